This design comes from an exercise in tuning for small area on the open sky130 flow, not from production work.
Where RTL was checked, it was by simulation tests only, not by an equivalence proof against the original.
Order is by start time. A run may have started before the one above it ended, and the first run may already hold edits.
The series may have gaps, and a smaller design here may also do less where the tests do not look.
The RTL of runs 3 to 6 was laid out without a check of its function.
The clock cells of runs 8 to 13 and 15 come from the design's own scripts or RTL, not from TritonCTS.
No driver is modelled on the clock port, so clock power and skew are understated where the tree is cut down; a real chip needs a root buffer or a tree.
Power is estimated from default activity; no workload was simulated.

==> flow/design.v <==
`timescale 1ns / 1ps
module MESI_FSM #( 
    parameter Cache_Block_Size = 8,  
    parameter host_pid = 2'b00 )(  
    input logic clk,  
    input logic resetn,  
    input logic Core_Op,  
    output logic PrHlt,  
    input logic [3:0] pr_addr,  
    output logic [Cache_Block_Size-1:0] Cache_output,  
    input logic [Cache_Block_Size-1:0] Cache_input,  
    input logic [(2+3+2+2+Cache_Block_Size)-1:0] bus_in,  
    output logic [(2+3+2+2+Cache_Block_Size)-1:0] bus_out,  
    input logic flag_in,  
    output logic flag_out  
    );
    typedef enum logic {PrRd = 1'b0,  
                        PrWr = 1'b1  
                        } Pr_Op;  
    typedef enum bit[1:0] {Modified = 2'b11,  
                           Exclusive = 2'b10,
                           Shared = 2'b01,
                           Invalid = 2'b00} MESI;  
    typedef enum logic[2:0]{BusRd = 3'b000,  
                           BusRdX = 3'b001,  
                           BusUpgr = 3'b010,  
                           FlushOpt = 3'b011,  
                           Fill = 3'b100,  
                           NotValid = 3'b111
                           } bus_transaction_id;  
    logic [Cache_Block_Size-1:0] L1_Cache [0:3];  
    logic [1:0] tag_directory [0:3];  
    MESI Cache_Status [0:3];  
    logic [1:0] index;
    logic [1:0] tag;
    assign tag = pr_addr[3:2];
    assign index = pr_addr[1:0];
    logic [1:0] guest_pid;  
    bus_transaction_id trans_id;  
    logic [1:0] bus_tag;  
    logic [1:0] bus_index;  
    logic [Cache_Block_Size-1:0] bus_data;  
    assign guest_pid = bus_in[(2+3+2+2+Cache_Block_Size)-1:(2+3+2+2+Cache_Block_Size)-2];  
    assign bus_tag = bus_in[(2+3+2+2+Cache_Block_Size)-6:(2+3+2+2+Cache_Block_Size)-7];  
    assign bus_index = bus_in[(2+3+2+2+Cache_Block_Size)-8:(2+3+2+2+Cache_Block_Size)-9];  
    assign bus_data = bus_in[Cache_Block_Size-1:0];  
    always_comb begin
        case (bus_in[(2+3+2+2+Cache_Block_Size)-3:(2+3+2+2+Cache_Block_Size)-5])
            3'b000: trans_id = BusRd;
            3'b001: trans_id = BusRdX;
            3'b010: trans_id = BusUpgr;
            3'b011: trans_id = FlushOpt;
            3'b100: trans_id = Fill;
            default: trans_id = NotValid;  
        endcase
    end
    bit [1:0] bus_access_counter;
    bit [3:0] invalid_state_counter;
    function logic is_hit(input logic [1:0] _tag_, input logic [1:0] _index_);
        is_hit = ((Cache_Status[_index_] != Invalid) && (tag_directory[index] == _tag_));
    endfunction
    always_ff@(posedge clk)
        begin 
            if(!resetn) begin  
                Cache_Status[0] = Invalid; Cache_Status[1] = Invalid; Cache_Status[2] = Invalid; Cache_Status[3] = Invalid;  
                L1_Cache[0] = '0; L1_Cache[1] = '0; L1_Cache[2] = '0; L1_Cache[3] = '0;  
                tag_directory[0] = 2'b00; tag_directory[1] = 2'b00; tag_directory[2] = 2'b00; tag_directory[3] = 2'b00;  
                Cache_output = '0;
                bus_out = '0;
                bus_access_counter = 2'b00;  
                invalid_state_counter = 3'b00;  
                flag_out = 1'b0; 
                PrHlt = 1'b0;
            end
            else begin
                flag_out = 1'b0;  
                bus_access_counter = bus_access_counter + 1;  
                if((guest_pid != host_pid) && is_hit(bus_tag, bus_index) && (flag_in)) begin  
                    case(Cache_Status[bus_index])
                        Modified: begin 
                            case(trans_id)
                                BusRd: begin 
                                    Cache_Status[bus_index] = Shared;
                                    bus_out = {host_pid, FlushOpt, bus_tag, bus_index, L1_Cache[bus_index]};
                                    flag_out = 1'b1; 
                                end
                                BusRdX: begin 
                                    Cache_Status[bus_index] = Invalid;
                                    bus_out = {host_pid, FlushOpt, bus_tag, bus_index, L1_Cache[bus_index]};
                                    flag_out = 1'b1;
                                end 
                            endcase
                        end
                        Exclusive: begin 
                            case(trans_id)
                                BusRd: begin 
                                    Cache_Status[bus_index] = Shared;
                                end
                                BusRdX: begin 
                                    Cache_Status[bus_index] = Invalid;
                                end 
                            endcase
                        end
                        Shared: begin 
                            case(trans_id)
                                BusRd: begin end  
                                BusRdX: begin 
                                    Cache_Status[bus_index] = Invalid;
                                end
                                BusUpgr: begin 
                                    Cache_Status[bus_index] = Invalid;
                                end  
                            endcase    
                        end
                        Invalid: begin
                            if(PrHlt == 1'b1) begin  
                                case(trans_id) 
                                    FlushOpt: begin  
                                        PrHlt = 1'b0;  
                                        case(Core_Op)
                                            PrRd: begin 
                                                L1_Cache[bus_index] = bus_data;  
                                                Cache_output = L1_Cache[bus_index];
                                                Cache_Status[index] = Shared;  
                                            end
                                            PrWr: begin 
                                                L1_Cache[bus_index] = Cache_input; 
                                                tag_directory[index] = bus_tag;
                                                Cache_Status[index] = Modified;  
                                            end
                                        endcase
                                    end
                                endcase
                            end     
                        end
                    endcase
                end
                else if((guest_pid != host_pid) && (!is_hit(bus_tag, bus_index)) && (flag_in)) begin 
                    if(PrHlt == 1'b1) begin  
                                case(trans_id) 
                                    FlushOpt: begin  
                                        PrHlt = 1'b0;  
                                        case(Core_Op)
                                            PrRd: begin 
                                                L1_Cache[bus_index] = bus_data;  
                                                tag_directory[index] = bus_tag;
                                                Cache_output = L1_Cache[bus_index];
                                                Cache_Status[index] = Shared;  
                                            end
                                            PrWr: begin 
                                                L1_Cache[bus_index] = Cache_input; 
                                                tag_directory[index] = bus_tag;
                                                Cache_Status[index] = Modified;  
                                            end
                                        endcase
                                    end
                                endcase
                            end     
                end
                if(is_hit(tag, index)) begin  
                    case(Cache_Status[index])
                        Modified: begin
                                case(Core_Op)
                                PrRd: begin
                                        Cache_output = L1_Cache[index];   
                                    end   
                                PrWr: begin 
                                    L1_Cache[index] = Cache_input;  
                                    tag_directory[index] = tag;
                                end   
                                endcase
                        end
                        Exclusive: begin
                                case(Core_Op)
                                PrRd: begin
                                        Cache_output = L1_Cache[index];   
                                    end   
                                PrWr: begin 
                                    L1_Cache[index] = Cache_input;  
                                    tag_directory[index] = tag;
                                    Cache_Status[index] = Modified;  
                                end   
                                endcase
                        end
                        Shared: begin
                                case(Core_Op)
                                PrRd: begin
                                        Cache_output = L1_Cache[index];   
                                    end   
                                PrWr: begin 
                                    bus_out = {host_pid, BusUpgr, tag, index, 8'h00};  
                                    flag_out = 1'b1;
                                    L1_Cache[index] = Cache_input;  
                                    tag_directory[index] = tag;
                                    Cache_Status[index] = Modified;  
                                end   
                                endcase
                        end
                        Invalid: begin
                                case(Core_Op)
                                PrRd: begin
                                        bus_out = {host_pid, BusRd, tag, index, 8'h00};  
                                        flag_out = 1'b1;
                                        PrHlt = 1'b1;  
                                        if(invalid_state_counter == 3'b010) begin  
                                            bus_out = {host_pid, Fill, tag, index, 8'b11111111};  
                                            flag_out = 1'b1;
                                            L1_Cache[index] = 8'b11111111;
                                            tag_directory[index] = tag;
                                            Cache_output = L1_Cache[index];   
                                            Cache_Status[index] = Exclusive;  
                                            PrHlt = 1'b0;  
                                            invalid_state_counter = 0;         
                                        end
                                        else
                                            invalid_state_counter = invalid_state_counter + 1;
                                    end   
                                    PrWr: begin 
                                        bus_out = {host_pid, BusRdX, tag, index, 8'h00};  
                                        flag_out = 1'b1;
                                        PrHlt = 1'b1;  
                                        if(invalid_state_counter == 3'b010) begin  
                                            bus_out = {host_pid, Fill, tag, index, 8'b11111111};  
                                            flag_out = 1'b1;
                                            L1_Cache[index] = 8'b11111111;  
                                            tag_directory[index] = tag;
                                            L1_Cache[index] = Cache_input;   
                                            tag_directory[index] = tag;  
                                            Cache_Status[index] = Modified;  
                                            PrHlt = 1'b0;  
                                            invalid_state_counter = 0;         
                                        end
                                        else
                                            invalid_state_counter = invalid_state_counter + 1;
                                    end   
                                endcase
                        end
                        default: begin 
                                 end      
                    endcase
                end
                else begin 
                    case(Core_Op)
                        PrRd: begin
                                bus_out = {host_pid, BusRd, tag, index, 8'h00};  
                                flag_out = 1'b1;
                                PrHlt = 1'b1;  
                                if(invalid_state_counter == 3'b010) begin  
                                    bus_out = {host_pid, Fill, tag, index, 8'b11111111};  
                                    flag_out = 1'b1;
                                    L1_Cache[index] = 8'b11111111;
                                    tag_directory[index] = tag;
                                    Cache_output = L1_Cache[index];   
                                    Cache_Status[index] = (tag == bus_tag && index == bus_index)? Shared : Exclusive;  
                                    PrHlt = 1'b0;  
                                    invalid_state_counter = 0;         
                                end
                                else
                                    invalid_state_counter = invalid_state_counter + 1;
                            end   
                            PrWr: begin 
                                bus_out = {host_pid, BusRdX, tag, index, 8'h00};  
                                flag_out = 1'b1;
                                PrHlt = 1'b1;  
                                if(invalid_state_counter == 3'b010) begin  
                                    bus_out = {host_pid, Fill, tag, index, 8'b11111111};  
                                    flag_out = 1'b1;
                                    L1_Cache[index] = 8'b11111111;  
                                    tag_directory[index] = tag;
                                    L1_Cache[index] = Cache_input;   
                                    tag_directory[index] = tag;  
                                    Cache_Status[index] = Modified;  
                                    PrHlt = 1'b0;  
                                    invalid_state_counter = 0;         
                                end
                                else
                                    invalid_state_counter = invalid_state_counter + 1;
                            end   
                    endcase
                end 
            end
        end
endmodule
==> flow/run.sh <==
#!/bin/bash
# synth_recipe.tcl (not shown) runs the flow's synth.tcl, then flattens the netlist and writes it again
# the make line also repeats each setting of config.mk as NAME=value (left out here)
make -C /OpenROAD-flow-scripts/flow DESIGN_CONFIG=/design/flow/config.mk WORK_HOME=/design/flow/orfs CLKGATE_MAP_FILE= SYNTH_SCRIPT=/design/flow/synth_recipe.tcl finish
==> flow/config.mk <==
export PLATFORM = sky130hd
export DESIGN_NAME = MESI_FSM
export DESIGN_NICKNAME = MESI_FSM
export VERILOG_FILES = /design/flow/design.v
export SDC_FILE = /design/flow/constraint.sdc
export NUM_CORES = 4
export LEC_CHECK = 0
export CAP_MARGIN = 20
export CORE_MARGIN = 2
export CORE_UTILIZATION = 40
export SLEW_MARGIN = 20
==> flow/constraint.sdc <==
create_clock -name core_clock -period 8.0 [get_ports {clk}]
set_input_delay 1.6000 -clock core_clock [delete_from_list [all_inputs] [get_ports {clk}]]
set_output_delay 1.6000 -clock core_clock [all_outputs]
set_load 0.01 [all_outputs]
==> results of run 1 <==
==> per-stage QoR <==
stage | cells | power (mW) | hold slack, ns
after CTS | 848 | 1.405 | 0.4897
after global placement | 832 | 0.9678 | 0.4767
after floorplan | 642 | 0.8210 | 0.4674
final | 848 | 1.407 | 0.4854
after detailed placement | 832 | 0.9679 | 0.4801
after global routing | 848 | 1.471 | 0.5147
==> cell usage in the layout, fill, tap and decap left out, types with 3 or more instances in the layout <==
cell,count
o221a_2,6
inv_1,11
buf_4,15
clkdlybuf4s50_1,59
mux2_2,6
or3_1,3
o21ai_0,53
o211ai_1,4
and2_1,3
a21oi_1,52
clkbuf_16,9
a31oi_1,7
and3_1,4
a221oi_1,4
nor2b_1,3
dfxtp_1,79
xor2_1,4
ha_1,3
o31ai_1,18
nand2b_1,6
xnor2_1,9
o221a_1,3
o21a_1,7
nor4_1,3
nor3_1,36
o211a_1,17
a311oi_1,12
nand3_1,10
a211oi_1,11
mux2i_1,26
nor2_1,50
mux4_2,21
nand2_1,61
==> routing by layer <==
layer | share of wire | track usage
met4 | 0.035 | 0.1083
met2 | 0.45 | 0.4153
met3 | 0.084 | 0.04670
met1 | 0.43 | 0.3658
met5 | 0 | 0
==> power by group through the flow <==
stage	sequential [mW]	clock [mW]	combinational (mW)
after global routing	0.490	0.457	0.524
final	0.484	0.436	0.487
after detailed placement	0.492	0	0.476
after floorplan	0.489	0	0.332
after CTS	0.484	0.442	0.478
after global placement	0.492	0	0.476
==> state kept, by name (all words and copies together) (netlist names) <==
register               flops
Cache_Status               8
Cache_output               8
L1_Cache                  32
PrHlt                      1
bus_out                   17
flag_out                   1
invalid_state_counter      4
tag_directory              8
==> area by class of cell <==
| cell class | instances | area, um^2 | area share |
|---|---|---|---|
| clock buffers | 10 | 239.0 | 0.03741 |
| clock inverters | 6 | 68.82 | 0.01077 |
| inverters | 12 | 45.04 | 0.007052 |
| multi-input cells | 491 | 3530 | 0.5526 |
| flip-flops and latches | 79 | 1582 | 0.2476 |
| well taps | 176 | 220.2 | 0.03448 |
| repair buffers | 74 | 703.2 | 0.1101 |
==> worst max-delay path by stage <==
| stage | from | endpoint | slack (ns) |
|---|---|---|---|
| 2_1_floorplan | pr_addr[0] | Cache_output[1] | 2.45 |
| 3_3_place_gp | pr_addr[1] | tag_directory[3][0] | 1.05 |
| 3_5_place_dp | pr_addr[1] | tag_directory[0][0] | 0.89 |
| 4_1_cts | pr_addr[1] | tag_directory[0][0] | 1.23 |
| 5_1_grt | pr_addr[1] | tag_directory[0][0] | 0.76 |
| 6_report | pr_addr[1] | tag_directory[0][0] | 1.09 |
==> kinds of logic (layout without fill, tap and decap cells) <==
kind of cell,after synthesis,in the layout,share of synthesized area
AND/OR/NAND/NOR,191,191,0.1628
flip-flops,79,79,0.2906
multiplexers,54,54,0.1513
AO/OA/AOI/OAI,229,229,0.3003
adder cells (fa/ha/maj),3,3,0.006899
buffers and inverters,72,102,0.06208
XOR/XNOR,14,14,0.02598
==> critical path: cells and delay by family <==
kind | cells | cell delay (ns)
muxes | 2 | 0.69
and+or+nand+nor | 4 | 1.31
adders and majority gates | 1 | 0.30
AOI/OAI and AO/OA | 7 | 1.96
xor gates and xnor gates | 1 | 0.38
buffers and inverters | 2 | 0.84
==> metrics.md, run 1 <==
| Metric | Value |
|---|---|
| Worst setup margin | 1.090 ns |
| First-pass GRT wire length | 29710 um |
| Main flop type after synthesis | dfxtp_1 |
| Final setup fails | 0 |
| IO Pins | 60 |
| Ant. Diodes | 0 |
| P_sw | around 0.51 mW |
| Min Clock Period, post-route | 6.910 ns |
| Max-cap violations | 0 |
| CTS max path bufs | 2 |
| Hold Path Origin | bus_out[11] |
| Sequential power share | 0.344 |
| R2R Path Start | tag_directory[0][0] |
| Layout cells sized above 1 | 0.1205 |
| Via/cell ratio | between 6 and 7 |
| CTS tree | yes |
| Slowest stage delay, CP | between 0.6 and 0.7 ns |
| Slowest CP cell | a21oi_2 |
| Max_slew headroom | 0.3516 |
| RSZ-0062 raised after global routing | no |
| Initial antenna violation count | 0 |
| Postcts setup bufs | 0 |
| Wirelength, routed | around 19000 um |
| EDFF count, synth | 0 |
| Largest net degree at the start of global routing | 47 |
| Clk pwr share | 0.310 |
| Root Buffer | clkbuf_16 |
| Tcrit/Tclk final | 0.8637 |
| Setup_tns | 0 ns |
| Worst Tran Pin Value | between 0.9 and 1 ns |
| DR vias | ~5.5k |
| Vias in the first global route | about 5.3k |
| Final hold violation count | 0 |
| CTS H-Tree Depth | 3 |
| Area grow syn2layout | 17.38% |
| Final Cell Area | 6387 um^2 |
| Switching share of total power | 0.3633 |
| NumNets Final | 703 |
| DRT antenna net count | 0 |
| Ranking of synthesized cells by area | dfxtp_1 29%, mux4_2 8.7%, o21ai_0 4.9%, a21oi_1 4.8%, mux2i_1 4.8% |
| Clk latency of the worst-skew pair | approximately 0.35 ns |
| Combinational cell fraction of total power | 0.346 |
| Die Footprint | 14550 um^2 |
| Synth unique cells | 72 |
| # port buffers | 59 |
| Slew Viols, Final | 0 |
| Setup Crit Path Kind | in -> reg |
| CTS clock-pin slew for the worst setup and hold paths | 0.07 ns |
| Placed Area | 6080 um^2 |
| 1st-pass router iterations | 6 |
| Synth cell count leaders | 79 x dfxtp_1, 61 x nand2_1, 53 x o21ai_0 |
| Final Wtd Congestion | ~0.96 |
| Hpwl dp | 12950 um |
| Asr flop ratio synth | 0 |
| R2R depth | 15 |
| Max Fclk | around 0.14 GHz |
| Worst r2r dst | tag_directory[0][0] |
| Leakage power | 2.252 nW |
| Hold Path Depth | 2 |
| Hold path endpoint | bus_out[11] |
| Initial Utilization | 0.4109 |
| DRC Markers | 0 |
| Routed WL per cell | 22.58 um |
| Arrival @ worst endpoint | around 7.1 ns |
| Yosys top cell area share | 0.2906 |
| Post-Syn Area per Cell | around 8.5 um^2 |
| DRT iter0 DRCs | 758 |
| Sequential area share after synthesis | 0.2906 |
| Startpoint class of the critical path | input port |
| CP Max Fanout | 20 |
| Internal Dissipation | 0.8960 mW |
| Final Util | 0.4823 |
| Remaining global-route overflow | 0 |
| Clk sinks | 79 |
| CTS hold repair buffers | 0 |
| Most common cell in the synthesized netlist | dfxtp_1 |
| Fillers | 1272 |
| # rows | 42 |
| Mapped Cells | 642 |
| Clock skew | 0.009491 ns |
| Post_cts resized | 0 |
| Critical path capture point type | register |
| PwrDens | 220.3 nW/um^2 |
| Synth warn | 4 |
| Die width | 120.6 um |
| Crit path cell chain | clkdlybuf4s50_1 > buf_4 > mux4_2 > xnor2_1 > nand3_1 > nor4_1 > o21ai_0 > a32oi_1 > mux2i_1 > nand2_1 > o21ai_0 > ha_1 > a221oi_2 > o31a_2 > nand2_1 > a21oi_2 > o311ai_0 |
| Post-synth top area cell | dfxtp_1 |
| Worst Hold Class | reg -> reg |
| Worst vdd ir | 134.6 uV |
| Core area | between 10000 and 15000 um^2 |
| Post-Syn Area | 5441 um^2 |
| GR Util All Layers | 0.2669 |
| DP Worst Slack | 0.8855 ns |
| Seq cells post-synth | 79 |
| CTS buffer count | 9 |
| Status | complete, no violations |
| Critical Path RT | 8.18 ns |
| Die Y | 120.6 um |
| R2R Setup Slk | 2.87 ns |
==> run 2, diff against run 1 <==
==> flow/design.v (replaced) <==
module MESI_FSM #(
    parameter Cache_Block_Size = 8,
    parameter host_pid = 2'b00 )(
    input logic clk,
    input logic resetn,
    input logic Core_Op,                     
    output logic PrHlt,
    input logic [3:0] pr_addr,               
    output logic [Cache_Block_Size-1:0] Cache_output,
    input logic [Cache_Block_Size-1:0] Cache_input,
    input logic [(2+3+2+2+Cache_Block_Size)-1:0] bus_in,
    output logic [(2+3+2+2+Cache_Block_Size)-1:0] bus_out,
    input logic flag_in,
    output logic flag_out
    );
    logic [7:0] data [0:3];
    logic [1:0] tagd [0:3];
    logic [1:0] st   [0:3];
    logic [1:0] cnt;           
    logic [2:0] bo_tid;
    logic [3:0] bo_addr;
    logic [7:0] bo_data;
    wire       op    = Core_Op;
    wire [1:0] ptag  = pr_addr[3:2];
    wire [1:0] pidx  = pr_addr[1:0];
    wire [2:0] tid   = bus_in[14:12];
    wire [1:0] btag  = bus_in[11:10];
    wire [1:0] bidx  = bus_in[9:8];
    wire [7:0] bdata = bus_in[7:0];
    wire       snoop = flag_in & (bus_in[16] | bus_in[15]);
    wire [1:0] sb    = st[bidx];
    wire [1:0] tp    = tagd[pidx];
    wire [1:0] sp    = st[pidx];
    wire       hitA  = (sb != 2'b00) & (tp == btag);
    wire       A     = snoop & hitA;
    wire       B     = snoop & ~hitA & PrHlt & (tid == 3'd3);
    wire       t0    = (tid == 3'd0);
    wire       t1    = (tid == 3'd1);
    wire       t2    = (tid == 3'd2);
    wire       flush = A & (sb == 2'b11) & (t0 | t1);
    wire [1:0] sb_a  = t0 ? 2'b01 : (t1 | (t2 & (sb == 2'b01))) ? 2'b00 : sb;
    wire       same  = (pidx == bidx);
    wire [1:0] t1p   = B ? btag : tp;
    wire [1:0] s1p   = B ? {op, 1'b1} : (A & same) ? sb_a : sp;
    wire       hitP  = (s1p != 2'b00) & (t1p == ptag);
    wire       miss  = ~hitP;
    wire       fill  = miss & (cnt == 2'd2);
    wire       upgr  = hitP & op & (s1p == 2'b01);
    wire       preq  = miss | upgr;
    wire       pwr   = (hitP & op) | fill;           
    wire [7:0] pval  = op ? Cache_input : 8'hFF;
    wire [7:0] bval  = op ? Cache_input : bdata;
    wire [1:0] sfill = op ? 2'b11 : ((ptag == btag) & same) ? 2'b01 : 2'b10;
    wire [7:0] dp    = data[pidx];
    wire [7:0] db    = data[bidx];
    always_ff @(posedge clk) begin
        if (!resetn) begin
            for (int i = 0; i < 4; i++) begin
                data[i] <= '0;
                tagd[i] <= '0;
                st[i]   <= '0;
            end
            cnt          <= '0;
            PrHlt        <= 1'b0;
            flag_out     <= 1'b0;
            Cache_output <= '0;
            bo_tid       <= '0;
            bo_addr      <= '0;
            bo_data      <= '0;
        end else begin
            for (int i = 0; i < 4; i++) begin
                if (pwr && pidx == i)
                    data[i] <= pval;
                else if (B && bidx == i)
                    data[i] <= bval;
                if (fill && pidx == i)
                    tagd[i] <= ptag;
                else if (B && pidx == i)
                    tagd[i] <= btag;
                if (hitP && op && pidx == i)
                    st[i] <= 2'b11;
                else if (fill && pidx == i)
                    st[i] <= sfill;
                else if (B && pidx == i)
                    st[i] <= {op, 1'b1};
                else if (A && bidx == i)
                    st[i] <= sb_a;
            end
            if (miss)
                cnt <= fill ? 2'd0 : cnt + 2'd1;
            if (miss)
                PrHlt <= ~fill;
            else if (B)
                PrHlt <= 1'b0;
            flag_out <= preq | flush;
            if (!op) begin
                if (hitP)
                    Cache_output <= (B & same) ? bdata : dp;
                else if (fill)
                    Cache_output <= 8'hFF;
                else if (B)
                    Cache_output <= bdata;
            end
            if (preq) begin
                bo_tid  <= fill ? 3'd4 : upgr ? 3'd2 : {2'b00, op};
                bo_addr <= pr_addr;
                bo_data <= fill ? 8'hFF : 8'h00;
            end else if (flush) begin
                bo_tid  <= 3'd3;
                bo_addr <= bus_in[11:8];
                bo_data <= db;
            end
        end
    end
    assign bus_out = {host_pid, bo_tid, bo_addr, bo_data};
endmodule
==> run 2 against run 1 <==
Maximum frequency rose by 31%. Register-to-register slack improved by 1.8 ns. Combinational power fell by 66%. Clock-buffer cell count fell by 1. Global-route usage fell by 2.9 points.
==> metrics.md, run 2 <==
| Metric | Value |
|---|---|
| Status | complete, no violations |
| R2R depth | 9 |
| Die Footprint | around 12000 um^2 |
| Largest net degree at the start of global routing | 29 |
| NumNets Final | 544 |
| Max_slew headroom | 0.3470 |
| Asr flop ratio synth | 0 |
| R2R Setup Slk | 4.62 ns |
| Most common cell in the synthesized netlist | dfxtp_1 |
| Slowest CP cell | clkdlybuf4s50_1 |
| IO Pins | 60 |
| Critical Path RT | 8.24 ns |
| Post_cts resized | 0 |
| Most frequent cells in the layout | 75 x dfxtp_1, 57 x clkdlybuf4s50_1, 52 x a21oi_1 |
| Routed WL per cell | 20.51 um |
| Setup Crit Path Kind | in -> reg |
| CTS clock-pin slew for the worst setup and hold paths | roughly 0.080 ns |
| # port buffers | 57 |
| Slew Viols, Final | 0 |
| Arrival @ worst endpoint | 5.52 ns |
| Fin Hold WS | 0.4566 ns |
| Postcts setup bufs | 0 |
| R2R Path Start | tagd[3][0] |
| Die Y | 107.4 um |
| Max reg flops | 32 |
| DRC Markers | 0 |
| Crit path buf inv count | 2 |
| Max Fclk | 0.1892 GHz |
| CP Max Fanout | 17 |
| Post-Syn Area per Cell | about 9.2 um^2 |
| Synth cell count leaders | 75 x dfxtp_1, 52 x a21oi_1, 52 x nor2_1 |
| Synth unique cells | 59 |
| Area grow syn2layout | 19.42% |
| GR Util All Layers | 0.2381 |
| DR vias | 3967 |
| Ant. Diodes | 0 |
| Tcrit/Tclk final | 0.6608 |
| Sequential area share after synthesis | 0.3509 |
| Hold Path Depth | 2 |
| PwrDens | 166.8 nW/um^2 |
| CTS buffer count | 9 |
| Main flop type after synthesis | dfxtp_1 |
| Remaining global-route overflow | 0 |
| Via/cell ratio | 6.084 |
| Mapped Cells | about 470 |
| Hold path endpoint | bo_tid[2] |
| Wirelength, routed | 13370 um |
| Initial antenna violation count | 0 |
| Worst r2r dst | data[2][5] |
| EDFF count, synth | 0 |
| CTS H-Tree Depth | 3 |
| Ranking of synthesized cells by area | dfxtp_1 35%, mux4_2 12%, o2bb2ai_1 6.5%, a21oi_1 6.1%, nor2_1 4.6% |
| Clk latency of the worst-skew pair | approximately 0.37 ns |
| Fillers | 1006 |
| Core area | between 10000 and 15000 um^2 |
| Clock skew | around 0.014 ns |
| First-pass GRT wire length | 20740 um |
| Startpoint class of the critical path | input port |
| Layout cells sized above 1 | 0.1395 |
| Final hold violation count | 0 |
| Vias in the first global route | 3747 |
| Clk sinks | 75 |
| Seq cells post-synth | 75 |
| Die width | ~110 um |
| Synth warn | 4 |
| Initial Utilization | 0.4126 |
| DRT iter0 DRCs | 336 |
| Commonest non-fill, non-tap cell in the layout | dfxtp_1 |
| Leakage power | 1.763 nW |
| Final Wtd Congestion | a little under 0.9 |
| Worst vdd ir | 63.18 uV |
| RSZ-0062 raised after global routing | no |
| Root Buffer | clkbuf_8 |
| Post-synth top area cell | dfxtp_1 |
| Final setup fails | 0 |
| Setup_tns | 0 ns |
| Worst Hold Class | reg -> reg |
| Hpwl dp | 9528 um |
| DRT antenna net count | 0 |
| CTS max path bufs | 2 |
| Slowest stage delay, CP | around 1.1 ns |
| CTS tree | yes |
| Worst Tran Pin Value | around 0.98 ns |
| # rows | 37 |
| Post-Syn Area | 4279 um^2 |
| Critical path capture point type | register |
| Crit path cell chain | clkdlybuf4s50_1 > mux4_2 > o311a_1 > o21a_1 > o311ai_2 > buf_4 > mux2i_1 > and2_1 > nor3_4 > o2bb2ai_1 |
| Yosys top cell area share | 0.3509 |
| CTS hold repair buffers | 0 |
| Crit path max-delay family | buffers and inverters |
| Max-cap violations | 0 |
| Min Clock Period, post-route | 5.286 ns |
| 1st-pass router iterations | 8 |
| Hold Path Origin | bo_tid[2] |
run 2: cell types whose count changed in the layout (fill, tap and decap cells not counted), sizes merged, moves of 13 or more:
cell / change
a311oi: -13
mux2i: -15
nand2: -36
nor3: -25
o211a: -17
o21ai: -34
o22ai: +13
o2bb2ai: +32
o31ai: -17
run 2: how the worst max path moves through the flow:
stage	cells after the start	to	start	slack [ns]
floorplan	9	st[3][0]	pr_addr[1]	3.90
global placement	10	Cache_output[2]	bus_in[9]	2.48
detailed placement	10	data[2][3]	bus_in[9]	2.41
CTS	10	data[2][5]	bus_in[9]	2.79
global route	10	data[2][6]	bus_in[9]	2.59
finish	10	data[2][5]	bus_in[9]	2.71
run 2: per-stage QoR:
stage	std cells	util	power, mW	instance area (um^2)	worst slack [ns]
final	652	0.4928	0.8522	5110	2.714
after global routing	652	0.4928	0.8914	5110	2.587
after CTS	652	0.4925	0.8564	5107	2.793
after detailed placement	636	0.4747	0.5757	4922	2.405
after global placement	636	0.4742	0.5752	4917	2.480
after floorplan	468	-	0.5114	4283	3.896
run 2: power by group:
part	internal (mW)	switching (mW)	total (mW)
registers	0.391	0.0117	0.402
clock network	0.118	0.164	0.282
logic	0.0734	0.0941	0.167
total	0.583	0.270	0.852
run 2: layout make-up:
type                            count  area (um^2)  area share
Multi-Input combinational cell    356         2608      0.5103
Sequential cell                    75         1501      0.2938
Timing Repair Buffer               65        630.6      0.1234
Tap cell                          136        170.2     0.03330
Clock buffer                        9        123.9     0.02424
Clock inverter                      7        61.31     0.01200
Inverter                            4        15.01    0.002938
run 2: per-layer routing:
metal	wire length [um]	GRT usage
met3	1251	0.05932
met4	261	0.07326
met5	0	0
met1	6090	0.3445
met2	5768	0.3490
run 2: worst reg2reg max path: stages (launching register included):
cell and delay [ns]:
dfxtp_1 0.33, mux4_2 0.54, xnor2_1 0.27, nand3_1 0.28, o311ai_2 0.36, buf_4 0.26
mux2i_1 0.39, and2_1 0.47, nor3_4 0.17, o2bb2ai_1 0.18
run 2: logic make-up (layout without fill, tap and decap cells):
group / Yosys count / count (layout) / synth area share
mux: 35 / 35 / 0.1465
xor+xnor: 10 / 10 / 0.02047
simple gates: 143 / 143 / 0.1784
buf+inv: 37 / 85 / 0.04356
flops: 75 / 75 / 0.3509
other cells: 1 / 2 / 0.0008764
compound gates: 166 / 166 / 0.2594
==> run 3, diff against run 2 <==
==> flow/design.v (replaced) <==
module MESI_FSM #(
    parameter Cache_Block_Size = 8,
    parameter host_pid = 2'b00 )(
    input logic clk,
    input logic resetn,
    input logic Core_Op,                     
    output logic PrHlt,
    input logic [3:0] pr_addr,               
    output logic [Cache_Block_Size-1:0] Cache_output,
    input logic [Cache_Block_Size-1:0] Cache_input,
    input logic [(2+3+2+2+Cache_Block_Size)-1:0] bus_in,
    output logic [(2+3+2+2+Cache_Block_Size)-1:0] bus_out,
    input logic flag_in,
    output logic flag_out
    );
    logic [7:0] data [0:3];
    logic [1:0] tagd [0:3];
    logic [1:0] st   [0:3];
    logic [1:0] cnt;           
    logic [2:0] bo_tid;
    logic [3:0] bo_addr;
    logic [7:0] bo_data;
    wire       op    = Core_Op;
    wire [1:0] ptag  = pr_addr[3:2];
    wire [1:0] pidx  = pr_addr[1:0];
    wire [2:0] tid   = bus_in[14:12];
    wire [1:0] btag  = bus_in[11:10];
    wire [1:0] bidx  = bus_in[9:8];
    wire [7:0] bdata = bus_in[7:0];
    wire       rst   = ~resetn;
    wire [3:0] ps, bs;
    assign ps[0] = ~pidx[1] & ~pidx[0];
    assign ps[1] = ~pidx[1] &  pidx[0];
    assign ps[2] =  pidx[1] & ~pidx[0];
    assign ps[3] =  pidx[1] &  pidx[0];
    assign bs[0] = ~bidx[1] & ~bidx[0];
    assign bs[1] = ~bidx[1] &  bidx[0];
    assign bs[2] =  bidx[1] & ~bidx[0];
    assign bs[3] =  bidx[1] &  bidx[0];
    wire       snoop = flag_in & (bus_in[16] | bus_in[15]);
    wire [1:0] sb    = (st[0] & {2{bs[0]}}) | (st[1] & {2{bs[1]}}) |
                       (st[2] & {2{bs[2]}}) | (st[3] & {2{bs[3]}});
    wire [1:0] tp    = (tagd[0] & {2{ps[0]}}) | (tagd[1] & {2{ps[1]}}) |
                       (tagd[2] & {2{ps[2]}}) | (tagd[3] & {2{ps[3]}});
    wire [1:0] sp    = (st[0] & {2{ps[0]}}) | (st[1] & {2{ps[1]}}) |
                       (st[2] & {2{ps[2]}}) | (st[3] & {2{ps[3]}});
    wire       hitA  = (sb != 2'b00) & (tp == btag);
    wire       A     = snoop & hitA;
    wire       B     = snoop & ~hitA & PrHlt & (tid == 3'd3);
    wire       t0    = (tid == 3'd0);
    wire       t1    = (tid == 3'd1);
    wire       t2    = (tid == 3'd2);
    wire       flush = A & sb[1] & sb[0] & (t0 | t1);
    wire       same  = (pidx == bidx);
    function automatic logic [1:0] snoop_next(input logic [1:0] s);
        snoop_next[1] = ~(t0 | t1) & s[1];
        snoop_next[0] = t0 | (~t1 & ~(t2 & ~s[1]) & s[0]);
    endfunction
    wire [1:0] sb_a  = snoop_next(sb);
    wire [1:0] s1p   = B ? {op, 1'b1} : (A & same) ? sb_a : sp;
    wire       hitP  = B ? (btag == ptag) : ((s1p != 2'b00) & (tp == ptag));
    wire       miss  = ~hitP;
    wire       fill  = miss & cnt[1];
    wire       upgr  = hitP & op & ~s1p[1];
    wire       preq  = miss | upgr;
    wire       pwr   = (hitP & op) | fill;           
    wire       shr   = (ptag == btag) & same;
    wire [7:0] xval  = (op ? Cache_input : bdata) & {8{resetn}};
    wire       ones  = ~op & fill & resetn;          
    wire [3:0] dwe;
    genvar gi;
    generate for (gi = 0; gi < 4; gi++) begin : g_we
        assign dwe[gi] = rst | (pwr & ps[gi]) | (B & bs[gi]);
    end endgenerate
    wire       co_dp  = ~op & hitP & ~(B & same);
    wire       co_bd  = ~op & B & (hitP ? same : ~fill);
    wire       co_ff  = ~op & fill;
    wire       co_ld  = rst | co_dp | co_bd | co_ff;
    wire [7:0] dp     = (data[0] & {8{ps[0]}}) | (data[1] & {8{ps[1]}}) |
                        (data[2] & {8{ps[2]}}) | (data[3] & {8{ps[3]}});
    wire [7:0] db     = (data[0] & {8{bs[0]}}) | (data[1] & {8{bs[1]}}) |
                        (data[2] & {8{bs[2]}}) | (data[3] & {8{bs[3]}});
    always_ff @(posedge clk) begin
        for (int i = 0; i < 4; i++) begin
            data[i] <= (data[i] & {8{~dwe[i]}}) | (xval & {8{dwe[i]}}) | {8{ones & ps[i]}};
            if (rst)
                tagd[i] <= '0;
            else if (fill && ps[i])
                tagd[i] <= ptag;
            else if (B && ps[i])
                tagd[i] <= btag;
            if (rst)
                st[i] <= '0;
            else if (pwr && ps[i])
                st[i] <= {op | ~shr, op | shr};
            else if (B && ps[i])
                st[i] <= {op, 1'b1};
            else if (A && bs[i])
                st[i] <= snoop_next(st[i]);
        end
        if (rst)
            cnt <= '0;
        else if (miss)
            cnt <= {~cnt[1] & cnt[0], ~cnt[1] & ~cnt[0]};
        if (rst)
            PrHlt <= 1'b0;
        else if (miss)
            PrHlt <= ~cnt[1];
        else if (B)
            PrHlt <= 1'b0;
        flag_out <= resetn & (preq | flush);
        Cache_output <= (Cache_output & {8{~co_ld}}) |
                        (dp & {8{co_dp & resetn}}) |
                        (bdata & {8{co_bd & resetn}}) |
                        {8{co_ff & resetn}};
        if (rst) begin
            bo_tid  <= '0;
            bo_addr <= '0;
            bo_data <= '0;
        end else if (preq) begin
            bo_tid  <= fill ? 3'd4 : upgr ? 3'd2 : {2'b00, op};
            bo_addr <= pr_addr;
            bo_data <= {8{fill}};
        end else if (flush) begin
            bo_tid  <= 3'd3;
            bo_addr <= bus_in[11:8];
            bo_data <= db;
        end
    end
    assign bus_out = {host_pid, bo_tid, bo_addr, bo_data};
endmodule
==> flow/flow/run.sh (new file) <==
#!/bin/bash
# Standard ORFS flow (standard.sh, unchanged synthesis), with
# smaller port buffers and a lighter clock tree.
set -euo pipefail
cd "$(dirname "$0")/.."
bash standard.sh \
  REMOVE_ABC_BUFFERS=1 \
  BUFFER_PORTS_ARGS="-buffer_cell sky130_fd_sc_hd__buf_1" \
  CTS_ARGS="-sink_clustering_enable -repair_clock_nets -dont_use_dummy_load -buf_list sky130_fd_sc_hd__clkbuf_8 -sink_clustering_size 20" \
  finish > flow_standard.log 2>&1
==> flow/standard.sh (new file) <==
#!/bin/bash
# synth_recipe.tcl (not shown) runs the flow's synth.tcl, then flattens the netlist and writes it again
# the make line also repeats each setting of config.mk as NAME=value (left out here)
make -C /OpenROAD-flow-scripts/flow DESIGN_CONFIG=/design/flow/config.mk WORK_HOME=/design/flow/orfs CLKGATE_MAP_FILE= SYNTH_SCRIPT=/design/flow/synth_recipe.tcl "${@:-finish}"
--- a/flow/config.mk
+++ b/flow/config.mk
@@ -7,5 +7,6 @@
 export LEC_CHECK = 0
-export CAP_MARGIN = 20
+export CAP_MARGIN = 0
 export CORE_MARGIN = 2
 export CORE_UTILIZATION = 40
-export SLEW_MARGIN = 20
+export GPL_TIMING_DRIVEN = 0
+export SLEW_MARGIN = 0
removed: flow/run.sh
==> run 3 against run 2 <==
Final area is 6.1% lower. Highest routed layer unchanged. Sequential power rose by about 10%. Clock power fell by 19%. Still clean. Largest cell class unchanged.
==> metrics.md, run 3 <==
| Metric | Value |
|---|---|
| Fillers | 1094 |
| Initial antenna violation count | 0 |
| DRC Markers | 0 |
| Ranking of synthesized cells by area | dfxtp_1 34%, mux4_2 11%, o211ai_1 5.4%, nand4_1 4.6%, mux2_2 3.3% |
| Max_slew headroom | 0.08049 |
| Top cell by count, worst path | o22ai_1 |
| Final Util | 0.4405 |
| Status | complete, no violations |
| CTS tree | yes |
| Setup_tns | 0 ns |
| Commonest non-fill, non-tap cell in the layout | dfxtp_1 |
| Min Clock Period, post-route | 5.542 ns |
| Clk latency of the worst-skew pair | 0.36 ns |
| Routed WL per cell | 21.07 um |
| Synth warn | 4 |
| Final hold violation count | 0 |
| Worst vdd ir | around 79 uV |
| CTS buffer count | 9 |
| # rows | 38 |
| Crit path cell chain | buf_1 > mux4_2 > xor2_1 > or3_1 > o21a_1 > o22ai_1 > nand2b_1 > o22ai_1 |
| Vias in the first global route | 3951 |
| Cell count after placement | 634 |
| Postcts setup bufs | 0 |
| Core area | 10890 um^2 |
| DRT iter0 DRCs | about 350 |
| Final Wtd Congestion | 0.9083 |
| CTS max path bufs | 2 |
| Asr flop ratio synth | 0 |
| 1st-pass router iterations | 5 |
| NumNets Final | 538 |
| Post_cts resized | 0 |
| Critical Path RT | roughly 8.2 ns |
| Root Buffer | clkbuf_8 |
| DRT antenna net count | 0 |
| Final setup fails | 0 |
| Clk sinks | 75 |
| Critical path capture point type | register |
| Area grow syn2layout | 7.277% |
| Synth cell count leaders | 75 x dfxtp_1, 33 x nand4_1, 32 x o211ai_1 |
| Most frequent cells in the layout | 75 x dfxtp_1, 54 x buf_1, 33 x nand4_1 |
| Crit path max-delay family | compound AO/OA/AOI/OAI gates |
| Die width | 109.7 um |
| Slew Viols, Final | 0 |
| Mapped Cells | 474 |
| CTS hold repair buffers | 0 |
| First-pass GRT wire length | 21070 um |
| IO Pins | 60 |
| DP Worst Slack | a little under 2 ns |
| Synth unique cells | 60 |
| Post-synth top area cell | dfxtp_1 |
| EDFF count, synth | 0 |
| Final Cell Area | approximately 4800 um^2 |
| Slowest stage delay, CP | 1.03 ns |
| CTS clock-pin slew for the worst setup and hold paths | 0.08 ns |
| Max reg flops | 32 |
| PwrDens | around 180 nW/um^2 |
| Worst setup margin | 2.458 ns |
| Clock skew | 0.02023 ns |
| Slowest CP cell | o22ai_1 |
| DR vias | 4166 |
| Hpwl dp | between 9000 and 10000 um |
| Fin cells | 643 |
| Remaining global-route overflow | 0 |
| Die Y | approximately 110 um |
| Max-cap violations | 0 |
| Die Footprint | approximately 12000 um^2 |
| Total power draw | 0.8871 mW |
| Placed Area | 4671 um^2 |
| Yosys top cell area share | 0.3359 |
| Initial Utilization | 0.4106 |
| Layout cells sized above 1 | 0.1372 |
| Crit path buf inv count | 1 |
| Max Fclk | 0.1805 GHz |
| Sequential area share after synthesis | 0.3359 |
| Startpoint class of the critical path | input port |
| Leakage power | 1.701 nW |
| Seq cells post-synth | 75 |
| # port buffers | 57 |
| RSZ-0062 raised after global routing | no |
| Via/cell ratio | 6.479 |
| Tcrit/Tclk final | 0.6927 |
| Worst Tran Pin Value | 1.379 ns |
| CP Max Fanout | 23 |
| Post-Syn Area per Cell | 9.432 um^2 |
| Setup Crit Path Kind | in -> reg |
| Largest net degree at the start of global routing | 35 |
| Arrival @ worst endpoint | 5.77 ns |
| Ant. Diodes | 0 |
| Post-Syn Area | 4471 um^2 |
| Main flop type after synthesis | dfxtp_1 |
| Worst Hold Class | reg -> reg |
| Fin Hold WS | around 0.47 ns |
| CTS H-Tree Depth | 3 |
| Most common cell in the synthesized netlist | dfxtp_1 |
| Wirelength, routed | 13550 um |
| GR Util All Layers | 0.2333 |
-- run 3: cells by family after synthesis --
group                  share of synthesized area
buffers and inverters                    0.05290
other                                  0.0008388
XOR/XNOR                                 0.01959
flip-flops                                0.3359
AND/OR/NAND/NOR                           0.1819
multiplexers                              0.1637
AO/OA/AOI/OAI                             0.2452
-- run 3: worst paths after layout --
kind / from / to / slack (ns) / cells past startpoint
worst max-delay path: pr_addr[1] / bo_tid[2] / 2.46 / 8
worst min-delay path: bo_tid[2] / bo_tid[2] / 0.47 / 2
worst max register to register: tagd[3][0] / bo_tid[2] / 4.35 / 7
worst min register to register: bo_tid[2] / bo_tid[2] / 0.47 / 2
-- run 3: worst reg2reg max path, stage by stage (launching register included) --
cell and delay (ns):
dfxtp_1 0.31, mux4_2 0.51, xor2_1 0.21, or3_1 0.54
o21a_1 0.33, o22ai_1 1.03, nand2b_1 0.44, o22ai_1 0.15
-- run 3: layout make-up --
class / instances / area (um^2) / area share
clock buffer: 9 / 123.9 / 0.02583
tap: 140 / 175.2 / 0.03652
inverter: 11 / 41.29 / 0.008609
sequential: 75 / 1501 / 0.3131
multi-input combinational: 351 / 2736 / 0.5706
timing repair buffer: 57 / 217.7 / 0.04540
-- run 3: power breakdown --
part | leakage (nW) | internal [mW] | total (mW) | switching (mW)
combinational | 1.02 | 0.0891 | 0.216 | 0.127
clock | 0.0647 | 0.100 | 0.228 | 0.127
sequential | 0.618 | 0.413 | 0.444 | 0.0310
total | 1.70 | 0.602 | 0.887 | 0.285
-- run 3: layer usage --
metal  part of all wire  track usage
met4              0.021      0.09403
met5                  0            0
met1               0.43       0.3055
met3              0.076      0.05335
met2               0.47       0.3717
==> run 4, diff against run 3 <==
--- a/flow/design.v
+++ b/flow/design.v
@@ -29,3 +29,2 @@
     wire [7:0] bdata = bus_in[7:0];
-    wire       rst   = ~resetn;
     wire [3:0] ps, bs;
@@ -39,9 +38,10 @@
     assign bs[3] =  bidx[1] &  bidx[0];
+    wire [1:0] sb, sp, tp;
+    genvar gi, gj;
+    generate for (gj = 0; gj < 2; gj++) begin : g_rd
+        mesi_sel4 u_sb (.d0(st[0][gj]),   .d1(st[1][gj]),   .d2(st[2][gj]),   .d3(st[3][gj]),   .s(bs), .y(sb[gj]));
+        mesi_sel4 u_sp (.d0(st[0][gj]),   .d1(st[1][gj]),   .d2(st[2][gj]),   .d3(st[3][gj]),   .s(ps), .y(sp[gj]));
+        mesi_sel4 u_tp (.d0(tagd[0][gj]), .d1(tagd[1][gj]), .d2(tagd[2][gj]), .d3(tagd[3][gj]), .s(ps), .y(tp[gj]));
+    end endgenerate
     wire       snoop = flag_in & (bus_in[16] | bus_in[15]);
-    wire [1:0] sb    = (st[0] & {2{bs[0]}}) | (st[1] & {2{bs[1]}}) |
-                       (st[2] & {2{bs[2]}}) | (st[3] & {2{bs[3]}});
-    wire [1:0] tp    = (tagd[0] & {2{ps[0]}}) | (tagd[1] & {2{ps[1]}}) |
-                       (tagd[2] & {2{ps[2]}}) | (tagd[3] & {2{ps[3]}});
-    wire [1:0] sp    = (st[0] & {2{ps[0]}}) | (st[1] & {2{ps[1]}}) |
-                       (st[2] & {2{ps[2]}}) | (st[3] & {2{ps[3]}});
     wire       hitA  = (sb != 2'b00) & (tp == btag);
@@ -67,8 +67,23 @@
     wire       shr   = (ptag == btag) & same;
-    wire [7:0] xval  = (op ? Cache_input : bdata) & {8{resetn}};
-    wire       ones  = ~op & fill & resetn;          
-    wire [3:0] dwe;
-    genvar gi;
-    generate for (gi = 0; gi < 4; gi++) begin : g_we
-        assign dwe[gi] = rst | (pwr & ps[gi]) | (B & bs[gi]);
+    wire [7:0] xval  = op ? Cache_input : bdata;
+    wire       ones  = resetn & ~op & fill;          
+    logic [7:0] dnext [0:3];
+    generate for (gi = 0; gi < 4; gi++) begin : g_blk
+        wire wr   = (pwr & ps[gi]) | (B & bs[gi]);
+        wire load = resetn & wr;
+        wire keep = resetn & ~wr;
+        wire one  = ones & ps[gi];
+        for (gj = 0; gj < 8; gj++) begin : g_bit
+            mesi_a221o u_d (.a1(data[gi][gj]), .a2(keep), .b1(xval[gj]), .b2(load), .c1(one), .x(dnext[gi][gj]));
+        end
+    end endgenerate
+    wire [1:0] tv    = fill ? ptag : btag;
+    logic [1:0] tnext [0:3];
+    generate for (gi = 0; gi < 4; gi++) begin : g_tag
+        wire wr   = ps[gi] & (fill | B);
+        wire load = resetn & wr;
+        wire keep = resetn & ~wr;
+        for (gj = 0; gj < 2; gj++) begin : g_bit
+            mesi_a22o u_t (.a1(tagd[gi][gj]), .a2(keep), .b1(tv[gj]), .b2(load), .x(tnext[gi][gj]));
+        end
     end endgenerate
@@ -77,17 +92,28 @@
     wire       co_ff  = ~op & fill;
-    wire       co_ld  = rst | co_dp | co_bd | co_ff;
-    wire [7:0] dp     = (data[0] & {8{ps[0]}}) | (data[1] & {8{ps[1]}}) |
-                        (data[2] & {8{ps[2]}}) | (data[3] & {8{ps[3]}});
-    wire [7:0] db     = (data[0] & {8{bs[0]}}) | (data[1] & {8{bs[1]}}) |
-                        (data[2] & {8{bs[2]}}) | (data[3] & {8{bs[3]}});
+    wire [3:0] co_s   = ps & {4{resetn & co_dp}};
+    wire       co_sbd = resetn & co_bd;
+    wire       co_k   = resetn & ~(co_dp | co_bd | co_ff);
+    wire       co_nff = ~(resetn & co_ff);
+    wire [7:0] co_next;
+    generate for (gj = 0; gj < 8; gj++) begin : g_co
+        wire u, v;
+        mesi_a222oi u_u (.a1(data[0][gj]), .a2(co_s[0]), .b1(data[1][gj]), .b2(co_s[1]), .c1(data[2][gj]), .c2(co_s[2]), .y(u));
+        mesi_a222oi u_v (.a1(data[3][gj]), .a2(co_s[3]), .b1(bdata[gj]), .b2(co_sbd), .c1(Cache_output[gj]), .c2(co_k), .y(v));
+        mesi_nand3 u_o (.a(u), .b(v), .c(co_nff), .y(co_next[gj]));
+    end endgenerate
+    wire [3:0] bo_s   = bs & {4{resetn & flush & ~preq}};
+    wire       bo_k   = resetn & ~(preq | flush);
+    wire       bo_nff = ~(resetn & fill);
+    wire [7:0] bo_next;
+    generate for (gj = 0; gj < 8; gj++) begin : g_bo
+        wire u, v;
+        mesi_a222oi u_u (.a1(data[0][gj]), .a2(bo_s[0]), .b1(data[1][gj]), .b2(bo_s[1]), .c1(data[2][gj]), .c2(bo_s[2]), .y(u));
+        mesi_a22oi  u_v (.a1(data[3][gj]), .a2(bo_s[3]), .b1(bo_data[gj]), .b2(bo_k), .y(v));
+        mesi_nand3 u_o (.a(u), .b(v), .c(bo_nff), .y(bo_next[gj]));
+    end endgenerate
     always_ff @(posedge clk) begin
         for (int i = 0; i < 4; i++) begin
-            data[i] <= (data[i] & {8{~dwe[i]}}) | (xval & {8{dwe[i]}}) | {8{ones & ps[i]}};
-            if (rst)
-                tagd[i] <= '0;
-            else if (fill && ps[i])
-                tagd[i] <= ptag;
-            else if (B && ps[i])
-                tagd[i] <= btag;
-            if (rst)
+            data[i] <= dnext[i];
+            tagd[i] <= tnext[i];
+            if (!resetn)
                 st[i] <= '0;
@@ -100,3 +126,3 @@
         end
-        if (rst)
+        if (!resetn)
             cnt <= '0;
@@ -104,3 +130,3 @@
             cnt <= {~cnt[1] & cnt[0], ~cnt[1] & ~cnt[0]};
-        if (rst)
+        if (!resetn)
             PrHlt <= 1'b0;
@@ -110,11 +136,8 @@
             PrHlt <= 1'b0;
-        flag_out <= resetn & (preq | flush);
-        Cache_output <= (Cache_output & {8{~co_ld}}) |
-                        (dp & {8{co_dp & resetn}}) |
-                        (bdata & {8{co_bd & resetn}}) |
-                        {8{co_ff & resetn}};
-        if (rst) begin
+        flag_out     <= resetn & (preq | flush);
+        Cache_output <= co_next;
+        bo_data      <= bo_next;
+        if (!resetn) begin
             bo_tid  <= '0;
             bo_addr <= '0;
-            bo_data <= '0;
         end else if (preq) begin
@@ -122,3 +145,2 @@
             bo_addr <= pr_addr;
-            bo_data <= {8{fill}};
         end else if (flush) begin
@@ -126,3 +148,2 @@
             bo_addr <= bus_in[11:8];
-            bo_data <= db;
         end
@@ -131 +152,22 @@
 endmodule
+module mesi_a221o (input logic a1, a2, b1, b2, c1, output logic x);
+    assign x = (a1 & a2) | (b1 & b2) | c1;
+endmodule
+module mesi_a22o (input logic a1, a2, b1, b2, output logic x);
+    assign x = (a1 & a2) | (b1 & b2);
+endmodule
+module mesi_a222oi (input logic a1, a2, b1, b2, c1, c2, output logic y);
+    assign y = ~((a1 & a2) | (b1 & b2) | (c1 & c2));
+endmodule
+module mesi_a22oi (input logic a1, a2, b1, b2, output logic y);
+    assign y = ~((a1 & a2) | (b1 & b2));
+endmodule
+module mesi_nand3 (input logic a, b, c, output logic y);
+    assign y = ~(a & b & c);
+endmodule
+module mesi_sel4 (input logic d0, d1, d2, d3, input logic [3:0] s, output logic y);
+    wire u, v;
+    mesi_a22oi u_u (.a1(d0), .a2(s[0]), .b1(d1), .b2(s[1]), .y(u));
+    mesi_a22oi u_v (.a1(d2), .a2(s[2]), .b1(d3), .b2(s[3]), .y(v));
+    assign y = ~(u & v);
+endmodule
==> flow/flow/run.sh (replaced) <==
#!/bin/bash
# The standard ORFS flow (standard.sh, unchanged synthesis) with:
# ABC's buffers removed and every combinational cell downsized after
# floorplan, buf_1 port buffers, and a clock tree of clkbuf_8 without
# dummy loads.
set -euo pipefail
cd "$(dirname "$0")/.."
W=$(pwd)
bash standard.sh \
  REMOVE_ABC_BUFFERS=1 \
  POST_FLOORPLAN_TCL=$W/flow/downsize.tcl \
  BUFFER_PORTS_ARGS="-buffer_cell sky130_fd_sc_hd__buf_1" \
  CTS_ARGS="-sink_clustering_enable -repair_clock_nets -dont_use_dummy_load -buf_list sky130_fd_sc_hd__clkbuf_8 -sink_clustering_size 20" \
  finish > flow_standard.log 2>&1
==> flow/flow/downsize.tcl (new file) <==
# Swap every combinational cell for the smallest cell of the same function
# (same name up to the drive-strength suffix). Later repair steps fix any
# slew, capacitance or timing this breaks.
set db [ord::get_db]
set block [[$db getChip] getBlock]
set dont_use [split $::env(DONT_USE_CELLS)]
set n 0
foreach inst [$block getInsts] {
  set m [$inst getMaster]
  set name [$m getName]
  if { ![regexp {^(sky130_fd_sc_hd__[a-z0-9]+)_([0-9]+)$} $name -> base sz] } { continue }
  if { [regexp {df|dl|tap|fill|decap|conb|clk|probe|lpflow|diode} $base] } { continue }
  set best $m
  foreach s {0 1 2 4 6 8 12 16} {
    set c [$db findMaster ${base}_$s]
    if { $c eq "NULL" || $c eq "" } { continue }
    if { [lsearch -exact $dont_use ${base}_$s] >= 0 } { continue }
    if { [$c getWidth] < [$best getWidth] } { set best $c }
  }
  if { $best ne $m } {
    replace_cell [$inst getName] [$best getName]
    incr n
  }
}
puts "downsize: replaced $n cells"
--- a/flow/config.mk
+++ b/flow/config.mk
@@ -12 +12,3 @@
 export SLEW_MARGIN = 0
+export SYNTH_HIERARCHICAL = 1
+export SYNTH_MINIMUM_KEEP_SIZE = 0
==> run 4 against run 3 <==
Die area down 5.9%. Clock power about the same. Synthesized cell count down 9.3%. Clock skew up 0.0028 ns. Largest cell class unchanged. Combinational power down 31%. Non-clock buffer count up 3. Synthesized area down 6.2%. Register-to-register slack worse by 1.1 ns. Utilization down 0.91 points. Critical path depth up 5. Setup slack worse by 1.0 ns. Wire length down 4.3%.
==> metrics.md, run 4 <==
| Metric | Value |
|---|---|
| Post-synth top area cell | dfxtp_1 |
| Max-cap violations | 0 |
| Min Clock Period, post-route | about 6.6 ns |
| CTS hold repair buffers | 0 |
| CTS clock-pin slew for the worst setup and hold paths | 0.08 ns |
| Root Buffer | clkbuf_8 |
| Leakage power | approximately 1.6 nW |
| PwrDens | 180.7 nW/um^2 |
| Met2 WL | 5944 um |
| 1st-pass router iterations | 6 |
| Critical path capture point type | register |
| # rows | 37 |
| Initial antenna violation count | 0 |
| Largest net degree at the start of global routing | 31 |
| DRC Markers | 0 |
| Most frequent cells in the layout | 75 x dfxtp_1, 57 x buf_1, 41 x nor2_1 |
| Asr flop ratio synth | 0 |
| Layout cells sized above 1 | 0.08125 |
| Wire length on met3 | 1022 um |
| DR vias | 4049 |
| Die Y | approximately 110 um |
| Mapped Cells | 430 |
| NumNets Final | 515 |
| Clock skew | 0.02308 ns |
| Worst vdd ir | 76.98 uV |
| Worst Hold Class | reg -> reg |
| Post-Syn Area | 4195 um^2 |
| Ranking of synthesized cells by area | dfxtp_1 36%, a221o_1 7.6%, a22oi_2 6.0%, a222oi_1 5.7%, mux2_2 3.8% |
| DR top layer | met4 |
| Startpoint class of the critical path | input port |
| DRT iter0 DRCs | 470 |
| IO Pins | 60 |
| EDFF count, synth | 0 |
| Critical Path RT | 8.28 ns |
| Wire length on met1 | 5632 um |
| Core area | 10230 um^2 |
| CTS buffer count | 9 |
| Wirelength, routed | between 10000 and 15000 um |
| Remaining global-route overflow | 0 |
| Max Fclk | 0.1521 GHz |
| Synth cell count leaders | 75 x dfxtp_1, 41 x nor2_1, 36 x nand2_1 |
| Post-Syn Area per Cell | 9.756 um^2 |
| GR Util All Layers | 0.2331 |
| Post_cts resized | 0 |
| Setup Crit Path Kind | in -> reg |
| Worst Tran Pin Value | 1.393 ns |
| Max reg flops | 32 |
| Ant. Diodes | 0 |
| Final Wtd Congestion | 0.9258 |
| Setup_tns | 0 ns |
| Hpwl dp | 8965 um |
| Worst setup margin | 1.424 ns |
| Synth unique cells | 64 |
| Die width | around 110 um |
| Arrival @ worst endpoint | 6.85 ns |
| Clk sinks | 75 |
| CTS max path bufs | 2 |
| Yosys top cell area share | 0.3579 |
| Main flop type after synthesis | dfxtp_1 |
| Routed WL per cell | about 21 um |
| Commonest non-fill, non-tap cell in the layout | dfxtp_1 |
| CTS H-Tree Depth | 3 |
| Most common cell in the synthesized netlist | dfxtp_1 |
| Via/cell ratio | about 6.6 |
| Synth warn | 15 |
| Sequential area share after synthesis | 0.3579 |
| Area grow syn2layout | 5.189% |
| Slew Viols, Final | 0 |
| Status | complete, no violations |
| First-pass GRT wire length | just over 20000 um |
| CTS tree | yes |
| Seq cells post-synth | 75 |
| Die Footprint | 11320 um^2 |
| Initial Utilization | 0.4101 |
| Tcrit/Tclk final | 0.8220 |
| Postcts setup bufs | 0 |
| Vias in the first global route | approximately 3.8k |
| Final hold violation count | 0 |
| DP Worst Slack | 1.310 ns |
| Max_slew headroom | 0.07115 |
| # port buffers | 57 |
| Final setup fails | 0 |
| RSZ-0062 raised after global routing | no |
| CP Max Fanout | 11 |
| DRT antenna net count | 0 |
| Clk latency of the worst-skew pair | 0.35 ns |
[run 4: cell types whose count changed in the layout (fill, tap and decap cells not counted), moves of 7 or more]
cell	previous run	this run
a222oi_1	0	24
a22oi_1	1	21
a31oi_1	9	1
a21oi_1	24	9
o21ai_0	25	12
o211ai_1	32	3
o31ai_1	1	8
nand3_1	7	24
a22o_1	0	8
nor2_1	23	41
nand2_1	29	36
nand4_1	33	4
a221o_1	8	32
mux4_2	22	0
[run 4: cell families (layout without fill, tap and decap cells)]
logic type      count (synthesis)  after routing  synth area share
compound gates                156            156            0.3570
simple gates                  136            136            0.1631
flops                          75             75            0.3579
buf+inv                        30             79           0.03937
mux                            22             22           0.06084
xor+xnor                       10             10           0.02088
other cells                     1              2         0.0008939
[run 4: stage by stage]
stage	util	instances	instance area, um^2	hold WS [ns]	total power, mW
after CTS	0.4299	615	4398	0.4756	0.7994
after floorplan	-	411	4071	0.4757	0.5310
after detailed placement	0.4178	606	4274	0.4631	0.5724
after global placement	0.4125	604	4220	0.4535	0.5669
final	0.4313	616	4413	0.4682	0.7976
after global routing	0.4313	616	4413	0.4993	0.8343
[run 4: final cells by class]
type / instances / area, um^2
Clock buffer: 9 / 123.9
Sequential cell: 75 / 1501
Tap cell: 136 / 170.2
Timing Repair Buffer: 60 / 247.7
Fill cell: 1062 / 5818
Multi-Input combinational cell: 326 / 2332
Inverter: 10 / 37.54
[run 4: per-module statistics from Yosys (local to each module, per instance)]
module | cells inside | cell area (um^2) | flip-flops and latches
MESI_FSM | 324 | 3212 | 75
mesi_a222oi | 1 | 10.01 | 0
mesi_a22o | 1 | 8.758 | 0
mesi_sel4 | 1 | 3.754 | 0
mesi_nand3 | 1 | 5.005 | 0
mesi_a221o | 1 | 10.01 | 0
mesi_a22oi | 1 | 12.51 | 0
[run 4: power breakdown]
group	switching (mW)	total (mW)	internal (mW)	leakage [nW]
clock	0.129	0.230	0.101	0.0647
sequential	0.0207	0.419	0.398	0.610
combinational	0.0946	0.149	0.0544	0.969
[run 4: final timing paths]
check | to | slack (ns) | cells past startpoint | from
max | data[3][7] | 1.42 | 13 | pr_addr[1]
min | bo_tid[2] | 0.47 | 2 | bo_tid[2]
max reg2reg | data[3][7] | 3.22 | 10 | tagd[2][0]
min reg2reg | bo_tid[2] | 0.47 | 2 | bo_tid[2]
[run 4: layer usage]
metal | vias to the layer above | GRT usage
met3 | 41 | 0.03863
met4 | 0 | 0.1002
met5 | - | 0
met1 | 1935 | 0.3103
li1 | 1849 | -
met2 | 224 | 0.3727
[run 4: critical path, stage by stage]
cell and delay, ns:
buf_1 0.22, nand2b_1 0.37, inv_1 0.29, a22oi_1 0.22, nand2_1 0.16, xor2_1 0.22
or4_1 0.70, nor4_1 0.89, o31ai_2 0.09, buf_4 0.23, mux2_1 0.39, a221oi_1 1.14
a221o_1 0.32
==> run 5, diff against run 4 <==
==> flow/design.v (replaced) <==
module MESI_FSM #(
    parameter Cache_Block_Size = 8,
    parameter host_pid = 2'b00 )(
    input logic clk,
    input logic resetn,
    input logic Core_Op,                     
    output logic PrHlt,
    input logic [3:0] pr_addr,               
    output logic [Cache_Block_Size-1:0] Cache_output,
    input logic [Cache_Block_Size-1:0] Cache_input,
    input logic [(2+3+2+2+Cache_Block_Size)-1:0] bus_in,
    output logic [(2+3+2+2+Cache_Block_Size)-1:0] bus_out,
    input logic flag_in,
    output logic flag_out
    );
    logic [7:0] data [0:3];
    logic [1:0] tagd [0:3];
    logic [1:0] st   [0:3];
    logic [1:0] cnt;           
    logic [2:0] bo_tid;
    logic [3:0] bo_addr;
    logic [7:0] bo_data;
    wire       rn    = resetn;
    wire       op    = Core_Op;
    wire [1:0] ptag  = pr_addr[3:2];
    wire [1:0] pidx  = pr_addr[1:0];
    wire [2:0] tid   = bus_in[14:12];
    wire [1:0] btag  = bus_in[11:10];
    wire [1:0] bidx  = bus_in[9:8];
    wire [7:0] bdata = bus_in[7:0];
    wire [3:0] ps, bs, nps, nbs;
    mesi_dec u_pdec (.a(pidx), .s(ps), .ns(nps));
    mesi_dec u_bdec (.a(bidx), .s(bs), .ns(nbs));
    wire [1:0] sb, sp, tp;
    genvar gi, gj;
    generate for (gj = 0; gj < 2; gj++) begin : g_rd
        mesi_sel4 u_sb (.d0(st[0][gj]),   .d1(st[1][gj]),   .d2(st[2][gj]),   .d3(st[3][gj]),   .ns(nbs), .y(sb[gj]));
        mesi_sel4 u_sp (.d0(st[0][gj]),   .d1(st[1][gj]),   .d2(st[2][gj]),   .d3(st[3][gj]),   .ns(nps), .y(sp[gj]));
        mesi_sel4 u_tp (.d0(tagd[0][gj]), .d1(tagd[1][gj]), .d2(tagd[2][gj]), .d3(tagd[3][gj]), .ns(nps), .y(tp[gj]));
    end endgenerate
    wire       snoop = flag_in & (bus_in[16] | bus_in[15]);
    wire       hitA  = (sb != 2'b00) & (tp == btag);
    wire       A     = snoop & hitA;
    wire       B     = snoop & ~hitA & PrHlt & (tid == 3'd3);
    wire       t0    = (tid == 3'd0);
    wire       t1    = (tid == 3'd1);
    wire       t2    = (tid == 3'd2);
    wire       t01   = ~tid[2] & ~tid[1];
    wire       flush = A & sb[1] & sb[0] & t01;
    wire       same  = (pidx == bidx);
    wire [1:0] sba;
    assign sba[1] = ~t01 & sb[1];
    assign sba[0] = t0 | (~t1 & ~(t2 & ~sb[1]) & sb[0]);
    wire       v1p   = (A & same) ? (sba != 2'b00) : (sp != 2'b00);
    wire       s1p1  = (A & same) ? sba[1] : sp[1];
    wire       eqpb  = (ptag == btag);
    wire       hitP  = B ? eqpb : (v1p & (tp == ptag));
    wire       miss  = ~hitP;
    wire       fill  = miss & cnt[1];
    wire       upgr  = ~B & hitP & op & ~s1p1;
    wire       preq  = miss | upgr;
    wire       pwr   = (hitP & op) | fill;           
    wire       shr   = eqpb & same;
    wire [1:0] wv    = {op | (pwr & ~shr), ~pwr | op | shr};
    wire [1:0] tv    = (B & ~fill) ? btag : ptag;
    wire       WR    = rn & (pwr | B);
    wire       AR    = rn & A;
    wire       pwrR  = rn & pwr;
    wire       BR    = rn & B;
    wire       ones  = rn & ~op & fill;              
    wire [7:0] xval  = op ? Cache_input : bdata;
    wire       co_dp  = ~op & hitP & ~(B & same);
    wire       co_bd  = ~op & B & (hitP ? same : ~fill);
    wire       co_ff  = ~op & fill;
    wire       CD     = rn & co_dp;
    wire       co_sbd = rn & co_bd;
    wire       co_k   = rn & ~(co_dp | co_bd | co_ff);
    wire       co_nff = ~(rn & co_ff);
    wire       BD     = rn & flush & ~preq;
    wire       SPR    = rn & preq;
    wire       bo_k   = rn & ~(preq | flush);
    wire       bo_nff = ~(rn & fill);
    wire [3:0] Lp, tkeep, Ab, Kp, load, keep, one, co_s, bo_s;
    generate for (gi = 0; gi < 4; gi++) begin : g_blk
        mesi_blk u_blk (.rn(rn), .ps(ps[gi]), .bs(bs[gi]), .nps(nps[gi]), .nbs(nbs[gi]),
                        .WR(WR), .AR(AR), .pwrR(pwrR), .BR(BR), .ones(ones), .CD(CD), .BD(BD),
                        .Lp(Lp[gi]), .tkeep(tkeep[gi]), .Ab(Ab[gi]), .Kp(Kp[gi]),
                        .load(load[gi]), .keep(keep[gi]), .one(one[gi]),
                        .co_s(co_s[gi]), .bo_s(bo_s[gi]));
    end endgenerate
    logic [7:0] dnext [0:3];
    logic [1:0] tnext [0:3];
    logic [1:0] snext [0:3];
    wire  [7:0] co_next, bod_next;
    wire  [3:0] boa_next;
    generate for (gi = 0; gi < 4; gi++) begin : g_dp
        for (gj = 0; gj < 8; gj++) begin : g_d
            mesi_a221o u_d (.a1(data[gi][gj]), .a2(keep[gi]), .b1(xval[gj]), .b2(load[gi]), .c1(one[gi]), .x(dnext[gi][gj]));
        end
        for (gj = 0; gj < 2; gj++) begin : g_ts
            mesi_a22o  u_t (.a1(tagd[gi][gj]), .a2(tkeep[gi]), .b1(tv[gj]), .b2(Lp[gi]), .x(tnext[gi][gj]));
            mesi_a222o u_s (.a1(st[gi][gj]), .a2(Kp[gi]), .b1(sba[gj]), .b2(Ab[gi]), .c1(wv[gj]), .c2(Lp[gi]), .x(snext[gi][gj]));
        end
    end endgenerate
    generate for (gj = 0; gj < 8; gj++) begin : g_out
        wire u, v, w, z;
        mesi_a222oi u_cu (.a1(data[0][gj]), .a2(co_s[0]), .b1(data[1][gj]), .b2(co_s[1]), .c1(data[2][gj]), .c2(co_s[2]), .y(u));
        mesi_a222oi u_cv (.a1(data[3][gj]), .a2(co_s[3]), .b1(bdata[gj]), .b2(co_sbd), .c1(Cache_output[gj]), .c2(co_k), .y(v));
        mesi_nand3  u_co (.a(u), .b(v), .c(co_nff), .y(co_next[gj]));
        mesi_a222oi u_bu (.a1(data[0][gj]), .a2(bo_s[0]), .b1(data[1][gj]), .b2(bo_s[1]), .c1(data[2][gj]), .c2(bo_s[2]), .y(w));
        mesi_a22oi  u_bv (.a1(data[3][gj]), .a2(bo_s[3]), .b1(bo_data[gj]), .b2(bo_k), .y(z));
        mesi_nand3  u_bo (.a(w), .b(z), .c(bo_nff), .y(bod_next[gj]));
    end endgenerate
    generate for (gj = 0; gj < 4; gj++) begin : g_boa
        mesi_a222o u_a (.a1(pr_addr[gj]), .a2(SPR), .b1(bus_in[8+gj]), .b2(BD), .c1(bo_addr[gj]), .c2(bo_k), .x(boa_next[gj]));
    end endgenerate
    always_ff @(posedge clk) begin
        for (int i = 0; i < 4; i++) begin
            data[i] <= dnext[i];
            tagd[i] <= tnext[i];
            st[i]   <= snext[i];
        end
        bo_data      <= bod_next;
        bo_addr      <= boa_next;
        Cache_output <= co_next;
        bo_tid[2] <= (rn & fill) | (bo_tid[2] & bo_k);
        bo_tid[1] <= (rn & upgr) | BD | (bo_tid[1] & bo_k);
        bo_tid[0] <= (rn & miss & ~cnt[1] & op) | BD | (bo_tid[0] & bo_k);
        flag_out <= rn & (preq | flush);
        if (!rn)
            cnt <= '0;
        else if (miss)
            cnt <= {~cnt[1] & cnt[0], ~cnt[1] & ~cnt[0]};
        if (!rn)
            PrHlt <= 1'b0;
        else if (miss)
            PrHlt <= ~cnt[1];
        else if (B)
            PrHlt <= 1'b0;
    end
    assign bus_out = {host_pid, bo_tid, bo_addr, bo_data};
endmodule
module mesi_blk (
    input  logic rn, ps, bs, nps, nbs,
    input  logic WR, AR, pwrR, BR, ones, CD, BD,
    output logic Lp, tkeep, Ab, Kp, load, keep, one, co_s, bo_s);
    assign Lp    = ps & WR;                  
    assign tkeep = rn & ~Lp;
    assign Ab    = bs & AR & ~Lp;            
    assign Kp    = rn & ~Lp & ~(bs & AR);
    assign load  = (pwrR & ps) | (BR & bs);  
    assign keep  = rn & ~load;
    assign one   = ones & ps;
    assign co_s  = ps & CD;
    assign bo_s  = bs & BD;
endmodule
module mesi_dec (input logic [1:0] a, output logic [3:0] s, output logic [3:0] ns);
    assign s[0]  = ~a[1] & ~a[0];
    assign s[1]  = ~a[1] &  a[0];
    assign s[2]  =  a[1] & ~a[0];
    assign s[3]  =  a[1] &  a[0];
    assign ns[0] =  a[1] |  a[0];
    assign ns[1] =  a[1] | ~a[0];
    assign ns[2] = ~a[1] |  a[0];
    assign ns[3] = ~a[1] | ~a[0];
endmodule
module mesi_sel4 (input logic d0, d1, d2, d3, input logic [3:0] ns, output logic y);
    wire u, v;
    mesi_o22ai u_u (.a1(d0), .a2(ns[0]), .b1(d1), .b2(ns[1]), .y(u));
    mesi_o22ai u_v (.a1(d2), .a2(ns[2]), .b1(d3), .b2(ns[3]), .y(v));
    mesi_nor2  u_y (.a(u), .b(v), .y(y));
endmodule
module mesi_a221o (input logic a1, a2, b1, b2, c1, output logic x);
    assign x = (a1 & a2) | (b1 & b2) | c1;
endmodule
module mesi_a22o (input logic a1, a2, b1, b2, output logic x);
    assign x = (a1 & a2) | (b1 & b2);
endmodule
module mesi_a222o (input logic a1, a2, b1, b2, c1, c2, output logic x);
    wire y;
    mesi_a222oi u_y (.a1(a1), .a2(a2), .b1(b1), .b2(b2), .c1(c1), .c2(c2), .y(y));
    assign x = ~y;
endmodule
module mesi_a222oi (input logic a1, a2, b1, b2, c1, c2, output logic y);
    assign y = ~((a1 & a2) | (b1 & b2) | (c1 & c2));
endmodule
module mesi_a22oi (input logic a1, a2, b1, b2, output logic y);
    assign y = ~((a1 & a2) | (b1 & b2));
endmodule
module mesi_o22ai (input logic a1, a2, b1, b2, output logic y);
    assign y = ~((a1 | a2) & (b1 | b2));
endmodule
module mesi_nor2 (input logic a, b, output logic y);
    assign y = ~(a | b);
endmodule
module mesi_nand3 (input logic a, b, c, output logic y);
    assign y = ~(a & b & c);
endmodule
==> run 5 against run 4 <==
First-iteration DRC count is 39% lower. Clock power is 4% lower. Utilization is 0.95 points higher. Clock skew is 0.0044 ns higher. Worst hold slack better by 0.0056 ns. Final area is 9.0% lower. Final cell count is 12% lower. Synthesized area is 12% lower. Largest cell class unchanged. Largest power group unchanged. Maximum frequency is 6.3% higher. Die area is 11% lower. Setup slack better by 0.39 ns. Critical path depth stayed put.
==> metrics.md, run 5 <==
| Metric | Value |
|---|---|
| Max_slew headroom | 0.2019 |
| CP Depth | 13 |
| Compound-gate portion of the synthesized area | 0.3169 |
| Clk sinks | 75 |
| Arrival @ worst endpoint | 6.47 ns |
| Die Y | 100.1 um |
| Clk pwr share | 0.285 |
| Simple-gate share of the synthesized area | 0.1828 |
| CTS tree | yes |
| Internal Dissipation | 0.5506 mW |
| Clk latency of the worst-skew pair | 0.35 ns |
| P_sw | 0.2219 mW |
| RSZ-0062 raised after global routing | no |
| R2R Path Start | tagd[0][0] |
| Post-Syn Area | 3696 um^2 |
| Worst r2r dst | data[3][1] |
| Origin of the worst setup path | pr_addr[1] |
| Asr flop ratio synth | 0 |
| Post-synthesis mux area share | 0.04130 |
| Leakage power | 1.568 nW |
| Synth cell count leaders | 75 x dfxtp_1, 36 x a222oi_1, 32 x a221o_1 |
| Min Clock Period, post-route | around 6.2 ns |
| Final setup fails | 0 |
| # rows | 35 |
| Layout cells sized above 1 | 0.04630 |
| Final Wtd Congestion | 0.8408 |
| Worst Hold Class | reg -> reg |
| Post-synthesis xor/xnor area fraction | 0.01896 |
| Setup Crit Path Kind | in -> reg |
| Most frequent cells in the layout | 75 x dfxtp_1, 57 x buf_1, 36 x a222oi_1 |
| Initial antenna violation count | 0 |
| Yosys top cell area share | 0.4062 |
| GR Util All Layers | 0.2301 |
| IO Pins | 60 |
| # port buffers | 57 |
| Crit path cell chain | buf_1 > or2_1 > o22ai_1 > nor2_1 > xor2_1 > o311ai_0 > nor2_1 > nor3_1 > mux2i_1 > nor2_1 > a22o_1 > nor2_1 > a221o_1 |
| Worst vdd ir | between 80 and 90 uV |
| Commonest non-fill, non-tap cell in the layout | dfxtp_1 |
| Post-Syn Area per Cell | 9.936 um^2 |
| CTS hold repair buffers | 0 |
| Slowest CP cell | nor3_1 |
| CTS H-Tree Depth | 3 |
| Crit path buf inv count | 1 |
| CTS clock-pin slew for the worst setup and hold paths | 0.06 ns |
| Core area | 9109 um^2 |
| Synth unique cells | 49 |
| Final Cell Area | between 4000 and 5000 um^2 |
| DRT antenna net count | 0 |
| R2R depth | 11 |
| Largest family of logic cells by synthesized area | compound AO/OA/AOI/OAI gates |
| Worst Tran Pin Value | roughly 1.2 ns |
| Sequential area share after synthesis | 0.4062 |
| Setup_tns | 0 ns |
| Fin Hold WS | approximately 0.47 ns |
| Slew Viols, Final | 0 |
| CTS buffer count | 9 |
| Top cell by count, worst path | nor2_1 |
| Post-synth top area cell | dfxtp_1 |
| Most common cell in the synthesized netlist | dfxtp_1 |
| Setup crit end | data[3][1] |
| Sequential power share | 0.544 |
| Combinational cell fraction of total power | 0.172 |
| Startpoint class of the critical path | input port |
| Hpwl dp | approximately 8000 um |
| Largest net degree at the start of global routing | 18 |
| Final hold violation count | 0 |
| EDFF count, synth | 0 |
| 1st-pass router iterations | 8 |
| PwrDens | 192.4 nW/um^2 |
| Initial Utilization | 0.4058 |
| DRC Markers | 0 |
| Via/cell ratio | roughly 6.4 |
| Synth warn | 16 |
| Crit path max-delay family | simple AND/OR/NAND/NOR gates |
| Tcrit/Tclk final | 0.7735 |
| Max reg flops | 32 |
| Postcts setup bufs | 0 |
| Critical Path RT | 8.28 ns |
| Max-cap violations | 0 |
| Post_cts resized | 0 |
| Post-synthesis adder-cell area fraction | 0 |
| Max Fclk | 0.1616 GHz |
| Die Footprint | 10030 um^2 |
| NumNets Final | 467 |
| Clock skew | between 0.02 and 0.03 ns |
| DRT iter0 DRCs | 287 |
| First-pass GRT wire length | roughly 18000 um |
| Slowest stage delay, CP | 0.96 ns |
| Seq cells post-synth | 75 |
| Area grow syn2layout | 8.632% |
| Die width | 100.1 um |
| Ranking of synthesized cells by area | dfxtp_1 41%, a222oi_1 9.7%, a221o_1 8.7%, mux2_2 3.0%, and2_2 2.8% |
| Vias in the first global route | approximately 3.5k |
| Wirelength, routed | about 11000 um |
| CTS max path bufs | 2 |
| Placed Area | 3891 um^2 |
| CP Max Fanout | 10 |
| Switching share of total power | 0.2873 |
| Main flop type after synthesis | dfxtp_1 |
| Critical path capture point type | register |
| Mapped Cells | 372 |
| DR vias | about 3.5k |
| Routed WL per cell | 20.61 um |
| Root Buffer | clkbuf_8 |
| Status | complete, no violations |
| Remaining global-route overflow | 0 |
| Ant. Diodes | 0 |
| R2R Setup Slk | 3.33 ns |
run 5: layout make-up:
cell class	count	area [um^2]
multi-input cells	270	1958
flip-flops and latches	75	1501
well taps	111	138.9
repair buffers	57	214.0
inverters	21	78.83
clock buffers	9	123.9
fillers	926	5094
run 5: metal layers:
metal	track usage	wire length, um	part of all wire	vias up
met5	0	0	0	-
met4	0.09589	272	0.024	0
met3	0.05710	886	0.079	25
met2	0.3753	5329	0.48	193
met1	0.2907	4702	0.42	1634
li1	-	-	-	1628
run 5: logic make-up after synthesis:
| kind of cell | after synthesis |
|---|---|
| compound gates | 127 |
| xor+xnor | 8 |
| buf+inv | 28 |
| flops | 75 |
| mux | 14 |
| other cells | 1 |
| simple gates | 119 |
run 5: Yosys stat by module, one instance, submodules excluded, a selection:
module       cells inside  flops+latches  copies in the design  area (um^2)
MESI_FSM              182             75                     1         2235
mesi_a221o              1              0                    32        10.01
mesi_a222o              1              0                    12        3.754
mesi_a222oi             1              0                    36        10.01
mesi_a22o               1              0                     8        8.758
mesi_a22oi              1              0                     8        12.51
mesi_dec                8              0                     2        46.29
mesi_nand3              1              0                    16        5.005
mesi_nor2               1              0                     6        3.754
mesi_o22ai              1              0                    12        6.256
run 5: how the worst min path moves through the flow:
stage                     startpoint    endpoint  slack, ns  cells past startpoint
after floorplan           tagd[1][0]  tagd[1][0]       0.46                      1
after CTS                  bo_tid[2]   bo_tid[2]       0.49                      2
after global placement     bo_tid[2]   bo_tid[2]       0.46                      2
final                      bo_tid[2]   bo_tid[2]       0.47                      2
after global routing       bo_tid[2]   bo_tid[2]       0.50                      2
after detailed placement  bo_addr[3]  bo_addr[3]       0.47                      2
run 5: power groups by stage:
stage / Combinational, mW / Sequential [mW] / Clock, mW
6_report: 0.133 / 0.420 / 0.220
5_1_grt: 0.146 / 0.423 / 0.243
4_1_cts: 0.132 / 0.419 / 0.230
3_5_place_dp: 0.131 / 0.428 / 0
3_3_place_gp: 0.129 / 0.427 / 0
2_1_floorplan: 0.0869 / 0.429 / 0
run 5: worst register-to-register path, delay by kind of cell (launching register included):
| family | cells | cell delay (ns) |
|---|---|---|
| compound gates | 4 | 1.68 |
| flops | 1 | 0.32 |
| xor+xnor | 1 | 0.21 |
| simple gates | 5 | 2.13 |
| mux | 1 | 0.28 |
run 5: metrics by stage:
step           total power, mW    util  instances  setup WS (ns)
2_1_floorplan           0.5154       -        366          3.030
3_3_place_gp            0.5560  0.4272        534          1.596
3_5_place_dp            0.5589  0.4272        534          1.535
4_1_cts                 0.7806  0.4408        543          1.921
5_1_grt                 0.8116  0.4408        543          1.487
6_report                0.7726  0.4408        543          1.812
==> run 6, diff against run 5 <==
--- a/flow/flow/run.sh
+++ b/flow/flow/run.sh
@@ -12,3 +12,3 @@
   BUFFER_PORTS_ARGS="-buffer_cell sky130_fd_sc_hd__buf_1" \
-  CTS_ARGS="-sink_clustering_enable -repair_clock_nets -dont_use_dummy_load -buf_list sky130_fd_sc_hd__clkbuf_8 -sink_clustering_size 20" \
+  CTS_ARGS="-sink_clustering_enable -repair_clock_nets -dont_use_dummy_load -buf_list sky130_fd_sc_hd__clkbuf_16 -sink_clustering_size 40 -sink_clustering_max_diameter 200" \
   finish > flow_standard.log 2>&1
==> run 6 against run 5 <==
Still clean on timing, DRC and antenna. Worst hold slack worse by 0.0018 ns. Synthesized area unchanged. Clock skew decreased by 0.010 ns. Final area up 2.5%. Global-route usage increased by 0.24 points. Sequential power about the same. Utilization is 1.1 points higher. Final cell count unchanged. Register-to-register slack lost 0.02 ns. Non-clock buffer count unchanged. Largest cell class unchanged. Largest power group unchanged.
==> metrics.md, run 6 <==
| Metric | Value |
|---|---|
| Status | complete, no violations |
| Fillers | 906 |
| Hpwl dp | 8005 um |
| Final Util | 0.4519 |
| Synth cell count leaders | 75 x dfxtp_1, 36 x a222oi_1, 32 x a221o_1 |
| CP Max Fanout | 10 |
| # rows | 35 |
| Sequential area share after synthesis | 0.4062 |
| Mapped Cells | 372 |
| Post_cts resized | 0 |
| Die width | 100.1 um |
| Slew Viols, Final | 0 |
| Wire length on met3 | 922 um |
| DRT iter0 DRCs | 296 |
| CTS max path bufs | 2 |
| Clock skew | ~0.017 ns |
| Layout cells sized above 1 | 0.04630 |
| Slowest stage delay, CP | 0.98 ns |
| Commonest non-fill, non-tap cell in the layout | dfxtp_1 |
| Switching share of total power | 0.2694 |
| Asr flop ratio synth | 0 |
| Slowest CP cell | nor3_1 |
| R2R Path Start | st[2][0] |
| CTS hold repair buffers | 0 |
| GR Util All Layers | 0.2326 |
| Crit path max-delay family | simple AND/OR/NAND/NOR gates |
| Die Footprint | 10030 um^2 |
| Max_slew headroom | 0.1838 |
| Critical Path RT | roughly 8.3 ns |
| Wire length on met1 | 4712 um |
| Final setup fails | 0 |
| Met2 WL | 5233 um |
| RSZ-0062 raised after global routing | no |
| Cell count after placement | approximately 530 |
| Most common cell in the synthesized netlist | dfxtp_1 |
| Leakage power | around 1.6 nW |
| DRT antenna net count | 0 |
| Setup_tns | 0 ns |
| Ant. Diodes | 0 |
| Main flop type after synthesis | dfxtp_1 |
| Worst vdd ir | 105.0 uV |
| Crit path buf inv count | 1 |
| Core area | 9109 um^2 |
| Max Fclk | ~0.16 GHz |
| Arrival @ worst endpoint | between 6 and 7 ns |
| DR top layer | met4 |
| DRC Markers | 0 |
| Worst Tran Pin Value | 1.215 ns |
| Die Y | 100.1 um |
| Postcts setup bufs | 0 |
| First-pass GRT wire length | 18040 um |
| IO Pins | 60 |
| Post-Syn Area per Cell | between 9 and 10 um^2 |
| Final Wtd Congestion | 0.8408 |
| Clk sinks | 75 |
| CTS clock-pin slew for the worst setup and hold paths | about 0.050 ns |
| Wirelength, routed | roughly 11000 um |
| Max reg flops | 32 |
| Seq cells post-synth | 75 |
| Fin cells | 543 |
| Most frequent cells in the layout | 75 x dfxtp_1, 57 x buf_1, 36 x a222oi_1 |
| Largest net degree at the start of global routing | 18 |
| CTS buffer count | 9 |
| Synth unique cells | roughly 50 |
| Combinational cell fraction of total power | 0.150 |
| Tcrit/Tclk final | 0.7748 |
| Crit path cell chain | buf_1 > or2_1 > o22ai_1 > nor2_1 > xor2_1 > o311ai_0 > nor2_1 > nor3_1 > mux2i_1 > nor2_1 > a22o_1 > nor2_1 > a221o_1 |
| Min Clock Period, post-route | about 6.2 ns |
| Internal Dissipation | 0.6479 mW |
| NumNets Final | 467 |
| P_sw | 0.2389 mW |
| Routed WL per cell | 20.56 um |
| Sequential power share | 0.474 |
| Top cell by count, worst path | nor2_1 |
| Max-cap violations | 0 |
| EDFF count, synth | 0 |
| Synth warn | 16 |
| Initial antenna violation count | 0 |
| Final hold violation count | 0 |
| Remaining global-route overflow | 0 |
| Ranking of synthesized cells by area | dfxtp_1 41%, a222oi_1 9.7%, a221o_1 8.7%, mux2_2 3.0%, and2_2 2.8% |
| Post-synth top area cell | dfxtp_1 |
| Critical path capture point type | register |
| Hold Path Origin | bo_tid[2] |
| CTS H-Tree Depth | 3 |
| Post-Syn Area | 3696 um^2 |
| Via/cell ratio | 6.401 |
| Startpoint class of the critical path | input port |
| Initial Utilization | 0.4058 |
| Clk latency of the worst-skew pair | 0.33 ns |
| # port buffers | 57 |
| Area grow syn2layout | 11.37% |
| Yosys top cell area share | 0.4062 |
| Total power draw | 0.8868 mW |
| CTS tree | yes |
| Clk pwr share | 0.376 |
| Origin of the worst setup path | pr_addr[1] |
| Vias in the first global route | 3460 |
| DR vias | between 3k and 4k |
| Worst Hold Class | reg -> reg |
| 1st-pass router iterations | 8 |
| PwrDens | 215.4 nW/um^2 |
| Setup Crit Path Kind | in -> reg |
| Root Buffer | clkbuf_16 |
run 6: layout make-up:
type | instances | area (um^2) | share of cell area
Inverter | 21 | 78.83 | 0.01915
Multi-Input combinational cell | 270 | 1958 | 0.4757
Sequential cell | 75 | 1501 | 0.3647
Clock buffer | 9 | 225.2 | 0.05471
Timing Repair Buffer | 57 | 214.0 | 0.05198
Tap cell | 111 | 138.9 | 0.03374
run 6: stage by stage:
step / hold slack, ns / worst slack (ns) / instance area (um^2)
CTS: 0.4841 / 1.863 / 4116
finish: 0.4720 / 1.802 / 4116
global placement: 0.4571 / 1.596 / 3891
detailed placement: 0.4713 / 1.535 / 3891
global route: 0.4988 / 1.358 / 4116
floorplan: 0.4565 / 3.030 / 3657
run 6: kinds of logic (layout without fill, tap and decap cells):
| kind of cell | count (synthesis) | count (layout) | share of synthesized area |
|---|---|---|---|
| AOI/OAI and AO/OA | 127 | 127 | 0.3169 |
| xor gates and xnor gates | 8 | 8 | 0.01896 |
| buffers and inverters | 28 | 87 | 0.03283 |
| DFF | 75 | 75 | 0.4062 |
| muxes | 14 | 14 | 0.04130 |
| other | 1 | 2 | 0.001015 |
| and+or+nand+nor | 119 | 119 | 0.1828 |
run 6: power by group through the flow:
| stage | sequential [mW] | clock, mW | combinational (mW) |
|---|---|---|---|
| floorplan | 0.429 | 0 | 0.0869 |
| global placement | 0.427 | 0 | 0.129 |
| detailed placement | 0.428 | 0 | 0.131 |
| CTS | 0.420 | 0.339 | 0.132 |
| global route | 0.424 | 0.352 | 0.146 |
| finish | 0.421 | 0.334 | 0.133 |
run 6: modules after synthesis (local to each module, per instance), a selection:
module	cell area [um^2]	copies in the design	flops+latches	cells
mesi_dec	46.29	2	0	8
MESI_FSM	2235	1	75	182
mesi_a222oi	10.01	36	0	1
mesi_nand3	5.005	16	0	1
mesi_a222o	3.754	12	0	1
mesi_blk	73.82	4	0	11
mesi_a221o	10.01	32	0	1
run 6: final timing paths:
kind | endpoint | slack [ns] | cells past startpoint
worst max-delay path | data[3][1] | 1.80 | 13
worst min-delay path | bo_tid[2] | 0.47 | 2
worst max register to register | data[3][1] | 3.31 | 11
worst min register to register | bo_tid[2] | 0.47 | 2
run 6: layer usage:
metal	vias to the layer above	track usage
met1	1638	0.2941
met4	0	0.1096
li1	1625	-
met3	28	0.05084
met5	-	0
met2	185	0.3779
run 6: tightest hold or removal path, stage by stage (launching register included):
cell and delay (ns):
dfxtp_1 0.30, inv_1 0.05, o31ai_1 0.07
==> run 7, diff against run 6 <==
--- a/flow/design.v
+++ b/flow/design.v
@@ -40,48 +40,98 @@
     end endgenerate
-    wire       snoop = flag_in & (bus_in[16] | bus_in[15]);
-    wire       hitA  = (sb != 2'b00) & (tp == btag);
-    wire       A     = snoop & hitA;
-    wire       B     = snoop & ~hitA & PrHlt & (tid == 3'd3);
-    wire       t0    = (tid == 3'd0);
-    wire       t1    = (tid == 3'd1);
-    wire       t2    = (tid == 3'd2);
-    wire       t01   = ~tid[2] & ~tid[1];
-    wire       flush = A & sb[1] & sb[0] & t01;
-    wire       same  = (pidx == bidx);
+    wire rst, nsnoopR, t01, x1, x0, nsbv, nhitA, A, nA, is3H, B, flush;
+    c_inv    u_rst  (.a(rn), .y(rst));
+    c_o211ai u_snp  (.a1(bus_in[16]), .a2(bus_in[15]), .b1(flag_in), .c1(rn), .y(nsnoopR));
+    c_nor2   u_t01  (.a(tid[2]), .b(tid[1]), .y(t01));
+    c_xnor2  u_x1   (.a(tp[1]), .b(btag[1]), .y(x1));
+    c_xnor2  u_x0   (.a(tp[0]), .b(btag[0]), .y(x0));
+    c_nor2   u_nsbv (.a(sb[1]), .b(sb[0]), .y(nsbv));
+    c_nand3b u_nhA  (.an(nsbv), .b(x1), .c(x0), .y(nhitA));      
+    c_nor2   u_A    (.a(nsnoopR), .b(nhitA), .y(A));               
+    c_inv    u_nA   (.a(A), .y(nA));
+    c_and4b  u_is3H (.an(tid[2]), .b(tid[1]), .c(tid[0]), .d(PrHlt), .x(is3H));
+    c_and3b  u_B    (.an(nsnoopR), .b(nhitA), .c(is3H), .x(B));    
+    c_and4   u_fl   (.a(A), .b(sb[1]), .c(sb[0]), .d(t01), .x(flush));
     wire [1:0] sba;
-    assign sba[1] = ~t01 & sb[1];
-    assign sba[0] = t0 | (~t1 & ~(t2 & ~sb[1]) & sb[0]);
-    wire       v1p   = (A & same) ? (sba != 2'b00) : (sp != 2'b00);
-    wire       s1p1  = (A & same) ? sba[1] : sp[1];
-    wire       eqpb  = (ptag == btag);
-    wire       hitP  = B ? eqpb : (v1p & (tp == ptag));
-    wire       miss  = ~hitP;
-    wire       fill  = miss & cnt[1];
-    wire       upgr  = ~B & hitP & op & ~s1p1;
-    wire       preq  = miss | upgr;
-    wire       pwr   = (hitP & op) | fill;           
-    wire       shr   = eqpb & same;
-    wire [1:0] wv    = {op | (pwr & ~shr), ~pwr | op | shr};
-    wire [1:0] tv    = (B & ~fill) ? btag : ptag;
-    wire       WR    = rn & (pwr | B);
-    wire       AR    = rn & A;
-    wire       pwrR  = rn & pwr;
-    wire       BR    = rn & B;
-    wire       ones  = rn & ~op & fill;              
-    wire [7:0] xval  = op ? Cache_input : bdata;
-    wire       co_dp  = ~op & hitP & ~(B & same);
-    wire       co_bd  = ~op & B & (hitP ? same : ~fill);
-    wire       co_ff  = ~op & fill;
-    wire       CD     = rn & co_dp;
-    wire       co_sbd = rn & co_bd;
-    wire       co_k   = rn & ~(co_dp | co_bd | co_ff);
-    wire       co_nff = ~(rn & co_ff);
-    wire       BD     = rn & flush & ~preq;
-    wire       SPR    = rn & preq;
-    wire       bo_k   = rn & ~(preq | flush);
-    wire       bo_nff = ~(rn & fill);
+    wire nk0, sbx;
+    c_nor2b  u_sba1 (.a(t01), .bn(sb[1]), .y(sba[1]));
+    c_inv    u_nk0  (.a(tid[0]), .y(nk0));
+    c_o31a   u_sbx  (.a1(tid[2]), .a2(tid[0]), .a3(sb[1]), .b1(sb[0]), .x(sbx));
+    c_mux2   u_sba0 (.a0(sbx), .a1(nk0), .s(t01), .x(sba[0]));
+    wire sm1, sm0, e1, e0, y1, y0, same, eqpb, nshr, shr;
+    c_xnor2  u_sm1  (.a(pidx[1]), .b(bidx[1]), .y(sm1));
+    c_xnor2  u_sm0  (.a(pidx[0]), .b(bidx[0]), .y(sm0));
+    c_xnor2  u_e1   (.a(ptag[1]), .b(btag[1]), .y(e1));
+    c_xnor2  u_e0   (.a(ptag[0]), .b(btag[0]), .y(e0));
+    c_xnor2  u_y1   (.a(tp[1]), .b(ptag[1]), .y(y1));
+    c_xnor2  u_y0   (.a(tp[0]), .b(ptag[0]), .y(y0));
+    c_and2   u_same (.a(sm1), .b(sm0), .x(same));
+    c_and2   u_eqpb (.a(e1), .b(e0), .x(eqpb));
+    c_nand2  u_nshr (.a(same), .b(eqpb), .y(nshr));
+    c_inv    u_shr  (.a(nshr), .y(shr));
+    wire ASm, sbav, spv, v1p, vt, nhitP, hitP, nAt, ns1p1, upgr;
+    c_and2   u_ASm  (.a(A), .b(same), .x(ASm));
+    c_or2    u_sbav (.a(sba[1]), .b(sba[0]), .x(sbav));
+    c_or2    u_spv  (.a(sp[1]), .b(sp[0]), .x(spv));
+    c_mux2   u_v1p  (.a0(spv), .a1(sbav), .s(ASm), .x(v1p));
+    c_and4   u_vt   (.a(v1p), .b(y1), .c(y0), .d(rn), .x(vt));
+    c_mux2i  u_nhP  (.a0(vt), .a1(eqpb), .s(B), .y(nhitP));
+    c_inv    u_hP   (.a(nhitP), .y(hitP));                         
+    c_nand2  u_nAt  (.a(ASm), .b(t01), .y(nAt));
+    c_nand2  u_ns1  (.a(sp[1]), .b(nAt), .y(ns1p1));                
+    c_and4b  u_upg  (.an(B), .b(vt), .c(Core_Op), .d(ns1p1), .x(upgr));
+    wire missR, fillR, nfillR, pwrR, preqR, nWR, nones;
+    c_and2   u_miss (.a(nhitP), .b(rn), .x(missR));
+    c_and2   u_fill (.a(missR), .b(cnt[1]), .x(fillR));
+    c_inv    u_nfil (.a(fillR), .y(nfillR));
+    c_a21o   u_pwr  (.a1(hitP), .a2(Core_Op), .b1(fillR), .x(pwrR));    
+    c_or2    u_preq (.a(missR), .b(upgr), .x(preqR));                    
+    c_nor2   u_nWR  (.a(pwrR), .b(B), .y(nWR));
+    c_or2b   u_none (.a(Core_Op), .bn(fillR), .x(nones));               
+    wire Bs, CD, nCD, cbx, cby, co_sbd, cbz, co_k, co_nff;
+    c_and2   u_Bs   (.a(B), .b(same), .x(Bs));
+    c_nor3   u_CD   (.a(Core_Op), .b(nhitP), .c(Bs), .y(CD));
+    c_inv    u_nCD  (.a(CD), .y(nCD));
+    c_nor2   u_cbx  (.a(eqpb), .b(cnt[1]), .y(cbx));
+    c_or2    u_cby  (.a(shr), .b(cbx), .x(cby));
+    c_and3b  u_csbd (.an(Core_Op), .b(B), .c(cby), .x(co_sbd));
+    c_nor3   u_cbz  (.a(B), .b(hitP), .c(cnt[1]), .y(cbz));
+    c_o21a   u_cok  (.a1(Core_Op), .a2(cbz), .b1(rn), .x(co_k));
+    assign co_nff = nones;
+    wire BD, nBD, SPR, bo_k, bo_nff;
+    c_nor2b  u_BD   (.a(preqR), .bn(flush), .y(BD));
+    c_inv    u_nBD  (.a(BD), .y(nBD));
+    c_nor3   u_bok  (.a(preqR), .b(flush), .c(rst), .y(bo_k));
+    assign SPR    = preqR;
+    assign bo_nff = nfillR;
+    wire [2:0] tid_next;
+    wire nc1, mw, f_next, zc, hb;
+    wire [1:0] cnt_next;
+    wire h_next;
+    c_a21o   u_tid2 (.a1(bo_tid[2]), .a2(bo_k), .b1(fillR), .x(tid_next[2]));
+    c_a211o  u_tid1 (.a1(bo_tid[1]), .a2(bo_k), .b1(upgr), .c1(BD), .x(tid_next[1]));
+    c_inv    u_nc1  (.a(cnt[1]), .y(nc1));
+    c_and3   u_mw   (.a(missR), .b(nc1), .c(Core_Op), .x(mw));
+    c_a211o  u_tid0 (.a1(bo_tid[0]), .a2(bo_k), .b1(mw), .c1(BD), .x(tid_next[0]));
+    c_or2    u_fo   (.a(preqR), .b(flush), .x(f_next));
+    c_a22o   u_c1   (.a1(missR), .a2(cnt[0]), .b1(hitP), .b2(cnt[1]), .x(cnt_next[1]));
+    c_nor2   u_zc   (.a(cnt[1]), .b(cnt[0]), .y(zc));
+    c_a22o   u_c0   (.a1(missR), .a2(zc), .b1(hitP), .b2(cnt[0]), .x(cnt_next[0]));
+    c_and3b  u_hb   (.an(B), .b(hitP), .c(PrHlt), .x(hb));
+    c_a21o   u_h    (.a1(missR), .a2(nc1), .b1(hb), .x(h_next));
+    wire [1:0] wv, tv;
+    wire Bnf;
+    wire [7:0] xval;
+    c_a21o   u_wv1  (.a1(pwrR), .a2(nshr), .b1(Core_Op), .x(wv[1]));
+    c_or3b   u_wv0  (.a(Core_Op), .b(shr), .cn(pwrR), .x(wv[0]));
+    c_nor2b  u_Bnf  (.a(fillR), .bn(B), .y(Bnf));
+    generate for (gj = 0; gj < 2; gj++) begin : g_tv
+        c_mux2 u_tv (.a0(ptag[gj]), .a1(btag[gj]), .s(Bnf), .x(tv[gj]));
+    end endgenerate
+    generate for (gj = 0; gj < 8; gj++) begin : g_xv
+        c_mux2 u_xv (.a0(bdata[gj]), .a1(Cache_input[gj]), .s(Core_Op), .x(xval[gj]));
+    end endgenerate
     wire [3:0] Lp, tkeep, Ab, Kp, load, keep, one, co_s, bo_s;
     generate for (gi = 0; gi < 4; gi++) begin : g_blk
-        mesi_blk u_blk (.rn(rn), .ps(ps[gi]), .bs(bs[gi]), .nps(nps[gi]), .nbs(nbs[gi]),
-                        .WR(WR), .AR(AR), .pwrR(pwrR), .BR(BR), .ones(ones), .CD(CD), .BD(BD),
+        mesi_blk u_blk (.rst(rst), .ps(ps[gi]), .bs(bs[gi]), .nps(nps[gi]), .nbs(nbs[gi]),
+                        .nWR(nWR), .nA(nA), .pwrR(pwrR), .B(B), .nones(nones), .nCD(nCD), .nBD(nBD),
                         .Lp(Lp[gi]), .tkeep(tkeep[gi]), .Ab(Ab[gi]), .Kp(Kp[gi]),
@@ -125,16 +175,6 @@
         Cache_output <= co_next;
-        bo_tid[2] <= (rn & fill) | (bo_tid[2] & bo_k);
-        bo_tid[1] <= (rn & upgr) | BD | (bo_tid[1] & bo_k);
-        bo_tid[0] <= (rn & miss & ~cnt[1] & op) | BD | (bo_tid[0] & bo_k);
-        flag_out <= rn & (preq | flush);
-        if (!rn)
-            cnt <= '0;
-        else if (miss)
-            cnt <= {~cnt[1] & cnt[0], ~cnt[1] & ~cnt[0]};
-        if (!rn)
-            PrHlt <= 1'b0;
-        else if (miss)
-            PrHlt <= ~cnt[1];
-        else if (B)
-            PrHlt <= 1'b0;
+        bo_tid   <= tid_next;
+        flag_out <= f_next;
+        cnt      <= cnt_next;
+        PrHlt    <= h_next;
     end
@@ -143,24 +183,29 @@
 module mesi_blk (
-    input  logic rn, ps, bs, nps, nbs,
-    input  logic WR, AR, pwrR, BR, ones, CD, BD,
+    input  logic rst, ps, bs, nps, nbs,
+    input  logic nWR, nA, pwrR, B, nones, nCD, nBD,
     output logic Lp, tkeep, Ab, Kp, load, keep, one, co_s, bo_s);
-    assign Lp    = ps & WR;                  
-    assign tkeep = rn & ~Lp;
-    assign Ab    = bs & AR & ~Lp;            
-    assign Kp    = rn & ~Lp & ~(bs & AR);
-    assign load  = (pwrR & ps) | (BR & bs);  
-    assign keep  = rn & ~load;
-    assign one   = ones & ps;
-    assign co_s  = ps & CD;
-    assign bo_s  = bs & BD;
+    wire bsA;
+    c_nor2 u_Lp (.a(nps), .b(nWR), .y(Lp));           
+    c_nor2 u_tk (.a(Lp), .b(rst), .y(tkeep));
+    c_nor2 u_bA (.a(nbs), .b(nA), .y(bsA));           
+    c_nor3 u_Ab (.a(nbs), .b(nA), .c(Lp), .y(Ab));
+    c_nor3 u_Kp (.a(rst), .b(Lp), .c(bsA), .y(Kp));
+    c_a22o u_ld (.a1(pwrR), .a2(ps), .b1(B), .b2(bs), .x(load));    
+    c_nor2 u_kp (.a(load), .b(rst), .y(keep));
+    c_nor2 u_on (.a(nones), .b(nps), .y(one));
+    c_nor2 u_cs (.a(nCD), .b(nps), .y(co_s));
+    c_nor2 u_bs (.a(nBD), .b(nbs), .y(bo_s));
 endmodule
 module mesi_dec (input logic [1:0] a, output logic [3:0] s, output logic [3:0] ns);
-    assign s[0]  = ~a[1] & ~a[0];
-    assign s[1]  = ~a[1] &  a[0];
-    assign s[2]  =  a[1] & ~a[0];
-    assign s[3]  =  a[1] &  a[0];
-    assign ns[0] =  a[1] |  a[0];
-    assign ns[1] =  a[1] | ~a[0];
-    assign ns[2] = ~a[1] |  a[0];
-    assign ns[3] = ~a[1] | ~a[0];
+    wire n1, n0;
+    c_inv   u_n1 (.a(a[1]), .y(n1));
+    c_inv   u_n0 (.a(a[0]), .y(n0));
+    c_nor2  u_s0 (.a(a[1]), .b(a[0]), .y(s[0]));
+    c_nor2  u_s1 (.a(a[1]), .b(n0),   .y(s[1]));
+    c_nor2  u_s2 (.a(n1),   .b(a[0]), .y(s[2]));
+    c_nor2  u_s3 (.a(n1),   .b(n0),   .y(s[3]));
+    c_nand2 u_n0s (.a(n1),   .b(n0),   .y(ns[0]));
+    c_nand2 u_n1s (.a(n1),   .b(a[0]), .y(ns[1]));
+    c_nand2 u_n2s (.a(a[1]), .b(n0),   .y(ns[2]));
+    c_nand2 u_n3s (.a(a[1]), .b(a[0]), .y(ns[3]));
 endmodule
@@ -198 +243,24 @@
 endmodule
+module c_inv    (input logic a, output logic y);                   assign y = ~a;                         endmodule
+module c_nand2  (input logic a, b, output logic y);                assign y = ~(a & b);                   endmodule
+module c_nor2   (input logic a, b, output logic y);                assign y = ~(a | b);                   endmodule
+module c_nor3   (input logic a, b, c, output logic y);             assign y = ~(a | b | c);               endmodule
+module c_and2   (input logic a, b, output logic x);                assign x = a & b;                      endmodule
+module c_and3   (input logic a, b, c, output logic x);             assign x = a & b & c;                  endmodule
+module c_and4   (input logic a, b, c, d, output logic x);          assign x = a & b & c & d;              endmodule
+module c_or2    (input logic a, b, output logic x);                assign x = a | b;                      endmodule
+module c_xnor2  (input logic a, b, output logic y);                assign y = ~(a ^ b);                   endmodule
+module c_nor2b  (input logic a, bn, output logic y);               assign y = ~a & bn;                    endmodule
+module c_or2b   (input logic a, bn, output logic x);               assign x = a | ~bn;                    endmodule
+module c_or3b   (input logic a, b, cn, output logic x);            assign x = a | b | ~cn;                endmodule
+module c_nand3b (input logic an, b, c, output logic y);            assign y = an | ~b | ~c;               endmodule
+module c_and3b  (input logic an, b, c, output logic x);            assign x = ~an & b & c;                endmodule
+module c_and4b  (input logic an, b, c, d, output logic x);         assign x = ~an & b & c & d;            endmodule
+module c_o211ai (input logic a1, a2, b1, c1, output logic y);      assign y = ~((a1 | a2) & b1 & c1);     endmodule
+module c_o21a   (input logic a1, a2, b1, output logic x);          assign x = (a1 | a2) & b1;             endmodule
+module c_o31a   (input logic a1, a2, a3, b1, output logic x);      assign x = (a1 | a2 | a3) & b1;        endmodule
+module c_a21o   (input logic a1, a2, b1, output logic x);          assign x = (a1 & a2) | b1;             endmodule
+module c_a211o  (input logic a1, a2, b1, c1, output logic x);      assign x = (a1 & a2) | b1 | c1;        endmodule
+module c_a22o   (input logic a1, a2, b1, b2, output logic x);      assign x = (a1 & a2) | (b1 & b2);      endmodule
+module c_mux2   (input logic a0, a1, s, output logic x);           assign x = s ? a1 : a0;                endmodule
+module c_mux2i  (input logic a0, a1, s, output logic y);           assign y = ~(s ? a1 : a0);             endmodule
--- a/flow/flow/run.sh
+++ b/flow/flow/run.sh
@@ -12,3 +12,3 @@
   BUFFER_PORTS_ARGS="-buffer_cell sky130_fd_sc_hd__buf_1" \
-  CTS_ARGS="-sink_clustering_enable -repair_clock_nets -dont_use_dummy_load -buf_list sky130_fd_sc_hd__clkbuf_16 -sink_clustering_size 40 -sink_clustering_max_diameter 200" \
+  CTS_ARGS="-sink_clustering_enable -repair_clock_nets -dont_use_dummy_load -buf_list sky130_fd_sc_hd__clkbuf_8 -sink_clustering_size 20" \
   finish > flow_standard.log 2>&1
==> run 7 against run 6 <==
Clock-buffer cell count unchanged. Clock power shrank 34%. Sequential power hardly changed. Setup slack better by 0.26 ns.
==> metrics.md, run 7 <==
| Metric | Value |
|---|---|
| Status | complete, no violations |
| Initial antenna violation count | 0 |
| Crit path buf inv count | 3 |
| Min Clock Period, post-route | 5.935 ns |
| Sequential area share after synthesis | 0.4237 |
| Mapped Cells | about 350 |
| CTS hold repair buffers | 0 |
| Most common cell in the synthesized netlist | dfxtp_1 |
| Max-cap violations | 0 |
| Startpoint class of the critical path | input port |
| Commonest non-fill, non-tap cell in the layout | dfxtp_1 |
| Die width | between 90 and 100 um |
| Worst Hold Class | reg -> reg |
| Top cell by count, worst path | nor2_1 |
| Post_cts resized | 0 |
| Arrival @ worst endpoint | 6.22 ns |
| IO Pins | 60 |
| Vias in the first global route | 2941 |
| CTS clock-pin slew for the worst setup and hold paths | about 0.070 ns |
| Slowest CP cell | nor2_1 |
| Critical Path RT | around 8.3 ns |
| DRT iter0 DRCs | ~370 |
| Postcts setup bufs | 0 |
| Initial Utilization | 0.4103 |
| Crit path cell chain | buf_1 > inv_1 > nand2_1 > o22ai_1 > nor2_1 > xnor2_1 > nand3b_1 > nor2_1 > and2_1 > mux2_1 > and4_1 > and4b_1 > or2_1 > nor2b_1 > inv_1 > nor2_1 > a222oi_1 > nand3_1 |
| Final Cell Area | 3842 um^2 |
| Worst vdd ir | 64.21 uV |
| Final setup fails | 0 |
| Max reg flops | 32 |
| Layout cells sized above 1 | 0.02433 |
| CTS tree | yes |
| Wirelength, routed | roughly 10000 um |
| Crit path max-delay family | simple AND/OR/NAND/NOR gates |
| NumNets Final | 446 |
| Setup_tns | 0 ns |
| Largest net degree at the start of global routing | 18 |
| Max_slew headroom | 0.3573 |
| Total power draw | between 0.7 and 0.8 mW |
| DRC Markers | 0 |
| First-pass GRT wire length | 16120 um |
| Asr flop ratio synth | 0 |
| Synth cell count leaders | 75 x dfxtp_1, 48 x nor2_1, 36 x a222oi_1 |
| 1st-pass router iterations | 6 |
| RSZ-0062 raised after global routing | no |
| Ranking of synthesized cells by area | dfxtp_1 42%, a222oi_1 10%, a221o_1 9.0%, mux2_4 5.1%, nor2_1 5.1% |
| Synth warn | 16 |
| Area grow syn2layout | 8.439% |
| Remaining global-route overflow | 0 |
| Routed WL per cell | ~20 um |
| # port buffers | 57 |
| GR Util All Layers | 0.2137 |
| Tcrit/Tclk final | 0.7419 |
| EDFF count, synth | 0 |
| Final hold violation count | 0 |
| Seq cells post-synth | 75 |
| Leakage power | 1.554 nW |
| Setup Crit Path Kind | in -> reg |
| Slowest stage delay, CP | between 0.5 and 0.6 ns |
| CTS max path bufs | 2 |
| Post-Syn Area per Cell | 10.24 um^2 |
| Core area | 8636 um^2 |
| Post-synth top area cell | dfxtp_1 |
| Max Fclk | 0.1685 GHz |
| Die Y | 98.12 um |
| Synth unique cells | 31 |
| Worst Tran Pin Value | 0.9588 ns |
| PwrDens | 199.1 nW/um^2 |
| Via/cell ratio | 6.378 |
| Ant. Diodes | 0 |
| Yosys top cell area share | 0.4237 |
| Die Footprint | 9628 um^2 |
| DRT antenna net count | 0 |
| CTS H-Tree Depth | 3 |
| Hpwl dp | between 7000 and 8000 um |
| CTS buffer count | 9 |
| Placed Area | 3719 um^2 |
| Clk latency of the worst-skew pair | 0.35 ns |
| Most frequent cells in the layout | 75 x dfxtp_1, 57 x buf_1, 48 x nor2_1 |
| Clk sinks | 75 |
| CP Max Fanout | 8 |
| Post-Syn Area | 3543 um^2 |
| DR vias | 3310 |
| Final Wtd Congestion | roughly 0.86 |
| Critical path capture point type | register |
| Clock skew | 0.01365 ns |
| Root Buffer | clkbuf_8 |
| Slew Viols, Final | 0 |
| # rows | 34 |
| Main flop type after synthesis | dfxtp_1 |
==> run 7: changes by cell type after synthesis, moves of 7 or more <==
cell	delta
nor2b_1	-7
mux2_2	-10
mux2_4	+12
nor2_1	+22
and2_2	-14
nor3_2	+11
==> run 7: power by group <==
| group | switching, mW | internal [mW] |
|---|---|---|
| Sequential | 0.0199 | 0.402 |
| Clock | 0.122 | 0.100 |
| Combinational | 0.0734 | 0.0477 |
==> run 7: worst reg2reg max path, cell delays in order, from the launching register on <==
cell      delay (ns)
dfxtp_1         0.33
o22ai_1         0.17
nor2_1          0.12
o31a_1          0.25
mux2_1          0.39
or2_1           0.26
mux2_1          0.30
and4_1          0.19
and4b_1         0.22
or2_1           0.34
nor2b_1         0.52
inv_1           0.18
nor2_1          0.59
a222oi_1        0.29
nand3_1         0.15
==> run 7: layer usage <==
layer	GRT usage	up-vias	routed length [um]
li1	-	1521	-
met4	0.08120	0	193
met5	0	-	0
met2	0.3198	168	4628
met3	0.04868	16	827
met1	0.3004	1605	4810
==> run 7: cell type report <==
| class | count | area [um^2] |
|---|---|---|
| tap | 108 | 135.1 |
| fill | 863 | 4793 |
| inverter | 25 | 93.84 |
| multi-input combinational | 245 | 1774 |
| clock buffer | 9 | 123.9 |
| timing repair buffer | 57 | 214.0 |
| sequential | 75 | 1501 |
==> run 7: metrics by stage <==
step / utilization / hold WS [ns] / setup WS, ns / instances
final: 0.4449 / 0.4604 / 2.065 / 519
after global routing: 0.4449 / 0.4969 / 1.770 / 519
after floorplan: - / 0.4565 / 2.937 / 345
after CTS: 0.4449 / 0.4643 / 2.194 / 519
after detailed placement: 0.4306 / 0.4507 / 1.849 / 510
after global placement: 0.4300 / 0.4469 / 1.996 / 510
==> run 7: logic make-up after synthesis <==
family,Yosys count,share of synthesized area
and+or+nand+nor,111,0.1734
xor gates and xnor gates,8,0.01977
muxes,13,0.05367
AOI/OAI and AO/OA,111,0.2977
DFF,75,0.4237
other,1,0.001058
buffers and inverters,27,0.03072
==> run 7: path summary, 6_finish.rpt <==
check        startpoint  slack [ns]         end  cells after the start
max          pr_addr[1]        2.06  bo_data[0]                     18
min           bo_tid[2]        0.46   bo_tid[2]                      1
max reg2reg    st[2][1]        3.68  bo_data[0]                     14
min reg2reg   bo_tid[2]        0.46   bo_tid[2]                      1
==> run 7: Yosys stat by module, one instance, submodules excluded, excerpt <==
module | cells | copies in the design | flops+latches | area [um^2]
mesi_a222o | 1 | 12 | 0 | 3.754
c_a21o | 1 | 4 | 0 | 7.507
c_or2b | 1 | 1 | 0 | 6.256
c_nand3b | 1 | 1 | 0 | 7.507
MESI_FSM | 78 | 1 | 75 | 1520
mesi_nor2 | 1 | 6 | 0 | 3.754
c_a211o | 1 | 2 | 0 | 8.758
c_a22o | 1 | 6 | 0 | 8.758
mesi_nand3 | 1 | 16 | 0 | 5.005
mesi_a222oi | 1 | 36 | 0 | 10.01
c_nand2 | 1 | 11 | 0 | 3.754
c_and4b | 1 | 2 | 0 | 10.01
c_xnor2 | 1 | 8 | 0 | 8.758
c_nor2 | 1 | 42 | 0 | 3.754
c_and2 | 1 | 6 | 0 | 6.256
==> run 8, diff against run 7 <==
==> flow/flow/run.sh (replaced) <==
#!/bin/bash
# The standard ORFS flow (standard.sh, unchanged synthesis) with:
# ABC's buffers removed and every combinational cell downsized after
# floorplan (flow/downsize.tcl), buf_1 port buffers, and a one-level clock
# tree of three buffers in place of clock_tree_synthesis (flow/manual_cts.tcl).
set -euo pipefail
cd "$(dirname "$0")/.."
W=$(pwd)
bash standard.sh \
  REMOVE_ABC_BUFFERS=1 \
  POST_FLOORPLAN_TCL=$W/flow/downsize.tcl \
  PRE_CTS_TCL=$W/flow/manual_cts.tcl \
  BUFFER_PORTS_ARGS="-buffer_cell sky130_fd_sc_hd__buf_1" \
  finish > flow_standard.log 2>&1
==> flow/flow/manual_cts.tcl (new file) <==
proc mcts_split { pts k } {
  if { $k <= 1 || [llength $pts] <= 1 } { return [list $pts] }
  set xs {}; set ys {}
  foreach p $pts { lappend xs [lindex $p 1]; lappend ys [lindex $p 2] }
  set xs [lsort -integer $xs]; set ys [lsort -integer $ys]
  set dx [expr {[lindex $xs end] - [lindex $xs 0]}]
  set dy [expr {[lindex $ys end] - [lindex $ys 0]}]
  set idx [expr {$dx >= $dy ? 1 : 2}]
  set s [lsort -integer -index $idx $pts]
  set k1 [expr {$k / 2}]
  set n1 [expr {int(round(double([llength $s]) * $k1 / $k))}]
  return [concat [mcts_split [lrange $s 0 [expr {$n1 - 1}]] $k1] \
                 [mcts_split [lrange $s $n1 end] [expr {$k - $k1}]]]
}

proc mcts_centre { pts } {
  set sx 0; set sy 0
  foreach p $pts { incr sx [lindex $p 1]; incr sy [lindex $p 2] }
  set n [llength $pts]
  return [list [expr {$sx / $n}] [expr {$sy / $n}]]
}

proc clock_tree_synthesis { args } {
  set k 3
  set leaf sky130_fd_sc_hd__buf_12
  set root ""
  if { [info exists ::env(MCTS_K)] } { set k $::env(MCTS_K) }
  if { [info exists ::env(MCTS_BUF)] } { set leaf $::env(MCTS_BUF) }
  if { [info exists ::env(MCTS_ROOT)] } { set root $::env(MCTS_ROOT) }
  set db [ord::get_db]
  set block [[$db getChip] getBlock]
  set clk [$block findNet clk]
  set pts {}
  foreach it [$clk getITerms] {
    if { [$it isInputSignal] } {
      set inst [$it getInst]
      set loc [$inst getLocation]
      lappend pts [list $it [lindex $loc 0] [lindex $loc 1]]
    }
  }
  puts "manual cts: [llength $pts] sinks, $k groups of $leaf, root '$root'"
  set groups [mcts_split $pts $k]
  set drv $clk
  if { $root ne "" } {
    set rnet [odb::dbNet_create $block clknet_root]
    $rnet setSigType CLOCK
    set rinst [odb::dbInst_create $block [$db findMaster $root] clkbuf_root]
    [$rinst findITerm A] connect $clk
    [$rinst findITerm X] connect $rnet
    set c [mcts_centre $pts]
    $rinst setLocation [lindex $c 0] [lindex $c 1]
    $rinst setPlacementStatus PLACED
    set drv $rnet
  }
  set g 0
  foreach grp $groups {
    set net [odb::dbNet_create $block clknet_leaf_$g]
    $net setSigType CLOCK
    set inst [odb::dbInst_create $block [$db findMaster $leaf] clkbuf_leaf_$g]
    [$inst findITerm A] connect $drv
    [$inst findITerm X] connect $net
    foreach p $grp {
      set it [lindex $p 0]
      $it disconnect
      $it connect $net
    }
    set c [mcts_centre $grp]
    $inst setLocation [lindex $c 0] [lindex $c 1]
    $inst setPlacementStatus PLACED
    puts "manual cts: group $g: [llength $grp] sinks"
    incr g
  }
  set_propagated_clock [all_clocks]
}
==> run 8 against run 7 <==
Final area decreased by 1.7%. Still clean. Critical path type unchanged. Setup slack worse by 0.21 ns. Wire length fell by 1.1%. Clock power shrank 29%.
==> metrics.md, run 8 <==
| Metric | Value |
|---|---|
| Yosys top cell area share | 0.4237 |
| Final setup fails | 0 |
| Slowest stage delay, CP | around 0.55 ns |
| CTS clock-pin slew for the worst setup and hold paths | 0.11 ns |
| Switching share of total power | 0.2710 |
| Tcrit/Tclk final | 0.7676 |
| Clock skew | 0.009012 ns |
| CP Max Fanout | 8 |
| Top cell by count, worst path | nor2_1 |
| Arrival @ worst endpoint | 6.22 ns |
| Total power draw | 0.7000 mW |
| Remaining global-route overflow | 0 |
| Cell count after placement | around 500 |
| Grt peak-use layer | met2 |
| Simple-gate share of the synthesized area | 0.1734 |
| Status | complete, no violations |
| 1st-pass router iterations | 6 |
| Worst Tran Pin Value | just under 1 ns |
| Post-Syn Area | 3543 um^2 |
| Max_slew headroom | 0.3444 |
| Clk pwr share | 0.225 |
| RSZ-0062 raised after global routing | no |
| Global-route met2 utilization | 0.3193 |
| First-pass GRT wire length | 15960 um |
| Die width | 98.12 um |
| Met1 usage | 0.3013 |
| Setup Crit Path Kind | in -> reg |
| # port buffers | 57 |
| Setup_tns | 0 ns |
| DRT antenna net count | 0 |
| Sequential area share after synthesis | 0.4237 |
| Max Fclk | around 0.16 GHz |
| Initial antenna violation count | 0 |
| Core area | 8636 um^2 |
| Post-synthesis xor/xnor area fraction | 0.01977 |
| Crit path cell chain | buf_1 > inv_1 > nand2_1 > o22ai_1 > nor2_1 > xnor2_1 > nand3b_1 > nor2_1 > and2_1 > mux2_1 > and4_1 > and4b_1 > or2_1 > nor2b_1 > inv_1 > nor2_1 > a222oi_1 > nand3_1 |
| Max-cap violations | 0 |
| Slowest CP cell | nor2_1 |
| Die Y | 98.12 um |
| Fin Hold WS | around 0.48 ns |
| Startpoint class of the critical path | input port |
| P_sw | 0.1897 mW |
| Final Wtd Congestion | 0.8560 |
| Critical path capture point type | register |
| Mapped Cells | 346 |
| Sequential power share | 0.602 |
| NumNets Final | 440 |
| Final Util | 0.4376 |
| Wirelength, routed | 10340 um |
| Routed WL per cell | 20.16 um |
| Synth cell count leaders | 75 x dfxtp_1, 48 x nor2_1, 36 x a222oi_1 |
| Post-synthesis adder-cell area fraction | 0 |
| Synth warn | 16 |
| Initial Utilization | 0.4103 |
| Vias in the first global route | 2899 |
| Worst vdd ir | 94.97 uV |
| Post_cts resized | 0 |
| Synth unique cells | 31 |
| Asr flop ratio synth | 0 |
| Slew Viols, Final | 0 |
| Ant. Diodes | 0 |
| Worst Hold Class | reg -> reg |
| Final hold violation count | 0 |
| Area grow syn2layout | 6.638% |
| Post-synth top area cell | dfxtp_1 |
| Hpwl dp | around 7600 um |
| Combinational cell fraction of total power | 0.173 |
| Largest family of logic cells by synthesized area | compound AO/OA/AOI/OAI gates |
| # rows | 34 |
| IO Pins | 60 |
| Clk latency of the worst-skew pair | 0.14 ns |
| Leakage power | 1.518 nW |
| Post-synthesis mux area share | 0.05367 |
| Postcts setup bufs | 0 |
| DR vias | 3230 |
| Via/cell ratio | approximately 6.3 |
| Max reg flops | 32 |
| Fin cells | 513 |
| Critical Path RT | 8.07 ns |
| DRC Markers | 0 |
| Die Footprint | 9628 um^2 |
| Main flop type after synthesis | dfxtp_1 |
| Internal Dissipation | 0.5102 mW |
| Seq cells post-synth | 75 |
| Largest net degree at the start of global routing | 26 |
| Commonest non-fill, non-tap cell in the layout | dfxtp_1 |
| PwrDens | 185.2 nW/um^2 |
| DRT iter0 DRCs | about 410 |
| Global routing usage on met3 | 0.02577 |
| Post-Syn Area per Cell | 10.24 um^2 |
| Most common cell in the synthesized netlist | dfxtp_1 |
| EDFF count, synth | 0 |
| CTS hold repair buffers | 0 |
| Ranking of synthesized cells by area | dfxtp_1 42%, a222oi_1 10%, a221o_1 9.0%, mux2_4 5.1%, nor2_1 5.1% |
| Compound-gate portion of the synthesized area | 0.2977 |
| Most frequent cells in the layout | 75 x dfxtp_1, 57 x buf_1, 48 x nor2_1 |
| GR Util All Layers | 0.2022 |
| Min Clock Period, post-route | 6.141 ns |
| Layout cells sized above 1 | 0.009877 |
-- run 8: cell types whose count changed in the layout (fill, tap and decap cells not counted) --
cell / before / now
clkbuf_8: 9 / 0
buf_12: 0 / 3
-- run 8: final cells by class --
class                   count  area (um^2)
well taps                 108        135.1
multi-input cells         245         1774
inverters                  25        93.84
plain buffers               3        60.06
flip-flops and latches     75         1501
fillers                   864         4857
repair buffers             57        214.0
-- run 8: metrics by stage --
stage	instance area, um^2	worst slack, ns
floorplan	3532	2.937
global placement	3714	1.996
detailed placement	3719	1.849
CTS	3779	1.983
global route	3779	1.568
finish	3779	1.859
-- run 8: layer usage --
metal	wire, um	part of all wire
met5	0	0
met1	4842	0.47
met2	4622	0.45
met3	740	0.072
met4	136	0.013
-- run 8: per-module statistics from Yosys (local to each module, per instance), excerpt --
| module | flops+latches | times used | cells |
|---|---|---|---|
| c_nand3b | 0 | 1 | 1 |
| c_mux2 | 0 | 12 | 1 |
| c_o21a | 0 | 1 | 1 |
| mesi_a22o | 0 | 8 | 1 |
| c_o31a | 0 | 1 | 1 |
| c_nor2b | 0 | 3 | 1 |
| c_mux2i | 0 | 1 | 1 |
| c_a21o | 0 | 4 | 1 |
| mesi_o22ai | 0 | 12 | 1 |
| mesi_a221o | 0 | 32 | 1 |
| c_a211o | 0 | 2 | 1 |
| c_or2 | 0 | 5 | 1 |
| c_or2b | 0 | 1 | 1 |
| c_and2 | 0 | 6 | 1 |
| c_and4 | 0 | 2 | 1 |
-- run 8: cell families after synthesis --
kind of cell / Yosys count
compound gates: 111
flops: 75
buf+inv: 27
mux: 13
xor+xnor: 8
simple gates: 111
other cells: 1
-- run 8: path summary, 6_finish.rpt --
path         startpoint          to  slack (ns)  cells after the start
max          pr_addr[1]  bo_data[1]        1.86                     18
min reg2reg   bo_tid[0]   bo_tid[0]        0.48                      1
max reg2reg    st[2][1]  bo_data[1]        3.63                     14
min           bo_tid[0]   bo_tid[0]        0.48                      1
-- run 8: critical path, delay by kind of cell --
kind                      cells  cell delay, ns
xor gates and xnor gates      1            0.17
buffers and inverters         3            0.61
and+or+nand+nor              11            3.03
muxes                         1            0.33
AOI/OAI and AO/OA             2            0.46
-- run 8: power by group through the flow --
stage | combinational [mW] | clock [mW] | sequential [mW]
after global placement | 0.117 | 0 | 0.428
after floorplan | 0.0808 | 0 | 0.431
after detailed placement | 0.119 | 0 | 0.429
final | 0.121 | 0.158 | 0.421
after CTS | 0.119 | 0.161 | 0.421
after global routing | 0.132 | 0.176 | 0.425
==> run 9, diff against run 8 <==
--- a/flow/flow/run.sh
+++ b/flow/flow/run.sh
@@ -4,3 +4,3 @@
 # floorplan (flow/downsize.tcl), buf_1 port buffers, and a one-level clock
-# tree of three buffers in place of clock_tree_synthesis (flow/manual_cts.tcl).
+# tree of a few buffers in place of clock_tree_synthesis (flow/manual_cts.tcl).
 set -euo pipefail
==> flow/flow/manual_cts.tcl (replaced) <==
proc mcts_split { pts k } {
  if { $k <= 1 || [llength $pts] <= 1 } { return [list $pts] }
  set xs {}; set ys {}
  foreach p $pts { lappend xs [lindex $p 1]; lappend ys [lindex $p 2] }
  set xs [lsort -integer $xs]; set ys [lsort -integer $ys]
  set dx [expr {[lindex $xs end] - [lindex $xs 0]}]
  set dy [expr {[lindex $ys end] - [lindex $ys 0]}]
  set idx [expr {$dx >= $dy ? 1 : 2}]
  set s [lsort -integer -index $idx $pts]
  set k1 [expr {$k / 2}]
  set n1 [expr {int(round(double([llength $s]) * $k1 / $k))}]
  return [concat [mcts_split [lrange $s 0 [expr {$n1 - 1}]] $k1] \
                 [mcts_split [lrange $s $n1 end] [expr {$k - $k1}]]]
}

proc mcts_centre { pts } {
  set sx 0; set sy 0
  foreach p $pts { incr sx [lindex $p 1]; incr sy [lindex $p 2] }
  set n [llength $pts]
  return [list [expr {$sx / $n}] [expr {$sy / $n}]]
}

# build K groups driven by cell leaf; returns the created instances and nets
proc mcts_build { block clk pts k leaf tag } {
  set db [ord::get_db]
  set made {}
  set g 0
  foreach grp [mcts_split $pts $k] {
    set net [odb::dbNet_create $block clknet_${tag}_$g]
    $net setSigType CLOCK
    set inst [odb::dbInst_create $block [$db findMaster $leaf] clkbuf_${tag}_$g]
    [$inst findITerm A] connect $clk
    [$inst findITerm X] connect $net
    foreach p $grp {
      set it [lindex $p 0]
      $it disconnect
      $it connect $net
    }
    set c [mcts_centre $grp]
    $inst setLocation [lindex $c 0] [lindex $c 1]
    $inst setPlacementStatus PLACED
    lappend made [list $inst $net $grp]
    incr g
  }
  return $made
}

proc mcts_undo { clk made } {
  foreach m $made {
    lassign $m inst net grp
    foreach p $grp {
      set it [lindex $p 0]
      $it disconnect
      $it connect $clk
    }
    odb::dbInst_destroy $inst
    odb::dbNet_destroy $net
  }
}

proc mcts_max_slew { } {
  set mx 0
  foreach p [get_pins -hierarchical */CLK] {
    foreach t {rise fall} {
      set s [get_property $p slew_max_$t]
      if { $s > $mx } { set mx $s }
    }
  }
  return $mx
}

proc clock_tree_synthesis { args } {
  set target 0.115
  if { [info exists ::env(MCTS_TARGET)] } { set target $::env(MCTS_TARGET) }
  set cands {
    {2 sky130_fd_sc_hd__buf_12}
    {3 sky130_fd_sc_hd__buf_8}
    {2 sky130_fd_sc_hd__clkbuf_16}
    {2 sky130_fd_sc_hd__buf_16}
    {4 sky130_fd_sc_hd__clkbuf_8}
    {3 sky130_fd_sc_hd__buf_12}
    {4 sky130_fd_sc_hd__buf_8}
    {3 sky130_fd_sc_hd__clkbuf_16}
    {4 sky130_fd_sc_hd__buf_12}
    {3 sky130_fd_sc_hd__buf_16}
    {4 sky130_fd_sc_hd__buf_16}
  }
  set db [ord::get_db]
  set block [[$db getChip] getBlock]
  set clk [$block findNet clk]
  set pts {}
  foreach it [$clk getITerms] {
    if { [$it isInputSignal] } {
      set loc [[$it getInst] getLocation]
      lappend pts [list $it [lindex $loc 0] [lindex $loc 1]]
    }
  }
  set_propagated_clock [all_clocks]
  set n 0
  foreach c $cands {
    lassign $c k leaf
    set made [mcts_build $block $clk $pts $k $leaf t$n]
    estimate_parasitics -placement
    set s [mcts_max_slew]
    puts "manual cts: $k x $leaf: estimated max clock-pin slew [format %.1f [expr {$s * 1000}]] ps"
    if { $s <= $target || $n == [llength $cands] - 1 } {
      puts "manual cts: kept $k x $leaf for [llength $pts] flip-flops"
      return
    }
    mcts_undo $clk $made
    incr n
  }
}
--- a/flow/config.mk
+++ b/flow/config.mk
@@ -9,3 +9,3 @@
 export CORE_MARGIN = 2
-export CORE_UTILIZATION = 40
+export CORE_UTILIZATION = 60
 export GPL_TIMING_DRIVEN = 0
==> run 9 against run 8 <==
Register-to-register slack better by 0.18 ns. Clock skew decreased by 0.0024 ns. Flip-flop and latch count unchanged. Worst hold slack better by 0.0031 ns. Final cell count fell by 7.0%.
==> metrics.md, run 9 <==
| Metric | Value |
|---|---|
| Hpwl dp | 6825 um |
| Tcrit/Tclk final | 0.7417 |
| Slowest stage delay, CP | 0.40 ns |
| Yosys top cell area share | 0.4237 |
| Slowest CP cell | nor2_1 |
| Sequential area share after synthesis | 0.4237 |
| Most common cell in the synthesized netlist | dfxtp_1 |
| Max-cap violations | 0 |
| Fin Hold WS | 0.4784 ns |
| Max_slew headroom | 0.4060 |
| Critical Path RT | 8.03 ns |
| Seq cells post-synth | 75 |
| GR Util All Layers | 0.2740 |
| DRT iter0 DRCs | approximately 410 |
| DP Worst Slack | 1.996 ns |
| Critical path capture point type | register |
| Worst Hold Class | reg -> reg |
| DRC Markers | 0 |
| 1st-pass router iterations | 8 |
| NumNets Final | 440 |
| Worst vdd ir | 225.5 uV |
| Setup Crit Path Kind | in -> reg |
| Worst Tran Pin Value | 0.8862 ns |
| DRT antenna net count | 0 |
| Worst setup margin | 2.066 ns |
| EDFF count, synth | 0 |
| Layout cells sized above 1 | 0.009877 |
| Top cell by count, worst path | nor2_1 |
| Vias in the first global route | 2795 |
| Final Cell Area | 3734 um^2 |
| Synth unique cells | 31 |
| First-pass GRT wire length | ~14000 um |
| Arrival @ worst endpoint | 5.96 ns |
| CTS clock-pin slew for the worst setup and hold paths | 0.10 ns |
| Postcts setup bufs | 0 |
| Ant. Diodes | 0 |
| Post-Syn Area | about 3500 um^2 |
| Wirelength, routed | 9177 um |
| # rows | 27 |
| Largest net degree at the start of global routing | 26 |
| Slew Viols, Final | 0 |
| Final hold violation count | 0 |
| Max reg flops | 32 |
| Post_cts resized | 0 |
| Post-synth top area cell | dfxtp_1 |
| Die Footprint | 6537 um^2 |
| IO Pins | 60 |
| # port buffers | between 50 and 60 |
| Fillers | 505 |
| Most frequent cells in the layout | 75 x dfxtp_1, 57 x buf_1, 48 x nor2_1 |
| Main flop type after synthesis | dfxtp_1 |
| PwrDens | ~190 nW/um^2 |
| CTS hold repair buffers | 0 |
| RSZ-0062 raised after global routing | no |
| Max Fclk | 0.1685 GHz |
| CP Max Fanout | 7 |
| Synth warn | 16 |
| Commonest non-fill, non-tap cell in the layout | dfxtp_1 |
| Multi-input logic area | roughly 1800 um^2 |
| Die Y | between 80 and 90 um |
| Remaining global-route overflow | 0 |
| Mapped Cells | 346 |
| Startpoint class of the critical path | input port |
| Via/cell ratio | roughly 6.8 |
| Ranking of synthesized cells by area | dfxtp_1 42%, a222oi_1 10%, a221o_1 9.0%, mux2_4 5.1%, nor2_1 5.1% |
| Min Clock Period, post-route | 5.934 ns |
| Crit path cell chain | buf_1 > inv_1 > nand2_1 > o22ai_1 > nor2_1 > xnor2_1 > nand3b_1 > nor2_1 > and2_1 > mux2_1 > and4_1 > mux2i_1 > and2_1 > and2_1 > a21o_1 > nor2_1 > nor2_1 > nor3_1 > a222oi_1 > inv_1 |
| Final setup fails | 0 |
| Die width | 80.85 um |
| Total power draw | 0.6964 mW |
| Clock skew | 0.006568 ns |
| Register area | 1501 um^2 |
| Status | complete, no violations |
| Area grow syn2layout | 5.367% |
| Synth cell count leaders | 75 x dfxtp_1, 48 x nor2_1, 36 x a222oi_1 |
| Clk latency of the worst-skew pair | ~0.13 ns |
| Setup_tns | 0 ns |
| Leakage power | 1.518 nW |
| Placed Area | around 3700 um^2 |
| Core area | 5608 um^2 |
| Asr flop ratio synth | 0 |
| Routed WL per cell | 19.24 um |
| DR vias | 3241 |
| Initial Utilization | 0.6319 |
| Post-Syn Area per Cell | 10.24 um^2 |
| Final Wtd Congestion | 0.9302 |
| Initial antenna violation count | 0 |
## run 9: cell counts in the layout (fill, tap and decap cells not counted)
Identical to the previous run, type by type.
## run 9: path summary, 6_finish.rpt
check / startpoint / to / slack (ns) / cells past startpoint
worst max-delay path: pr_addr[1] / st[0][0] / 2.07 / 20
worst min-delay path: bo_tid[1] / bo_tid[1] / 0.48 / 1
worst max register to register: st[0][1] / st[0][0] / 3.81 / 16
worst min register to register: bo_tid[1] / bo_tid[1] / 0.48 / 1
## run 9: final cells by class
type / count / share of cell area
multi-input combinational: 245 / 0.4752
timing repair buffer: 57 / 0.05731
inverter: 25 / 0.02513
buffer: 3 / 0.01609
tap: 72 / 0.02413
sequential: 75 / 0.4021
## run 9: worst max-delay path: cells and delay by family
kind                   cells  cell delay, ns
XOR/XNOR                   1            0.16
multiplexers               2            0.54
AND/OR/NAND/NOR           11            2.40
buffers and inverters      3            0.47
AO/OA/AOI/OAI              3            0.78
## run 9: stage by stage
stage | instances | utilization
after floorplan | 345 | -
after global placement | 474 | 0.6542
after detailed placement | 474 | 0.6551
after CTS | 477 | 0.6658
after global routing | 477 | 0.6658
final | 477 | 0.6658
## run 9: cell families (layout without fill, tap and decap cells)
group           Yosys count  after routing  synth area share
other cells               1              2          0.001058
buf+inv                  27             85           0.03072
compound gates          111            111            0.2977
mux                      13             13           0.05367
simple gates            111            111            0.1734
flops                    75             75            0.4237
xor+xnor                  8              8           0.01977
## run 9: power by group
group / switching (mW) / leakage, nW / total [mW] / internal [mW]
sequential: 0.0199 / 0.611 / 0.421 / 0.401
clock: 0.0947 / 0.0282 / 0.156 / 0.0611
combinational: 0.0715 / 0.878 / 0.119 / 0.0477
## run 9: modules after synthesis (local to each module, per instance), excerpt
| module | copies in the design | cells inside |
|---|---|---|
| c_xnor2 | 8 | 1 |
| c_and4 | 2 | 1 |
| c_mux2 | 12 | 1 |
| mesi_a222o | 12 | 1 |
| c_inv | 13 | 1 |
| mesi_o22ai | 12 | 1 |
| c_or3b | 1 | 1 |
| c_nor2 | 42 | 1 |
| c_o31a | 1 | 1 |
## run 9: per-layer routing
metal	GRT usage	part of all wire	routed length, um	vias to the layer above
met4	0.02542	0.0077	71	0
met3	0.03556	0.10	942	8
met1	0.4547	0.49	4504	1520
met5	0	0	0	-
li1	-	-	-	1527
met2	0.3851	0.40	3658	186
==> run 10, diff against run 9 <==
--- a/flow/config.mk
+++ b/flow/config.mk
@@ -9,3 +9,3 @@
 export CORE_MARGIN = 2
-export CORE_UTILIZATION = 60
+export CORE_UTILIZATION = 75
 export GPL_TIMING_DRIVEN = 0
==> run 10 against run 9 <==
Still clean. Combinational power barely moved. Setup slack got worse by 0.0029 ns. Final area fell by 0.60%. Utilization rose by 14 points. Worst hold slack got worse by 0.011 ns. Via count rose by 2.3%. Total power fell by 0.43%. Sequential share of layout area rose by 0.24 points. Critical path depth fell by 3. Sequential power barely moved. Global-route usage rose by 5.9 points. Critical path type unchanged. Critical endpoint is now bo_data[6]. Largest cell class unchanged. Highest routed layer unchanged.
==> metrics.md, run 10 <==
| Metric | Value |
|---|---|
| Most common cell in the synthesized netlist | dfxtp_1 |
| GR Util All Layers | 0.3327 |
| Status | complete, no violations |
| Global routing usage on met3 | 0.04006 |
| # rows | 25 |
| Switching share of total power | 0.2639 |
| R2R Path Start | st[0][1] |
| Initial Utilization | 0.7654 |
| Tcrit/Tclk final | 0.7421 |
| DRT iter0 DRCs | 439 |
| Leakage power | between 1.5 and 2 nW |
| Global-route met2 utilization | 0.5091 |
| Final hold violation count | 0 |
| Initial antenna violation count | 0 |
| Hpwl dp | 6759 um |
| CP Max Fanout | 8 |
| Slew Viols, Final | 0 |
| Crit path max-delay family | simple AND/OR/NAND/NOR gates |
| Worst vdd ir | 179.5 uV |
| Vias in the first global route | 2795 |
| CTS clock-pin slew for the worst setup and hold paths | 0.09 ns |
| Combinational cell fraction of total power | 0.173 |
| Max_slew headroom | 0.3403 |
| Routed WL per cell | 19.64 um |
| Arrival @ worst endpoint | around 6 ns |
| Critical Path RT | 8.07 ns |
| Layout cells sized above 1 | 0.009877 |
| Clock skew | between 0.003 and 0.004 ns |
| Via/cell ratio | 7.224 |
| Clk latency of the worst-skew pair | 0.13 ns |
| Startpoint class of the critical path | input port |
| IO Pins | 60 |
| Core area | 4629 um^2 |
| NumNets Final | 440 |
| Final Cell Area | 3711 um^2 |
| Die width | 72.74 um |
| Ant. Diodes | 0 |
| Sequential power share | 0.608 |
| # port buffers | 57 |
| Final Wtd Congestion | between 0.9 and 1 |
| Sequential area share after synthesis | 0.4237 |
| DP Worst Slack | 2.039 ns |
| Crit path buf inv count | 3 |
| Origin of the worst setup path | bus_in[9] |
| Setup_tns | 0 ns |
| Final setup fails | 0 |
| Die Y | 72.74 um |
| Placed Area | between 3000 and 4000 um^2 |
| P_sw | around 0.18 mW |
| Grt peak-use layer | met1 |
| Critical path capture point type | register |
| 1st-pass router iterations | 9 |
| Post-synth top area cell | dfxtp_1 |
| Min Clock Period, post-route | 5.937 ns |
| Asr flop ratio synth | 0 |
| Remaining global-route overflow | 0 |
| Synth unique cells | 31 |
| DRC Markers | 0 |
| Commonest non-fill, non-tap cell in the layout | dfxtp_1 |
| Worst Hold Class | reg -> reg |
| Slowest CP cell | nor2b_1 |
| RSZ-0062 raised after global routing | no |
| Area grow syn2layout | 4.732% |
| Clk pwr share | 0.219 |
| Seq cells post-synth | 75 |
| Ranking of synthesized cells by area | dfxtp_1 42%, a222oi_1 10%, a221o_1 9.0%, mux2_4 5.1%, nor2_1 5.1% |
| Most frequent cells in the layout | 75 x dfxtp_1, 57 x buf_1, 48 x nor2_1 |
| Setup Crit Path Kind | in -> reg |
| PwrDens | about 190 nW/um^2 |
| Die Footprint | 5290 um^2 |
| Synth cell count leaders | 75 x dfxtp_1, 48 x nor2_1, 36 x a222oi_1 |
| Post-Syn Area | 3543 um^2 |
| Met1 usage | 0.5219 |
| Postcts setup bufs | 0 |
| Internal Dissipation | 0.5104 mW |
| Max Fclk | 0.1684 GHz |
| Post-Syn Area per Cell | about 10 um^2 |
| Synth warn | 16 |
| Worst Tran Pin Value | 0.9842 ns |
| Crit path cell chain | buf_1 > inv_1 > nand2_1 > o22ai_1 > nor2_1 > o31a_1 > mux2_1 > or2_1 > mux2_1 > and4_1 > and4b_1 > or2_1 > nor2b_1 > inv_1 > nor2_1 > a222oi_1 > nand3_1 |
| Mapped Cells | approximately 350 |
| Max reg flops | 32 |
| Hold Path Origin | bo_tid[2] |
| Yosys top cell area share | 0.4237 |
| Max-cap violations | 0 |
| Post_cts resized | 0 |
| Slowest stage delay, CP | 0.51 ns |
| First-pass GRT wire length | between 10000 and 15000 um |
| Main flop type after synthesis | dfxtp_1 |
| Worst setup margin | roughly 2.1 ns |
| Largest net degree at the start of global routing | 26 |
| EDFF count, synth | 0 |
| CTS hold repair buffers | 0 |
| DR vias | approximately 3.3k |
| DRT antenna net count | 0 |
| Wirelength, routed | between 9000 and 10000 um |
run 10: metrics by stage:
| step | std cells | utilization | hold WS [ns] | power (mW) |
|---|---|---|---|---|
| detailed placement | 456 | 0.7886 | 0.4471 | 0.5451 |
| global placement | 456 | 0.7876 | 0.4383 | 0.5399 |
| global route | 459 | 0.8016 | 0.4905 | 0.7204 |
| CTS | 459 | 0.8016 | 0.4692 | 0.6902 |
| floorplan | 345 | - | 0.4565 | 0.5123 |
| finish | 459 | 0.8016 | 0.4675 | 0.6934 |
run 10: final cells by class:
| type | count | area, um^2 |
|---|---|---|
| buffer | 3 | 60.06 |
| inverter | 25 | 93.84 |
| sequential | 75 | 1501 |
| fill | 318 | 918.4 |
| tap | 54 | 67.56 |
| timing repair buffer | 57 | 214.0 |
| multi-input combinational | 245 | 1774 |
run 10: logic make-up after synthesis:
| kind of cell | after synthesis | synth area share |
|---|---|---|
| buffers and inverters | 27 | 0.03072 |
| DFF | 75 | 0.4237 |
| other | 1 | 0.001058 |
| and+or+nand+nor | 111 | 0.1734 |
| muxes | 13 | 0.05367 |
| AOI/OAI and AO/OA | 111 | 0.2977 |
| xor gates and xnor gates | 8 | 0.01977 |
run 10: routing by layer:
metal / wire (um) / part of all wire / vias to the layer above
li1: - / - / 1523
met1: 4011 / 0.44 / 1554
met2: 3890 / 0.43 / 221
met3: 1004 / 0.11 / 18
met5: 0 / 0 / -
met4: 112 / 0.012 / 0
run 10: final timing paths:
path,cells past startpoint,end,slack [ns]
max reg2reg,14,bo_data[6],3.74
max,17,bo_data[6],2.06
min reg2reg,1,bo_tid[2],0.47
min,1,bo_tid[2],0.47
run 10: power by group through the flow:
stage | sequential (mW) | combinational, mW | clock, mW
global route | 0.425 | 0.131 | 0.165
detailed placement | 0.429 | 0.116 | 0
global placement | 0.428 | 0.112 | 0
CTS | 0.421 | 0.117 | 0.152
finish | 0.422 | 0.120 | 0.152
floorplan | 0.431 | 0.0808 | 0
run 10: Yosys stat by module (local to each module, per instance), excerpt:
module	times used	cells inside	flip-flops and latches
mesi_a22oi	8	1	0
mesi_a22o	8	1	0
c_mux2	12	1	0
c_nor2b	3	1	0
c_nand2	11	1	0
c_o31a	1	1	0
c_and4b	2	1	0
c_and3b	3	1	0
c_and3	1	1	0
mesi_nor2	6	1	0
mesi_nand3	16	1	0
c_or2b	1	1	0
c_and4	2	1	0
==> run 11, diff against run 10 <==
--- a/flow/design.v
+++ b/flow/design.v
@@ -30,5 +30,5 @@
     wire [7:0] bdata = bus_in[7:0];
-    wire [3:0] ps, bs, nps, nbs;
-    mesi_dec u_pdec (.a(pidx), .s(ps), .ns(nps));
-    mesi_dec u_bdec (.a(bidx), .s(bs), .ns(nbs));
+    wire [3:0] nps, nbs;
+    mesi_dec u_pdec (.a(pidx), .ns(nps));
+    mesi_dec u_bdec (.a(bidx), .ns(nbs));
     wire [1:0] sb, sp, tp;
@@ -60,4 +60,4 @@
     wire sm1, sm0, e1, e0, y1, y0, same, eqpb, nshr, shr;
-    c_xnor2  u_sm1  (.a(pidx[1]), .b(bidx[1]), .y(sm1));
-    c_xnor2  u_sm0  (.a(pidx[0]), .b(bidx[0]), .y(sm0));
+    c_o22ai  u_sm1  (.a1(nps[0]), .a2(nbs[0]), .b1(nps[1]), .b2(nbs[1]), .y(sm1));    
+    c_o22ai  u_sm0  (.a1(nps[2]), .a2(nbs[2]), .b1(nps[3]), .b2(nbs[3]), .y(sm0));    
     c_xnor2  u_e1   (.a(ptag[1]), .b(btag[1]), .y(e1));
@@ -66,3 +66,3 @@
     c_xnor2  u_y0   (.a(tp[0]), .b(ptag[0]), .y(y0));
-    c_and2   u_same (.a(sm1), .b(sm0), .x(same));
+    c_or2    u_same (.a(sm1), .b(sm0), .x(same));
     c_and2   u_eqpb (.a(e1), .b(e0), .x(eqpb));
@@ -88,7 +88,9 @@
     c_nor2   u_nWR  (.a(pwrR), .b(B), .y(nWR));
+    wire npwrR, nB;
+    c_inv    u_npw  (.a(pwrR), .y(npwrR));
+    c_inv    u_nB   (.a(B), .y(nB));
     c_or2b   u_none (.a(Core_Op), .bn(fillR), .x(nones));               
-    wire Bs, CD, nCD, cbx, cby, co_sbd, cbz, co_k, co_nff;
+    wire Bs, nCD, cbx, cby, co_sbd, cbz, co_k, co_nff;
     c_and2   u_Bs   (.a(B), .b(same), .x(Bs));
-    c_nor3   u_CD   (.a(Core_Op), .b(nhitP), .c(Bs), .y(CD));
-    c_inv    u_nCD  (.a(CD), .y(nCD));
+    c_or3    u_nCD  (.a(Core_Op), .b(nhitP), .c(Bs), .x(nCD));
     c_nor2   u_cbx  (.a(eqpb), .b(cnt[1]), .y(cbx));
@@ -134,4 +136,4 @@
     generate for (gi = 0; gi < 4; gi++) begin : g_blk
-        mesi_blk u_blk (.rst(rst), .ps(ps[gi]), .bs(bs[gi]), .nps(nps[gi]), .nbs(nbs[gi]),
-                        .nWR(nWR), .nA(nA), .pwrR(pwrR), .B(B), .nones(nones), .nCD(nCD), .nBD(nBD),
+        mesi_blk u_blk (.rst(rst), .nps(nps[gi]), .nbs(nbs[gi]),
+                        .nWR(nWR), .nA(nA), .npwrR(npwrR), .nB(nB), .nones(nones), .nCD(nCD), .nBD(nBD),
                         .Lp(Lp[gi]), .tkeep(tkeep[gi]), .Ab(Ab[gi]), .Kp(Kp[gi]),
@@ -183,4 +185,4 @@
 module mesi_blk (
-    input  logic rst, ps, bs, nps, nbs,
-    input  logic nWR, nA, pwrR, B, nones, nCD, nBD,
+    input  logic rst, nps, nbs,
+    input  logic nWR, nA, npwrR, nB, nones, nCD, nBD,
     output logic Lp, tkeep, Ab, Kp, load, keep, one, co_s, bo_s);
@@ -192,3 +194,3 @@
     c_nor3 u_Kp (.a(rst), .b(Lp), .c(bsA), .y(Kp));
-    c_a22o u_ld (.a1(pwrR), .a2(ps), .b1(B), .b2(bs), .x(load));    
+    c_o22ai u_ld (.a1(npwrR), .a2(nps), .b1(nB), .b2(nbs), .y(load));    
     c_nor2 u_kp (.a(load), .b(rst), .y(keep));
@@ -198,3 +200,3 @@
 endmodule
-module mesi_dec (input logic [1:0] a, output logic [3:0] s, output logic [3:0] ns);
+module mesi_dec (input logic [1:0] a, output logic [3:0] ns);
     wire n1, n0;
@@ -202,6 +204,2 @@
     c_inv   u_n0 (.a(a[0]), .y(n0));
-    c_nor2  u_s0 (.a(a[1]), .b(a[0]), .y(s[0]));
-    c_nor2  u_s1 (.a(a[1]), .b(n0),   .y(s[1]));
-    c_nor2  u_s2 (.a(n1),   .b(a[0]), .y(s[2]));
-    c_nor2  u_s3 (.a(n1),   .b(n0),   .y(s[3]));
     c_nand2 u_n0s (.a(n1),   .b(n0),   .y(ns[0]));
@@ -251,2 +249,4 @@
 module c_or2    (input logic a, b, output logic x);                assign x = a | b;                      endmodule
+module c_or3    (input logic a, b, c, output logic x);             assign x = a | b | c;                  endmodule
+module c_o22ai  (input logic a1, a2, b1, b2, output logic y);      assign y = ~((a1 | a2) & (b1 | b2));   endmodule
 module c_xnor2  (input logic a, b, output logic y);                assign y = ~(a ^ b);                   endmodule
--- a/flow/config.mk
+++ b/flow/config.mk
@@ -9,3 +9,3 @@
 export CORE_MARGIN = 2
-export CORE_UTILIZATION = 75
+export CORE_UTILIZATION = 60
 export GPL_TIMING_DRIVEN = 0
==> run 11 against run 10 <==
Maximum frequency fell by 0.64%. Die area increased by 22%. Critical path depth rose by 1. Largest cell class unchanged.
==> metrics.md, run 11 <==
| Metric | Value |
|---|---|
| Asr flop ratio synth | 0 |
| Synth unique cells | 32 |
| R2R Setup Slk | 3.62 ns |
| Postcts setup bufs | 0 |
| Most frequent cells in the layout | 75 x dfxtp_1, 57 x buf_1, 40 x nor2_1 |
| Sequential area share after synthesis | 0.4292 |
| Synth warn | 16 |
| DRT iter0 DRCs | around 410 |
| DRT antenna net count | 0 |
| Die width | 80.36 um |
| PwrDens | 187.0 nW/um^2 |
| Post-Syn Area per Cell | 10.32 um^2 |
| Fin Hold WS | around 0.48 ns |
| Largest net degree at the start of global routing | 26 |
| Clock skew | 0.01323 ns |
| Post-Syn Area | 3498 um^2 |
| Fillers | 472 |
| Routed WL per cell | 18.64 um |
| DR vias | 3178 |
| Die Footprint | 6458 um^2 |
| 1st-pass router iterations | 8 |
| Most common cell in the synthesized netlist | dfxtp_1 |
| Final setup fails | 0 |
| Seq cells post-synth | 75 |
| CTS clock-pin slew for the worst setup and hold paths | 0.10 ns |
| GR Util All Layers | 0.2634 |
| Final Wtd Congestion | between 0.9 and 1 |
| Worst vdd ir | 165.1 uV |
| Setup_tns | 0 ns |
| Initial Utilization | 0.6276 |
| Post-synth top area cell | dfxtp_1 |
| Min Clock Period, post-route | 5.975 ns |
| Max-cap violations | 0 |
| Max_slew headroom | 0.3792 |
| Startpoint class of the critical path | input port |
| IO Pins | 60 |
| Main flop type after synthesis | dfxtp_1 |
| Post_cts resized | 0 |
| CTS hold repair buffers | 0 |
| Area grow syn2layout | 5.579% |
| # rows | 27 |
| Tcrit/Tclk final | 0.7469 |
| Commonest non-fill, non-tap cell in the layout | dfxtp_1 |
| Initial antenna violation count | 0 |
| Ant. Diodes | 0 |
| Setup Crit Path Kind | in -> reg |
| # port buffers | 57 |
| Remaining global-route overflow | 0 |
| Vias in the first global route | 2649 |
| Mapped Cells | ~340 |
| Yosys top cell area share | 0.4292 |
| Clk latency of the worst-skew pair | around 0.14 ns |
| Slew Viols, Final | 0 |
| Layout cells sized above 1 | 0.01005 |
| DRC Markers | 0 |
| Via/cell ratio | 6.762 |
| Critical path capture point type | register |
| Crit path cell chain | buf_1 > inv_1 > nand2_1 > o22ai_1 > nor2_1 > o31a_1 > mux2_1 > or2_1 > mux2_1 > and4_1 > mux2i_1 > and2_1 > and2_1 > a21o_1 > inv_1 > o22ai_1 > nor2_1 > a221o_1 |
| CP Max Fanout | 9 |
| Slowest CP cell | o22ai_1 |
| Worst Hold Class | reg -> reg |
| Max reg flops | 32 |
| Ranking of synthesized cells by area | dfxtp_1 43%, a222oi_1 10%, a221o_1 9.2%, mux2_4 5.2%, nor2_1 4.3% |
| EDFF count, synth | 0 |
| Final hold violation count | 0 |
| Worst Tran Pin Value | 0.9262 ns |
| RSZ-0062 raised after global routing | no |
| Slowest stage delay, CP | 0.59 ns |
| Arrival @ worst endpoint | 6.00 ns |
| Status | complete, no violations |
| Critical Path RT | 8.02 ns |
| NumNets Final | 433 |
| Leakage power | 1.493 nW |
| Hpwl dp | 6712 um |
| First-pass GRT wire length | ~14000 um |
| Synth cell count leaders | 75 x dfxtp_1, 40 x nor2_1, 36 x a222oi_1 |
| Max Fclk | 0.1674 GHz |
| Die Y | 80.36 um |
| Wirelength, routed | 8760 um |
| Core area | 5574 um^2 |
run 11: cell types whose count changed after synthesis, moves of 2 or more:
cell,change
xnor2_1,-2
o22ai_1,+6
nor2_1,-8
a22o_1,-4
run 11: path summary, 6_finish.rpt:
path | startpoint | endpoint | depth (start not counted)
worst min register to register | bo_tid[2] | bo_tid[2] | 1
worst max register to register | st[0][1] | data[3][4] | 15
worst max-delay path | bus_in[9] | data[3][4] | 18
worst min-delay path | bo_tid[2] | bo_tid[2] | 1
run 11: critical path: cells and delay by family:
kind	cells	cell delay, ns
AOI/OAI and AO/OA	5	1.64
buffers and inverters	3	0.30
muxes	3	0.89
and+or+nand+nor	7	1.57
run 11: power breakdown:
group	switching [mW]	internal [mW]
sequential	0.0200	0.401
clock	0.0917	0.0611
combinational	0.0699	0.0466
run 11: final cells by class:
cell class                 instances  area (um^2)  share of cell area
multi-input combinational        237         1730              0.4685
buffer                             3        60.06             0.01626
timing repair buffer              57        214.0             0.05793
inverter                          26        97.59             0.02642
sequential                        75         1501              0.4065
tap                               72        90.09             0.02439
run 11: kinds of logic after synthesis:
kind of cell | Yosys count | share of synthesized area
AO/OA/AOI/OAI | 113 | 0.3022
AND/OR/NAND/NOR | 103 | 0.1660
flip-flops | 75 | 0.4292
buffers and inverters | 28 | 0.03219
multiplexers | 13 | 0.05436
XOR/XNOR | 6 | 0.01502
other | 1 | 0.001072
run 11: layer usage:
metal | wire length (um) | global-route usage | vias to the layer above
li1 | - | - | 1509
met1 | 4230 | 0.4367 | 1495
met2 | 3576 | 0.3933 | 170
met3 | 915 | 0.01348 | 4
met4 | 38 | 0.01017 | 0
met5 | 0 | 0 | -
run 11: through the flow:
step,cells,worst slack (ns),cell area [um^2],utilization,total power [mW]
after floorplan,338,2.909,3487,-,0.5108
after global placement,467,2.002,3628,0.6510,0.5404
after detailed placement,467,2.022,3633,0.6519,0.5434
after CTS,470,2.157,3694,0.6626,0.6923
after global routing,470,1.562,3694,0.6626,0.7188
final,470,2.025,3694,0.6626,0.6908
run 11: Yosys stat by module (local to each module, per instance), excerpt:
module       area (um^2)  cells  flops+latches  times used
mesi_nand3         5.005      1              0          16
mesi_a22o          8.758      1              0           8
c_and4b            10.01      1              0           2
c_o22ai            6.256      1              0           6
mesi_a222oi        10.01      1              0          36
c_or3b             8.758      1              0           1
c_xnor2            8.758      1              0           6
c_and4             8.758      1              0           2
c_and3             6.256      1              0           1
c_and2             6.256      1              0           5
c_nand2            3.754      1              0          11
c_nor2             3.754      1              0          34
c_or2b             6.256      1              0           1
==> run 12, diff against run 11 <==
==> flow/design.v (replaced) <==
module MESI_FSM #(
    parameter Cache_Block_Size = 8,
    parameter host_pid = 2'b00 )(
    input logic clk,
    input logic resetn,
    input logic Core_Op,                     
    output logic PrHlt,
    input logic [3:0] pr_addr,               
    output logic [Cache_Block_Size-1:0] Cache_output,
    input logic [Cache_Block_Size-1:0] Cache_input,
    input logic [(2+3+2+2+Cache_Block_Size)-1:0] bus_in,
    output logic [(2+3+2+2+Cache_Block_Size)-1:0] bus_out,
    input logic flag_in,
    output logic flag_out
    );
    logic [7:0] data [0:3];
    logic [1:0] tagd [0:3];
    logic [1:0] st   [0:3];
    logic [1:0] cnt;           
    logic [2:0] bo_tid;
    logic [3:0] bo_addr;
    logic [7:0] bo_data;
    wire       rn    = resetn;
    wire       op    = Core_Op;
    wire [7:0] bdata = bus_in[7:0];
    wire [3:0] nps, nbs;
    wire [3:0] Lp, tkeep, Ab, Kp, load, keep, one, co_s, bo_s;
    wire [1:0] wv, tv, sba, sb, sp, tp;
    wire       co_sbd, co_k, co_nff, bo_k, bo_nff, SPR, BD;
    wire [2:0] tid_next;
    wire       f_next, h_next;
    wire [1:0] cnt_next;
    mesi_ctl u_ctl (.rn(rn), .op(op), .H(PrHlt), .pr_addr(pr_addr), .bus_in(bus_in[16:8]),
                    .flag_in(flag_in), .cnt(cnt), .sb(sb), .sp(sp), .tp(tp), .bo_tid(bo_tid),
                    .nps(nps), .nbs(nbs), .Lp(Lp), .tkeep(tkeep), .Ab(Ab), .Kp(Kp),
                    .load(load), .keep(keep), .one(one), .co_s(co_s), .bo_s(bo_s),
                    .wv(wv), .tv(tv), .sba(sba), .co_sbd(co_sbd), .co_k(co_k), .co_nff(co_nff),
                    .bo_k(bo_k), .bo_nff(bo_nff), .SPR(SPR), .BD(BD), .tid_next(tid_next),
                    .f_next(f_next), .h_next(h_next), .cnt_next(cnt_next));
    genvar gi, gj;
    generate for (gj = 0; gj < 2; gj++) begin : g_rd
        mesi_sel4 u_sb (.d0(st[0][gj]),   .d1(st[1][gj]),   .d2(st[2][gj]),   .d3(st[3][gj]),   .ns(nbs), .y(sb[gj]));
        mesi_sel4 u_sp (.d0(st[0][gj]),   .d1(st[1][gj]),   .d2(st[2][gj]),   .d3(st[3][gj]),   .ns(nps), .y(sp[gj]));
        mesi_sel4 u_tp (.d0(tagd[0][gj]), .d1(tagd[1][gj]), .d2(tagd[2][gj]), .d3(tagd[3][gj]), .ns(nps), .y(tp[gj]));
    end endgenerate
    wire [7:0] xval;
    generate for (gj = 0; gj < 8; gj++) begin : g_xv
        mesi_mux2 u_xv (.a0(bdata[gj]), .a1(Cache_input[gj]), .s(op), .x(xval[gj]));
    end endgenerate
    logic [7:0] dnext [0:3];
    logic [1:0] tnext [0:3];
    logic [1:0] snext [0:3];
    wire  [7:0] co_next, bod_next;
    wire  [3:0] boa_next;
    generate for (gi = 0; gi < 4; gi++) begin : g_dp
        for (gj = 0; gj < 8; gj++) begin : g_d
            mesi_a221o u_d (.a1(data[gi][gj]), .a2(keep[gi]), .b1(xval[gj]), .b2(load[gi]), .c1(one[gi]), .x(dnext[gi][gj]));
        end
        for (gj = 0; gj < 2; gj++) begin : g_ts
            mesi_a22o  u_t (.a1(tagd[gi][gj]), .a2(tkeep[gi]), .b1(tv[gj]), .b2(Lp[gi]), .x(tnext[gi][gj]));
            mesi_a222o u_s (.a1(st[gi][gj]), .a2(Kp[gi]), .b1(sba[gj]), .b2(Ab[gi]), .c1(wv[gj]), .c2(Lp[gi]), .x(snext[gi][gj]));
        end
    end endgenerate
    generate for (gj = 0; gj < 8; gj++) begin : g_out
        wire u, v, w, z;
        mesi_a222oi u_cu (.a1(data[0][gj]), .a2(co_s[0]), .b1(data[1][gj]), .b2(co_s[1]), .c1(data[2][gj]), .c2(co_s[2]), .y(u));
        mesi_a222oi u_cv (.a1(data[3][gj]), .a2(co_s[3]), .b1(bdata[gj]), .b2(co_sbd), .c1(Cache_output[gj]), .c2(co_k), .y(v));
        mesi_nand3  u_co (.a(u), .b(v), .c(co_nff), .y(co_next[gj]));
        mesi_a222oi u_bu (.a1(data[0][gj]), .a2(bo_s[0]), .b1(data[1][gj]), .b2(bo_s[1]), .c1(data[2][gj]), .c2(bo_s[2]), .y(w));
        mesi_a22oi  u_bv (.a1(data[3][gj]), .a2(bo_s[3]), .b1(bo_data[gj]), .b2(bo_k), .y(z));
        mesi_nand3  u_bo (.a(w), .b(z), .c(bo_nff), .y(bod_next[gj]));
    end endgenerate
    generate for (gj = 0; gj < 4; gj++) begin : g_boa
        mesi_a222o u_a (.a1(pr_addr[gj]), .a2(SPR), .b1(bus_in[8+gj]), .b2(BD), .c1(bo_addr[gj]), .c2(bo_k), .x(boa_next[gj]));
    end endgenerate
    always_ff @(posedge clk) begin
        for (int i = 0; i < 4; i++) begin
            data[i] <= dnext[i];
            tagd[i] <= tnext[i];
            st[i]   <= snext[i];
        end
        bo_data      <= bod_next;
        bo_addr      <= boa_next;
        Cache_output <= co_next;
        bo_tid   <= tid_next;
        flag_out <= f_next;
        cnt      <= cnt_next;
        PrHlt    <= h_next;
    end
    assign bus_out = {host_pid, bo_tid, bo_addr, bo_data};
endmodule
module mesi_sel4 (input logic d0, d1, d2, d3, input logic [3:0] ns, output logic y);
    wire u, v;
    mesi_o22ai u_u (.a1(d0), .a2(ns[0]), .b1(d1), .b2(ns[1]), .y(u));
    mesi_o22ai u_v (.a1(d2), .a2(ns[2]), .b1(d3), .b2(ns[3]), .y(v));
    mesi_nor2  u_y (.a(u), .b(v), .y(y));
endmodule
module mesi_a221o (input logic a1, a2, b1, b2, c1, output logic x);
    assign x = (a1 & a2) | (b1 & b2) | c1;
endmodule
module mesi_a22o (input logic a1, a2, b1, b2, output logic x);
    assign x = (a1 & a2) | (b1 & b2);
endmodule
module mesi_a222o (input logic a1, a2, b1, b2, c1, c2, output logic x);
    wire y;
    mesi_a222oi u_y (.a1(a1), .a2(a2), .b1(b1), .b2(b2), .c1(c1), .c2(c2), .y(y));
    assign x = ~y;
endmodule
module mesi_a222oi (input logic a1, a2, b1, b2, c1, c2, output logic y);
    assign y = ~((a1 & a2) | (b1 & b2) | (c1 & c2));
endmodule
module mesi_a22oi (input logic a1, a2, b1, b2, output logic y);
    assign y = ~((a1 & a2) | (b1 & b2));
endmodule
module mesi_o22ai (input logic a1, a2, b1, b2, output logic y);
    assign y = ~((a1 | a2) & (b1 | b2));
endmodule
module mesi_nor2 (input logic a, b, output logic y);
    assign y = ~(a | b);
endmodule
module mesi_nand3 (input logic a, b, c, output logic y);
    assign y = ~(a & b & c);
endmodule
module mesi_mux2 (input logic a0, a1, s, output logic x);
    assign x = s ? a1 : a0;
endmodule
module mesi_ctl (rn, op, H, pr_addr, bus_in, flag_in, cnt, sb, sp, tp, bo_tid, nps, nbs, Lp, tkeep, Ab, Kp, load, keep, one, co_s, bo_s, wv, tv, sba, co_sbd, co_k, co_nff, bo_k, bo_nff, SPR, BD, tid_next, f_next, h_next, cnt_next);
    input rn;
    input op;
    input H;
    input [3:0] pr_addr;
    input [16:8] bus_in;
    input flag_in;
    input [1:0] cnt;
    input [1:0] sb;
    input [1:0] sp;
    input [1:0] tp;
    input [2:0] bo_tid;
    output [3:0] nps;
    output [3:0] nbs;
    output [3:0] Lp;
    output [3:0] tkeep;
    output [3:0] Ab;
    output [3:0] Kp;
    output [3:0] load;
    output [3:0] keep;
    output [3:0] one;
    output [3:0] co_s;
    output [3:0] bo_s;
    output [1:0] wv;
    output [1:0] tv;
    output [1:0] sba;
    output co_sbd;
    output co_k;
    output co_nff;
    output bo_k;
    output bo_nff;
    output SPR;
    output BD;
    output [2:0] tid_next;
    output f_next;
    output h_next;
    output [1:0] cnt_next;
    wire w0, w1, w2, w3, w4, w5, w6, w7, w8, w9, w10, w11;
    wire w12, w13, w14, w15, w16, w17, w18, w19, w20, w21, w22, w23;
    wire w24, w25, w26, w27, w28, w29, w30, w31, w32, w33, w34, w35;
    wire w36, w37, w38, w39, w40, w41, w42, w43, w44, w45, w46, w47;
    wire w48, w49, w50, w51, w52, w53, w54, w55, w56, w57, w58, w59;
    wire w60, w61, w62, w63, w64, w65;
    c_nor2 g0 (.a(bus_in[14]), .b(bus_in[13]), .y(w0));
    c_a21oi g1 (.a1(sb[1]), .a2(sb[0]), .b1(w0), .y(w1));
    c_and2 g2 (.a(bus_in[13]), .b(bus_in[12]), .x(w2));
    c_o21ai g3 (.a1(bus_in[14]), .a2(w2), .b1(sb[0]), .y(w3));
    c_o21ai g4 (.a1(bus_in[12]), .a2(w1), .b1(w3), .y(sba[0]));
    c_inv g5 (.a(sb[1]), .y(w4));
    c_nor2 g6 (.a(w4), .b(w0), .y(sba[1]));
    c_inv g7 (.a(pr_addr[0]), .y(w5));
    c_inv g8 (.a(pr_addr[1]), .y(w6));
    c_nand2 g9 (.a(w5), .b(w6), .y(nps[0]));
    c_o21ai g10 (.a1(bus_in[15]), .a2(bus_in[16]), .b1(flag_in), .y(w7));
    c_nor3b g11 (.a(bus_in[14]), .b(w7), .c_n(H), .y(w8));
    c_inv g12 (.a(bus_in[10]), .y(w9));
    c_inv g13 (.a(tp[1]), .y(w10));
    c_inv g14 (.a(bus_in[11]), .y(w11));
    c_o22ai g15 (.a1(sb[1]), .a2(sb[0]), .b1(w11), .b2(tp[1]), .y(w12));
    c_a21oi g16 (.a1(tp[0]), .a2(w9), .b1(w12), .y(w13));
    c_o221ai g17 (.a1(tp[0]), .a2(w9), .b1(bus_in[11]), .b2(w10), .c1(w13), .y(w14));
    c_nand3 g18 (.a(w2), .b(w8), .c(w14), .y(w15));
    c_inv g19 (.a(pr_addr[3]), .y(w16));
    c_inv g20 (.a(pr_addr[2]), .y(w17));
    c_o22ai g21 (.a1(bus_in[10]), .a2(pr_addr[2]), .b1(w9), .b2(w17), .y(w18));
    c_o221ai g22 (.a1(w11), .a2(pr_addr[3]), .b1(bus_in[11]), .b2(w16), .c1(w18), .y(w19));
    c_inv g23 (.a(bus_in[9]), .y(w20));
    c_inv g24 (.a(bus_in[8]), .y(w21));
    c_o22ai g25 (.a1(bus_in[8]), .a2(pr_addr[0]), .b1(w21), .b2(w5), .y(w22));
    c_o221ai g26 (.a1(w20), .a2(pr_addr[1]), .b1(bus_in[9]), .b2(w6), .c1(w22), .y(w23));
    c_or2 g27 (.a(w7), .b(w14), .x(w24));
    c_nor2 g28 (.a(w23), .b(w24), .y(w25));
    c_or2 g29 (.a(sp[1]), .b(w25), .x(w26));
    c_nor2 g30 (.a(tp[0]), .b(w17), .y(w27));
    c_o221ai g31 (.a1(tp[1]), .a2(w16), .b1(w10), .b2(pr_addr[3]), .c1(w15), .y(w28));
    c_inv g32 (.a(w25), .y(w29));
    c_nor3 g33 (.a(sba[0]), .b(sba[1]), .c(w29), .y(w30));
    c_a2111oi g34 (.a1(tp[0]), .a2(w17), .b1(w27), .c1(w28), .d1(w30), .y(w31));
    c_o21ai g35 (.a1(sp[0]), .a2(w26), .b1(w31), .y(w32));
    c_o21ai g36 (.a1(w15), .a2(w19), .b1(w32), .y(w33));
    c_inv g37 (.a(w33), .y(w34));
    c_nand2 g38 (.a(cnt[1]), .b(w34), .y(w35));
    c_nor2 g39 (.a(op), .b(w35), .y(w36));
    c_nand2 g40 (.a(rn), .b(w36), .y(co_nff));
    c_nor2 g41 (.a(nps[0]), .b(co_nff), .y(one[0]));
    c_nand2 g42 (.a(w5), .b(pr_addr[1]), .y(nps[2]));
    c_inv g43 (.a(rn), .y(w37));
    c_nor2 g44 (.a(w37), .b(w15), .y(w38));
    c_inv g45 (.a(w38), .y(w39));
    c_nand2 g46 (.a(w21), .b(bus_in[9]), .y(nbs[2]));
    c_nor2 g47 (.a(op), .b(w34), .y(w40));
    c_nor2 g48 (.a(cnt[1]), .b(w33), .y(w41));
    c_nor3 g49 (.a(w40), .b(w41), .c(w37), .y(w42));
    c_inv g50 (.a(w42), .y(w43));
    c_o22ai g51 (.a1(w39), .a2(nbs[2]), .b1(nps[2]), .b2(w43), .y(load[2]));
    c_nor2 g52 (.a(w37), .b(load[2]), .y(keep[2]));
    c_nand2 g53 (.a(pr_addr[0]), .b(w6), .y(nps[1]));
    c_nand2 g54 (.a(bus_in[8]), .b(w20), .y(nbs[1]));
    c_o22ai g55 (.a1(w39), .a2(nbs[1]), .b1(w43), .b2(nps[1]), .y(load[1]));
    c_nor2 g56 (.a(w37), .b(load[1]), .y(keep[1]));
    c_nand2 g57 (.a(w21), .b(w20), .y(nbs[0]));
    c_o22ai g58 (.a1(w39), .a2(nbs[0]), .b1(nps[0]), .b2(w43), .y(load[0]));
    c_nor2 g59 (.a(w37), .b(load[0]), .y(keep[0]));
    c_nor2 g60 (.a(w38), .b(w42), .y(w44));
    c_nor2 g61 (.a(nps[2]), .b(w44), .y(Lp[2]));
    c_nor2 g62 (.a(w37), .b(Lp[2]), .y(tkeep[2]));
    c_or2 g63 (.a(w37), .b(w24), .x(w45));
    c_o21a g64 (.a1(nbs[2]), .a2(w45), .b1(tkeep[2]), .x(Kp[2]));
    c_nor2 g65 (.a(nps[1]), .b(w44), .y(Lp[1]));
    c_nor2 g66 (.a(w37), .b(Lp[1]), .y(tkeep[1]));
    c_o21a g67 (.a1(nbs[1]), .a2(w45), .b1(tkeep[1]), .x(Kp[1]));
    c_nor2 g68 (.a(nps[0]), .b(w44), .y(Lp[0]));
    c_nor2 g69 (.a(w37), .b(Lp[0]), .y(tkeep[0]));
    c_o21a g70 (.a1(nbs[0]), .a2(w45), .b1(tkeep[0]), .x(Kp[0]));
    c_nor3 g71 (.a(nbs[2]), .b(w45), .c(Lp[2]), .y(Ab[2]));
    c_nor3 g72 (.a(nbs[1]), .b(w45), .c(Lp[1]), .y(Ab[1]));
    c_nor3 g73 (.a(nbs[0]), .b(w45), .c(Lp[0]), .y(Ab[0]));
    c_inv g74 (.a(w35), .y(w46));
    c_nor2 g75 (.a(w15), .b(w46), .y(w47));
    c_inv g76 (.a(w47), .y(w48));
    c_o22ai g77 (.a1(w9), .a2(w48), .b1(w17), .b2(w47), .y(tv[0]));
    c_inv g78 (.a(op), .y(w49));
    c_o21a g79 (.a1(sba[1]), .a2(w29), .b1(w26), .x(w50));
    c_nor3 g80 (.a(w49), .b(w32), .c(w50), .y(w51));
    c_nor2 g81 (.a(w4), .b(w24), .y(w52));
    c_nand3 g82 (.a(sb[0]), .b(w52), .c(w0), .y(w53));
    c_nor4 g83 (.a(w34), .b(w51), .c(w37), .d(w53), .y(BD));
    c_inv g84 (.a(BD), .y(w54));
    c_nor2 g85 (.a(nbs[2]), .b(w54), .y(bo_s[2]));
    c_nor2 g86 (.a(nbs[1]), .b(w54), .y(bo_s[1]));
    c_nor2 g87 (.a(nbs[0]), .b(w54), .y(bo_s[0]));
    c_o21a g88 (.a1(w23), .a2(w15), .b1(w40), .x(w55));
    c_nand2 g89 (.a(rn), .b(w55), .y(w56));
    c_nor2 g90 (.a(nps[1]), .b(w56), .y(co_s[1]));
    c_nor2 g91 (.a(nps[0]), .b(w56), .y(co_s[0]));
    c_o21ai g92 (.a1(cnt[0]), .a2(w41), .b1(rn), .y(w57));
    c_a21oi g93 (.a1(cnt[0]), .a2(w34), .b1(w57), .y(cnt_next[0]));
    c_nor2 g94 (.a(w34), .b(w51), .y(w58));
    c_nand3 g95 (.a(w58), .b(w53), .c(rn), .y(w59));
    c_inv g96 (.a(w59), .y(bo_k));
    c_a221o g97 (.a1(rn), .a2(w51), .b1(bo_tid[1]), .b2(bo_k), .c1(BD), .x(tid_next[1]));
    c_inv g98 (.a(bo_tid[2]), .y(w60));
    c_nand2 g99 (.a(rn), .b(w46), .y(bo_nff));
    c_o21ai g100 (.a1(w60), .a2(w59), .b1(bo_nff), .y(tid_next[2]));
    c_nand2 g101 (.a(bus_in[8]), .b(bus_in[9]), .y(nbs[3]));
    c_nor2 g102 (.a(w54), .b(nbs[3]), .y(bo_s[3]));
    c_nand2 g103 (.a(pr_addr[0]), .b(pr_addr[1]), .y(nps[3]));
    c_nor2 g104 (.a(w56), .b(nps[3]), .y(co_s[3]));
    c_nor2 g105 (.a(co_nff), .b(nps[3]), .y(one[3]));
    c_o22ai g106 (.a1(w39), .a2(nbs[3]), .b1(w43), .b2(nps[3]), .y(load[3]));
    c_nor2 g107 (.a(w37), .b(load[3]), .y(keep[3]));
    c_nor2 g108 (.a(w44), .b(nps[3]), .y(Lp[3]));
    c_nor2 g109 (.a(w37), .b(Lp[3]), .y(tkeep[3]));
    c_o21a g110 (.a1(w45), .a2(nbs[3]), .b1(tkeep[3]), .x(Kp[3]));
    c_nor3 g111 (.a(w45), .b(nbs[3]), .c(Lp[3]), .y(Ab[3]));
    c_o22ai g112 (.a1(cnt[1]), .a2(w34), .b1(cnt[0]), .b2(w33), .y(w61));
    c_nor2 g113 (.a(w37), .b(w61), .y(cnt_next[1]));
    c_nor2 g114 (.a(w37), .b(w58), .y(SPR));
    c_a211oi g115 (.a1(w23), .a2(w33), .b1(w48), .c1(op), .y(w62));
    c_nor4 g116 (.a(w55), .b(w62), .c(w36), .d(w37), .y(co_k));
    c_nor2b g117 (.a(w37), .b_n(w62), .y(co_sbd));
    c_a21oi g118 (.a1(H), .a2(w15), .b1(w34), .y(w63));
    c_nor3 g119 (.a(w46), .b(w63), .c(w37), .y(h_next));
    c_a21oi g120 (.a1(w58), .a2(w53), .b1(w37), .y(f_next));
    c_o22ai g121 (.a1(w11), .a2(w48), .b1(w16), .b2(w47), .y(tv[1]));
    c_nor2 g122 (.a(w23), .b(w19), .y(w64));
    c_o21ai g123 (.a1(w35), .a2(w64), .b1(w49), .y(wv[1]));
    c_o21ai g124 (.a1(w23), .a2(w19), .b1(w36), .y(wv[0]));
    c_nor2 g125 (.a(w37), .b(w49), .y(w65));
    c_a221o g126 (.a1(w41), .a2(w65), .b1(bo_tid[0]), .b2(bo_k), .c1(BD), .x(tid_next[0]));
    c_nor2 g127 (.a(nps[2]), .b(w56), .y(co_s[2]));
    c_nor2 g128 (.a(co_nff), .b(nps[2]), .y(one[2]));
    c_nor2 g129 (.a(co_nff), .b(nps[1]), .y(one[1]));
endmodule
module c_a2111oi (input logic a1, a2, b1, c1, d1, output logic y); assign y = (~a1&~b1&~c1&~d1) | (~a2&~b1&~c1&~d1); endmodule
module c_a211oi (input logic a1, a2, b1, c1, output logic y); assign y = (~a1&~b1&~c1) | (~a2&~b1&~c1); endmodule
module c_a21oi (input logic a1, a2, b1, output logic y); assign y = (~a1&~b1) | (~a2&~b1); endmodule
module c_a221o (input logic a1, a2, b1, b2, c1, output logic x); assign x = (b1&b2) | (a1&a2) | (c1); endmodule
module c_and2 (input logic a, b, output logic x); assign x = (a&b); endmodule
module c_inv (input logic a, output logic y); assign y = (~a); endmodule
module c_nand2 (input logic a, b, output logic y); assign y = (~a) | (~b); endmodule
module c_nand3 (input logic a, b, c, output logic y); assign y = (~a) | (~b) | (~c); endmodule
module c_nor2 (input logic a, b, output logic y); assign y = (~a&~b); endmodule
module c_nor2b (input logic a, b_n, output logic y); assign y = (~a&b_n); endmodule
module c_nor3 (input logic a, b, c, output logic y); assign y = (~a&~b&~c); endmodule
module c_nor3b (input logic a, b, c_n, output logic y); assign y = (~a&~b&c_n); endmodule
module c_nor4 (input logic a, b, c, d, output logic y); assign y = (~a&~b&~c&~d); endmodule
module c_o21a (input logic a1, a2, b1, output logic x); assign x = (a1&b1) | (a2&b1); endmodule
module c_o21ai (input logic a1, a2, b1, output logic y); assign y = (~a1&~a2) | (~b1); endmodule
module c_o221ai (input logic a1, a2, b1, b2, c1, output logic y); assign y = (~b1&~b2) | (~a1&~a2) | (~c1); endmodule
module c_o22ai (input logic a1, a2, b1, b2, output logic y); assign y = (~b1&~b2) | (~a1&~a2); endmodule
module c_or2 (input logic a, b, output logic x); assign x = (a) | (b); endmodule
==> run 12 against run 11 <==
Die area shrank 0.96%. Critical path depth grew 1. Maximum frequency shrank 7.6%. Flip-flop and latch count is the same. Clock skew shrank 0.0031 ns. Utilization shrank 0.82 points. Total power grew 2.7%. Still clean on timing, DRC and antenna. Critical endpoint is now bo_data[3].
==> metrics.md, run 12 <==
| Metric | Value |
|---|---|
| Status | complete, no violations |
| Worst Hold Class | reg -> reg |
| Setup Crit Path Kind | in -> reg |
| DRC Markers | 0 |
| R2R Setup Slk | 3.20 ns |
| Final Wtd Congestion | 0.9094 |
| Post-Syn Area per Cell | 10.01 um^2 |
| Global routing usage on met3 | 0.01584 |
| Slowest CP cell | nor4_1 |
| Mapped Cells | 346 |
| Commonest non-fill, non-tap cell in the layout | dfxtp_1 |
| Crit path buf inv count | 4 |
| Simple-gate share of the synthesized area | 0.1355 |
| Final hold violation count | 0 |
| DRT antenna net count | 0 |
| Slowest stage delay, CP | 0.92 ns |
| CP Depth | 19 |
| Post-synthesis mux area share | 0.03468 |
| Clk latency of the worst-skew pair | 0.14 ns |
| Tcrit/Tclk final | 0.8081 |
| Die width | 79.98 um |
| Seq cells post-synth | 75 |
| Grt peak-use layer | met2 |
| Final setup fails | 0 |
| Post-synthesis xor/xnor area fraction | 0 |
| Core area | 5540 um^2 |
| Top cell by count, worst path | inv_1 |
| Max_slew headroom | 0.1810 |
| Worst setup margin | 1.535 ns |
| Routed WL per cell | 20.21 um |
| Vias in the first global route | 2956 |
| Placed Area | 3566 um^2 |
| Max-cap violations | 0 |
| Origin of the worst setup path | pr_addr[0] |
| Remaining global-route overflow | 0 |
| CTS clock-pin slew for the worst setup and hold paths | 0.10 ns |
| Fin cells | 477 |
| Met1 usage | 0.3868 |
| Setup_tns | 0 ns |
| Largest net degree at the start of global routing | 26 |
| Clock skew | 0.01016 ns |
| CP Max Fanout | 8 |
| Via/cell ratio | 6.943 |
| NumNets Final | 440 |
| DR vias | around 3.3k |
| Post-Syn Area | 3463 um^2 |
| Hpwl dp | between 7000 and 8000 um |
| CTS hold repair buffers | 0 |
| IO Pins | 60 |
| Ant. Diodes | 0 |
| Asr flop ratio synth | 0 |
| Min Clock Period, post-route | between 6 and 7 ns |
| Final Cell Area | between 3000 and 4000 um^2 |
| Total power draw | 0.7091 mW |
| Largest family of logic cells by synthesized area | compound AO/OA/AOI/OAI gates |
| Critical path capture point type | register |
| Global-route met2 utilization | 0.5142 |
| 1st-pass router iterations | 8 |
| Max Fclk | 0.1547 GHz |
| R2R depth | 16 |
| Layout cells sized above 1 | 0.007407 |
| Crit path max-delay family | simple AND/OR/NAND/NOR gates |
| Wirelength, routed | ~9600 um |
| Postcts setup bufs | 0 |
| Synth cell count leaders | 75 x dfxtp_1, 46 x nor2_1, 36 x a222oi_1 |
| Compound-gate portion of the synthesized area | 0.3551 |
| Post-synthesis adder-cell area fraction | 0 |
| First-pass GRT wire length | 14880 um |
| Post-synth top area cell | dfxtp_1 |
| Sequential area share after synthesis | 0.4335 |
| Cell count after placement | between 400 and 500 |
| # rows | 27 |
| GR Util All Layers | 0.2913 |
| Slew Viols, Final | 0 |
| Most common cell in the synthesized netlist | dfxtp_1 |
| RSZ-0062 raised after global routing | no |
| Post_cts resized | 0 |
| Worst vdd ir | 120.5 uV |
| Most frequent cells in the layout | 75 x dfxtp_1, 57 x buf_1, 46 x nor2_1 |
| R2R Path Start | st[0][0] |
| DRT iter0 DRCs | 424 |
| Die Y | 79.98 um |
| # port buffers | 57 |
| Initial Utilization | 0.6251 |
| PwrDens | 195.6 nW/um^2 |
| Yosys top cell area share | 0.4335 |
| Initial antenna violation count | 0 |
| Ranking of synthesized cells by area | dfxtp_1 43%, a222oi_1 10%, a221o_1 9.8%, nor2_1 5.0%, o22ai_1 4.0% |
| Main flop type after synthesis | dfxtp_1 |
| Max reg flops | 32 |
| Area grow syn2layout | 4.697% |
| Synth unique cells | 25 |
| Worst r2r dst | bo_data[3] |
| Synth warn | 16 |
| EDFF count, synth | 0 |
| Startpoint class of the critical path | input port |
| Critical Path RT | 8.07 ns |
| Worst Tran Pin Value | 1.217 ns |
| Crit path cell chain | buf_1 > inv_1 > nand2_1 > o22ai_1 > nor2_1 > o22ai_1 > a21oi_1 > o221ai_1 > nand3_1 > o221ai_1 > a2111oi_0 > o21ai_1 > o21ai_1 > inv_1 > nor4_1 > inv_1 > nor2_1 > a222oi_1 > nand3_1 |
| Arrival @ worst endpoint | 6.54 ns |
| Die Footprint | 6396 um^2 |
| Leakage power | 1.417 nW |
| DP Worst Slack | 1.534 ns |
| Setup crit end | bo_data[3] |
run 12: tightest hold or removal path, delay by kind of cell, from the launching register on:
family / cells / cell delay (ns)
compound gates: 1 / 0.05
buf+inv: 1 / 0.05
flops: 1 / 0.32
run 12: how the worst min path moves through the flow:
stage | slack [ns] | endpoint | startpoint | cells past startpoint
2_1_floorplan | 0.44 | cnt[0] | cnt[0] | 1
3_3_place_gp | 0.43 | bo_tid[2] | bo_tid[2] | 2
3_5_place_dp | 0.44 | bo_tid[2] | bo_tid[2] | 2
4_1_cts | 0.46 | bo_tid[2] | bo_tid[2] | 2
5_1_grt | 0.50 | bo_tid[2] | bo_tid[2] | 2
6_report | 0.46 | bo_tid[2] | bo_tid[2] | 2
run 12: where the power goes:
part / internal, mW / switching [mW]
clock network: 0.0612 / 0.0943
registers: 0.405 / 0.0219
logic: 0.0467 / 0.0797
run 12: final cells by class:
cell class                      count  area, um^2
Multi-Input combinational cell    237        1637
Inverter                           33       123.9
Timing Repair Buffer               57       214.0
Sequential cell                    75        1501
Fill cell                         499        1914
Tap cell                           72       90.09
Buffer                              3       60.06
run 12: cell families after synthesis:
| kind of cell | count (synthesis) |
|---|---|
| AOI/OAI and AO/OA | 134 |
| buffers and inverters | 35 |
| DFF | 75 |
| muxes | 8 |
| other | 1 |
| and+or+nand+nor | 93 |
run 12: metrics by stage:
| step | util | hold slack [ns] |
|---|---|---|
| 6_report | 0.6545 | 0.4567 |
| 2_1_floorplan | - | 0.4367 |
| 3_5_place_dp | 0.6436 | 0.4408 |
| 3_3_place_gp | 0.6436 | 0.4340 |
| 5_1_grt | 0.6545 | 0.4972 |
| 4_1_cts | 0.6545 | 0.4568 |
run 12: routing by layer:
metal / share of wire / vias to the layer above / wire length (um)
li1: - / 1534 / -
met1: 0.40 / 1581 / 3810
met2: 0.50 / 179 / 4840
met3: 0.079 / 18 / 758
met4: 0.024 / 0 / 232
met5: 0 / - / 0
run 12: per-module statistics from Yosys (local to each module, per instance), excerpt:
module       copies in the design  flops+latches  area (um^2)
c_a21oi                         5              0        8.758
c_o22ai                        10              0        6.256
mesi_mux2                       8              0        15.01
c_nand2                        12              0        3.754
mesi_a222o                     12              0        3.754
c_o221ai                        4              0        15.01
c_a2111oi                       1              0        15.01
c_nor3                          8              0        10.01
mesi_nor2                       6              0        3.754
c_o21a                          6              0        7.507
mesi_a222oi                    36              0        10.01
c_nor2b                         1              0        13.76
MESI_FSM                        1             75         1520
c_nor3b                         1              0        12.51
==> run 13, diff against run 12 <==
==> flow/design.v (replaced) <==
module MESI_FSM #(
    parameter Cache_Block_Size = 8,
    parameter host_pid = 2'b00 )(
    input logic clk,
    input logic resetn,
    input logic Core_Op,                     
    output logic PrHlt,
    input logic [3:0] pr_addr,               
    output logic [Cache_Block_Size-1:0] Cache_output,
    input logic [Cache_Block_Size-1:0] Cache_input,
    input logic [(2+3+2+2+Cache_Block_Size)-1:0] bus_in,
    output logic [(2+3+2+2+Cache_Block_Size)-1:0] bus_out,
    input logic flag_in,
    output logic flag_out
    );
    logic [7:0] data [0:3];
    logic [1:0] tagd [0:3];
    logic [1:0] st   [0:3];
    logic [1:0] cnt;           
    logic [2:0] bo_tid;
    logic [3:0] bo_addr;
    logic [7:0] bo_data;
    wire       rn    = resetn;
    wire       op    = Core_Op;
    wire [7:0] bdata = bus_in[7:0];
    wire [3:0] nps, nbs;
    wire [3:0] Lp, tkeep, Ab, Kp, load, keep, one, co_s, bo_s;
    wire [1:0] wv, tv, sba, sb, sp, tp;
    wire       co_sbd, co_k, co_nff, bo_k, bo_nff, SPR, BD;
    wire [2:0] tid_next;
    wire       f_next, h_next;
    wire [1:0] cnt_next;
    mesi_ctl u_ctl (.rn(rn), .op(op), .H(PrHlt), .pr_addr(pr_addr), .bus_in(bus_in[16:8]),
                    .flag_in(flag_in), .cnt(cnt), .sb(sb), .sp(sp), .tp(tp), .bo_tid(bo_tid),
                    .nps(nps), .nbs(nbs), .Lp(Lp), .tkeep(tkeep), .Ab(Ab), .Kp(Kp),
                    .load(load), .keep(keep), .one(one), .co_s(co_s), .bo_s(bo_s),
                    .wv(wv), .tv(tv), .sba(sba), .co_sbd(co_sbd), .co_k(co_k), .co_nff(co_nff),
                    .bo_k(bo_k), .bo_nff(bo_nff), .SPR(SPR), .BD(BD), .tid_next(tid_next),
                    .f_next(f_next), .h_next(h_next), .cnt_next(cnt_next));
    genvar gi, gj;
    generate for (gj = 0; gj < 2; gj++) begin : g_rd
        mesi_sel4 u_sb (.d0(st[0][gj]),   .d1(st[1][gj]),   .d2(st[2][gj]),   .d3(st[3][gj]),   .ns(nbs), .y(sb[gj]));
        mesi_sel4 u_sp (.d0(st[0][gj]),   .d1(st[1][gj]),   .d2(st[2][gj]),   .d3(st[3][gj]),   .ns(nps), .y(sp[gj]));
        mesi_sel4 u_tp (.d0(tagd[0][gj]), .d1(tagd[1][gj]), .d2(tagd[2][gj]), .d3(tagd[3][gj]), .ns(nps), .y(tp[gj]));
    end endgenerate
    wire [7:0] xval;
    generate for (gj = 0; gj < 8; gj++) begin : g_xv
        mesi_mux2 u_xv (.a0(bdata[gj]), .a1(Cache_input[gj]), .s(op), .x(xval[gj]));
    end endgenerate
    logic [7:0] dnext [0:3];
    logic [1:0] tnext [0:3];
    logic [1:0] snext [0:3];
    wire  [7:0] co_next, bod_next;
    wire  [3:0] boa_next;
    generate for (gi = 0; gi < 4; gi++) begin : g_dp
        for (gj = 0; gj < 8; gj++) begin : g_d
            mesi_a221o u_d (.a1(data[gi][gj]), .a2(keep[gi]), .b1(xval[gj]), .b2(load[gi]), .c1(one[gi]), .x(dnext[gi][gj]));
        end
        for (gj = 0; gj < 2; gj++) begin : g_ts
            mesi_a22o  u_t (.a1(tagd[gi][gj]), .a2(tkeep[gi]), .b1(tv[gj]), .b2(Lp[gi]), .x(tnext[gi][gj]));
            mesi_a222o u_s (.a1(st[gi][gj]), .a2(Kp[gi]), .b1(sba[gj]), .b2(Ab[gi]), .c1(wv[gj]), .c2(Lp[gi]), .x(snext[gi][gj]));
        end
    end endgenerate
    generate for (gj = 0; gj < 8; gj++) begin : g_out
        wire u, v, w, z;
        mesi_a222oi u_cu (.a1(data[0][gj]), .a2(co_s[0]), .b1(data[1][gj]), .b2(co_s[1]), .c1(data[2][gj]), .c2(co_s[2]), .y(u));
        mesi_a222oi u_cv (.a1(data[3][gj]), .a2(co_s[3]), .b1(bdata[gj]), .b2(co_sbd), .c1(Cache_output[gj]), .c2(co_k), .y(v));
        mesi_nand3  u_co (.a(u), .b(v), .c(co_nff), .y(co_next[gj]));
        mesi_a222oi u_bu (.a1(data[0][gj]), .a2(bo_s[0]), .b1(data[1][gj]), .b2(bo_s[1]), .c1(data[2][gj]), .c2(bo_s[2]), .y(w));
        mesi_a22oi  u_bv (.a1(data[3][gj]), .a2(bo_s[3]), .b1(bo_data[gj]), .b2(bo_k), .y(z));
        mesi_nand3  u_bo (.a(w), .b(z), .c(bo_nff), .y(bod_next[gj]));
    end endgenerate
    generate for (gj = 0; gj < 4; gj++) begin : g_boa
        mesi_a222o u_a (.a1(pr_addr[gj]), .a2(SPR), .b1(bus_in[8+gj]), .b2(BD), .c1(bo_addr[gj]), .c2(bo_k), .x(boa_next[gj]));
    end endgenerate
    always_ff @(posedge clk) begin
        for (int i = 0; i < 4; i++) begin
            data[i] <= dnext[i];
            tagd[i] <= tnext[i];
            st[i]   <= snext[i];
        end
        bo_data      <= bod_next;
        bo_addr      <= boa_next;
        Cache_output <= co_next;
        bo_tid   <= tid_next;
        flag_out <= f_next;
        cnt      <= cnt_next;
        PrHlt    <= h_next;
    end
    assign bus_out = {host_pid, bo_tid, bo_addr, bo_data};
endmodule
module mesi_sel4 (input logic d0, d1, d2, d3, input logic [3:0] ns, output logic y);
    wire u, v;
    mesi_o22ai u_u (.a1(d0), .a2(ns[0]), .b1(d1), .b2(ns[1]), .y(u));
    mesi_o22ai u_v (.a1(d2), .a2(ns[2]), .b1(d3), .b2(ns[3]), .y(v));
    mesi_nor2  u_y (.a(u), .b(v), .y(y));
endmodule
module mesi_a221o (input logic a1, a2, b1, b2, c1, output logic x);
    assign x = (a1 & a2) | (b1 & b2) | c1;
endmodule
module mesi_a22o (input logic a1, a2, b1, b2, output logic x);
    assign x = (a1 & a2) | (b1 & b2);
endmodule
module mesi_a222o (input logic a1, a2, b1, b2, c1, c2, output logic x);
    wire y;
    mesi_a222oi u_y (.a1(a1), .a2(a2), .b1(b1), .b2(b2), .c1(c1), .c2(c2), .y(y));
    assign x = ~y;
endmodule
module mesi_a222oi (input logic a1, a2, b1, b2, c1, c2, output logic y);
    assign y = ~((a1 & a2) | (b1 & b2) | (c1 & c2));
endmodule
module mesi_a22oi (input logic a1, a2, b1, b2, output logic y);
    assign y = ~((a1 & a2) | (b1 & b2));
endmodule
module mesi_o22ai (input logic a1, a2, b1, b2, output logic y);
    assign y = ~((a1 | a2) & (b1 | b2));
endmodule
module mesi_nor2 (input logic a, b, output logic y);
    assign y = ~(a | b);
endmodule
module mesi_nand3 (input logic a, b, c, output logic y);
    assign y = ~(a & b & c);
endmodule
module mesi_mux2 (input logic a0, a1, s, output logic x);
    assign x = s ? a1 : a0;
endmodule
module mesi_ctl (rn, op, H, pr_addr, bus_in, flag_in, cnt, sb, sp, tp, bo_tid, nps, nbs, Lp, tkeep, Ab, Kp, load, keep, one, co_s, bo_s, wv, tv, sba, co_sbd, co_k, co_nff, bo_k, bo_nff, SPR, BD, tid_next, f_next, h_next, cnt_next);
    input rn;
    input op;
    input H;
    input [3:0] pr_addr;
    input [16:8] bus_in;
    input flag_in;
    input [1:0] cnt;
    input [1:0] sb;
    input [1:0] sp;
    input [1:0] tp;
    input [2:0] bo_tid;
    output [3:0] nps;
    output [3:0] nbs;
    output [3:0] Lp;
    output [3:0] tkeep;
    output [3:0] Ab;
    output [3:0] Kp;
    output [3:0] load;
    output [3:0] keep;
    output [3:0] one;
    output [3:0] co_s;
    output [3:0] bo_s;
    output [1:0] wv;
    output [1:0] tv;
    output [1:0] sba;
    output co_sbd;
    output co_k;
    output co_nff;
    output bo_k;
    output bo_nff;
    output SPR;
    output BD;
    output [2:0] tid_next;
    output f_next;
    output h_next;
    output [1:0] cnt_next;
    wire w0, w1, w2, w3, w4, w5, w6, w7, w8, w9, w10, w11;
    wire w12, w13, w14, w15, w16, w17, w18, w19, w20, w21, w22, w23;
    wire w24, w25, w26, w27, w28, w29, w30, w31, w32, w33, w34, w35;
    wire w36, w37, w38, w39, w40, w41, w42, w43, w44, w45, w46, w47;
    wire w48, w49, w50, w51, w52, w53, w54, w55, w56, w57, w58, w59;
    c_nand2 g0 (.a(bus_in[8]), .b(bus_in[9]), .y(nbs[3]));
    c_inv g1 (.a(rn), .y(w0));
    c_nand2 g2 (.a(pr_addr[0]), .b(pr_addr[1]), .y(nps[3]));
    c_inv g3 (.a(op), .y(w1));
    c_nand3 g4 (.a(bus_in[13]), .b(bus_in[12]), .c(H), .y(w2));
    c_o211ai g5 (.a1(bus_in[16]), .a2(bus_in[15]), .b1(flag_in), .c1(rn), .y(w3));
    c_inv g6 (.a(sb[1]), .y(w4));
    c_inv g7 (.a(sb[0]), .y(w5));
    c_inv g8 (.a(bus_in[11]), .y(w6));
    c_inv g9 (.a(tp[1]), .y(w7));
    c_o22ai g10 (.a1(w6), .a2(tp[1]), .b1(bus_in[11]), .b2(w7), .y(w8));
    c_inv g11 (.a(bus_in[10]), .y(w9));
    c_inv g12 (.a(tp[0]), .y(w10));
    c_o22ai g13 (.a1(w9), .a2(tp[0]), .b1(bus_in[10]), .b2(w10), .y(w11));
    c_a211oi g14 (.a1(w4), .a2(w5), .b1(w8), .c1(w11), .y(w12));
    c_nor4 g15 (.a(bus_in[14]), .b(w2), .c(w3), .d(w12), .y(w13));
    c_inv g16 (.a(w13), .y(w14));
    c_inv g17 (.a(pr_addr[2]), .y(w15));
    c_inv g18 (.a(pr_addr[3]), .y(w16));
    c_o22ai g19 (.a1(pr_addr[3]), .a2(bus_in[11]), .b1(w16), .b2(w6), .y(w17));
    c_o221ai g20 (.a1(pr_addr[2]), .a2(w9), .b1(w15), .b2(bus_in[10]), .c1(w17), .y(w18));
    c_nand2b g21 (.a_n(w3), .b(w12), .y(w19));
    c_inv g22 (.a(pr_addr[0]), .y(w20));
    c_inv g23 (.a(bus_in[8]), .y(w21));
    c_inv g24 (.a(bus_in[9]), .y(w22));
    c_inv g25 (.a(pr_addr[1]), .y(w23));
    c_o22ai g26 (.a1(bus_in[9]), .a2(pr_addr[1]), .b1(w22), .b2(w23), .y(w24));
    c_o221ai g27 (.a1(bus_in[8]), .a2(w20), .b1(w21), .b2(pr_addr[0]), .c1(w24), .y(w25));
    c_nor2 g28 (.a(w19), .b(w25), .y(w26));
    c_nor3 g29 (.a(bus_in[12]), .b(bus_in[14]), .c(sb[1]), .y(w27));
    c_nor2 g30 (.a(bus_in[13]), .b(bus_in[14]), .y(w28));
    c_inv g31 (.a(w28), .y(w29));
    c_o32ai g32 (.a1(w5), .a2(w27), .a3(w28), .b1(bus_in[12]), .b2(w29), .y(sba[0]));
    c_nor2 g33 (.a(w4), .b(w28), .y(sba[1]));
    c_nor2 g34 (.a(sba[0]), .b(sba[1]), .y(w30));
    c_o22ai g35 (.a1(pr_addr[2]), .a2(w10), .b1(pr_addr[3]), .b2(w7), .y(w31));
    c_o221ai g36 (.a1(w16), .a2(tp[1]), .b1(w15), .b2(tp[0]), .c1(rn), .y(w32));
    c_a2111oi g37 (.a1(w26), .a2(w30), .b1(w13), .c1(w31), .d1(w32), .y(w33));
    c_o31ai g38 (.a1(sp[1]), .a2(sp[0]), .a3(w26), .b1(w33), .y(w34));
    c_o21ai g39 (.a1(w14), .a2(w18), .b1(w34), .y(w35));
    c_inv g40 (.a(w35), .y(w36));
    c_inv g41 (.a(cnt[1]), .y(w37));
    c_nor2 g42 (.a(w0), .b(w35), .y(w38));
    c_inv g43 (.a(w38), .y(w39));
    c_nor2 g44 (.a(w37), .b(w39), .y(w40));
    c_inv g45 (.a(w40), .y(bo_nff));
    c_o21ai g46 (.a1(w1), .a2(w36), .b1(bo_nff), .y(w41));
    c_inv g47 (.a(w41), .y(w42));
    c_o22ai g48 (.a1(nps[3]), .a2(w42), .b1(nbs[3]), .b2(w14), .y(load[3]));
    c_nor2 g49 (.a(w0), .b(load[3]), .y(keep[3]));
    c_nand2 g50 (.a(w1), .b(w40), .y(co_nff));
    c_nor2 g51 (.a(nps[3]), .b(co_nff), .y(one[3]));
    c_o211ai g52 (.a1(w25), .a2(w14), .b1(w1), .c1(w35), .y(w43));
    c_nor2 g53 (.a(nps[3]), .b(w43), .y(co_s[3]));
    c_nand2 g54 (.a(w26), .b(w28), .y(w44));
    c_a211oi g55 (.a1(sp[1]), .a2(w44), .b1(w1), .c1(w34), .y(w45));
    c_or2 g56 (.a(w38), .b(w45), .x(SPR));
    c_or4 g57 (.a(w4), .b(w5), .c(w29), .d(w19), .x(w46));
    c_nor2 g58 (.a(SPR), .b(w46), .y(BD));
    c_inv g59 (.a(BD), .y(w47));
    c_nor2 g60 (.a(nbs[3]), .b(w47), .y(bo_s[3]));
    c_nand2 g61 (.a(w20), .b(pr_addr[1]), .y(nps[2]));
    c_nor2 g62 (.a(w13), .b(w41), .y(w48));
    c_nor2 g63 (.a(nps[2]), .b(w48), .y(Lp[2]));
    c_nand2 g64 (.a(w21), .b(bus_in[9]), .y(nbs[2]));
    c_nor2 g65 (.a(nps[3]), .b(w48), .y(Lp[3]));
    c_o22ai g66 (.a1(nps[2]), .a2(w42), .b1(nbs[2]), .b2(w14), .y(load[2]));
    c_nor2 g67 (.a(w0), .b(Lp[2]), .y(tkeep[2]));
    c_nor3 g68 (.a(w19), .b(nbs[2]), .c(Lp[2]), .y(Ab[2]));
    c_o21a g69 (.a1(w19), .a2(nbs[2]), .b1(tkeep[2]), .x(Kp[2]));
    c_nor2 g70 (.a(w0), .b(load[2]), .y(keep[2]));
    c_nor2 g71 (.a(nps[2]), .b(co_nff), .y(one[2]));
    c_nor2 g72 (.a(nps[2]), .b(w43), .y(co_s[2]));
    c_nor2 g73 (.a(nbs[2]), .b(w47), .y(bo_s[2]));
    c_nand2 g74 (.a(pr_addr[0]), .b(w23), .y(nps[1]));
    c_nor2 g75 (.a(nps[1]), .b(w48), .y(Lp[1]));
    c_nand2 g76 (.a(bus_in[8]), .b(w22), .y(nbs[1]));
    c_nor2 g77 (.a(w0), .b(Lp[3]), .y(tkeep[3]));
    c_o22ai g78 (.a1(nps[1]), .a2(w42), .b1(nbs[1]), .b2(w14), .y(load[1]));
    c_nor2 g79 (.a(w0), .b(Lp[1]), .y(tkeep[1]));
    c_nor3 g80 (.a(w19), .b(nbs[1]), .c(Lp[1]), .y(Ab[1]));
    c_o21a g81 (.a1(w19), .a2(nbs[1]), .b1(tkeep[1]), .x(Kp[1]));
    c_nor2 g82 (.a(w0), .b(load[1]), .y(keep[1]));
    c_nor2 g83 (.a(nps[1]), .b(co_nff), .y(one[1]));
    c_nor2 g84 (.a(nps[1]), .b(w43), .y(co_s[1]));
    c_nor2 g85 (.a(nbs[1]), .b(w47), .y(bo_s[1]));
    c_nand2 g86 (.a(w20), .b(w23), .y(nps[0]));
    c_nor2 g87 (.a(nps[0]), .b(w48), .y(Lp[0]));
    c_nand2 g88 (.a(w21), .b(w22), .y(nbs[0]));
    c_o22ai g89 (.a1(nps[0]), .a2(w42), .b1(nbs[0]), .b2(w14), .y(load[0]));
    c_nor2 g90 (.a(w0), .b(Lp[0]), .y(tkeep[0]));
    c_nor3 g91 (.a(w19), .b(nbs[0]), .c(Lp[0]), .y(Ab[0]));
    c_o21a g92 (.a1(w19), .a2(nbs[0]), .b1(tkeep[0]), .x(Kp[0]));
    c_nor2 g93 (.a(w0), .b(load[0]), .y(keep[0]));
    c_nor2 g94 (.a(nps[0]), .b(co_nff), .y(one[0]));
    c_nor2 g95 (.a(nps[0]), .b(w43), .y(co_s[0]));
    c_nor2 g96 (.a(nbs[0]), .b(w47), .y(bo_s[0]));
    c_nor2 g97 (.a(w25), .b(w18), .y(w49));
    c_or3 g98 (.a(op), .b(bo_nff), .c(w49), .x(wv[0]));
    c_o21ai g99 (.a1(bo_nff), .a2(w49), .b1(w1), .y(wv[1]));
    c_inv g100 (.a(H), .y(w50));
    c_nand2 g101 (.a(w37), .b(w38), .y(w51));
    c_o21ai g102 (.a1(w50), .a2(w34), .b1(w51), .y(h_next));
    c_inv g103 (.a(cnt[0]), .y(w52));
    c_a22oi g104 (.a1(cnt[0]), .a2(w36), .b1(w52), .b2(w51), .y(cnt_next[0]));
    c_o22ai g105 (.a1(w37), .a2(w36), .b1(w52), .b2(w39), .y(cnt_next[1]));
    c_nand2b g106 (.a_n(SPR), .b(w46), .y(f_next));
    c_nor2 g107 (.a(w0), .b(f_next), .y(bo_k));
    c_a21oi g108 (.a1(bo_tid[0]), .a2(bo_k), .b1(BD), .y(w53));
    c_o21ai g109 (.a1(w1), .a2(w51), .b1(w53), .y(tid_next[0]));
    c_a21oi g110 (.a1(bo_tid[1]), .a2(bo_k), .b1(w45), .y(w54));
    c_nand2 g111 (.a(w47), .b(w54), .y(tid_next[1]));
    c_nand2 g112 (.a(bo_tid[2]), .b(bo_k), .y(w55));
    c_nand2 g113 (.a(bo_nff), .b(w55), .y(tid_next[2]));
    c_a31oi g114 (.a1(w14), .a2(w36), .a3(w37), .b1(op), .y(w56));
    c_nor2 g115 (.a(w0), .b(w56), .y(co_k));
    c_a21oi g116 (.a1(w37), .a2(w18), .b1(w49), .y(w57));
    c_nor3 g117 (.a(op), .b(w14), .c(w57), .y(co_sbd));
    c_nor2 g118 (.a(w14), .b(w40), .y(w58));
    c_inv g119 (.a(w58), .y(w59));
    c_o22ai g120 (.a1(w16), .a2(w58), .b1(w6), .b2(w59), .y(tv[1]));
    c_o22ai g121 (.a1(w15), .a2(w58), .b1(w9), .b2(w59), .y(tv[0]));
    c_nor3 g122 (.a(nbs[3]), .b(w19), .c(Lp[3]), .y(Ab[3]));
    c_o21a g123 (.a1(nbs[3]), .a2(w19), .b1(tkeep[3]), .x(Kp[3]));
endmodule
module c_a2111oi (input logic a1, a2, b1, c1, d1, output logic y); assign y = (~a1&~b1&~c1&~d1) | (~a2&~b1&~c1&~d1); endmodule
module c_a211oi (input logic a1, a2, b1, c1, output logic y); assign y = (~a1&~b1&~c1) | (~a2&~b1&~c1); endmodule
module c_a21oi (input logic a1, a2, b1, output logic y); assign y = (~a1&~b1) | (~a2&~b1); endmodule
module c_a22oi (input logic a1, a2, b1, b2, output logic y); assign y = (~a1&~b1) | (~a1&~b2) | (~a2&~b1) | (~a2&~b2); endmodule
module c_a31oi (input logic a1, a2, a3, b1, output logic y); assign y = (~a1&~b1) | (~a2&~b1) | (~a3&~b1); endmodule
module c_inv (input logic a, output logic y); assign y = (~a); endmodule
module c_nand2 (input logic a, b, output logic y); assign y = (~a) | (~b); endmodule
module c_nand2b (input logic a_n, b, output logic y); assign y = (a_n) | (~b); endmodule
module c_nand3 (input logic a, b, c, output logic y); assign y = (~a) | (~b) | (~c); endmodule
module c_nor2 (input logic a, b, output logic y); assign y = (~a&~b); endmodule
module c_nor3 (input logic a, b, c, output logic y); assign y = (~a&~b&~c); endmodule
module c_nor4 (input logic a, b, c, d, output logic y); assign y = (~a&~b&~c&~d); endmodule
module c_o211ai (input logic a1, a2, b1, c1, output logic y); assign y = (~a1&~a2) | (~b1) | (~c1); endmodule
module c_o21a (input logic a1, a2, b1, output logic x); assign x = (a1&b1) | (a2&b1); endmodule
module c_o21ai (input logic a1, a2, b1, output logic y); assign y = (~a1&~a2) | (~b1); endmodule
module c_o221ai (input logic a1, a2, b1, b2, c1, output logic y); assign y = (~b1&~b2) | (~a1&~a2) | (~c1); endmodule
module c_o22ai (input logic a1, a2, b1, b2, output logic y); assign y = (~b1&~b2) | (~a1&~a2); endmodule
module c_o31ai (input logic a1, a2, a3, b1, output logic y); assign y = (~a1&~a2&~a3) | (~b1); endmodule
module c_o32ai (input logic a1, a2, a3, b1, b2, output logic y); assign y = (~a1&~a2&~a3) | (~b1&~b2); endmodule
module c_or2 (input logic a, b, output logic x); assign x = (a) | (b); endmodule
module c_or3 (input logic a, b, c, output logic x); assign x = (a) | (b) | (c); endmodule
module c_or4 (input logic a, b, c, d, output logic x); assign x = (a) | (b) | (c) | (d); endmodule
==> run 13 against run 12 <==
First-iteration DRC count shrank 2.4%. Worst hold slack got worse by 0.0016 ns. Via count down 3.3%. Final cell count decreased by 1.3%. Critical path type unchanged.
==> metrics.md, run 13 <==
| Metric | Value |
|---|---|
| CP Max Fanout | 12 |
| GR Util All Layers | 0.2793 |
| # rows | 27 |
| Slew Viols, Final | 0 |
| Ranking of synthesized cells by area | dfxtp_1 44%, a222oi_1 11%, a221o_1 9.4%, nor2_1 4.6%, o22ai_1 4.4% |
| Mapped Cells | 340 |
| IO Pins | 60 |
| EDFF count, synth | 0 |
| Critical Path RT | approximately 8 ns |
| Via/cell ratio | 6.798 |
| Max reg flops | 32 |
| Max Fclk | about 0.16 GHz |
| PwrDens | around 210 nW/um^2 |
| 1st-pass router iterations | 6 |
| Arrival @ worst endpoint | 6.36 ns |
| Remaining global-route overflow | 0 |
| NumNets Final | 434 |
| Yosys top cell area share | 0.4391 |
| Post_cts resized | 0 |
| Final hold violation count | 0 |
| Most common cell in the synthesized netlist | dfxtp_1 |
| Final Util | 0.6524 |
| Main flop type after synthesis | dfxtp_1 |
| Slowest CP cell | o22ai_1 |
| Synth unique cells | 29 |
| Setup Crit Path Kind | in -> reg |
| DRT iter0 DRCs | 414 |
| Initial antenna violation count | 0 |
| Commonest non-fill, non-tap cell in the layout | dfxtp_1 |
| DRT antenna net count | 0 |
| Initial Utilization | 0.6210 |
| Final setup fails | 0 |
| Crit path buf inv count | 5 |
| Clk latency of the worst-skew pair | 0.14 ns |
| Worst setup margin | between 1.5 and 2 ns |
| Synth cell count leaders | 75 x dfxtp_1, 42 x nor2_1, 37 x inv_1 |
| Hpwl dp | between 6000 and 7000 um |
| Register area | 1501 um^2 |
| Status | complete, no violations |
| Synth warn | 16 |
| Startpoint class of the critical path | input port |
| Post-Syn Area | 3420 um^2 |
| Internal Dissipation | 0.5412 mW |
| CTS clock-pin slew for the worst setup and hold paths | 0.09 ns |
| Worst vdd ir | 217.6 uV |
| Seq cells post-synth | 75 |
| DP Worst Slack | 1.736 ns |
| Switching share of total power | 0.2873 |
| # port buffers | 57 |
| Routed WL per cell | 18.68 um |
| Ant. Diodes | 0 |
| DR vias | 3202 |
| Worst Tran Pin Value | 0.8920 ns |
| Vias in the first global route | 2828 |
| Die Footprint | 6319 um^2 |
| Fin Hold WS | 0.4551 ns |
| Post-Syn Area per Cell | between 10 and 15 um^2 |
| Setup_tns | 0 ns |
| Crit path cell chain | buf_1 > inv_1 > nand2_1 > o22ai_1 > nor2_1 > o22ai_1 > a211oi_1 > nand2b_1 > nor2_1 > a2111oi_0 > o31ai_1 > o21ai_1 > nor2_1 > inv_1 > nor2_1 > inv_1 > o21ai_1 > inv_1 > o22ai_1 > nor2_1 > a221o_1 |
| Top cell by count, worst path | nor2_1 |
| DRC Markers | 0 |
| Worst Hold Class | reg -> reg |
| Layout cells sized above 1 | 0.007519 |
| Max_slew headroom | 0.4031 |
| Core area | 5507 um^2 |
| Combinational cell fraction of total power | 0.201 |
| Multi-input logic area | 1588 um^2 |
| Post-synth top area cell | dfxtp_1 |
| Asr flop ratio synth | 0 |
| Area grow syn2layout | 5.050% |
| Wirelength, routed | 8800 um |
| Leakage power | about 1.4 nW |
| Clock skew | roughly 0.011 ns |
| Crit path max-delay family | compound AO/OA/AOI/OAI gates |
| Die Y | slightly below 80 um |
| Postcts setup bufs | 0 |
| First-pass GRT wire length | 14280 um |
| Most frequent cells in the layout | 75 x dfxtp_1, 57 x buf_1, 42 x nor2_1 |
| Final Wtd Congestion | 0.9443 |
| Slowest stage delay, CP | 0.59 ns |
| Tcrit/Tclk final | 0.7919 |
| RSZ-0062 raised after global routing | no |
| Clk pwr share | 0.202 |
| Max-cap violations | 0 |
| Sequential power share | 0.597 |
| Min Clock Period, post-route | 6.336 ns |
| CTS hold repair buffers | 0 |
| Largest net degree at the start of global routing | 26 |
| P_sw | 0.2182 mW |
| Critical path capture point type | register |
| Die width | about 79 um |
| Fillers | 487 |
| Sequential area share after synthesis | 0.4391 |
[run 13: cells by family (layout without fill, tap and decap cells)]
group | after synthesis | count (layout) | share of synthesized area
other cells | 1 | 2 | 0.001097
compound gates | 132 | 132 | 0.3626
simple gates | 85 | 85 | 0.1171
flops | 75 | 75 | 0.4391
mux | 8 | 8 | 0.03513
buf+inv | 39 | 97 | 0.04500
[run 13: path summary, 6_finish.rpt]
check,slack [ns],from,end,cells past startpoint
hold reg to reg,0.46,bo_tid[2],bo_tid[2],2
setup reg to reg,3.49,tagd[2][0],data[2][5],18
hold / removal,0.46,bo_tid[2],bo_tid[2],2
setup / recovery,1.66,pr_addr[0],data[2][5],21
[run 13: layer usage]
layer / track usage / wire length [um] / part of all wire / vias to the layer above
li1: - / - / - / 1511
met1: 0.4499 / 4261 / 0.48 / 1528
met2: 0.4303 / 3769 / 0.43 / 158
met3: 0.01018 / 727 / 0.083 / 5
met4: 0.02241 / 40 / 0.0045 / 0
met5: 0 / 0 / 0 / -
[run 13: per-module statistics from Yosys (local to each module, per instance), a selection]
module      cell area (um^2)  copies in the design  flip-flops and latches  cells
c_o32ai                16.27                     1                       0      1
c_o221ai               15.01                     3                       0      1
mesi_a22oi             12.51                     8                       0      1
c_a22oi                12.51                     1                       0      1
mesi_a221o             10.01                    32                       0      1
mesi_a22o              8.758                     8                       0      1
c_o21a                 7.507                     4                       0      1
c_o22ai                6.256                    12                       0      1
mesi_o22ai             6.256                    12                       0      1
c_nand3                5.005                     1                       0      1
mesi_nor2              3.754                     6                       0      1
c_nand2                3.754                    14                       0      1
c_nor2                 3.754                    36                       0      1
[run 13: worst reg2reg max path, cell delays in order (launching register included)]
cell and delay [ns]:
dfxtp_1 0.35, o22ai_1 0.09, nor2_1 0.25, o22ai_1 0.13, a211oi_1 0.30, nand2b_1 0.32
nor2_1 0.25, a2111oi_0 0.14, o31ai_1 0.14, o21ai_1 0.17, nor2_1 0.20, inv_1 0.08
nor2_1 0.18, inv_1 0.21, o21ai_1 0.17, inv_1 0.12, o22ai_1 0.59, nor2_1 0.31
a221o_1 0.38
[run 13: power groups by stage]
stage / logic, mW / registers [mW] / clock network [mW]
2_1_floorplan: 0.104 / 0.466 / 0
3_3_place_gp: 0.147 / 0.460 / 0
3_5_place_dp: 0.150 / 0.461 / 0
4_1_cts: 0.150 / 0.453 / 0.155
5_1_grt: 0.170 / 0.459 / 0.167
6_report: 0.152 / 0.454 / 0.153
[run 13: area by class of cell]
| type | count | area share |
|---|---|---|
| Buffer | 3 | 0.01672 |
| Inverter | 37 | 0.03866 |
| Multi-Input combinational cell | 227 | 0.4420 |
| Sequential cell | 75 | 0.4180 |
| Tap cell | 72 | 0.02508 |
| Timing Repair Buffer | 57 | 0.05956 |
[run 13: per-stage QoR]
stage | cells | instance area (um^2) | total power [mW]
after detailed placement | 468 | 3532 | 0.6106
after global routing | 471 | 3592 | 0.7955
final | 471 | 3592 | 0.7594
after global placement | 468 | 3532 | 0.6064
after CTS | 471 | 3592 | 0.7580
after floorplan | 339 | 3408 | 0.5698
==> run 14, diff against run 13 <==
--- a/flow/config.mk
+++ b/flow/config.mk
@@ -9,3 +9,3 @@
 export CORE_MARGIN = 2
-export CORE_UTILIZATION = 60
+export CORE_UTILIZATION = 85
 export GPL_TIMING_DRIVEN = 0
==> run 14 against run 13 <==
The flow now stops in global placement (3_3_place_gp). Synthesized area is the same. Synthesized cell count is the same.
==> metrics.md, run 14 <==
| Metric | Value |
|---|---|
| Status | did not finish |
| Halt Stage | global placement (3_3_place_gp) |
| First Error | [ERROR GPL-0301] Utilization 100.611 % exceeds 100%. |
| Die width | a little under 70 um |
| Post-Syn Area | 3420 um^2 |
| Synth cell count leaders | 75 x dfxtp_1, 42 x nor2_1, 37 x inv_1 |
| Sequential area share after synthesis | 0.4391 |
| # port buffers | between 50 and 60 |
| Most common cell in the synthesized netlist | dfxtp_1 |
| Synth warn | 16 |
| Main flop type after synthesis | dfxtp_1 |
| Asr flop ratio synth | 0 |
| IO Pins | 60 |
| Die Y | roughly 67 um |
| Ranking of synthesized cells by area | dfxtp_1 44%, a222oi_1 11%, a221o_1 9.4%, nor2_1 4.6%, o22ai_1 4.4% |
| Post-Syn Area per Cell | 10.06 um^2 |
| Initial Utilization | 0.8673 |
| Post-synth top area cell | dfxtp_1 |
| Yosys top cell area share | 0.4391 |
| Seq cells post-synth | 75 |
| # rows | 23 |
| Synth unique cells | 29 |
| EDFF count, synth | 0 |
| Mapped Cells | 340 |
run 14: cells by family after synthesis:
kind of cell,count (synthesis),share of synthesized area
compound gates,132,0.3626
buf+inv,39,0.04500
flops,75,0.4391
mux,8,0.03513
other cells,1,0.001097
simple gates,85,0.1171
run 14: per-module statistics from Yosys (local to each module, per instance), a selection:
module,area (um^2),times used,flops+latches,cells inside
c_a2111oi,15.01,1,0,1
c_a211oi,12.51,2,0,1
mesi_a221o,10.01,32,0,1
c_or3,6.256,1,0,1
c_or2,6.256,1,0,1
c_o22ai,6.256,12,0,1
c_inv,3.754,25,0,1
mesi_a222o,3.754,12,0,1
mesi_nor2,3.754,6,0,1
c_nor2,3.754,36,0,1
==> run 15, diff against run 14 <==
--- a/flow/flow/run.sh
+++ b/flow/flow/run.sh
@@ -4,3 +4,4 @@
 # floorplan (flow/downsize.tcl), buf_1 port buffers, and a one-level clock
-# tree of a few buffers in place of clock_tree_synthesis (flow/manual_cts.tcl).
+# tree of a few buffers in place of clock_tree_synthesis (flow/manual_cts.tcl);
+# the tie cell for bus_out[16:15] is not split per load.
 set -euo pipefail
@@ -10,2 +11,3 @@
   REMOVE_ABC_BUFFERS=1 \
+  SKIP_REPAIR_TIE_FANOUT=1 \
   POST_FLOORPLAN_TCL=$W/flow/downsize.tcl \
--- a/flow/config.mk
+++ b/flow/config.mk
@@ -9,3 +9,3 @@
 export CORE_MARGIN = 2
-export CORE_UTILIZATION = 85
+export CORE_UTILIZATION = 60
 export GPL_TIMING_DRIVEN = 0
==> run 15 against run 14 <==
The run now finishes clean. Synthesized area stayed put. Synthesized cell count did not move.
==> metrics.md, run 15 <==
| Metric | Value |
|---|---|
| Max reg flops | 32 |
| NumNets Final | approximately 430 |
| Synth unique cells | 29 |
| Core area | 5507 um^2 |
| Cell count after placement | about 470 |
| IO Pins | 60 |
| Final Cell Area | between 3000 and 4000 um^2 |
| Internal Dissipation | 0.5412 mW |
| Initial Utilization | 0.6210 |
| Grt peak-use layer | met1 |
| # port buffers | 57 |
| Seq cells post-synth | 75 |
| Setup_tns | 0 ns |
| PwrDens | roughly 210 nW/um^2 |
| Ant. Diodes | 0 |
| Critical Path RT | 8.02 ns |
| Combinational cell fraction of total power | 0.201 |
| Commonest non-fill, non-tap cell in the layout | dfxtp_1 |
| Max Fclk | 0.1586 GHz |
| Final Util | 0.6517 |
| R2R Setup Slk | 3.49 ns |
| Routed WL per cell | 18.92 um |
| Synth cell count leaders | 75 x dfxtp_1, 42 x nor2_1, 37 x inv_1 |
| Wirelength, routed | 8892 um |
| Clk pwr share | 0.203 |
| Sequential power share | 0.596 |
| 1st-pass router iterations | 5 |
| First-pass GRT wire length | 13740 um |
| RSZ-0062 raised after global routing | no |
| DRT antenna net count | 0 |
| Total power draw | 0.7616 mW |
| DRT iter0 DRCs | 406 |
| Most common cell in the synthesized netlist | dfxtp_1 |
| Arrival @ worst endpoint | 6.33 ns |
| Die width | 79.50 um |
| Post-Syn Area | 3420 um^2 |
| CTS hold repair buffers | 0 |
| Critical path capture point type | register |
| Yosys top cell area share | 0.4391 |
| Final Wtd Congestion | just over 0.9 |
| Remaining global-route overflow | 0 |
| Post-Syn Area per Cell | 10.06 um^2 |
| Main flop type after synthesis | dfxtp_1 |
| Postcts setup bufs | 0 |
| Layout cells sized above 1 | 0.007538 |
| EDFF count, synth | 0 |
| Min Clock Period, post-route | 6.305 ns |
| Final hold violation count | 0 |
| Post-synth top area cell | dfxtp_1 |
| Post_cts resized | 0 |
| Final setup fails | 0 |
| # rows | 27 |
| DR vias | 3195 |
| Status | complete, no violations |
| Placed Area | 3528 um^2 |
| Via/cell ratio | roughly 6.8 |
| Die Y | 79.50 um |
| Slew Viols, Final | 0 |
| P_sw | 0.2203 mW |
| Mapped Cells | 340 |
| Die Footprint | 6319 um^2 |
| Global-route met2 utilization | 0.4134 |
| Largest net degree at the start of global routing | 26 |
| Clock skew | about 0.013 ns |
| Fin Hold WS | 0.4549 ns |
| Area grow syn2layout | 4.940% |
| Ranking of synthesized cells by area | dfxtp_1 44%, a222oi_1 11%, a221o_1 9.4%, nor2_1 4.6%, o22ai_1 4.4% |
| Fin cells | 470 |
| Max-cap violations | 0 |
| Worst Tran Pin Value | 0.9421 ns |
| Setup Crit Path Kind | in -> reg |
| Worst setup margin | roughly 1.7 ns |
| Switching share of total power | 0.2893 |
| CTS clock-pin slew for the worst setup and hold paths | 0.09 ns |
| Most frequent cells in the layout | 75 x dfxtp_1, 57 x buf_1, 42 x nor2_1 |
| Tcrit/Tclk final | 0.7882 |
| Synth warn | 16 |
| Global routing usage on met3 | 0.02262 |
| Vias in the first global route | 2789 |
| Hpwl dp | 6872 um |
| Sequential area share after synthesis | 0.4391 |
| DRC Markers | 0 |
| Met1 usage | 0.4243 |
| CP Max Fanout | 12 |
| DP Worst Slack | roughly 1.7 ns |
| Leakage power | 1.410 nW |
| Worst Hold Class | reg -> reg |
| Initial antenna violation count | 0 |
| Worst vdd ir | about 170 uV |
| Clk latency of the worst-skew pair | 0.14 ns |
| GR Util All Layers | 0.2683 |
| Max_slew headroom | 0.3696 |
| Asr flop ratio synth | 0 |
| Startpoint class of the critical path | input port |
-- run 15: final timing paths --
kind              start  cells past startpoint         end
max reg2reg  tagd[2][0]                     18  data[1][5]
min           bo_tid[2]                      2   bo_tid[2]
min reg2reg   bo_tid[2]                      2   bo_tid[2]
max          pr_addr[0]                     21  data[1][5]
-- run 15: cell families (layout without fill, tap and decap cells) --
logic type	count (synthesis)	after routing	synth area share
AOI/OAI and AO/OA	132	132	0.3626
DFF	75	75	0.4391
and+or+nand+nor	85	85	0.1171
muxes	8	8	0.03513
buffers and inverters	39	97	0.04500
other	1	1	0.001097
-- run 15: cell type report --
type	count	area, um^2
timing repair buffer	57	214.0
tap	72	90.09
buffer	3	60.06
sequential	75	1501
multi-input combinational	226	1584
inverter	37	138.9
fill	499	1918
-- run 15: worst max-delay path, stage by stage --
cell and delay [ns]:
buf_1 0.21, inv_1 0.11, nand2_1 0.28, o22ai_1 0.16, nor2_1 0.28, o22ai_1 0.14
a211oi_1 0.29, nand2b_1 0.29, nor2_1 0.25, a2111oi_0 0.13, o31ai_1 0.14, o21ai_1 0.19
nor2_1 0.20, inv_1 0.08, nor2_1 0.17, inv_1 0.21, o21ai_1 0.18, inv_1 0.13
o22ai_1 0.59, nor2_1 0.30, a221o_1 0.38
-- run 15: modules after synthesis (local to each module, per instance), excerpt --
module	flops+latches	cell area, um^2	cells	copies in the design
c_inv	0	3.754	1	25
c_a211oi	0	12.51	1	2
c_o21a	0	7.507	1	4
mesi_o22ai	0	6.256	1	12
c_a22oi	0	12.51	1	1
mesi_nor2	0	3.754	1	6
-- run 15: layer usage --
| layer | up-vias | part of all wire |
|---|---|---|
| met5 | - | 0 |
| met4 | 0 | 0.0057 |
| met1 | 1518 | 0.47 |
| li1 | 1514 | - |
| met2 | 159 | 0.43 |
| met3 | 4 | 0.094 |
-- run 15: power groups by stage --
stage	clock (mW)	sequential [mW]	combinational [mW]
2_1_floorplan	0	0.466	0.104
3_3_place_gp	0	0.460	0.147
3_5_place_dp	0	0.461	0.150
4_1_cts	0.155	0.453	0.150
5_1_grt	0.169	0.459	0.168
6_report	0.155	0.454	0.153

==> re-timing with driven ports <==
No port has a modelled driver above. Below, the same layouts with a new extraction and two added sets of constraints.
Step 1 assumes that a clkbuf_16 drives the clock port and a buf_2 every other input.
Step 2 adds t to the input delays and takes it off the output delays; t is the mean of the earliest and latest rising clock arrival at the registers after step 1. Input paths then give back, and output paths get back, about the clock's delay inside the block.
a / b / c = no drivers / after step 1 / after step 2; a / b = the first two.
run	t (ns)	setup WS [ns]	worst register clock-pin slew, ns	worst slew at a driven data input, ns
run 1	0.386	1.090 / 1.104 / 0.718	0.07 / 0.07	0.03
run 2	0.394	2.714 / 2.726 / 2.332	0.10 / 0.10	0.03
run 3	0.382	2.458 / 2.455 / 2.073	0.08 / 0.08	0.04
run 4	0.373	1.424 / 1.431 / 1.057	0.09 / 0.09	0.03
run 5	0.365	1.812 / 1.822 / 1.457	0.08 / 0.08	0.03
run 6	0.361	1.802 / 1.817 / 1.455	0.06 / 0.06	0.03
run 7	0.372	2.065 / 2.070 / 1.698	0.08 / 0.08	0.04
run 8	0.207	1.859 / 1.906 / 1.699	0.11 / 0.11	0.04
run 9	0.202	2.066 / 2.112 / 1.910	0.10 / 0.10	0.04
run 10	0.197	2.063 / 2.111 / 1.914	0.09 / 0.10	0.05
run 11	0.196	2.025 / 2.071 / 1.875	0.10 / 0.10	0.03
run 12	0.201	1.535 / 1.575 / 1.374	0.10 / 0.10	0.03
run 13	0.198	1.664 / 1.710 / 1.512	0.10 / 0.10	0.04
run 15	0.202	1.695 / 1.742 / 1.540	0.11 / 0.11	0.03
After both steps every run listed still meets setup and hold. The setup slack of run 3, which loses most, moves by -0.003 ns with the drivers and by -0.385 ns with both steps.
